Source: an optimization exercise on an open RTL-to-GDS flow (aim: small area). Production flows keep margins and buffers that such runs may drop. Where RTL was checked, it was by simulation tests only, not by an equivalence proof against the original. Order is by start time. A run may have started before the one above it ended, and the first run may already hold edits. The series may have gaps, and a smaller design here may also do less where the tests do not look. For runs 1 and 3 to 5, only the layout was checked, not whether the RTL still works. Power figures rest on the tool's default switching activity, not on a simulated workload.

===== run.sh =====
#!/bin/bash
# synth_recipe.tcl (not shown) runs the flow's synth.tcl, then flattens the netlist and writes it again
# the make line also repeats each setting of config.mk as NAME=value (left out here)
make -C /OpenROAD-flow-scripts/flow DESIGN_CONFIG=/design/flow/config.mk WORK_HOME=/design/flow/orfs CLKGATE_MAP_FILE= SYNTH_SCRIPT=/design/flow/synth_recipe.tcl finish

===== config.mk =====
export PLATFORM = sky130hd
export DESIGN_NAME = RISCVCPU
export DESIGN_NICKNAME = RISCVCPU
export VERILOG_FILES = /design/flow/design.v
export SDC_FILE = /design/flow/constraint.sdc
export NUM_CORES = 4
export LEC_CHECK = 0
export CAP_MARGIN = 20
export CORE_MARGIN = 2
export CORE_UTILIZATION = 40
export SLEW_MARGIN = 20

===== constraint.sdc =====
create_clock -name core_clock -period 20.0 [get_ports {clock}]
set_input_delay 4.0000 -clock core_clock [delete_from_list [all_inputs] [get_ports {clock}]]
set_output_delay 4.0000 -clock core_clock [all_outputs]
set_load 0.01 [all_outputs]

===== design.v =====
localparam int TAGMSB = 19;
localparam int TAGLSB = 6;
localparam logic [2:0] NO_EXCEPTION= 3'b0;
localparam logic [2:0] INVALID_ADDR = 3'b1;
localparam logic [2:0] UNALIGNED_ACCESS = 3'b10;
localparam logic [2:0] OVERFLOW = 3'b11;
localparam logic [2:0] DIVIDE_BY_ZERO = 3'b100;
localparam logic [31:0] INIT_ADDR = 32'h0000000;
localparam logic [31:0] EXCPT_ADDR = 32'h0002004;
localparam logic [6:0] LW      = 7'b0000011;
localparam logic [6:0] SW      = 7'b0100011;
localparam logic [6:0] LB      = 7'b0000011;
localparam logic [6:0] SB      = 7'b0100011;
localparam logic [6:0] JALR    = 7'b1100111;
localparam logic [6:0] BEQ     = 7'b1100011;
localparam logic [31:0] NOP_INST= 32'h00000013;
localparam logic [6:0] ALUopR  = 7'b0110011;  
localparam logic [6:0] ALUopI  = 7'b0010011;  
localparam logic [6:0] DRAIN_CACHE = 7'b1111111;
localparam logic [2:0] ADD     = 3'b000;
localparam logic [2:0] SUB     = 3'b000;
localparam logic [2:0] MUL     = 3'b000;
localparam logic [6:0] ADDSUB  = 7'b0000000;
localparam logic [6:0] MULOP   = 7'b0000001;
localparam logic [2:0] LW_FUNCT3 = 3'b010;
localparam logic [2:0] SW_FUNCT3 = 3'b010;
localparam logic [2:0] LB_FUNCT3 = 3'b000;
localparam logic [2:0] SB_FUNCT3 = 3'b000;
localparam logic [2:0] LH_FUNCT3 = 3'b100;
localparam logic [2:0] SH_FUNCT3 = 3'b100;
localparam logic [2:0] DIV    = 3'b100;
typedef struct packed {
    logic stall;
    logic takebranch;
    logic dcache_stall;
    logic load_use_stall;
    logic stall_mul;
    logic [2:0] excpt_out;
} control_signals_t;
typedef struct packed {
    logic [31:0] instruction;
    logic [6:0]  opcode;
    logic [4:0]  rs1;
    logic [4:0]  rs2;
} if_id_bus_t;
typedef struct packed {
    logic [31:0] instruction;
    logic [31:0] decodeA;
    logic [31:0] decodeB;
    logic [31:0] branch_offset;
    logic [6:0]  opcode;
    logic [4:0]  rs1;
    logic [4:0]  rs2;
    logic [4:0]  rd;
    logic [2:0]  funct3;
    logic [6:0]  funct7;
    logic [31:0] imm_i;
} id_ex_bus_t;
typedef struct packed {
    logic [31:0] instruction;
    logic [31:0] alu_result;
    logic [31:0] b_val;
    logic [6:0]  opcode;
    logic [4:0]  rd;
    logic [2:0]  funct3;
} ex_mem_bus_t;
typedef struct packed {
    logic [31:0] instruction;
    logic [31:0] wb_value;
    logic [6:0]  opcode;
    logic [4:0]  rd;
} mem_wb_bus_t;
typedef struct packed {
    logic valid;
    logic dirty;
    logic [TAGMSB:TAGLSB] tag;
} cache_tag_type;
typedef struct packed {
    logic [1:0] index;
    logic       we;
} cache_req_type;
typedef logic [127:0] cache_data_type;
typedef struct packed {
    logic [31:0] addr;
    logic [31:0] data;
    logic        rw;
    logic        valid;
} cpu_req_type;
typedef struct packed {
    logic [31:0] data;
    logic        ready;
} cpu_result_type;
typedef struct packed {
    logic [31:0]    addr;
    logic [127:0]   data;
    logic           rw;
    logic           valid;
} mem_req_type;
typedef struct packed {
    cache_data_type data;
    logic           ready;
} mem_data_type;
typedef struct packed {
  logic        valid;
  logic [31:0] addr;
  logic [31:0] data;
  logic [3:0]  wstrb;
} sb_entry_t;
localparam id_ex_bus_t  id_ex_nop  = '0;
localparam ex_mem_bus_t ex_mem_nop = '0;
localparam mem_wb_bus_t mem_wb_nop = '0;
localparam if_id_bus_t  if_id_nop  = '0;
module RISCVCPU(
    input  logic         clock,
    input  logic         reset,
    output logic [31:0]  imem_addr,
    input  logic [127:0] imem_data,
    output logic [9:0]   dmem_index,
    input  logic [127:0] dmem_rdata,
    output logic         dmem_we,
    output logic [127:0] dmem_wdata,
    output logic         wb_en,
    output logic [4:0]   wb_rd,
    output logic [31:0]  wb_data
);
    control_signals_t ctrl_signals;
    if_id_bus_t if_id_bus_in, if_id_bus_out;
    id_ex_bus_t id_ex_bus_in, id_ex_bus_out;
    ex_mem_bus_t ex_mem_bus_in, ex_mem_bus_out;
    mem_wb_bus_t mem_wb_bus_in, mem_wb_bus_out;
    logic bypassAfromMEM, bypassBfromMEM;
    logic bypassAfromALUinWB, bypassBfromALUinWB;
    logic bypassAfromLDinWB, bypassBfromLDinWB;
    logic bypassDecodeAfromWB, bypassDecodeBfromWB;
    logic takebranch;
    logic load_use_stall;
    logic dCacheStall;
    logic iCacheStall;
    logic stall_mul;
    logic [2:0] excpt;
    logic [31:0] regfile_out_rs1, regfile_out_rs2;
    RegFile regfile(
        .clock(clock),
        .reset(reset),
        .mem_wb_bus_in(mem_wb_bus_out),
        .regfile_out_rs1(regfile_out_rs1),
        .regfile_out_rs2(regfile_out_rs2),
        .rs1_idx(id_ex_bus_in.rs1),
        .rs2_idx(id_ex_bus_in.rs2),
        .excpt_in(excpt),
        .excpt_inst_in(ex_mem_bus_out.instruction)
    );
    logic [31:0] JalAddr;
    logic [31:0] if_pc;
    IF if_stage(
        .clock(clock),
        .reset(reset),
        .stall(ctrl_signals.stall),
        .iCacheStall(iCacheStall),
        .takebranch(ctrl_signals.takebranch),
        .branch_offset(id_ex_bus_in.branch_offset),
        .id_ex_bus_in(id_ex_bus_in),
        .JalAddr(JalAddr),
        .excpt_in(excpt),
        .PC(if_pc)
    );
    ID id_stage(
        .clock(clock),
        .reset(reset),
        .if_id_bus_in(if_id_bus_out),
        .mem_wb_bus_in(mem_wb_bus_out),
        .ctrl_signals_in(ctrl_signals),
        .RegsVal1(regfile_out_rs1),
        .RegsVal2(regfile_out_rs2),
        .id_ex_bus_out(id_ex_bus_in)
    );
    EX ex_stage(
        .clock(clock),
        .reset(reset),
        .id_ex_bus_in(id_ex_bus_out),
        .id_ex_bus_in_mul(id_ex_bus_in),
        .ex_mem_bus_out(ex_mem_bus_in),
        .ex_mem_bus_in(ex_mem_bus_out),
        .mem_wb_bus_in(mem_wb_bus_out),
        .bypassAfromMEM(bypassAfromMEM),
        .bypassBfromMEM(bypassBfromMEM),
        .bypassAfromALUinWB(bypassAfromALUinWB),
        .bypassBfromALUinWB(bypassBfromALUinWB),
        .bypassAfromLDinWB(bypassAfromLDinWB),
        .bypassBfromLDinWB(bypassBfromLDinWB),
        .ctrl_signals_in(ctrl_signals),
        .stall_mul(stall_mul)
    );
    MEM mem_stage(
        .clock(clock),
        .reset(reset),
        .ex_mem_bus_in(ex_mem_bus_out),
        .mem_wb_bus_out(mem_wb_bus_in),
        .stall(dCacheStall),
        .excpt_in(excpt),
        .dmem_index(dmem_index),
        .dmem_rdata(dmem_rdata),
        .dmem_we(dmem_we),
        .dmem_wdata(dmem_wdata)
    );
    PipelineRegs pipeline_regs(
        .clock(clock),
        .reset(reset),
        .ctrl_signals(ctrl_signals),
        .if_id_bus_in(if_id_bus_in), .if_id_bus_out(if_id_bus_out),
        .id_ex_bus_in(id_ex_bus_in), .id_ex_bus_out(id_ex_bus_out),
        .ex_mem_bus_in(ex_mem_bus_in), .ex_mem_bus_out(ex_mem_bus_out),
        .mem_wb_bus_in(mem_wb_bus_in), .mem_wb_bus_out(mem_wb_bus_out),
        .excpt_in(excpt)
    );
    ControlUnit control_unit (
        .id_ex_bus_in(id_ex_bus_in),
        .ex_mem_bus_in(ex_mem_bus_in),
        .mem_wb_bus_in(mem_wb_bus_in),
        .takebranch(takebranch),
        .JalAddr(JalAddr)
    );
    HazardUnit hazard_unit(
        .id_ex_bus_in(id_ex_bus_in),
        .ex_mem_bus_in(ex_mem_bus_in),
        .ex_mem_bus_out(ex_mem_bus_out),
        .stall(load_use_stall),
        .excpt_out(excpt)
    );
    BypassUnit bypass_unit(
        .id_ex_bus_in(id_ex_bus_out),
        .ex_mem_bus_in(ex_mem_bus_out),
        .mem_wb_bus_in(mem_wb_bus_out),
        .bypassAfromMEM(bypassAfromMEM),
        .bypassBfromMEM(bypassBfromMEM),
        .bypassAfromALUinWB(bypassAfromALUinWB),
        .bypassBfromALUinWB(bypassBfromALUinWB),
        .bypassAfromLDinWB(bypassAfromLDinWB),
        .bypassBfromLDinWB(bypassBfromLDinWB),
        .bypassDecodeAfromWB(bypassDecodeAfromWB),
        .bypassDecodeBfromWB(bypassDecodeBfromWB)
    );
    logic [31:0] tlb_phys_addr;
    logic        iTLB_stall;
    ITLB i_tlb(
    .clock         (clock),
    .reset         (reset),
    .virt_addr_in  (if_pc), 
    .phys_addr_out (tlb_phys_addr),
    .iTLB_stall    (iTLB_stall)
);
    logic [31:0] iCache_instr;     
    logic [31:0] iCache_memAddr;   
    logic [127:0] iMem_data;        
    ICache i_cache(
    .clock       (clock),
    .reset       (reset),
    .addr_in     (tlb_phys_addr >> 2),
    .data_out    (iCache_instr),
    .iCache_stall(iCacheStall),
    .mem_addr    (iCache_memAddr),
    .mem_dataOut (iMem_data)
);
    assign imem_addr = iCache_memAddr;
    assign iMem_data = imem_data;
    assign if_id_bus_in.opcode = '0;
    assign if_id_bus_in.rs1 = '0;
    assign if_id_bus_in.rs2 = '0;
    assign if_id_bus_in.instruction = iCacheStall ? 32'h00000013 : iCache_instr;
    always_comb begin
        ctrl_signals.takebranch    = takebranch;
        ctrl_signals.dcache_stall  = dCacheStall;
        ctrl_signals.load_use_stall= load_use_stall;
        ctrl_signals.stall_mul     = stall_mul;
        ctrl_signals.excpt_out     = excpt;
        ctrl_signals.stall         = load_use_stall | dCacheStall | stall_mul | iTLB_stall;
    end
    assign wb_en   = (excpt == 3'b000) &&
                     ((mem_wb_bus_out.opcode == LW) || (mem_wb_bus_out.opcode == ALUopR) || (mem_wb_bus_out.opcode == ALUopI)) &&
                     (mem_wb_bus_out.rd != 0);
    assign wb_rd   = mem_wb_bus_out.rd;
    assign wb_data = mem_wb_bus_out.wb_value;
endmodule
module IF(
    input  logic clock,
    input  logic reset,
    input  logic stall,
    input  logic iCacheStall,   
    input  logic takebranch,
    input  logic [31:0] branch_offset,
    input  id_ex_bus_t id_ex_bus_in,
    input  logic [31:0] JalAddr,
    output if_id_bus_t if_id_bus_out,
    input logic [2:0] excpt_in,
    output logic [31:0] PC
);
    always_ff @(posedge clock or posedge reset) begin
        if (reset) begin
            PC <= INIT_ADDR;
        end else if (excpt_in) begin
            PC <= EXCPT_ADDR;
        end  
        else if (takebranch) begin
            if (id_ex_bus_in.opcode == JALR) 
                PC <= JalAddr;
            else
                PC <= (PC - 32'd4) + branch_offset;
        end 
        else if (!stall) begin
            if (iCacheStall)
                PC <= PC;           
            else
                PC <= PC + 32'd4;   
        end
    end
endmodule
module ITLB(
    input  logic         clock,
    input  logic         reset,
    input  logic [31:0]  virt_addr_in,
    output logic [31:0]  phys_addr_out,
    output logic         iTLB_stall
);
    typedef enum logic [1:0] {
        IDLE,
        FAULT
    } state_t;
    state_t curr_state, next_state;
    logic        tlb_valid;
    logic [21:0] tlb_vpn;    
    logic [21:0] tlb_ppn;    
    logic [3:0] fault_counter;
    wire [9:0] page_offset = virt_addr_in[9:0];
    always_ff @(posedge clock or posedge reset) begin
        if (reset) begin
            curr_state     <= FAULT;
            tlb_valid      <= 1'b0;     
            fault_counter  <= 4'd0;
            tlb_vpn        <= 22'd0;
            tlb_ppn        <= 22'd0;
        end
        else begin
            curr_state <= next_state;
            case (curr_state)
                IDLE: begin
                end
                FAULT: begin
                    if (fault_counter < 4'd10) begin
                        fault_counter <= fault_counter + 4'd1;
                    end
                    else begin
                        tlb_valid     <= 1'b1;
                        tlb_vpn       <= virt_addr_in[31:10]; 
                        tlb_ppn       <= virt_addr_in[31:10];  
                        fault_counter <= 4'd0;
                    end
                end
            endcase
        end
    end
    always_comb begin
        next_state   = curr_state;
        iTLB_stall   = 1'b0;   
        case (curr_state)
            IDLE: begin
                if (!tlb_valid || (virt_addr_in[31:10] != tlb_vpn)) begin
                    next_state   = FAULT;
                    iTLB_stall   = 1'b1;
                end
            end
            FAULT: begin
                iTLB_stall = 1'b1;
                if (fault_counter == 4'd10) begin
                    next_state = IDLE;
                end
            end
        endcase
    end
    assign phys_addr_out = (tlb_valid && (virt_addr_in[31:10] == tlb_vpn))
                           ? {tlb_ppn, page_offset} + 4'd0000
                           : 32'hDEAD_BEEF;
endmodule
module ICache(
    input  logic         clock,
    input  logic         reset,
    input  logic [31:0]  addr_in,
    output logic [31:0]  data_out,
    output logic         iCache_stall,
    output logic [31:0]  mem_addr,
    input  logic [127:0] mem_dataOut
);
    typedef enum logic [1:0] {
        RESET_STATE, 
        IDLE,        
        MISS          
    } cache_state_e;
    cache_state_e state, next_state;
    logic [1:0]  index;
    logic [27:0] tag_in; 
    logic [1:0]  offset;
    logic         validMem [3:0];
    logic [27:0]  tagMem   [3:0];
    logic [127:0] dataMem  [3:0];
    logic [2:0] miss_wait_counter;
    assign offset  = addr_in[1:0];    
    assign index   = addr_in[3:2];    
    assign tag_in  = addr_in[31:4];   
    assign mem_addr = addr_in & 32'hFFFFFFFC;
    logic hit;
    assign hit = validMem[index] && (tagMem[index] == tag_in);
    always_comb begin
        unique case (state)
            RESET_STATE:  iCache_stall = 1;       
            IDLE:         iCache_stall = !hit;    
            MISS:         iCache_stall = 1;       
            default:      iCache_stall = 1;
        endcase
    end
    always_comb begin
        next_state = state; 
        case (state)
            RESET_STATE: begin
                next_state = IDLE;
            end
            IDLE: begin
                if (!hit) begin
                    next_state = MISS;
                end
            end
            MISS: begin
                if (miss_wait_counter == 0)
                    next_state = IDLE;
            end
        endcase
    end
    always_ff @(posedge clock or posedge reset) begin
        if (reset) begin
            validMem[0] <= 0;
            validMem[1] <= 0;
            validMem[2] <= 0;
            validMem[3] <= 0;
            tagMem[0] <= '0;
            tagMem[1] <= '0;
            tagMem[2] <= '0;
            tagMem[3] <= '0;
            dataMem[0] <= '0;
            dataMem[1] <= '0;
            dataMem[2] <= '0;
            dataMem[3] <= '0;
            miss_wait_counter <= 0;
            state <= RESET_STATE;
        end
        else begin
            state <= next_state;  
            case (next_state)
                IDLE: begin
                    miss_wait_counter <= 0;
                end
                MISS: begin
                    if (state != MISS) begin
                        miss_wait_counter <= 2;
                    end
                    else if (miss_wait_counter > 0) begin
                        miss_wait_counter <= miss_wait_counter - 1;
                        if (miss_wait_counter == 1) begin
                            dataMem[index]  <= mem_dataOut;
                            tagMem[index]   <= tag_in;
                            validMem[index] <= 1'b1;
                        end
                    end
                end
                default: ;
            endcase
        end
    end
    always_comb begin
        if ((state == IDLE) && hit) begin
            unique case (offset)
                2'd0: data_out = dataMem[index][127 : 96];
                2'd1: data_out = dataMem[index][95  : 64];
                2'd2: data_out = dataMem[index][63  : 32];
                2'd3: data_out = dataMem[index][31  :  0];
            endcase
        end
        else begin
            data_out = 32'h00000000;
        end
    end
endmodule
module ID(
    input  logic clock,
    input  logic reset,
    input  if_id_bus_t if_id_bus_in,
    input  mem_wb_bus_t mem_wb_bus_in,
    input  control_signals_t ctrl_signals_in,
    input logic [31:0] RegsVal1,
    input logic [31:0] RegsVal2,
    output id_ex_bus_t id_ex_bus_out
);
    logic [6:0]  IFIDop;
    logic [4:0]  IFIDrs1, IFIDrs2, IFIDrd;
    logic [2:0]  IFIDfunct3;
    logic [6:0]  IFIDfunct7;
    Decoder dec(
        .instruction(if_id_bus_in.instruction),
        .opcode(IFIDop), .rs1(IFIDrs1), .rs2(IFIDrs2), .rd(IFIDrd),
        .funct3(IFIDfunct3), .funct7(IFIDfunct7)
    );
    logic [31:0] DecodeA, DecodeB;
    always_comb begin
        DecodeA = (mem_wb_bus_in.rd === IFIDrs1 && mem_wb_bus_in.rd !== 0 && ((mem_wb_bus_in.opcode === ALUopR)||(mem_wb_bus_in.opcode===ALUopI)||(mem_wb_bus_in.opcode===LW)))
                  ? mem_wb_bus_in.wb_value : RegsVal1;
        DecodeB = (mem_wb_bus_in.rd === IFIDrs2 && mem_wb_bus_in.rd !== 0 && ((mem_wb_bus_in.opcode === ALUopR)||(mem_wb_bus_in.opcode===ALUopI)||(mem_wb_bus_in.opcode===LW)))
                  ? mem_wb_bus_in.wb_value : RegsVal2;
    end
    logic [31:0] branch_offset;
    assign branch_offset = {{20{if_id_bus_in.instruction[31]}},
                            if_id_bus_in.instruction[31],
                            if_id_bus_in.instruction[7],
                            if_id_bus_in.instruction[30:25],
                            if_id_bus_in.instruction[11:8], 1'b0};
    logic [31:0] imm_i;
    assign imm_i = {{20{if_id_bus_in.instruction[31]}}, if_id_bus_in.instruction[31:20]};
    assign id_ex_bus_out.instruction = if_id_bus_in.instruction;
    assign id_ex_bus_out.decodeA = DecodeA;
    assign id_ex_bus_out.decodeB = DecodeB;
    assign id_ex_bus_out.branch_offset = branch_offset;
    assign id_ex_bus_out.imm_i = imm_i;
    assign id_ex_bus_out.opcode = IFIDop;
    assign id_ex_bus_out.rs1 = IFIDrs1;
    assign id_ex_bus_out.rs2 = IFIDrs2;
    assign id_ex_bus_out.rd  = IFIDrd;
    assign id_ex_bus_out.funct3 = IFIDfunct3;
    assign id_ex_bus_out.funct7 = IFIDfunct7;
endmodule
module Decoder(
    input  logic [31:0] instruction,
    output logic [6:0]  opcode,
    output logic [4:0]  rs1,
    output logic [4:0]  rs2,
    output logic [4:0]  rd,
    output logic [2:0]  funct3,
    output logic [6:0]  funct7
);
    assign opcode = instruction[6:0];
    assign rd     = instruction[11:7];
    assign funct3 = instruction[14:12];
    assign rs1    = instruction[19:15];
    assign rs2    = instruction[24:20];
    assign funct7 = instruction[31:25];
endmodule
module RegFile(
    input logic clock,
    input logic reset,
    input mem_wb_bus_t mem_wb_bus_in,
    output logic [31:0] regfile_out_rs1,
    output logic [31:0] regfile_out_rs2,
    input  logic [4:0] rs1_idx,
    input  logic [4:0] rs2_idx,
    input logic [2:0] excpt_in,
    input [31:0] excpt_inst_in
);
    logic [31:0] Regs[0:31];
    always  @(posedge clock) begin
        if (excpt_in) begin
        end else if (((mem_wb_bus_in.opcode == LW) || (mem_wb_bus_in.opcode == ALUopR) || (mem_wb_bus_in.opcode == ALUopI))
            && (mem_wb_bus_in.rd != 0)) begin
            Regs[mem_wb_bus_in.rd] <= mem_wb_bus_in.wb_value;
        end
        Regs[0] <= 0;
    end
    assign regfile_out_rs1 = Regs[rs1_idx];
    assign regfile_out_rs2 = Regs[rs2_idx];
endmodule
module EX(
    input  logic clock,
    input  logic reset,
    input  id_ex_bus_t id_ex_bus_in,
    input  id_ex_bus_t id_ex_bus_in_mul,
    input  mem_wb_bus_t mem_wb_bus_in,
    output ex_mem_bus_t ex_mem_bus_out,
    input ex_mem_bus_t ex_mem_bus_in,
    input bypassAfromMEM,
    input bypassBfromMEM,
    input bypassAfromALUinWB,
    input bypassBfromALUinWB,
    input bypassAfromLDinWB,
    input bypassBfromLDinWB,
    input control_signals_t ctrl_signals_in,
    output logic stall_mul
    );
    logic [31:0] Ain, Bin;
    logic [31:0] BValue;  
    ALUInputSelect alu_input_select(
        .clock(clock),
        .IDEXop(id_ex_bus_in.opcode),
        .IDEXIR(id_ex_bus_in.instruction),
        .IDEXA(id_ex_bus_in.decodeA),
        .IDEXB(id_ex_bus_in.decodeB),
        .EXMEMALUOut(ex_mem_bus_in.alu_result),
        .MEMWBValue(mem_wb_bus_in.wb_value),
        .bypassAfromMEM(bypassAfromMEM),
        .bypassAfromALUinWB(bypassAfromALUinWB),
        .bypassAfromLDinWB(bypassAfromLDinWB),
        .bypassBfromMEM(bypassBfromMEM),
        .bypassBfromALUinWB(bypassBfromALUinWB),
        .bypassBfromLDinWB(bypassBfromLDinWB),
        .Ain(Ain),
        .Bin(Bin),
        .BypassRs2SW(BValue)
    );
    logic [31:0] EXMEMALUOut;
    logic [31:0] singleCycleALUResult;
    ALU alu(
        .clock(clock),
        .Ain(Ain),
        .Bin(Bin),
        .IDEXop(id_ex_bus_in.opcode),
        .IDEXfunct3(id_ex_bus_in.funct3),
        .IDEXfunct7(id_ex_bus_in.funct7),
        .EXMEMALUOut(singleCycleALUResult)
    );
    logic isMUL;
    logic [2:0] mul_stall_counter;
    logic startMulCycle;
    assign isMUL = (id_ex_bus_in.opcode == ALUopR) &&
                (id_ex_bus_in.funct7 == 7'b0000001) &&
                (id_ex_bus_in.funct3 == 3'b000);
    assign stall_mul = (isMUL && mul_stall_counter == 0) || (mul_stall_counter > 1);
    always_ff @(posedge clock or posedge reset) begin
        if (reset) begin
            mul_stall_counter <= 3'd0;
        end else begin
            if (isMUL && mul_stall_counter == 0) begin
                mul_stall_counter <= 3'd5;
            end else if (mul_stall_counter > 0) begin
                mul_stall_counter <= mul_stall_counter - 1;
            end
        end
    end
    logic [31:0] mul_result;
    logic        mul_valid_out;
    logic        mul_stall_out;
    MUL mul_unit(
        .clock(clock),
        .reset(reset),
        .A_in(Ain),
        .B_in(Bin),
        .valid_in(isMUL),        
        .result_out(mul_result),
        .valid_out(mul_valid_out),
        .stall_out(mul_stall_out)
    );
    always_comb begin
        if (isMUL && mul_valid_out)
            EXMEMALUOut = mul_result;    
        else if (isMUL && stall_mul)
            EXMEMALUOut = 32'd0;         
        else
            EXMEMALUOut = singleCycleALUResult;
    end
    assign ex_mem_bus_out.instruction = id_ex_bus_in.instruction;
    assign ex_mem_bus_out.alu_result = EXMEMALUOut;
    assign ex_mem_bus_out.b_val = (id_ex_bus_in.funct3 == SB_FUNCT3) ? {{24{BValue[7]}},  BValue[7:0]}  :   
                              (id_ex_bus_in.funct3 == SH_FUNCT3) ? {{16{BValue[15]}}, BValue[15:0]} :   
                            BValue;   
    assign ex_mem_bus_out.opcode = id_ex_bus_in.opcode;
    assign ex_mem_bus_out.rd = id_ex_bus_in.rd;
    assign ex_mem_bus_out.funct3 = id_ex_bus_in.funct3;
endmodule
module ALUInputSelect(
    input  logic clock,
    input  logic [6:0] IDEXop,
    input  logic [31:0] IDEXIR,
    input  logic [31:0] IDEXA,
    input  logic [31:0] IDEXB,
    input  logic [31:0] EXMEMALUOut,
    input  logic [31:0] MEMWBValue,
    input  logic bypassAfromMEM,
    input  logic bypassAfromALUinWB,
    input  logic bypassAfromLDinWB,
    input  logic bypassBfromMEM,
    input  logic bypassBfromALUinWB,
    input  logic bypassBfromLDinWB,
    output logic [31:0] Ain,
    output logic [31:0] Bin,
    output logic [31:0] BypassRs2SW  
);
    logic [31:0] BypassB;
    assign Ain = (bypassAfromMEM === 1'b1) ? EXMEMALUOut
             : ((bypassAfromALUinWB === 1'b1) || (bypassAfromLDinWB === 1'b1))
                ? MEMWBValue
                : IDEXA;
    assign BypassB = (bypassBfromMEM === 1'b1) ? EXMEMALUOut :
                     ((bypassBfromALUinWB === 1'b1) || (bypassBfromLDinWB === 1'b1)) ? MEMWBValue
                    : IDEXB;
    assign BypassRs2SW = BypassB;  
    logic [31:0] imm_i;  
    logic [31:0] imm_s;
    assign imm_i = {{20{IDEXIR[31]}}, IDEXIR[31:20]};
    assign imm_s = {{20{IDEXIR[31]}}, IDEXIR[31:25], IDEXIR[11:7]};
    assign Bin =
        (IDEXop == ALUopI || IDEXop == LW) ? imm_i :
        (IDEXop == SW)                    ? imm_s :
                                            BypassB;
endmodule
module ALU(
    input  logic clock,
    input  logic [31:0] Ain,
    input  logic [31:0] Bin,
    input  logic [6:0] IDEXop,
    input  logic [2:0] IDEXfunct3,
    input  logic [6:0] IDEXfunct7,
    output logic [31:0] EXMEMALUOut
);
    always_comb begin
        EXMEMALUOut = 0;
        if (IDEXop == LW || IDEXop == SW || IDEXop == ALUopI) begin
            case (IDEXop)
                LW, SW: EXMEMALUOut = Ain + Bin;
                ALUopI: begin
                    case (IDEXfunct3)
                        3'b000: EXMEMALUOut = Ain + Bin; 
                        3'b010: EXMEMALUOut = ($signed(Ain) < $signed(Bin)) ? 1 : 0;
                        3'b001: EXMEMALUOut = Ain << Bin[4:0];
                        default: EXMEMALUOut = 0;
                    endcase
                end
            endcase
        end else if (IDEXop == ALUopR) begin
            case ({IDEXfunct7, IDEXfunct3})
                {7'b0000000, 3'b000}: EXMEMALUOut = Ain + Bin;
                {7'b0100000, 3'b000}: EXMEMALUOut = Ain - Bin;
                {7'b0000000, 3'b111}: EXMEMALUOut = Ain & Bin;
                {7'b0000000, 3'b110}: EXMEMALUOut = Ain | Bin;
                {7'b0000001, 3'b000}: EXMEMALUOut = Ain * Bin;
                {7'b0000000, 3'b010}: EXMEMALUOut = ($signed(Ain) < $signed(Bin)) ? 1 : 0;
                default: EXMEMALUOut = 0;
            endcase
        end
    end
endmodule
module MUL(
    input  logic         clock,
    input  logic         reset,
    input  logic [31:0]  A_in,
    input  logic [31:0]  B_in,
    input  logic         valid_in,    
    output logic [31:0]  result_out,
    output logic         valid_out,   
    output logic         stall_out    
);
    logic [31:0] stage1_value;
    logic [31:0] stage2_value;
    logic [31:0] stage3_value;
    logic [31:0] stage4_value;
    logic [31:0] stage5_value;
    logic stage1_valid, stage2_valid, stage3_valid, stage4_valid, stage5_valid;
    logic [2:0] mul_stall_counter;
    always_ff @(posedge clock or posedge reset) begin
        if (reset) begin
            mul_stall_counter <= 3'd0;
        end
        else begin
            if (valid_in) begin
                mul_stall_counter <= 3'd4;
            end
            else if (mul_stall_counter > 0) begin
                mul_stall_counter <= mul_stall_counter - 1;
            end
        end
    end
    assign stall_out = (mul_stall_counter > 0);
    always_ff @(posedge clock or posedge reset) begin
        if (reset) begin
            stage1_value <= 32'd0;
            stage1_valid <= 1'b0;
        end
        else begin
            if (valid_in) begin
                stage1_value <= A_in * B_in;   
                stage1_valid <= 1'b1;
            end
            else begin
                stage1_value <= 32'd0;
                stage1_valid <= 1'b0;
            end
        end
    end
    always_ff @(posedge clock or posedge reset) begin
        if (reset) begin
            stage2_value <= 32'd0;
            stage2_valid <= 1'b0;
        end
        else begin
            stage2_value <= stage1_value;
            stage2_valid <= stage1_valid;
        end
    end
    always_ff @(posedge clock or posedge reset) begin
        if (reset) begin
            stage3_value <= 32'd0;
            stage3_valid <= 1'b0;
        end
        else begin
            stage3_value <= stage2_value;
            stage3_valid <= stage2_valid;
        end
    end
    always_ff @(posedge clock or posedge reset) begin
        if (reset) begin
            stage4_value <= 32'd0;
            stage4_valid <= 1'b0;
        end
        else begin
            stage4_value <= stage3_value;
            stage4_valid <= stage3_valid;
        end
    end
    always_ff @(posedge clock or posedge reset) begin
        if (reset) begin
            stage5_value <= 32'd0;
            stage5_valid <= 1'b0;
        end
        else begin
            stage5_value <= stage4_value;
            stage5_valid <= stage4_valid;
        end
    end
    assign result_out = stage5_value;
    assign valid_out  = stage5_valid;
endmodule
module MEM(
    input  logic                 clock,
    input  logic                 reset,
    input ex_mem_bus_t          ex_mem_bus_in,
    output mem_wb_bus_t          mem_wb_bus_out,
    output logic                stall,
    input logic [2:0]               excpt_in,
    output logic [9:0]          dmem_index,
    input  logic [127:0]        dmem_rdata,
    output logic                dmem_we,
    output logic [127:0]        dmem_wdata
);
    localparam ENTRY_COUNT = 4;
    cpu_req_type  cpu_req;
    assign cpu_req.addr  = ex_mem_bus_in.alu_result;   
    assign cpu_req.data  = ex_mem_bus_in.b_val;        
    assign cpu_req.rw    = (ex_mem_bus_in.opcode == SW);  
    assign cpu_req.valid = (
        (ex_mem_bus_in.opcode == LW) ||
        (ex_mem_bus_in.opcode == SW) 
    );
    mem_req_type   mem_req;
    mem_data_type  mem_data;
    logic [3:0] wstrb;
    always_comb begin
        wstrb = 4'b0000;
        if (ex_mem_bus_in.opcode == SW ) begin
            wstrb = 4'b1111;
            if (ex_mem_bus_in.funct3 == SB_FUNCT3) begin
                case (ex_mem_bus_in.alu_result[1:0])
                    2'b00: wstrb = 4'b0001;
                    2'b01: wstrb = 4'b0010;
                    2'b10: wstrb = 4'b0100;
                    2'b11: wstrb = 4'b1000;
                endcase
            end
        end
    end
    logic             sb_enq_valid;
    logic [31:0]      sb_enq_addr, sb_enq_data;
    logic             sb_enq_ready;
    logic             sb_deq_req;
    logic             sb_deq_valid;
    logic [31:0]      sb_deq_addr, sb_deq_data;
    logic             sb_drain_done;  
    logic [31:0] sb_load_data;
    logic        sb_load_hit;
    logic [2:0] sb_count;
    logic force_sb_drain;   
    StoreBuffer #(.ENTRY_COUNT(4)) sb (
        .clock       (clock),
        .reset       (reset),
        .enq_valid   (sb_enq_valid),
        .enq_addr    (sb_enq_addr),
        .enq_data    (sb_enq_data),
        .enq_ready   (sb_enq_ready),
        .enq_wstrb   (wstrb),
        .deq_req     (sb_deq_req),
        .deq_addr    (sb_deq_addr),
        .deq_data    (sb_deq_data),
        .deq_valid   (sb_deq_valid),
        .load_addr   (cpu_req.addr),
        .sb_load_data(sb_load_data),
        .sb_load_hit (sb_load_hit),
        .count_out(sb_count),
        .full       (force_sb_drain),   
        .flush       (1'b0),  
        .excpt_in    (excpt_in)
    );
    cpu_result_type cpu_res;
    dm_cache_fsm cache_controller(
        .clock       (clock),
        .reset       (reset),
        .cpu_req   (cpu_req),
        .cpu_res   (cpu_res),
        .mem_req   (mem_req),
        .mem_data  (mem_data),
        .sb_drain_valid(sb_deq_valid),    
        .sb_drain_addr (sb_deq_addr),
        .sb_drain_data (sb_deq_data),
        .sb_drain_done (sb_drain_done),   
        .force_drain   (force_sb_drain),   
        .excpt_in      (excpt_in)
    );
    DMemory main_memory (
        .clock    (clock),
        .reset    (reset),
        .mem_req  (mem_req),    
        .mem_data (mem_data),    
        .excpt_in (excpt_in),
        .dmem_index (dmem_index),
        .dmem_rdata (dmem_rdata),
        .dmem_we    (dmem_we),
        .dmem_wdata (dmem_wdata)
    );
    assign sb_deq_req = sb_deq_valid && ( ~cpu_req.valid || force_sb_drain );
    logic store_hit_and_done;
    assign store_hit_and_done = (cpu_req.valid && cpu_req.rw && cpu_res.ready);
    assign sb_enq_valid = store_hit_and_done;
    assign sb_enq_addr  = cpu_req.addr;
    assign sb_enq_data  = cpu_req.data;
    logic [31:0] finalValue;
    logic [31:0] rawData;
    always_comb begin
        finalValue = '0;
        rawData = '0;
        unique case (ex_mem_bus_in.opcode)
            ALUopR, ALUopI: begin
            finalValue = ex_mem_bus_in.alu_result;
            end
            LW: begin
            if (sb_load_hit) begin
                rawData = sb_load_data;  
            end else begin
                rawData = cpu_res.data; 
            end
            if (ex_mem_bus_in.funct3 == 3'b000) begin
                unique case (ex_mem_bus_in.alu_result[1:0])
                2'b11: finalValue = {{24{rawData[ 7]}}, rawData[ 7:0]};
                2'b10: finalValue = {{24{rawData[15]}}, rawData[15:8]};
                2'b01: finalValue = {{24{rawData[23]}}, rawData[23:16]};
                2'b00: finalValue = {{24{rawData[31]}}, rawData[31:24]};
                endcase
            end
            else begin
                finalValue = rawData;
            end
            end
            SW: begin
            finalValue = 32'b0;
            end
            default: begin
            finalValue = ex_mem_bus_in.alu_result;
            end
        endcase
    end
    assign mem_wb_bus_out.instruction = ex_mem_bus_in.instruction;
    assign mem_wb_bus_out.opcode      = ex_mem_bus_in.opcode;
    assign mem_wb_bus_out.rd          = ex_mem_bus_in.rd;
    assign mem_wb_bus_out.wb_value    = finalValue;
    assign stall = (
        (~cpu_res.ready && cpu_req.valid)
        || (store_hit_and_done && ~sb_enq_ready)
        || (force_sb_drain)
    );
endmodule
module StoreBuffer #(
  parameter ENTRY_COUNT = 4
)(
  input  logic                clock,
  input  logic                reset,
  input  logic                enq_valid,       
  input  logic [31:0]         enq_addr,
  input  logic [31:0]         enq_data,
  output logic                enq_ready,       
  input  logic [3:0]          enq_wstrb, 
  input  logic                deq_req,         
  output logic [31:0]         deq_addr,
  output logic [31:0]         deq_data,
  output logic                deq_valid,       
  input  logic [31:0]         load_addr,
  output logic [31:0]         sb_load_data,
  output logic                sb_load_hit,
  output logic [$clog2(ENTRY_COUNT+1)-1:0] count_out,
  output logic full,
  input  logic                flush,
  input logic [2:0]              excpt_in
);
  logic        sb_valid [ENTRY_COUNT];
  logic [31:0] sb_addr  [ENTRY_COUNT];
  logic [31:0] sb_data  [ENTRY_COUNT];
  logic [3:0]  sb_wstrb [ENTRY_COUNT];
  int unsigned head, tail;
  logic [$clog2(ENTRY_COUNT+1)-1:0] count; 
  always_ff @(posedge clock or posedge reset) begin
    if (reset) begin
      head  <= '0;
      tail  <= '0;
      count <= '0;
      for (int i=0; i<ENTRY_COUNT; i++) begin
        sb_valid[i] <= 1'b0;
      end
    end else if (excpt_in != 3'b000) begin
      head  <= '0;
      tail  <= '0;
      count <= '0;
      for (int i=0; i<ENTRY_COUNT; i++) begin
        sb_valid[i] <= 1'b0;
      end
    end else begin
      if (flush) begin
        head  <= '0;
        tail  <= '0;
        count <= '0;
        for (int i=0; i<ENTRY_COUNT; i++) begin
          sb_valid[i] <= 1'b0;
        end
      end
      else begin
        if (enq_valid && enq_ready) begin
          sb_valid[tail] <= 1'b1;
          sb_addr[tail]  <= enq_addr;
          sb_data[tail]  <= enq_data;
          sb_wstrb[tail] <= enq_wstrb;
          tail  <= (tail + 1) % ENTRY_COUNT;
          count <= count + 1;
        end
        if (deq_req && deq_valid) begin
          sb_valid[head] <= 1'b0;
          head  <= (head + 1) % ENTRY_COUNT;
          count <= count - 1;
        end
      end
    end
  end
  function logic [31:0] apply_wstrb(
    input logic [31:0] old_data,
    input logic [31:0] new_data,
    input logic [3:0]  wstrb
  );
    logic [31:0] out;
    out = old_data;
    if (wstrb[3]) out[ 7: 0] = new_data[ 7: 0];
    if (wstrb[2]) out[15: 8] = new_data[15: 8];
    if (wstrb[1]) out[23:16] = new_data[23:16];
    if (wstrb[0]) out[31:24] = new_data[31:24];
    apply_wstrb = out;
  endfunction
  assign enq_ready = (count < ENTRY_COUNT);
  assign deq_valid = (count > 0);
  assign deq_addr = sb_addr[head];
  assign deq_data = sb_data[head];
  logic        match_found;
  logic [31:0] match_data;
  logic [31:0] newest_idx;
  logic [31:0] base_data;   
  logic [31:0] merged_data;
  always_comb begin
    match_found = 1'b0;
    base_data   = '0;
    sb_load_hit  = 1'b0;
    sb_load_data = base_data;
    merged_data = base_data;
    for (int i = ENTRY_COUNT-1; i >= 0; i--) begin
      if (sb_valid[i] && (sb_addr[i] == load_addr)) begin
        sb_load_hit  = 1'b1;
        merged_data  = apply_wstrb(merged_data, sb_data[i], sb_wstrb[i]);
      end
    end
    sb_load_data = merged_data;
  end
  assign count_out    = count;
  assign full         = (count == ENTRY_COUNT);
endmodule
module dm_cache_fsm (
  input  bit                     clock,
  input  bit                     reset,
  input  cpu_req_type cpu_req,     
  input  mem_data_type mem_data,   
  output mem_req_type  mem_req,    
  output cpu_result_type cpu_res,   
  input  logic          sb_drain_valid,   
  input  logic [31:0]   sb_drain_addr,
  input  logic [31:0]   sb_drain_data,
  output logic          sb_drain_done,    
  input logic force_drain,
  input logic [2:0] excpt_in
);
  typedef enum {
    idle,
    compare_tag,
    allocate,
    write_back,
    drain_store   
  } cache_state_type;
  cache_state_type rstate, vstate;
  cache_tag_type tag_read;    
  cache_tag_type tag_write;   
  cache_req_type tag_req;     
  cache_data_type data_read;    
  cache_data_type data_write;   
  cache_req_type  data_req;     
  cpu_result_type v_cpu_res;
  mem_req_type v_mem_req;
  assign mem_req = v_mem_req;
  assign cpu_res = v_cpu_res;
  logic        use_cpu_req;    
  logic [31:0] active_addr;
  logic [31:0] active_wdata;   
  logic [31:0] write_back_addr;   
  always_comb begin
    if (cpu_req.valid && !force_drain) begin
      use_cpu_req  = 1'b1;
      active_addr  = cpu_req.addr;
      active_wdata = cpu_req.data;
    end
    else if (sb_drain_valid) begin
      use_cpu_req  = 1'b0;
      active_addr  = sb_drain_addr;
      active_wdata = sb_drain_data;
    end
    else begin
      use_cpu_req  = 1'b0;
      active_addr  = 32'b0;
      active_wdata = 32'b0;
    end
  end
  always_comb begin
    vstate = rstate;
    v_cpu_res = '0;
    tag_write = '0;
    tag_req.we = '0;
    tag_req.index = active_addr[5:4];
    data_req.we = '0;
    data_req.index = active_addr[5:4];
    data_write = data_read;
    case (active_addr[3:2])
      2'b00: data_write[31:0]   = active_wdata;
      2'b01: data_write[63:32]  = active_wdata;
      2'b10: data_write[95:64]  = active_wdata;
      2'b11: data_write[127:96] = active_wdata;
    endcase
    case (cpu_req.addr[3:2])
      2'b00: v_cpu_res.data = data_read[31:0];
      2'b01: v_cpu_res.data = data_read[63:32];
      2'b10: v_cpu_res.data = data_read[95:64];
      2'b11: v_cpu_res.data = data_read[127:96];
    endcase
    v_mem_req.addr  = active_addr;
    v_mem_req.data  = data_read;
    v_mem_req.rw    = '0;
    v_mem_req.valid = '0;
    sb_drain_done = 1'b0;
    if (rstate == write_back) begin
      v_mem_req.addr = write_back_addr;
    end
    else begin
      v_mem_req.addr  = active_addr;
    end
    case (rstate)
      idle: begin
        if (use_cpu_req) begin
          vstate = compare_tag;
        end
        else if (sb_drain_valid) begin
          tag_req.we     = 1'b1;
          tag_write.tag   = sb_drain_addr[TAGMSB:TAGLSB];     
          tag_write.valid = 1'b1;
          tag_write.dirty = 1'b1;
          data_req.we    = 1'b1;
          sb_drain_done = 1'b1;
          vstate = idle;
            vstate = idle;
          end
        else begin
          vstate = idle;
        end
      end
      compare_tag: begin
        if ((cpu_req.addr[TAGMSB:TAGLSB] == tag_read.tag) &&
            (tag_read.valid)) begin
          v_cpu_res.ready = '1;  
          if (cpu_req.rw) begin
            tag_req.we    = '1;
            tag_write.tag   = tag_read.tag;
            tag_write.valid = '1;
            tag_write.dirty = '1;
          end
          vstate = idle;
        end else begin
          tag_req.we       = '1;
          tag_write.valid  = '1;
          tag_write.tag    = cpu_req.addr[TAGMSB:TAGLSB];
          tag_write.dirty  = cpu_req.rw;
          v_mem_req.valid = '1;
          if ((tag_read.valid == 1'b0) || (tag_read.dirty == 1'b0)) begin
            vstate = allocate;
          end else begin
            v_mem_req.rw   = '1;  
            vstate = write_back;
          end
        end
      end
      allocate: begin
        v_mem_req.valid = '1;
        if (mem_data.ready) begin
          vstate = compare_tag;
          data_write = mem_data.data;
          data_req.we = '1;
        end
      end
      write_back: begin
        v_mem_req.rw = '1;  
        v_mem_req.addr = write_back_addr;  
        if (mem_data.ready) begin
          v_mem_req.valid = '1;
          v_mem_req.rw    = '0;  
          vstate          = allocate;
        end
      end
      drain_store: begin
        vstate = idle;
      end
    endcase
  end
  always_ff @(posedge clock) begin
    if (reset | excpt_in  ) begin
      rstate <= idle;
      write_back_addr <= 32'b0;  
    end
    else begin
      rstate <= vstate;
      if ((rstate == compare_tag) && (vstate == write_back)) begin
        write_back_addr <= { tag_read.tag, active_addr[TAGLSB-1:0] };
      end
    end
  end
  dm_cache_tag ctag (
    .clock      (clock),
    .reset      (reset),
    .tag_req  (tag_req),
    .tag_write(tag_write),
    .tag_read (tag_read)
  );
  dm_cache_data cdata (
    .clock        (clock),
    .reset        (reset),
    .data_req   (data_req),
    .data_write (data_write),
    .data_read  (data_read)
  );
endmodule
module dm_cache_data (
  input  bit              clock,
  input  bit              reset,        
  input  cache_req_type   data_req,     
  input  cache_data_type  data_write,   
  output cache_data_type  data_read     
);
  logic [127:0] data_mem [0:3];
  assign data_read = data_mem[data_req.index];
  always_ff @(posedge clock or posedge reset) begin
    if (reset) begin
      for (int i = 0; i < 4; i++) begin
        data_mem[i] <= '0;
      end
    end else if (data_req.we) begin
      data_mem[data_req.index] <= data_write;
    end
  end
endmodule
module dm_cache_tag (
  input  bit                 clock,       
  input  bit                 reset,       
  input  cache_req_type      tag_req,     
  input  cache_tag_type      tag_write,   
  output cache_tag_type      tag_read     
);
  logic [TAGMSB-TAGLSB+2:0] tag_mem [0:3];
  assign tag_read = tag_mem[tag_req.index];
  always_ff @(posedge clock or posedge reset) begin
    if (reset) begin
      for (int i = 0; i < 4; i++) begin
        tag_mem[i] <= '0;
      end
    end else if (tag_req.we) begin
      tag_mem[tag_req.index] <= tag_write;
    end
  end
endmodule
module DMemory(
    input  logic                     clock,
    input  logic                     reset,
    input  mem_req_type   mem_req,
    output mem_data_type  mem_data,
    input  logic [2:0]           excpt_in,
    output logic [9:0]    dmem_index,
    input  logic [127:0]  dmem_rdata,
    output logic          dmem_we,
    output logic [127:0]  dmem_wdata
);
  typedef enum logic [1:0] { M_IDLE, M_WAIT } mstate_t;
  mstate_t rstate, vstate;
  logic [2:0] waitCount;
  assign dmem_index = mem_req.addr[13:4];
  assign dmem_wdata = mem_req.data;
  assign dmem_we    = !excpt_in && rstate == M_WAIT && waitCount == 1 && mem_req.rw == 1'b1;
  always_ff @(posedge clock or posedge reset) begin
    if (reset) begin
      rstate     <= M_IDLE;
      waitCount  <= 0;
    end
    else if (excpt_in) begin
      rstate     <= M_IDLE;
      waitCount  <= 0;
    end
    else begin
      rstate <= vstate;
      if (rstate == M_IDLE && mem_req.valid) begin
        waitCount <= 5;
      end
      else if (rstate == M_WAIT && waitCount != 0) begin
        waitCount <= waitCount - 1;
      end
    end
  end
  always_comb begin
    mem_data.data  = '0;
    mem_data.ready = 1'b0;
    vstate         = rstate;
    case (rstate)
      M_IDLE: begin
        if (mem_req.valid) begin
          vstate = M_WAIT;
        end
      end
      M_WAIT: begin
        if (waitCount == 0) begin
          vstate         = M_IDLE;
          mem_data.ready = 1'b1;
          if (mem_req.rw == 1'b0) begin
            mem_data.data = dmem_rdata;
          end
        end
      end
      default: ;
    endcase
  end
endmodule
module PipelineRegs(
    input logic clock,
    input logic reset,
    input control_signals_t ctrl_signals,
    input if_id_bus_t if_id_bus_in,
    output if_id_bus_t if_id_bus_out,
    input id_ex_bus_t id_ex_bus_in,
    output id_ex_bus_t id_ex_bus_out,
    input ex_mem_bus_t ex_mem_bus_in,
    output ex_mem_bus_t ex_mem_bus_out,
    input mem_wb_bus_t mem_wb_bus_in,
    output mem_wb_bus_t mem_wb_bus_out,
    input logic [2:0] excpt_in
);
    if_id_bus_t if_id_reg;
    id_ex_bus_t id_ex_reg;
    ex_mem_bus_t ex_mem_reg;
    mem_wb_bus_t mem_wb_reg;
    always_ff @(posedge clock or posedge reset) begin
        if (reset) begin
            if_id_reg <= if_id_nop;
            id_ex_reg <= id_ex_nop;
            ex_mem_reg <= ex_mem_nop;
            mem_wb_reg <= mem_wb_nop;
        end
        else if (excpt_in) begin
            if_id_reg <= if_id_nop;
            id_ex_reg <= id_ex_nop;
            ex_mem_reg <= ex_mem_nop;
            mem_wb_reg <= ex_mem_bus_in;
        end else if (ctrl_signals.stall_mul) begin
            mem_wb_reg <= mem_wb_bus_in;
        end else if (ctrl_signals.takebranch && !ctrl_signals.stall) begin
            if_id_reg <= if_id_nop;
            id_ex_reg <= id_ex_bus_in;
            ex_mem_reg <= ex_mem_bus_in;
            mem_wb_reg <= mem_wb_bus_in;
        end else if (ctrl_signals.dcache_stall) begin
            mem_wb_reg <= mem_wb_reg;
        end else if (ctrl_signals.load_use_stall) begin
            id_ex_reg <= id_ex_nop;
            ex_mem_reg <= ex_mem_bus_in;
            mem_wb_reg <= mem_wb_bus_in;
        end else begin
            if_id_reg <= if_id_bus_in;
            id_ex_reg <= id_ex_bus_in;
            ex_mem_reg <= ex_mem_bus_in;
            mem_wb_reg <= mem_wb_bus_in;
        end
    end
    assign if_id_bus_out = if_id_reg;
    assign id_ex_bus_out = id_ex_reg;
    assign ex_mem_bus_out = ex_mem_reg;
    assign mem_wb_bus_out = mem_wb_reg;
endmodule
module ControlUnit(
    input id_ex_bus_t id_ex_bus_in,
    input ex_mem_bus_t ex_mem_bus_in,
    input mem_wb_bus_t mem_wb_bus_in,
    output logic takebranch,
    output logic [31:0] JalAddr
);
    logic bypassAfromMEM, bypassBfromMEM;
    logic bypassAfromALUinWB, bypassBfromALUinWB;
    logic bypassAfromLDinWB, bypassBfromLDinWB;
    logic bypassDecodeAfromWB, bypassDecodeBfromWB;
    BypassUnit bypass_unit(
        .id_ex_bus_in(id_ex_bus_in),
        .ex_mem_bus_in(ex_mem_bus_in),
        .mem_wb_bus_in(mem_wb_bus_in),
        .bypassAfromMEM(bypassAfromMEM),
        .bypassBfromMEM(bypassBfromMEM),
        .bypassAfromALUinWB(bypassAfromALUinWB),
        .bypassBfromALUinWB(bypassBfromALUinWB),
        .bypassAfromLDinWB(bypassAfromLDinWB),
        .bypassBfromLDinWB(bypassBfromLDinWB),
        .bypassDecodeAfromWB(bypassDecodeAfromWB),
        .bypassDecodeBfromWB(bypassDecodeBfromWB)
    );
    logic takebranch_int;
    logic [31:0] A;
    logic [31:0] B;
    assign A = (bypassAfromMEM === 1'b1) ? ex_mem_bus_in.alu_result
             : ((bypassAfromALUinWB === 1'b1) || (bypassAfromLDinWB === 1'b1))
                ? mem_wb_bus_in.wb_value
                : id_ex_bus_in.decodeA;
    assign B = (bypassBfromMEM === 1'b1) ? ex_mem_bus_in.alu_result
             : ((bypassBfromALUinWB === 1'b1) || (bypassBfromLDinWB === 1'b1))
                ? mem_wb_bus_in.wb_value
                : id_ex_bus_in.decodeB;
    assign takebranch_int = ((id_ex_bus_in.opcode == BEQ) && (A == B)) || (id_ex_bus_in.opcode == JALR);
    assign JalAddr = A + id_ex_bus_in.imm_i;
    assign takebranch = takebranch_int;
endmodule
module HazardUnit(
    input  id_ex_bus_t   id_ex_bus_in,
    input  ex_mem_bus_t ex_mem_bus_in,
    input  ex_mem_bus_t ex_mem_bus_out,
    output logic stall,
    output logic [2:0] excpt_out
);
    logic load_use_hazard;
    always_comb begin
        load_use_hazard = (ex_mem_bus_in.opcode == LW) && (
            (((id_ex_bus_in.opcode == LW)) && (id_ex_bus_in.rs1 == ex_mem_bus_in.rd)) ||
            ((id_ex_bus_in.opcode == SW) && ((id_ex_bus_in.rs1 == ex_mem_bus_in.rd) || (id_ex_bus_in.rs2 == ex_mem_bus_in.rd))) ||
            (((id_ex_bus_in.opcode == ALUopR) || (id_ex_bus_in.opcode == ALUopI)) && 
             ((id_ex_bus_in.rs1 == ex_mem_bus_in.rd) || (id_ex_bus_in.rs2 == ex_mem_bus_in.rd))) ||
            ((id_ex_bus_in.opcode == JALR) && (id_ex_bus_in.rs1 == ex_mem_bus_in.rd)) ||
            ((id_ex_bus_in.opcode == BEQ) && ((id_ex_bus_in.rs1 == ex_mem_bus_in.rd)  || (id_ex_bus_in.rs2 == ex_mem_bus_in.rd)))
        );
    end
    always_comb begin
        excpt_out = NO_EXCEPTION;
        if ((ex_mem_bus_out.opcode === LW || ex_mem_bus_out.opcode === SW) && (ex_mem_bus_out.funct3 != SB_FUNCT3 || ex_mem_bus_out.funct3 != LB_FUNCT3)) begin
            if (ex_mem_bus_out.alu_result[1:0] !== 2'b00) begin
                excpt_out = UNALIGNED_ACCESS;
            end
        end else if (id_ex_bus_in.opcode === ALUopR && id_ex_bus_in.funct3 === DIV) begin
            if (id_ex_bus_in.decodeB === 0) begin
                excpt_out = DIVIDE_BY_ZERO;
            end
        end else begin
            excpt_out = NO_EXCEPTION;
        end
    end
    assign stall = load_use_hazard;
endmodule
module BypassUnit(
    input id_ex_bus_t   id_ex_bus_in,
    input ex_mem_bus_t  ex_mem_bus_in,
    input mem_wb_bus_t  mem_wb_bus_in,
    output logic         bypassAfromMEM,
    output logic         bypassBfromMEM,
    output logic         bypassAfromALUinWB,
    output logic         bypassBfromALUinWB,
    output logic         bypassAfromLDinWB,
    output logic         bypassBfromLDinWB,
    output logic         bypassDecodeAfromWB,
    output logic         bypassDecodeBfromWB
);
    assign bypassAfromMEM = (id_ex_bus_in.rs1 == ex_mem_bus_in.rd) && (id_ex_bus_in.rs1 != 0) &&
                            ((ex_mem_bus_in.opcode == ALUopR) || (ex_mem_bus_in.opcode == ALUopI) || (ex_mem_bus_in.opcode == SW));
    assign bypassBfromMEM = (id_ex_bus_in.rs2 == ex_mem_bus_in.rd) && (id_ex_bus_in.rs2 != 0) &&
                            ((ex_mem_bus_in.opcode == ALUopR) || (ex_mem_bus_in.opcode == ALUopI) || (ex_mem_bus_in.opcode == SW));
    assign bypassAfromALUinWB = (id_ex_bus_in.rs1 == mem_wb_bus_in.rd) && (id_ex_bus_in.rs1 != 0) &&
                                ((mem_wb_bus_in.opcode == ALUopR) || (mem_wb_bus_in.opcode == ALUopI) || (mem_wb_bus_in.opcode == SW));
    assign bypassBfromALUinWB = (id_ex_bus_in.rs2 == mem_wb_bus_in.rd) && (id_ex_bus_in.rs2 != 0) &&
                                ((mem_wb_bus_in.opcode == ALUopR) || (mem_wb_bus_in.opcode == ALUopI) || (mem_wb_bus_in.opcode == SW));
    assign bypassAfromLDinWB = (id_ex_bus_in.rs1 == mem_wb_bus_in.rd) && (id_ex_bus_in.rs1 != 0) &&
                               (mem_wb_bus_in.opcode == LW);
    assign bypassBfromLDinWB = (id_ex_bus_in.rs2 == mem_wb_bus_in.rd) && (id_ex_bus_in.rs2 != 0) &&
                               (mem_wb_bus_in.opcode == LW);
endmodule

==> flow_summary_export.csv, run 1 <==
group,metric,value,unit
setup_path,crit_buf_inv,6,
synthesis,synth_top_area_cell,"dfrtp_1",
setup_path,r2r_slack,4.98,ns
sta,fmax,66.6,MHz
pwr,clockPowerShare,23.8,%
pwr,combPwrFrac,44.5,%
pwr,power_frac_seq,31.6,%
setup_path,cp-end-kind,"flop",
synthesis,synthAdderAreaFrac,7.23,%
synthesis,netlist.area_leader.share,24.7,%
floorplan,row_count,240,
synthesis,synth_cells,16100,
clock_tree,cts_max_level,5,
grt,first_global_vias,130000,
cells_and_area,regMostFlops,"regfile.Regs",
clock_tree,clock_latency,1.00,ns
floorplan,boundaryPins,467,
cells_and_area,drive_above_1_share,13.5,%
pwr,power-per-cell-area,135,nW/um2
sta,rsz0062_at_grt,"no",
sta,slew_headroom,11.0,%
run_status,status,"finished clean",
synthesis,muxShareOfSynthArea,13.3,%
setup_path,crit_family,"compound AO/OA/AOI/OAI gates",
synthesis,synth_area_leaders,"dfrtp_1, edfxtp_1, mux4_2",
clock_tree,numCtsBuffers,335,
setup_path,critPathMaxStageDelay,0.84,ns
synthesis,ys_ff_latch,3000,
cells_and_area,design_area,194000,um2
setup_path,cp-startpoint,"pipeline_regs.mem_wb_reg[4]$_DFFE_PP0P_",
sta,maxSlewViolCount,0,
synthesis,synth_edf_count,1264,
cells_and_area,largest_reg_flops,992,
pwr,swShare,42.9,%
synthesis,yosysSeqAreaShare,47.4,%
cells_and_area,fillers,39900,
placed_design,pre_cts_slack,5.59,ns
sta,hold_violations,0,
routing,drt-total-wl,669000,um
routing,route.antenna.remaining_nets,0,
clock_tree,clock_sinks,3000,
clock_tree,post-cts-setup-buffers,0,
sta,max_slew.worst_pin.slew,1.32,ns
floorplan,die-area,434000,um2
synthesis,synthFlopType,"dfrtp_1",
setup_path,critPathKind,"reg2reg",
synthesis,yosys.cell_types.count,123,
clock_tree,clock_path_buffers,4,
pwr,leakage,76.3,nW
grt,grt_max_degree,197,
placed_design,place_inst,21600,
sta,skew,0.0692,ns
sta,timing.final.crit_share,75.1,%
cells_and_area,top_regs,"regfile.Regs x992, i_cache.dataMem x512, mem_stage.cache_controller.cdata.data_mem x512",
grt,grt-ovfl-total,0,
hold_path,holdPathStages,0,
routing,avgRoutedWirePerCell,30.2,um
hold_path,hp-start,"ex_stage.mul_unit.stage3_value[28]$_DFF_PP0_",
grt,track_usage,30.1,%
placed_design,dp_hpwl,457000,um
synthesis,syn_area,171000,um2
pwr,internal-power,14.9,mW
synthesis,postSynthAreaPerCell,10.6,um2
clock_tree,cts-root-buf,"clkbuf_16",
routing,dr.pass1.iters,7,
flow_run,drv_cap,0,
grt,antenna_found_initial,74,
setup_path,cpMaxStageDelayCell,"nor3_2",
clock_tree,hold_buffers,0,
cells_and_area,final_cell_count_no_fill,22200,
clock_tree,path_clk_slew,0.07,ns
synthesis,synth_xor_area_share,2.51,%
floorplan,core_area,427000,um2
synthesis,async_reset_ff_share,56.5,%
routing,dr.first_iter.drc_count,17800,
sta,setup_viol,0,
setup_path,reg2reg_depth,42,
clock_tree,cts_tree,"yes",
synthesis,synth-compound-area-share,13.5,%
sta,worst_slack,4.98,ns
hold_path,hp-class,"reg2reg",
routing,drc,0,
synthesis,yosys_warnings,26,
setup_path,worstPathMaxFanout,33,
floorplan,die_x,659,um
placed_design,placed_cell_area,183000,um2
placed_design,gp_congestion,1.05,
sta,setup_tns,0,ns
cells_and_area,area_delta_synth_final,13.0,%
setup_path,startpoint_type,"flop",
routing,vias,136000,
setup_path,cp.arrival,15.83,ns
synthesis,synth_top_family_by_area,"compound AO/OA/AOI/OAI gates",
setup_path,required,20.81,ns
placed_design,io_buffers,462,
setup_path,worstSetupPathDepth,42,
setup_path,crit-reg2reg-launch,"pipeline_regs.mem_wb_reg[4]$_DFFE_PP0P_",
hold_path,min_to,"ex_stage.mul_unit.stage4_value[28]$_DFF_PP0_",
synthesis,synthSimpleGateAreaFrac,11.6,%
floorplan,initial_core_util,40.1,%
setup_path,cpMostUsedCell,"fa_1",
setup_path,reg2reg_to,"pipeline_regs.if_id_reg[38]$_DFFE_PP0P_",
cells_and_area,num-nets-final,17200,
routing,avgViaCountPerCell,6.14,
clock_tree,cts_resized,0,
sta,layout_min_cycle_time,15.02,ns
grt,grt_pass1_wl,957000,um
pwr,power_switching,11.2,mW
floorplan,die_y,659,um
pwr,peakVddDrop,0.222,mV
worst max path at each step:
| stage | endpoint | slack (ns) |
|---|---|---|
| 2_1_floorplan | mem_stage.cache_controller.rstate[1]$_SDFF_PP0_ | -9.83 |
| 3_3_place_gp | pipeline_regs.if_id_reg[33]$_DFFE_PP0P_ | 5.89 |
| 3_5_place_dp | pipeline_regs.if_id_reg[38]$_DFFE_PP0P_ | 5.59 |
| 4_1_cts | pipeline_regs.if_id_reg[38]$_DFFE_PP0P_ | 5.53 |
| 5_1_grt | pipeline_regs.if_id_reg[38]$_DFFE_PP0P_ | 4.56 |
| 6_report | pipeline_regs.if_id_reg[38]$_DFFE_PP0P_ | 4.98 |
worst register-to-register path: cells and delay by family, from the launching register on:
kind | cells | cell delay, ns
AO/OA/AOI/OAI | 17 | 4.57
buffers and inverters | 6 | 1.01
XOR/XNOR | 3 | 0.86
flip-flops | 1 | 0.70
AND/OR/NAND/NOR | 7 | 3.45
adder cells (fa/ha/maj) | 9 | 4.25
routing by layer:
layer	up-vias	GRT usage, %	share of wire [%]
li1	58200	-	-
met1	68300	40.6	40
met2	7873	44.7	43
met3	1787	7.58	11
met4	80	15.2	6.2
met5	-	0.332	0.11
per-stage QoR:
step | total power [mW] | utilization, % | hold WS, ns
after floorplan | 14.9 | - | 0.331
after global placement | 19.6 | 42.7 | 0.331
after detailed placement | 19.7 | 42.8 | 0.335
after CTS | 25.9 | 45.3 | 0.340
after global routing | 27.2 | 45.4 | 0.351
final | 26.1 | 45.4 | 0.330
power by group through the flow:
| stage | Sequential [mW] | Combinational, mW | Clock, mW |
|---|---|---|---|
| floorplan | 8.32 | 6.62 | 0 |
| global placement | 8.31 | 11.3 | 0 |
| detailed placement | 8.34 | 11.4 | 0 |
| CTS | 8.23 | 11.4 | 6.28 |
| global route | 8.35 | 12.4 | 6.52 |
| finish | 8.24 | 11.6 | 6.21 |
cells by family after synthesis:
kind of cell	Yosys count
AND/OR/NAND/NOR	4636
AO/OA/AOI/OAI	3702
flip-flops	3000
buffers and inverters	1870
multiplexers	1693
adder cells (fa/ha/maj)	743
XOR/XNOR	477
other	1
cell usage after synthesis (85+ instances only):
library cell  instances
a211oi_1            158
a21oi_1             880
a221oi_1            117
a22oi_1             193
a31oi_1              89
and2_1               98
and3_1               85
buf_1               134
buf_2               138
clkbuf_1            800
dfrtp_1            1693
edfxtp_1           1264
fa_1                413
ha_1                329
inv_1               678
mux2_2              608
mux2i_1             684
mux4_2              400
nand2_1            2311
nand3_1             159
nand4_1             115
nor2_1             1325
nor3_1              131
o21ai_0            1276
o221ai_1            100
o22ai_1              87
o31ai_1             124
xnor2_1             292
xor2_1              176
final cells by class:
cell class | instances | area, um2 | share of cell area [%]
Multi-Input combinational cell | 11300 | 83300 | 43.0
Inverter | 700 | 2640 | 1.36
Tap cell | 5687 | 7120 | 3.67
Clock inverter | 125 | 1360 | 0.703
Sequential cell | 3000 | 81200 | 41.9
Timing Repair Buffer | 921 | 8470 | 4.37
Clock buffer | 484 | 9500 | 4.91
Antenna cell | 18 | 45.0 | 0.0233
placed cells by master, fill, tap and decap left out, drive strengths merged, types with 176 or more instances in the layout:
cell type | Yosys | final
buf | 370 | 459
a22oi | 193 | 193
mux2i | 685 | 685
o21ai | 1320 | 1320
xnor2 | 292 | 292
mux2 | 608 | 608
ha | 329 | 329
clkbuf | 800 | 484
nand2 | 2312 | 2312
a21oi | 889 | 889
fa | 413 | 413
inv | 691 | 709
xor2 | 176 | 176
dfrtp | 1693 | 1693
edfxtp | 1264 | 1264
clkdlybuf4s50 | 0 | 462
nor2 | 1327 | 1327
mux4 | 400 | 400
==> inputs of run 2 (changes only) <==
==> design.v (replaced) <==
module RISCVCPU(
    input  logic         clock,
    input  logic         reset,
    output logic [31:0]  imem_addr,
    input  logic [127:0] imem_data,
    output logic [9:0]   dmem_index,
    input  logic [127:0] dmem_rdata,
    output logic         dmem_we,
    output logic [127:0] dmem_wdata,
    output logic         wb_en,
    output logic [4:0]   wb_rd,
    output logic [31:0]  wb_data
);
    logic [31:0] pc;
    logic [3:0]  tcnt;
    logic        tvalid;
    logic [21:0] tvpn;
    logic [2:0]  istate;
    logic [3:0]  ivalid;
    logic [25:0] itag [0:3];
    logic        ifid0;
    logic [31:1] ifid_hi;
    wire  [31:0] ifid = {ifid_hi, ifid0};
    logic [31:7] e_ir;
    logic        eR, eI, eL, eS;
    logic [31:0] e_A, e_B;
    logic [2:0]  mcnt;
    logic [31:0] s1, s2, s3, s4, s5;
    logic        v1, v2, v3, v4, v5;
    logic [31:0] m_alu, m_bval;
    logic [4:0]  m_rd;
    logic        m_byte;
    logic        mRI, mL, mS;
    logic [31:0] w_val;
    logic [4:0]  w_rd;
    logic        w_byp, w_wr;
    logic [31:0] rf [1:31];
    logic [3:0]  sbv;
    logic [13:2] sba [0:3];
    logic [31:0] sbd [0:3];
    logic [3:0]  sbb;
    logic [1:0]  sbh, sbt;
    logic [2:0]  sbc;
    localparam logic [1:0] C_IDLE = 2'd0, C_CMP = 2'd1, C_ALLOC = 2'd2, C_WB = 2'd3;
    logic [1:0]   cstate;
    logic [3:0]   dval, ddirty, dfilled;
    logic [13:6]  dtag [0:3];
    logic [31:0]  dw [0:15];       
    logic [13:6]  wbtag;
    logic [2:0]   mwc;
    wire [6:0] id_op  = ifid[6:0];
    wire [4:0] id_rs1 = ifid[19:15];
    wire [4:0] id_rs2 = ifid[24:20];
    wire       id_v   = id_op[0];
    wire       idR = id_v & ~id_op[6] &  id_op[5] &  id_op[4];
    wire       idI = id_v & ~id_op[6] & ~id_op[5] &  id_op[4];
    wire       idL = id_v & ~id_op[6] & ~id_op[5] & ~id_op[4];
    wire       idS = id_v & ~id_op[6] &  id_op[5] & ~id_op[4];
    wire       idB = id_v &  id_op[6] & ~id_op[2];
    wire       idJ = id_v &  id_op[6] &  id_op[2];
    wire [31:0] rf1 = (id_rs1 == 5'd0) ? 32'd0 : rf[id_rs1];
    wire [31:0] rf2 = (id_rs2 == 5'd0) ? 32'd0 : rf[id_rs2];
    assign wb_en   = w_wr;
    assign wb_rd   = w_rd;
    assign wb_data = w_val;
    wire [31:0] decA = (w_wr && w_rd == id_rs1) ? w_val : rf1;
    wire [31:0] decB = (w_wr && w_rd == id_rs2) ? w_val : rf2;
    wire [4:0] e_rs1 = e_ir[19:15];
    wire [4:0] e_rs2 = e_ir[24:20];
    wire [4:0] e_rd  = e_ir[11:7];
    wire [2:0] e_f3  = e_ir[14:12];
    wire aM = (e_rs1 == m_rd) && (e_rs1 != 5'd0) && (mRI | mS);
    wire bM = (e_rs2 == m_rd) && (e_rs2 != 5'd0) && (mRI | mS);
    wire aW = (e_rs1 == w_rd) && (e_rs1 != 5'd0) && w_byp;
    wire bW = (e_rs2 == w_rd) && (e_rs2 != 5'd0) && w_byp;
    wire [31:0] Ain  = aM ? m_alu : aW ? w_val : e_A;
    wire [31:0] BypB = bM ? m_alu : bW ? w_val : e_B;
    wire [31:0] imm_i = {{20{e_ir[31]}}, e_ir[31:20]};
    wire [31:0] imm_s = {{20{e_ir[31]}}, e_ir[31:25], e_ir[11:7]};
    wire [31:0] Bin  = (eI | eL) ? imm_i : eS ? imm_s : BypB;
    wire isMUL  = eR & e_ir[25];
    wire is_sub = eR & e_ir[30];
    wire is_slt = (eR | eI) & ~e_f3[2] & e_f3[1];
    wire do_sub = is_sub | is_slt;
    wire [31:0] sum = Ain + (do_sub ? ~Bin : Bin) + {31'd0, do_sub};
    wire slt = (Ain[31] ^ Bin[31]) ? Ain[31] : sum[31];
    wire [31:0] sll = Ain << Bin[4:0];
    logic [31:0] alu;
    always_comb begin
        if (isMUL)          alu = v5 ? s5 : 32'd0;
        else if (e_f3[2])   alu = e_f3[0] ? (Ain & Bin) : (Ain | Bin);
        else if (e_f3[0])   alu = sll;
        else if (is_slt)    alu = {31'd0, slt};
        else                alu = sum;
    end
    wire stall_mul = (isMUL && mcnt == 3'd0) || (mcnt > 3'd1);
    wire        cpu_valid = mL | mS;
    wire [13:2] caddr     = m_alu[13:2];
    wire        sb_full   = (sbc == 3'd4);
    wire        sb_any    = (sbc != 3'd0);
    wire        use_cpu   = cpu_valid & ~sb_full;
    wire [13:2] aaddr     = use_cpu ? caddr : sb_any ? sba[sbh] : 12'd0;
    wire [31:0] sb_head_d = sbd[sbh];
    wire [1:0]  aidx      = aaddr[5:4];
    wire [127:0] dline  = {dw[{aidx, 2'd3}], dw[{aidx, 2'd2}], dw[{aidx, 2'd1}], dw[{aidx, 2'd0}]};
    wire [127:0] dread  = dfilled[aidx] ? dline : 128'd0;
    wire         tvld   = dval[aidx];
    wire         tdirty = ddirty[aidx];
    wire [13:6]  ttag   = dtag[aidx];
    wire         thit   = tvld && (ttag == caddr[13:6]);
    wire mem_ready = (mwc == 3'd0);
    wire cmp_miss  = (cstate == C_CMP) && !thit;
    wire cmp_hit   = (cstate == C_CMP) && thit;
    wire need_wb   = tvld & tdirty;
    wire mreq_valid = cmp_miss || (cstate == C_ALLOC) || ((cstate == C_WB) && mem_ready);
    wire mreq_rw    = (cmp_miss && need_wb) || ((cstate == C_WB) && !mem_ready);
    wire drain      = (cstate == C_IDLE) && !use_cpu && sb_any;
    wire alloc_wr   = (cstate == C_ALLOC) && mem_ready;
    assign dmem_index = (cstate == C_WB) ? {wbtag, aidx} : aaddr[13:4];
    assign dmem_we    = (mwc == 3'd1) && mreq_rw;
    assign dmem_wdata = dread;
    wire cpu_ready = cmp_hit;
    wire sb_enq    = mS && cmp_hit;            
    wire sb_deq    = sb_any && (!cpu_valid || sb_full);
    wire dstall    = (!cpu_ready && cpu_valid) || sb_full;
    logic [3:0] sbm;
    always_comb
        for (int i = 0; i < 4; i++) sbm[i] = sbv[i] && (sba[i] == caddr);
    wire sb_hit = |sbm;
    logic [7:0]  fwd_hi;
    logic [23:0] fwd_lo;
    always_comb begin
        fwd_hi = 8'd0;
        fwd_lo = 24'd0;
        for (int i = 3; i >= 0; i--) begin
            if (sbm[i]) fwd_hi = sbd[i][31:24];
            if (sbm[i] && !sbb[i]) fwd_lo = sbd[i][23:0];
        end
    end
    logic [31:0] cword;
    always_comb
        case (caddr[3:2])
            2'd0: cword = dread[31:0];
            2'd1: cword = dread[63:32];
            2'd2: cword = dread[95:64];
            default: cword = dread[127:96];
        endcase
    wire [31:0] raw = sb_hit ? {fwd_hi, fwd_lo} : cword;
    wire [31:0] ldval = m_byte ? {{24{raw[31]}}, raw[31:24]} : raw;
    wire [31:0] mem_out = mL ? ldval : mS ? 32'd0 : m_alu;
    wire cAM = (id_rs1 == e_rd) && (id_rs1 != 5'd0) && (eR | eI | eS);
    wire cBM = (id_rs2 == e_rd) && (id_rs2 != 5'd0) && (eR | eI | eS);
    wire cAW = (id_rs1 == m_rd) && (id_rs1 != 5'd0) && (mRI | mL | mS);
    wire cBW = (id_rs2 == m_rd) && (id_rs2 != 5'd0) && (mRI | mL | mS);
    wire [31:0] cA = cAM ? alu : cAW ? mem_out : decA;
    wire [31:0] cB = cBM ? alu : cBW ? mem_out : decB;
    wire takebranch = (idB && (cA == cB)) || idJ;
    wire lu = eL && ( ((idL | idJ) && (id_rs1 == e_rd)) ||
                      ((idS | idR | idI | idB) && ((id_rs1 == e_rd) || (id_rs2 == e_rd))) );
    wire        tmatch = (pc[31:10] == tvpn);
    wire [31:0] phys   = (tvalid && tmatch) ? pc : 32'hDEAD_BEEF;
    wire        itlb_stall = !((tcnt == 4'd15) && tmatch);
    wire [1:0]  iidx   = phys[5:4];
    wire        ihit   = ivalid[iidx] && (itag[iidx] == phys[31:6]);
    wire        icstall = !((istate == 3'd0) && ihit);
    assign imem_addr = {2'b00, phys[31:4], 2'b00};
    logic [31:0] iword;
    always_comb
        case (phys[3:2])
            2'd0: iword = imem_data[127:96];
            2'd1: iword = imem_data[95:64];
            2'd2: iword = imem_data[63:32];
            default: iword = imem_data[31:0];
        endcase
    wire [31:0] if_instr = icstall ? 32'h00000013 : iword;
    wire stall = lu | dstall | stall_mul | itlb_stall;
    wire [31:0] boff   = {{19{ifid[31]}}, ifid[31], ifid[7], ifid[30:25], ifid[11:8], 1'b0};
    wire [31:0] id_immi = {{20{ifid[31]}}, ifid[31:20]};
    wire [31:0] pc_target = idJ ? (cA + id_immi) : (pc - 32'd4 + boff);
    always_ff @(posedge clock or posedge reset)
        if (reset)                  pc <= 32'd0;
        else if (takebranch)        pc <= pc_target;
        else if (!stall && !icstall) pc <= pc + 32'd4;
    always_ff @(posedge clock or posedge reset)
        if (reset) begin
            tcnt   <= 4'd0;
            tvalid <= 1'b0;
        end else if (tcnt == 4'd15) begin
            if (!tmatch) tcnt <= 4'd0;
        end else if (tcnt == 4'd10) begin
            tcnt   <= 4'd15;
            tvalid <= 1'b1;
        end else
            tcnt <= tcnt + 4'd1;
    always_ff @(posedge clock)
        if (tcnt == 4'd10) tvpn <= pc[31:10];
    always_ff @(posedge clock or posedge reset)
        if (reset) begin
            istate <= 3'd4;
            ivalid <= 4'd0;
        end else begin
            case (istate)
                3'd0:    if (!ihit) istate <= 3'd3;
                3'd4:    istate <= 3'd0;
                default: istate <= istate - 3'd1;
            endcase
            if (istate == 3'd2) ivalid[iidx] <= 1'b1;
        end
    always_ff @(posedge clock)
        if (istate == 3'd2) itag[iidx] <= phys[31:6];
    wire brflush = takebranch && !stall;
    wire en_ifid = !stall_mul && !dstall && !lu;
    wire en_idex = !stall_mul && !dstall;
    wire en_exmem = !stall_mul && !dstall;
    wire en_memwb = stall_mul || !dstall;
    always_ff @(posedge clock or posedge reset)
        if (reset)        ifid0 <= 1'b0;
        else if (en_ifid) ifid0 <= if_instr[0] & !brflush;
    always_ff @(posedge clock)
        if (en_ifid) ifid_hi <= if_instr[31:1];
    always_ff @(posedge clock or posedge reset)
        if (reset) begin
            {eR, eI, eL, eS} <= 4'd0;
        end else if (en_idex) begin
            {eR, eI, eL, eS} <= lu ? 4'd0 : {idR, idI, idL, idS};
        end
    always_ff @(posedge clock)
        if (en_idex) begin
            e_ir <= ifid[31:7];
            e_A  <= decA;
            e_B  <= decB;
        end
    always_ff @(posedge clock or posedge reset)
        if (reset) begin
            mcnt <= 3'd0;
            {v1, v2, v3, v4, v5} <= 5'd0;
        end else begin
            if (isMUL && mcnt == 3'd0) mcnt <= 3'd5;
            else if (mcnt != 3'd0)     mcnt <= mcnt - 3'd1;
            {v1, v2, v3, v4, v5} <= {isMUL, v1, v2, v3, v4};
        end
    always_ff @(posedge clock) begin
        s1 <= Ain * Bin;
        s2 <= s1;
        s3 <= s2;
        s4 <= s3;
        s5 <= s4;
    end
    always_ff @(posedge clock or posedge reset)
        if (reset)         {mRI, mL, mS} <= 3'd0;
        else if (en_exmem) {mRI, mL, mS} <= {eR | eI, eL, eS};
    always_ff @(posedge clock)
        if (en_exmem) begin
            m_alu  <= alu;
            m_bval <= (e_f3 == 3'd0) ? {{24{BypB[7]}}, BypB[7:0]} : BypB;
            m_rd   <= e_rd;
            m_byte <= (e_f3 == 3'd0);
        end
    always_ff @(posedge clock or posedge reset)
        if (reset) begin
            w_byp <= 1'b0;
            w_wr  <= 1'b0;
        end else if (en_memwb) begin
            w_byp <= (mRI | mL | mS) && (m_rd != 5'd0);
            w_wr  <= (mRI | mL) && (m_rd != 5'd0);
        end
    always_ff @(posedge clock)
        if (en_memwb) begin
            w_val <= mem_out;
            w_rd  <= m_rd;
        end
    always_ff @(posedge clock)
        if (w_wr) rf[w_rd] <= w_val;
    always_ff @(posedge clock or posedge reset)
        if (reset) begin
            sbv <= 4'd0;
            sbh <= 2'd0;
            sbt <= 2'd0;
            sbc <= 3'd0;
        end else begin
            if (sb_enq) begin
                sbv[sbt] <= 1'b1;
                sbt <= sbt + 2'd1;
                sbc <= sbc + 3'd1;
            end
            if (sb_deq) begin
                sbv[sbh] <= 1'b0;
                sbh <= sbh + 2'd1;
                sbc <= sbc - 3'd1;
            end
        end
    always_ff @(posedge clock)
        if (sb_enq) begin
            sba[sbt] <= caddr;
            sbd[sbt] <= m_bval;
            sbb[sbt] <= m_byte;
        end
    always_ff @(posedge clock or posedge reset)
        if (reset) begin
            cstate  <= C_IDLE;
            dval    <= 4'd0;
            dfilled <= 4'd0;
        end else begin
            case (cstate)
                C_IDLE:  if (use_cpu) cstate <= C_CMP;
                C_CMP:   if (thit) cstate <= C_IDLE;
                         else cstate <= need_wb ? C_WB : C_ALLOC;
                C_ALLOC: if (mem_ready) cstate <= C_CMP;
                default: if (mem_ready) cstate <= C_ALLOC;
            endcase
            if (drain || cmp_miss) dval[aidx] <= 1'b1;
            if (alloc_wr) dfilled[aidx] <= 1'b1;
        end
    always_ff @(posedge clock) begin
        if (drain || (cmp_hit && mS)) ddirty[aidx] <= 1'b1;
        else if (cmp_miss)            ddirty[aidx] <= mS;
        if (drain)                    dtag[aidx] <= aaddr[13:6];
        else if (cmp_miss)            dtag[aidx] <= caddr[13:6];
        if (cmp_miss && need_wb)      wbtag <= ttag;
    end
    for (genvar li = 0; li < 4; li++) begin : g_line
        for (genvar wj = 0; wj < 4; wj++) begin : g_word
            always_ff @(posedge clock)
                if (aidx == li && (alloc_wr || (drain && aaddr[3:2] == wj)))
                    dw[4*li+wj] <= alloc_wr ? dmem_rdata[32*wj +: 32] : sb_head_d;
        end
    end
    always_ff @(posedge clock or posedge reset)
        if (reset)              mwc <= 3'd7;
        else if (mwc == 3'd7) begin
            if (mreq_valid)     mwc <= 3'd5;
        end else                mwc <= mwc - 3'd1;
endmodule
==> run 2 against run 1 <==
Final cell count is 33% lower. Critical path type unchanged. Non-clock buffer count down 103. Setup slack improved by 2.9 ns. Flip-flop and latch count fell by 666. Utilization grew 0.69 points. Still clean on timing, DRC and antenna. Final area is 23% lower. Highest routed layer unchanged. Via count decreased by 32%. Count of clock-buffer cells in the layout shrank 155.
==> flow_summary_export.csv, run 2 <==
group,metric,value,unit
synthesis,synthTopCellsByCount,"edfxtp_1, nor2_1, nand2_1, inv_1, mux4_2",
cells_and_area,multi_input_area,57200,um2
clock_tree,hold_buffers,0,
grt,grt_pass1_wl,707000,um
routing,vias,93200,
cells_and_area,fillers,28700,
cells_and_area,final_cell_mix,"edfxtp_1, nor2_1, nand2_1, inv_1, mux4_2",
sta,setup_tns,0,ns
placed_design,gp_congestion,1.00,
clock_tree,clock_latency,0.94,ns
setup_path,cp.arrival,12.93,ns
placed_design,dp_hpwl,350000,um
sta,timing.final.crit_share,60.8,%
routing,avgViaCountPerCell,6.24,
routing,drc,0,
routing,avgRoutedWirePerCell,33.8,um
grt,globalRouteMet3Util,6.61,%
synthesis,netlist.area_leader.share,48.1,%
flow_run,drv_cap,0,
synthesis,synth_cells,9971,
setup_path,required,20.77,ns
setup_path,critPathMaxStageDelay,0.79,ns
cells_and_area,area_delta_synth_final,14.8,%
grt,antenna_found_initial,25,
synthesis,async_reset_ff_share,3.64,%
clock_tree,numCtsBuffers,265,
clock_tree,clock_sinks,2334,
grt,busiest_layer,"met2",
synthesis,postSynthAreaPerCell,13.0,um2
grt,first_global_vias,92300,
floorplan,die-area,329000,um2
sta,skew,0.107,ns
clock_tree,cts_max_level,5,
synthesis,synth_top_area_cell,"edfxtp_1",
sta,fmax,82.2,MHz
clock_tree,path_clk_slew,0.06,ns
cells_and_area,largest_reg_flops,992,
grt,grt_max_degree,134,
setup_path,worstPathMaxFanout,47,
routing,dr.pass1.iters,7,
cells_and_area,num-nets-final,11300,
grt,gr-usage-met2,47.0,%
setup_path,cpMaxStageDelayCell,"nor3_1",
sta,layout_min_cycle_time,12.16,ns
grt,grt-ovfl-total,0,
sta,slew_headroom,9.65,%
floorplan,boundaryPins,467,
cells_and_area,top_regs,"rf x992, dw x512, sbd x128",
cells_and_area,layout_commonest_cell,"edfxtp_1",
placed_design,io_buffers,454,
sta,maxSlewViolCount,0,
routing,drt-total-wl,505000,um
synthesis,synth.most_common_cell,"edfxtp_1",
routing,dr.first_iter.drc_count,12300,
synthesis,yosys_warnings,2,
cells_and_area,regMostFlops,"rf",
routing,route.antenna.remaining_nets,0,
floorplan,initial_core_util,40.1,%
grt,grt_util_met1,39.2,%
floorplan,core_area,323000,um2
setup_path,critPathKind,"reg2reg",
synthesis,synth_edf_count,2079,
clock_tree,clock_path_buffers,4,
setup_path,startpoint_type,"flop",
sta,max_slew.worst_pin.slew,1.34,ns
setup_path,cp-end-kind,"flop",
hold_path,hp-class,"reg2reg",
setup_path,cpMostUsedCell,"buf_4",
synthesis,yosys.cell_types.count,122,
run_status,status,"finished clean",
floorplan,die_x,574,um
floorplan,die_y,574,um
synthesis,yosysSeqAreaShare,52.4,%
sta,hold_violations,0,
clock_tree,cts_resized,0,
clock_tree,cts-root-buf,"clkbuf_16",
grt,track_usage,30.0,%
synthesis,ys_ff_latch,2334,
sta,rsz0062_at_grt,"no",
clock_tree,cts_tree,"yes",
floorplan,row_count,209,
synthesis,synthFlopType,"edfxtp_1",
synthesis,synth_area_leaders,"edfxtp_1, mux4_2, fa_1",
synthesis,syn_area,130000,um2
cells_and_area,drive_above_1_share,15.7,%
clock_tree,post-cts-setup-buffers,0,
cells_and_area,regArea,68000,um2
sta,setup_viol,0,
[run 2: cell type report]
cell class,count,share of cell area [%]
Clock buffer,329,4.70
Multi-Input combinational cell,6327,38.4
Sequential cell,2334,45.6
Antenna cell,13,0.0218
Tap cell,4325,3.63
Inverter,644,1.63
Clock inverter,151,1.03
Timing Repair Buffer,818,4.92
[run 2: cells by family after synthesis]
family | after synthesis | synth area share [%]
other | 1 | 0.00289
adders and majority gates | 696 | 9.06
muxes | 914 | 12.9
xor gates and xnor gates | 395 | 2.66
and+or+nand+nor | 2225 | 7.90
buffers and inverters | 1313 | 4.04
AOI/OAI and AO/OA | 2093 | 11.1
DFF | 2334 | 52.4
[run 2: final timing paths]
| kind | depth (start not counted) | start | endpoint | slack, ns |
|---|---|---|---|---|
| min in group asynchronous | 2 | reset | sbv[3]$_DFF_PP0_ | 3.58 |
| worst max-delay path | 39 | sbh[1]$_DFFE_PP0P_ | pc[30]$_DFFE_PP0P_ | 7.84 |
| worst min register to register | 0 | s1[24]$_DFF_P_ | s2[24]$_DFF_P_ | 0.31 |
| worst max register to register | 39 | sbh[1]$_DFFE_PP0P_ | pc[30]$_DFFE_PP0P_ | 7.84 |
| max in group asynchronous | 3 | reset | pc[5]$_DFFE_PP0P_ | 15.11 |
| worst min-delay path | 0 | s1[24]$_DFF_P_ | s2[24]$_DFF_P_ | 0.31 |
[run 2: worst max-delay path: cells and delay by family (launching register included)]
| family | cells | cell delay (ns) |
|---|---|---|
| buffers and inverters | 7 | 2.80 |
| XOR/XNOR | 1 | 0.18 |
| adder cells (fa/ha/maj) | 2 | 0.73 |
| AND/OR/NAND/NOR | 6 | 2.15 |
| AO/OA/AOI/OAI | 20 | 4.37 |
| flip-flops | 1 | 0.34 |
| multiplexers | 3 | 1.27 |
[run 2: per-layer routing]
| metal | share of wire (%) | up-vias |
|---|---|---|
| met5 | 0.018 | - |
| met4 | 6.0 | 16 |
| met3 | 10 | 1115 |
| met2 | 46 | 5524 |
| met1 | 38 | 48000 |
| li1 | - | 38500 |
[run 2: per-stage QoR]
step / hold WS [ns] / setup slack, ns / std cells / util (%) / instance area [um2]
after floorplan: 0.310 / 10.44 / 9974 / - / 130000
after global placement: 0.310 / 8.36 / 14400 / 43.4 / 140000
after detailed placement: 0.312 / 8.31 / 14400 / 43.4 / 140000
after CTS: 0.315 / 8.25 / 14900 / 46.0 / 149000
after global routing: 0.313 / 7.40 / 14900 / 46.0 / 149000
final: 0.306 / 7.84 / 14900 / 46.1 / 149000
Power of run 2 is not shown: default switching activity piles up to over one toggle a cycle in this logic, so the estimate is an artifact.
==> inputs of run 3 (changes only) <==
--- a/design.v
+++ b/design.v
@@ -60,4 +60,11 @@
     wire       idJ = id_v &  id_op[6] &  id_op[2];
-    wire [31:0] rf1 = (id_rs1 == 5'd0) ? 32'd0 : rf[id_rs1];
-    wire [31:0] rf2 = (id_rs2 == 5'd0) ? 32'd0 : rf[id_rs2];
+    logic [31:0] rf1, rf2;
+    always_comb begin
+        rf1 = 32'd0;
+        rf2 = 32'd0;
+        for (int i = 1; i < 32; i++) begin
+            rf1 = rf1 | (rf[i] & {32{id_rs1 == 5'(i)}});
+            rf2 = rf2 | (rf[i] & {32{id_rs2 == 5'(i)}});
+        end
+    end
     assign wb_en   = w_wr;
@@ -96,2 +103,26 @@
     wire stall_mul = (isMUL && mcnt == 3'd0) || (mcnt > 3'd1);
+    logic [31:0] prod;
+    logic [31:0] pprow [0:15];
+    logic [31:0] ppneg;
+    always_comb begin
+        ppneg = 32'd0;
+        for (int j = 0; j < 16; j++) begin
+            logic bh, bm, bl, neg, one, two;
+            logic [32:0] x;
+            logic [31:0] pp;
+            bh = Bin[2*j+1];
+            bm = Bin[2*j];
+            bl = (j == 0) ? 1'b0 : Bin[2*j-1];
+            neg = bh & ~(bm & bl);
+            one = bm ^ bl;
+            two = (bh & ~bm & ~bl) | (~bh & bm & bl);
+            x = {Ain ^ {32{neg}}, neg};
+            for (int k = 0; k < 32; k++) pp[k] = (one & x[k+1]) | (two & x[k]);
+            pprow[j] = pp << (2*j);
+            ppneg[2*j] = neg;
+        end
+        prod = pprow[0] + pprow[1] + pprow[2] + pprow[3] + pprow[4] + pprow[5] + pprow[6] + pprow[7]
+             + pprow[8] + pprow[9] + pprow[10] + pprow[11] + pprow[12] + pprow[13] + pprow[14] + pprow[15]
+             + ppneg;
+    end
     wire        cpu_valid = mL | mS;
@@ -104,4 +135,8 @@
     wire [1:0]  aidx      = aaddr[5:4];
-    wire [127:0] dline  = {dw[{aidx, 2'd3}], dw[{aidx, 2'd2}], dw[{aidx, 2'd1}], dw[{aidx, 2'd0}]};
-    wire [127:0] dread  = dfilled[aidx] ? dline : 128'd0;
+    logic [127:0] dread;
+    always_comb begin
+        dread = 128'd0;
+        for (int l = 0; l < 4; l++)
+            dread = dread | ({dw[4*l+3], dw[4*l+2], dw[4*l+1], dw[4*l]} & {128{aidx == 2'(l) && dfilled[l]}});
+    end
     wire         tvld   = dval[aidx];
@@ -176,9 +211,10 @@
     wire stall = lu | dstall | stall_mul | itlb_stall;
-    wire [31:0] boff   = {{19{ifid[31]}}, ifid[31], ifid[7], ifid[30:25], ifid[11:8], 1'b0};
-    wire [31:0] id_immi = {{20{ifid[31]}}, ifid[31:20]};
-    wire [31:0] pc_target = idJ ? (cA + id_immi) : (pc - 32'd4 + boff);
+    wire [13:0] boff_m4 = {ifid[31], ifid[31], ifid[7], ifid[30:25], ifid[11:8], 1'b0} - 14'd4;
+    wire [31:0] add_a = idJ ? cA : pc;
+    wire [31:0] add_b = idJ ? {{20{ifid[31]}}, ifid[31:20]} :
+                        takebranch ? {{18{boff_m4[13]}}, boff_m4} : 32'd4;
+    wire [31:0] pc_next = add_a + add_b;
     always_ff @(posedge clock or posedge reset)
         if (reset)                  pc <= 32'd0;
-        else if (takebranch)        pc <= pc_target;
-        else if (!stall && !icstall) pc <= pc + 32'd4;
+        else if (takebranch || (!stall && !icstall)) pc <= pc_next;
     always_ff @(posedge clock or posedge reset)
@@ -242,3 +278,3 @@
     always_ff @(posedge clock) begin
-        s1 <= Ain * Bin;
+        s1 <= prod;
         s2 <= s1;
--- a/config.mk
+++ b/config.mk
@@ -9,3 +9,4 @@
 export CORE_MARGIN = 2
-export CORE_UTILIZATION = 40
+export CORE_UTILIZATION = 55
+export CTS_BUF_LIST = sky130_fd_sc_hd__clkbuf_8
 export SLEW_MARGIN = 20
==> run 3 against run 2 <==
Non-clock buffer count fell by 8. Setup slack got worse by 2.4 ns. Maximum frequency fell by 17%. Synthesized area fell by 8.0%. Final area fell by 8.7%. Worst hold slack got worse by 0.060 ns.
==> flow_summary_export.csv, run 3 <==
group,metric,value,unit
run_status,status,"finished clean",
floorplan,boundaryPins,467,
setup_path,cpMaxStageDelayCell,"o21ai_0",
clock_tree,cts_tree,"yes",
routing,dr.pass1.iters,12,
synthesis,async_reset_ff_share,3.70,%
floorplan,core_area,217000,um2
setup_path,required,20.97,ns
routing,drt-total-wl,518000,um
sta,setup_tns,0,ns
setup_path,r2r_slack,5.42,ns
setup_path,critPathMaxStageDelay,0.86,ns
routing,route.antenna.remaining_nets,0,
clock_tree,numCtsBuffers,387,
sta,setup_viol,0,
synthesis,synthFlopType,"edfxtp_1",
floorplan,row_count,171,
clock_tree,clock_path_buffers,4,
clock_tree,hold_buffers,0,
placed_design,io_buffers,454,
placed_design,dp_hpwl,325000,um
synthesis,yosys.cell_types.count,113,
floorplan,die_y,470,um
setup_path,worstPathMaxFanout,55,
routing,avgViaCountPerCell,7.31,
synthesis,synth_area_leaders,"edfxtp_1, a22oi_1, fa_1",
sta,fmax,68.6,MHz
cells_and_area,area_delta_synth_final,13.9,%
setup_path,reg2reg_depth,47,
floorplan,die-area,221000,um2
flow_run,drv_cap,0,
sta,layout_min_cycle_time,14.58,ns
synthesis,postSynthAreaPerCell,12.1,um2
synthesis,syn_area,119000,um2
clock_tree,clock_sinks,2325,
grt,antenna_found_initial,30,
setup_path,startpoint_type,"flop",
cells_and_area,multi_input_area,48800,um2
cells_and_area,top_regs,"rf x992, dw x512, sbd x128",
sta,rsz0062_at_grt,"no",
sta,maxSlewViolCount,0,
setup_path,critPathKind,"reg2reg",
cells_and_area,fillers,17100,
grt,grt_max_degree,90,
grt,track_usage,45.6,%
cells_and_area,layout_commonest_cell,"edfxtp_1",
routing,drc,0,
clock_tree,post-cts-setup-buffers,0,
sta,skew,0.169,ns
cells_and_area,largest_reg_flops,992,
grt,first_global_vias,94100,
routing,vias,99200,
synthesis,synth_top_area_cell,"edfxtp_1",
clock_tree,clock_latency,1.21,ns
setup_path,cp-startpoint,"mS$_DFFE_PP0P_",
cells_and_area,regMostFlops,"rf",
grt,grt-ovfl-total,0,
setup_path,cp-end-kind,"flop",
sta,max_slew.worst_pin.slew,1.37,ns
setup_path,cpMostUsedCell,"a21oi_1",
clock_tree,cts-root-buf,"clkbuf_8",
clock_tree,cts_max_level,5,
sta,timing.final.crit_share,72.9,%
synthesis,synth_edf_count,2079,
cells_and_area,num-nets-final,11100,
clock_tree,cts_resized,0,
routing,avgRoutedWirePerCell,38.2,um
hold_path,hp-class,"reg2reg",
floorplan,die_x,470,um
synthesis,yosysSeqAreaShare,56.8,%
setup_path,reg2reg_to,"pc[31]$_DFFE_PP0P_",
setup_path,cp.arrival,15.55,ns
synthesis,netlist.area_leader.share,52.3,%
synthesis,synth_cells,9884,
synthesis,synthTopCellsByCount,"edfxtp_1, a22oi_1, nand2_1, clkbuf_1, nor2_1",
grt,grt_pass1_wl,714000,um
synthesis,synth.most_common_cell,"edfxtp_1",
floorplan,initial_core_util,55.1,%
cells_and_area,regArea,67800,um2
synthesis,yosys_warnings,3,
cells_and_area,drive_above_1_share,12.4,%
cells_and_area,final_cell_mix,"edfxtp_1, a22oi_1, nand2_1, xnor2_1, clkdlybuf4s50_1",
sta,hold_violations,0,
setup_path,crit-reg2reg-launch,"mS$_DFFE_PP0P_",
clock_tree,path_clk_slew,0.06,ns
routing,dr.first_iter.drc_count,18800,
placed_design,gp_congestion,1.01,
setup_path,setup.worst_path.end,"pc[31]$_DFFE_PP0P_",
synthesis,ys_ff_latch,2325,
sta,slew_headroom,8.03,%
## run 3: changes by cell type after synthesis, moves of 170 or more
| cell | before | now |
|---|---|---|
| nor2_1 | 790 | 476 |
| fa_1 | 412 | 205 |
| mux4_2 | 597 | 71 |
| inv_1 | 630 | 311 |
| a22oi_1 | 145 | 1058 |
| nand3_1 | 159 | 329 |
## run 3: final cells by class
| class | count | area share (%) |
|---|---|---|
| clock inverter | 274 | 1.29 |
| tap | 2854 | 2.63 |
| multi-input combinational | 6546 | 35.9 |
| timing repair buffer | 810 | 5.31 |
| inverter | 328 | 0.915 |
| clock buffer | 405 | 4.10 |
| sequential | 2325 | 49.9 |
| antenna | 21 | 0.0386 |
## run 3: how the worst min path moves through the flow
stage                        start             end  slack (ns)  cells past startpoint
finish              s3[29]$_DFF_P_  s4[29]$_DFF_P_        0.25                      0
floorplan            s1[0]$_DFF_P_   s2[0]$_DFF_P_        0.31                      0
CTS                 s3[29]$_DFF_P_  s4[29]$_DFF_P_        0.26                      0
global placement    s3[10]$_DFF_P_  s4[10]$_DFF_P_        0.31                      0
global route        s3[29]$_DFF_P_  s4[29]$_DFF_P_        0.26                      0
detailed placement  s1[30]$_DFF_P_  s2[30]$_DFF_P_        0.31                      0
## run 3: through the flow
step | cells | utilization (%) | instance area, um2 | setup WS, ns | hold WS [ns]
after detailed placement | 12900 | 59.4 | 129000 | 5.89 | 0.312
after floorplan | 9887 | - | 119000 | 8.92 | 0.310
final | 13600 | 62.8 | 136000 | 5.42 | 0.247
after CTS | 13500 | 62.7 | 136000 | 5.71 | 0.256
after global placement | 12900 | 59.3 | 128000 | 6.03 | 0.309
after global routing | 13500 | 62.8 | 136000 | 4.65 | 0.260
## run 3: routing by layer
layer | global-route usage, % | up-vias | routed length, um | part of all wire (%)
met4 | 28.7 | 30 | 40600 | 7.8
met5 | 0.541 | - | 271 | 0.052
met1 | 59.2 | 48400 | 182000 | 35
met2 | 64.0 | 9287 | 213000 | 41
li1 | - | 39300 | - | -
met3 | 17.7 | 2168 | 81700 | 16
## run 3: logic make-up (layout without fill, tap and decap cells)
group                    count (synthesis)  count (layout)  share of synthesized area (%)
AO/OA/AOI/OAI                         2863            2863                           17.0
XOR/XNOR                               574             574                           4.22
adder cells (fa/ha/maj)                425             425                           5.71
buffers and inverters                 1016            1817                           3.33
flip-flops                            2325            2325                           56.8
multiplexers                           287             287                           3.32
other                                    1              25                        0.00314
AND/OR/NAND/NOR                       2393            2393                           9.65
## run 3: worst max-delay path: cells and delay by family, from the launching register on
| family | cells | cell delay, ns |
|---|---|---|
| muxes | 2 | 0.62 |
| AOI/OAI and AO/OA | 26 | 7.01 |
| xor gates and xnor gates | 2 | 0.43 |
| and+or+nand+nor | 10 | 3.41 |
| DFF | 1 | 0.55 |
| adders and majority gates | 2 | 0.42 |
| buffers and inverters | 5 | 1.84 |
Power of run 3 is left out for the same reason.
==> inputs of run 4 (changes only) <==
--- a/design.v
+++ b/design.v
@@ -27,3 +27,3 @@
     logic [2:0]  mcnt;
-    logic [31:0] s1, s2, s3, s4, s5;
+    logic [31:0] mq0, mqp;
     logic        v1, v2, v3, v4, v5;
@@ -96,3 +96,3 @@
     always_comb begin
-        if (isMUL)          alu = v5 ? s5 : 32'd0;
+        if (isMUL)          alu = (mcnt == 3'd1) ? mq0 : v5 ? mqp : 32'd0;
         else if (e_f3[2])   alu = e_f3[0] ? (Ain & Bin) : (Ain | Bin);
@@ -278,7 +278,4 @@
     always_ff @(posedge clock) begin
-        s1 <= prod;
-        s2 <= s1;
-        s3 <= s2;
-        s4 <= s3;
-        s5 <= s4;
+        if (isMUL && mcnt == 3'd0) mq0 <= prod;
+        if (mcnt == 3'd1)          mqp <= prod;
     end
==> flow/run.sh (new file) <==
#!/bin/bash
# Own layout flow: the standard flow (standard.sh) unchanged, except that
# the port buffers that global placement inserts use the smallest buffer cell.
set -euo pipefail
bash standard.sh "BUFFER_PORTS_ARGS=-buffer_cell sky130_fd_sc_hd__buf_1" finish > standard_flow.log 2>&1
==> standard.sh (new file) <==
#!/bin/bash
# synth_recipe.tcl (not shown) runs the flow's synth.tcl, then flattens the netlist and writes it again
# the make line also repeats each setting of config.mk as NAME=value (left out here)
make -C /OpenROAD-flow-scripts/flow DESIGN_CONFIG=/design/flow/config.mk WORK_HOME=/design/flow/orfs CLKGATE_MAP_FILE= SYNTH_SCRIPT=/design/flow/synth_recipe.tcl "${@:-finish}"
--- a/config.mk
+++ b/config.mk
@@ -9,4 +9,5 @@
 export CORE_MARGIN = 2
-export CORE_UTILIZATION = 55
-export CTS_BUF_LIST = sky130_fd_sc_hd__clkbuf_8
+export CORE_UTILIZATION = 40
+export CTS_CLUSTER_DIAMETER = 100
+export CTS_CLUSTER_SIZE = 22
 export SLEW_MARGIN = 20
removed: run.sh
==> run 4 against run 3 <==
Via count up 1.1%. Synthesized area up 1.1%. Non-clock buffer count up 35. Worst hold slack better by 0.11 ns. Maximum frequency down 0.23%. Setup slack worse by 0.034 ns. Die area up 39%. Critical endpoint is now pc[30]$_DFFE_PP0P_. Routed wire length up 4.3%. Utilization down 19 points. Still clean.
==> flow_summary_export.csv, run 4 <==
group,metric,value,unit
synthesis,async_reset_ff_share,3.86,%
cells_and_area,drive_above_1_share,9.70,%
grt,grt_max_degree,74,
setup_path,critPathKind,"reg2reg",
synthesis,netlist.area_leader.share,53.3,%
placed_design,io_buffers,454,
setup_path,cp.arrival,15.38,ns
synthesis,synth_top_area_cell,"edfxtp_1",
clock_tree,hold_buffers,0,
setup_path,required,20.77,ns
synthesis,synth_area_leaders,"edfxtp_1, a22oi_1, fa_1",
placed_design,gp_congestion,1.03,
sta,slew_headroom,10.6,%
clock_tree,cts_tree,"yes",
floorplan,row_count,201,
routing,vias,100000,
synthesis,synthFlopType,"edfxtp_1",
sta,fmax,68.4,MHz
grt,grt-ovfl-total,0,
cells_and_area,num-nets-final,11100,
sta,layout_min_cycle_time,14.61,ns
routing,drc,0,
setup_path,worstPathMaxFanout,22,
cells_and_area,top_regs,"rf x992, dw x512, sbd x128",
cells_and_area,area_delta_synth_final,9.58,%
sta,rsz0062_at_grt,"no",
floorplan,die-area,306000,um2
floorplan,die_x,553,um
setup_path,cpMaxStageDelayCell,"nor4_1",
placed_design,placed_cell_area,128000,um2
clock_tree,cts_max_level,3,
setup_path,startpoint_type,"flop",
grt,grt_pass1_wl,738000,um
synthesis,ys_ff_latch,2229,
cells_and_area,final_cell_mix,"edfxtp_1, a22oi_1, nand2_1, nand3_1, buf_1",
synthesis,synthTopCellsByCount,"edfxtp_1, a22oi_1, nand2_1, nand3_1, clkbuf_1",
sta,max_slew.worst_pin.slew,1.34,ns
synthesis,syn_area,121000,um2
run_status,status,"finished clean",
synthesis,postSynthAreaPerCell,11.8,um2
grt,first_global_vias,93400,
clock_tree,path_clk_slew,0.09,ns
synthesis,yosysSeqAreaShare,55.1,%
clock_tree,post-cts-setup-buffers,0,
routing,avgViaCountPerCell,6.92,
clock_tree,clock_sinks,2229,
routing,dr.pass1.iters,12,
flow_run,drv_cap,0,
cells_and_area,design_area,132000,um2
cells_and_area,fillers,27600,
grt,track_usage,33.9,%
clock_tree,clock_latency,0.99,ns
cells_and_area,largest_reg_flops,992,
setup_path,cpMostUsedCell,"a21oi_1",
floorplan,boundaryPins,467,
sta,setup_tns,0,ns
floorplan,die_y,553,um
sta,maxSlewViolCount,0,
cells_and_area,regMostFlops,"rf",
setup_path,critPathMaxStageDelay,1.09,ns
sta,skew,0.131,ns
sta,hold_violations,0,
synthesis,synth_edf_count,2143,
synthesis,yosys_warnings,3,
placed_design,dp_hpwl,355000,um
synthesis,yosys.cell_types.count,112,
clock_tree,numCtsBuffers,124,
hold_path,hp-class,"reg2reg",
clock_tree,clock_path_buffers,4,
clock_tree,cts-root-buf,"clkbuf_16",
routing,dr.first_iter.drc_count,20500,
sta,timing.final.crit_share,73.1,%
placed_design,pre_cts_slack,6.35,ns
sta,setup_viol,0,
sta,worst_slack,5.39,ns
routing,route.antenna.remaining_nets,0,
routing,avgRoutedWirePerCell,37.2,um
synthesis,synth_cells,10200,
grt,antenna_found_initial,47,
cells_and_area,layout_commonest_cell,"edfxtp_1",
sta,holdWs,0.356,ns
setup_path,cp-end-kind,"flop",
routing,drt-total-wl,540000,um
synthesis,synth.most_common_cell,"edfxtp_1",
floorplan,initial_core_util,40.2,%
floorplan,core_area,300000,um2
clock_tree,cts_resized,0,
[run 4: through the flow]
stage	instances	util (%)
after global placement	14300	42.8
after CTS	14500	44.0
after floorplan	10200	-
after global routing	14500	44.1
final	14500	44.1
after detailed placement	14300	42.8
[run 4: final cells by class]
cell class	count	area, um2	share of cell area (%)
antenna	15	37.5	0.0284
sequential	2229	66500	50.3
clock buffer	163	3260	2.46
timing repair buffer	845	4700	3.55
tap	3958	4950	3.74
clock inverter	23	334	0.253
multi-input combinational	6907	51100	38.6
inverter	356	1350	1.02
[run 4: critical path, delay by kind of cell, from the launching register on]
kind / cells / cell delay (ns)
and+or+nand+nor: 10 / 3.80
buffers and inverters: 2 / 0.68
xor gates and xnor gates: 3 / 0.55
adders and majority gates: 2 / 0.90
DFF: 1 / 0.83
AOI/OAI and AO/OA: 26 / 6.67
muxes: 2 / 1.00
[run 4: worst paths after layout]
check	start	end	slack, ns	cells after the start
setup reg to reg	w_rd[3]$_DFFE_PP_	pc[30]$_DFFE_PP0P_	5.39	45
min in group asynchronous	reset	v2$_DFF_PP0_	3.18	2
hold reg to reg	v2$_DFF_PP0_	v3$_DFF_PP0_	0.36	0
max in group asynchronous	reset	sbh[1]$_DFFE_PP0P_	15.34	3
setup / recovery	w_rd[3]$_DFFE_PP_	pc[30]$_DFFE_PP0P_	5.39	45
hold / removal	v2$_DFF_PP0_	v3$_DFF_PP0_	0.36	0
[run 4: kinds of logic (layout without fill, tap and decap cells)]
family	Yosys count	count (layout)	synth area share (%)
flops	2229	2229	55.1
other cells	1	19	0.00311
mux	343	343	3.77
simple gates	2875	2875	11.8
buf+inv	1080	1387	3.46
xor+xnor	550	550	4.00
fa+ha+maj	423	423	5.63
compound gates	2712	2712	16.2
[run 4: routing by layer]
layer  track usage [%]  vias to the layer above  part of all wire, %
li1                  -                    39900                    -
met1              45.1                    49400                   37
met2              48.5                     8967                   41
met3              11.4                     1905                   15
met4              18.5                       52                  7.0
met5                 0                        -                0.068
Power of run 4 is left out for the same reason.
==> inputs of run 5 (changes only) <==
--- a/config.mk
+++ b/config.mk
@@ -11,3 +11,3 @@
 export CTS_CLUSTER_DIAMETER = 100
-export CTS_CLUSTER_SIZE = 22
+export CTS_CLUSTER_SIZE = 18
 export SLEW_MARGIN = 20
==> run 5 against run 4 <==
Count of clock-buffer cells in the layout increased by 33. Non-clock buffer count increased by 2. Register-to-register slack improved by 0.03 ns. Flip-flop and latch count unchanged. Synthesized cell count unchanged. Synthesized area unchanged.
==> flow_summary_export.csv, run 5 <==
group,metric,value,unit
grt,grt_max_degree,74,
grt,antenna_found_initial,49,
cells_and_area,area_delta_synth_final,10.1,%
routing,avgRoutedWirePerCell,37.2,um
clock_tree,cts_tree,"yes",
clock_tree,path_clk_slew,0.08,ns
clock_tree,cts_resized,0,
cells_and_area,num-nets-final,11200,
synthesis,postSynthAreaPerCell,11.8,um2
routing,vias,99900,
grt,first_global_vias,93600,
sta,layout_min_cycle_time,14.58,ns
cells_and_area,top_regs,"rf x992, dw x512, sbd x128",
sta,setup_viol,0,
cells_and_area,layout_commonest_cell,"edfxtp_1",
flow_run,drv_cap,0,
placed_design,gp_congestion,1.03,
sta,max_slew.worst_pin.slew,1.34,ns
floorplan,boundaryPins,467,
synthesis,synth_area_leaders,"edfxtp_1, a22oi_1, fa_1",
synthesis,synth.most_common_cell,"edfxtp_1",
floorplan,die_x,553,um
sta,fmax,68.6,MHz
clock_tree,numCtsBuffers,150,
synthesis,synthTopCellsByCount,"edfxtp_1, a22oi_1, nand2_1, nand3_1, clkbuf_1",
synthesis,synth_top_area_cell,"edfxtp_1",
sta,setup_tns,0,ns
routing,route.antenna.remaining_nets,0,
sta,timing.final.crit_share,72.9,%
synthesis,async_reset_ff_share,3.86,%
sta,hold_violations,0,
cells_and_area,design_area,133000,um2
routing,dr.pass1.iters,10,
clock_tree,clock_latency,0.92,ns
placed_design,dp_hpwl,355000,um
cells_and_area,final_cell_mix,"edfxtp_1, a22oi_1, nand2_1, nand3_1, buf_1",
sta,maxSlewViolCount,0,
routing,drc,0,
setup_path,worstPathMaxFanout,22,
setup_path,cp.arrival,15.35,ns
floorplan,die-area,306000,um2
floorplan,die_y,553,um
synthesis,ys_ff_latch,2229,
grt,grt_pass1_wl,740000,um
routing,dr.first_iter.drc_count,20100,
clock_tree,clock_sinks,2229,
clock_tree,clock_path_buffers,4,
setup_path,r2r_slack,5.42,ns
setup_path,critPathKind,"reg2reg",
synthesis,synthFlopType,"edfxtp_1",
sta,holdWs,0.349,ns
setup_path,cpMaxStageDelayCell,"nor4_1",
setup_path,cp-end-kind,"flop",
setup_path,cpMostUsedCell,"a21oi_1",
floorplan,initial_core_util,40.2,%
floorplan,core_area,300000,um2
setup_path,critPathMaxStageDelay,1.08,ns
cells_and_area,largest_reg_flops,992,
synthesis,yosys_warnings,3,
setup_path,startpoint_type,"flop",
cells_and_area,drive_above_1_share,9.93,%
synthesis,syn_area,121000,um2
floorplan,row_count,201,
routing,avgViaCountPerCell,6.88,
synthesis,yosysSeqAreaShare,55.1,%
routing,drt-total-wl,541000,um
sta,slew_headroom,10.6,%
synthesis,netlist.area_leader.share,53.3,%
sta,rsz0062_at_grt,"no",
sta,skew,0.0853,ns
synthesis,synth_edf_count,2143,
synthesis,yosys.cell_types.count,112,
clock_tree,cts-root-buf,"clkbuf_16",
placed_design,io_buffers,454,
clock_tree,post-cts-setup-buffers,0,
placed_design,placed_cell_area,128000,um2
grt,grt-ovfl-total,0,
clock_tree,hold_buffers,0,
clock_tree,cts_max_level,4,
hold_path,hp-class,"reg2reg",
cells_and_area,regMostFlops,"rf",
synthesis,synth_cells,10200,
setup_path,required,20.77,ns
run_status,status,"finished clean",
grt,track_usage,34.0,%
-- run 5: cells by family after synthesis --
family	share of synthesized area [%]
AO/OA/AOI/OAI	16.2
XOR/XNOR	4.00
adder cells (fa/ha/maj)	5.63
buffers and inverters	3.46
flip-flops	55.1
multiplexers	3.77
other	0.00311
AND/OR/NAND/NOR	11.8
-- run 5: stage by stage --
| step | utilization [%] | instances | worst slack (ns) |
|---|---|---|---|
| floorplan | - | 10200 | 8.64 |
| global placement | 42.8 | 14300 | 6.43 |
| detailed placement | 42.8 | 14300 | 6.35 |
| CTS | 44.2 | 14500 | 6.33 |
| global route | 44.3 | 14500 | 5.06 |
| finish | 44.3 | 14500 | 5.42 |
-- run 5: area by class of cell --
type | instances | area [um2]
fill | 27500 | 167000
sequential | 2229 | 66500
multi-input combinational | 6907 | 51100
tap | 3958 | 4950
timing repair buffer | 847 | 4720
clock buffer | 196 | 4020
inverter | 356 | 1350
clock inverter | 20 | 231
antenna | 15 | 37.5
-- run 5: worst paths after layout --
path,start,endpoint,cells past startpoint
max,w_rd[3]$_DFFE_PP_,pc[30]$_DFFE_PP0P_,45
min,v3$_DFF_PP0_,v4$_DFF_PP0_,0
max reg2reg,w_rd[3]$_DFFE_PP_,pc[30]$_DFFE_PP0P_,45
min reg2reg,v3$_DFF_PP0_,v4$_DFF_PP0_,0
max in group asynchronous,reset,sbh[1]$_DFFE_PP0P_,3
min in group asynchronous,reset,v4$_DFF_PP0_,2
-- run 5: per-layer routing --
layer	up-vias	part of all wire [%]	track usage, %
met4	57	7.0	18.8
met5	-	0.083	0.266
met2	8960	41	48.8
met3	1866	15	11.5
li1	40000	-	-
met1	49000	37	44.9
-- run 5: worst max-delay path: cells and delay by family (launching register included) --
kind                       cells  cell delay [ns]
AOI/OAI and AO/OA             26             6.72
xor gates and xnor gates       3             0.54
adders and majority gates      2             0.89
buffers and inverters          2             0.67
DFF                            1             0.82
muxes                          2             1.03
and+or+nand+nor               10             3.71
Power of run 5 is left out for the same reason.
==> inputs of run 6 (changes only) <==
--- a/design.v
+++ b/design.v
@@ -28,2 +28,5 @@
     logic [31:0] mq0, mqp;
+    logic [31:0] macc;           
+    logic [31:0] mw;             
+    logic        mwa, mwb;       
     logic        v1, v2, v3, v4, v5;
@@ -103,4 +106,11 @@
     wire stall_mul = (isMUL && mcnt == 3'd0) || (mcnt > 3'd1);
-    logic [31:0] prod;
-    logic [31:0] pprow [0:15];
+    wire        mfirst = (mcnt == 3'd0) || (mcnt == 3'd3);
+    wire        mhi    = mfirst;
+    wire        mmid   = (mcnt == 3'd5) || (mcnt == 3'd2);
+    wire        mold   = (mcnt == 3'd5) || (mcnt == 3'd4);
+    wire [31:0] mA = (mold && mwa) ? mw : Ain;
+    wire [31:0] mB = (mold && mwb) ? mw : Bin;
+    wire [12:0] mwin = mhi ? {4'd0, mB[31:23]} : mmid ? mB[23:11] : {mB[11:0], 1'b0};
+    logic [31:0] mstep;
+    logic [31:0] pprow [0:5];
     logic [31:0] ppneg;
@@ -108,3 +118,3 @@
         ppneg = 32'd0;
-        for (int j = 0; j < 16; j++) begin
+        for (int j = 0; j < 6; j++) begin
             logic bh, bm, bl, neg, one, two;
@@ -112,5 +122,5 @@
             logic [31:0] pp;
-            bh = Bin[2*j+1];
-            bm = Bin[2*j];
-            bl = (j == 0) ? 1'b0 : Bin[2*j-1];
+            bh = mwin[2*j+2];
+            bm = mwin[2*j+1];
+            bl = mwin[2*j];
             neg = bh & ~(bm & bl);
@@ -118,3 +128,3 @@
             two = (bh & ~bm & ~bl) | (~bh & bm & bl);
-            x = {Ain ^ {32{neg}}, neg};
+            x = {mA ^ {32{neg}}, neg};
             for (int k = 0; k < 32; k++) pp[k] = (one & x[k+1]) | (two & x[k]);
@@ -123,5 +133,4 @@
         end
-        prod = pprow[0] + pprow[1] + pprow[2] + pprow[3] + pprow[4] + pprow[5] + pprow[6] + pprow[7]
-             + pprow[8] + pprow[9] + pprow[10] + pprow[11] + pprow[12] + pprow[13] + pprow[14] + pprow[15]
-             + ppneg;
+        mstep = (mfirst ? 32'd0 : {macc[19:0], 12'd0})
+              + pprow[0] + pprow[1] + pprow[2] + pprow[3] + pprow[4] + pprow[5] + ppneg;
     end
@@ -278,4 +287,10 @@
     always_ff @(posedge clock) begin
-        if (isMUL && mcnt == 3'd0) mq0 <= prod;
-        if (mcnt == 3'd1)          mqp <= prod;
+        macc <= mstep;
+        if (mcnt == 3'd4) mq0 <= mstep;
+        if (mcnt == 3'd1) mqp <= mstep;
+        if (mcnt == 3'd0) begin
+            mw  <= w_val;
+            mwa <= aW && !aM;
+            mwb <= bW && !bM;
+        end
     end
--- a/config.mk
+++ b/config.mk
@@ -11,3 +11,3 @@
 export CTS_CLUSTER_DIAMETER = 100
-export CTS_CLUSTER_SIZE = 18
+export CTS_CLUSTER_SIZE = 22
 export SLEW_MARGIN = 20
==> run 6 against run 5 <==
Synthesized cell count is 6.1% lower. Still clean. Via count is 3.7% lower. Critical path type unchanged. Global-route usage increased by 1.7 points. Die area is 3.4% lower.
==> flow_summary_export.csv, run 6 <==
group,metric,value,unit
synthesis,yosysSeqAreaShare,58.3,%
setup_path,critPathMaxStageDelay,0.98,ns
cells_and_area,largest_reg_flops,992,
floorplan,die_y,544,um
grt,antenna_found_initial,40,
floorplan,die-area,296000,um2
synthesis,async_reset_ff_share,3.77,%
cells_and_area,fillers,26700,
grt,grt_pass1_wl,735000,um
setup_path,worstPathMaxFanout,56,
grt,grt_max_degree,111,
sta,layout_min_cycle_time,15.03,ns
setup_path,reg2reg_to,"pc[31]$_DFFE_PP0P_",
sta,rsz0062_at_grt,"no",
placed_design,gp_congestion,1.01,
sta,setup_viol,0,
clock_tree,clock_latency,0.95,ns
synthesis,syn_area,117000,um2
flow_run,drv_cap,0,
sta,fmax,66.5,MHz
sta,timing.final.crit_share,75.1,%
clock_tree,clock_path_buffers,4,
placed_design,dp_hpwl,355000,um
setup_path,required,20.77,ns
routing,drc,0,
clock_tree,hold_buffers,0,
cells_and_area,layout_commonest_cell,"edfxtp_1",
cells_and_area,area_delta_synth_final,10.2,%
cells_and_area,regMostFlops,"rf",
sta,skew,0.0932,ns
clock_tree,cts_resized,0,
setup_path,reg2reg_depth,45,
routing,route.antenna.remaining_nets,0,
synthesis,postSynthAreaPerCell,12.2,um2
setup_path,r2r_slack,4.97,ns
cells_and_area,top_regs,"rf x992, dw x512, sbd x128",
clock_tree,clock_sinks,2283,
synthesis,synth_edf_count,2177,
sta,max_slew.worst_pin.slew,1.27,ns
setup_path,setup.worst_path.end,"pc[31]$_DFFE_PP0P_",
sta,maxSlewViolCount,0,
sta,slew_headroom,12.7,%
setup_path,cpMaxStageDelayCell,"o31ai_1",
clock_tree,cts_tree,"yes",
routing,vias,96200,
synthesis,ys_ff_latch,2283,
setup_path,critPathKind,"reg2reg",
clock_tree,numCtsBuffers,125,
cells_and_area,regArea,67900,um2
floorplan,core_area,291000,um2
floorplan,row_count,198,
synthesis,synthFlopType,"edfxtp_1",
clock_tree,cts_max_level,3,
clock_tree,cts-root-buf,"clkbuf_16",
routing,dr.first_iter.drc_count,18000,
cells_and_area,multi_input_area,46400,um2
grt,grt-ovfl-total,0,
clock_tree,path_clk_slew,0.09,ns
routing,dr.pass1.iters,13,
floorplan,initial_core_util,40.1,%
run_status,status,"finished clean",
grt,track_usage,35.7,%
routing,avgViaCountPerCell,6.92,
cells_and_area,drive_above_1_share,10.3,%
cells_and_area,num-nets-final,10400,
sta,hold_violations,0,
setup_path,crit-reg2reg-launch,"mS$_DFFE_PP0P_",
synthesis,synthTopCellsByCount,"edfxtp_1, a22oi_1, nand2_1, clkbuf_1, nor2_1",
setup_path,cp-end-kind,"flop",
synthesis,synth.most_common_cell,"edfxtp_1",
floorplan,boundaryPins,467,
synthesis,synth_top_area_cell,"edfxtp_1",
routing,avgRoutedWirePerCell,39.4,um
hold_path,hp-class,"reg2reg",
setup_path,cpMostUsedCell,"buf_4",
floorplan,die_x,544,um
sta,setup_tns,0,ns
synthesis,yosys.cell_types.count,106,
synthesis,netlist.area_leader.share,56.1,%
synthesis,synth_area_leaders,"edfxtp_1, a22oi_1, xnor2_1",
grt,first_global_vias,89600,
synthesis,yosys_warnings,3,
setup_path,cp.arrival,15.80,ns
placed_design,io_buffers,454,
routing,drt-total-wl,547000,um
clock_tree,post-cts-setup-buffers,0,
synthesis,synth_cells,9594,
setup_path,cp-startpoint,"mS$_DFFE_PP0P_",
setup_path,startpoint_type,"flop",
cells_and_area,final_cell_mix,"edfxtp_1, a22oi_1, nand2_1, buf_1, buf_4",
==> run 6: cell types whose count changed after synthesis, sizes merged, moves of 30 or more <==
cell	before	now
nand3	627	386
nand2	706	754
inv	352	234
clkbuf	542	507
a22o	134	203
edfxtp	2143	2177
a221oi	38	72
and3	159	119
nand4	238	186
fa	205	122
a22oi	935	990
and2	94	124
xnor2	439	364
ha	204	138
==> run 6: metal layers <==
layer	share of wire, %	global-route usage (%)	routed length (um)
met1	36	45.6	197000
met2	42	52.9	232000
met3	14	10.7	74900
met4	7.7	22.3	42300
met5	0.059	0.0812	323
==> run 6: kinds of logic (layout without fill, tap and decap cells) <==
group | count (synthesis) | in the layout | share of synthesized area (%)
AOI/OAI and AO/OA | 2778 | 2778 | 17.2
other | 1 | 25 | 0.00322
muxes | 303 | 303 | 3.50
xor gates and xnor gates | 458 | 458 | 3.44
adders and majority gates | 274 | 274 | 3.70
buffers and inverters | 911 | 1287 | 3.06
and+or+nand+nor | 2586 | 2586 | 10.8
DFF | 2283 | 2283 | 58.3
==> run 6: worst max-delay path, delay by kind of cell (launching register included) <==
kind / cells / cell delay, ns
compound gates: 25 / 7.70
xor+xnor: 2 / 0.44
fa+ha+maj: 2 / 0.54
buf+inv: 5 / 1.90
flops: 1 / 0.62
mux: 2 / 0.53
simple gates: 9 / 3.06
==> run 6: final cells by class <==
class,instances,share of cell area [%]
diodes,21,0.0409
inverters,235,0.694
flip-flops and latches,2283,52.9
clock inverters,23,0.219
clock buffers,165,2.58
repair buffers,864,3.74
well taps,3900,3.80
multi-input cells,6403,36.1
==> run 6: worst min-delay path by stage <==
stage	from	to	cells past startpoint
finish	v4$_DFF_PP0_	v5$_DFF_PP0_	0
global route	v4$_DFF_PP0_	v5$_DFF_PP0_	0
CTS	v2$_DFF_PP0_	v3$_DFF_PP0_	0
detailed placement	v2$_DFF_PP0_	v3$_DFF_PP0_	0
global placement	v4$_DFF_PP0_	v5$_DFF_PP0_	0
floorplan	v1$_DFF_PP0_	v2$_DFF_PP0_	0
==> run 6: per-stage QoR <==
step / setup WS, ns / hold slack (ns) / cells / utilization, % / instance area [um2]
after detailed placement: 5.07 / 0.335 / 13700 / 42.9 / 125000
final: 4.97 / 0.355 / 13900 / 44.2 / 129000
after global placement: 4.79 / 0.336 / 13700 / 42.9 / 125000
after floorplan: 8.74 / 0.331 / 9597 / - / 117000
after CTS: 5.03 / 0.355 / 13900 / 44.2 / 128000
after global routing: 4.39 / 0.375 / 13900 / 44.2 / 128000
Power of run 6 is not shown: the default activity estimate is doubtful for this run.
==> inputs of run 7 (changes only) <==
==> run.sh (new file) <==
#!/bin/bash
# synth_recipe.tcl (not shown) runs the flow's synth.tcl, then flattens the netlist and writes it again
# the make line also repeats each setting of config.mk as NAME=value (left out here)
make -C /OpenROAD-flow-scripts/flow DESIGN_CONFIG=/design/flow/config.mk WORK_HOME=/design/flow/orfs CLKGATE_MAP_FILE= SYNTH_SCRIPT=/design/flow/synth_recipe.tcl finish
removed: flow/run.sh
removed: standard.sh
==> run 7 against run 6 <==
Routed wire length is 0.71% lower. Synthesized area stayed put. Critical path depth stayed put. Setup slack better by 0.078 ns. Via count is 0.55% lower. Clock skew is 0.030 ns higher.
==> flow_summary_export.csv, run 7 <==
group,metric,value,unit
routing,avgRoutedWirePerCell,39.1,um
setup_path,cp-end-kind,"flop",
synthesis,netlist.area_leader.share,56.1,%
grt,track_usage,35.6,%
cells_and_area,num-nets-final,10400,
synthesis,synth_top_area_cell,"edfxtp_1",
sta,worst_slack,5.05,ns
flow_run,drv_cap,0,
clock_tree,clock_sinks,2283,
setup_path,cpMaxStageDelayCell,"nor3_1",
floorplan,row_count,198,
clock_tree,clock_latency,0.98,ns
routing,vias,95700,
clock_tree,cts-root-buf,"clkbuf_16",
setup_path,worstPathMaxFanout,29,
synthesis,synthTopCellsByCount,"edfxtp_1, a22oi_1, nand2_1, clkbuf_1, nor2_1",
grt,grt_max_degree,94,
setup_path,startpoint_type,"flop",
synthesis,synth_edf_count,2177,
sta,hold_violations,0,
grt,antenna_found_initial,34,
sta,skew,0.123,ns
routing,dr.pass1.iters,12,
floorplan,die-area,296000,um2
routing,avgViaCountPerCell,6.89,
cells_and_area,drive_above_1_share,10.0,%
cells_and_area,final_cell_mix,"edfxtp_1, a22oi_1, nand2_1, clkdlybuf4s50_1, buf_4",
synthesis,yosysSeqAreaShare,58.3,%
sta,setup_tns,0,ns
setup_path,required,20.79,ns
cells_and_area,regArea,67900,um2
grt,first_global_vias,90100,
sta,rsz0062_at_grt,"no",
cells_and_area,top_regs,"rf x992, dw x512, sbd x128",
setup_path,critPathMaxStageDelay,0.93,ns
synthesis,synth_area_leaders,"edfxtp_1, a22oi_1, xnor2_1",
floorplan,core_area,291000,um2
floorplan,boundaryPins,467,
sta,layout_min_cycle_time,14.95,ns
clock_tree,path_clk_slew,0.10,ns
placed_design,io_buffers,454,
synthesis,synth.most_common_cell,"edfxtp_1",
sta,maxSlewViolCount,0,
routing,dr.first_iter.drc_count,17900,
floorplan,die_x,544,um
synthesis,synthFlopType,"edfxtp_1",
routing,route.antenna.remaining_nets,0,
cells_and_area,layout_commonest_cell,"edfxtp_1",
sta,holdWs,0.356,ns
placed_design,pre_cts_slack,5.68,ns
synthesis,async_reset_ff_share,3.77,%
cells_and_area,multi_input_area,46300,um2
sta,setup_viol,0,
sta,timing.final.crit_share,74.8,%
floorplan,initial_core_util,40.1,%
hold_path,hp-class,"reg2reg",
routing,drc,0,
synthesis,synth_cells,9594,
run_status,status,"finished clean",
grt,grt-ovfl-total,0,
placed_design,gp_congestion,1.03,
clock_tree,cts_tree,"yes",
sta,max_slew.worst_pin.slew,1.30,ns
clock_tree,post-cts-setup-buffers,0,
cells_and_area,area_delta_synth_final,12.5,%
cells_and_area,regMostFlops,"rf",
routing,drt-total-wl,543000,um
synthesis,ys_ff_latch,2283,
sta,fmax,66.9,MHz
clock_tree,hold_buffers,0,
sta,slew_headroom,12.3,%
floorplan,die_y,544,um
cells_and_area,largest_reg_flops,992,
placed_design,dp_hpwl,350000,um
grt,grt_pass1_wl,736000,um
synthesis,syn_area,117000,um2
clock_tree,clock_path_buffers,4,
clock_tree,cts_max_level,3,
synthesis,yosys.cell_types.count,106,
clock_tree,cts_resized,0,
synthesis,yosys_warnings,3,
setup_path,critPathKind,"reg2reg",
clock_tree,numCtsBuffers,125,
synthesis,postSynthAreaPerCell,12.2,um2
cells_and_area,fillers,26100,
setup_path,cp.arrival,15.74,ns
-- run 7: per-layer routing --
metal	routed length (um)	GRT usage [%]	share of wire (%)	vias up
met1	193000	44.3	36	47500
met5	204	0	0.038	-
met3	78900	12.9	15	2033
met2	229000	52.3	42	8076
li1	-	-	-	38000
met4	42500	22.4	7.8	32
-- run 7: layout make-up --
class                   instances  share of cell area (%)
inverters                     235                   0.678
flip-flops and latches       2283                    51.8
repair buffers                855                    5.75
well taps                    3900                    3.72
diodes                         21                  0.0400
clock inverters                19                   0.189
clock buffers                 172                    2.59
multi-input cells            6403                    35.3
-- run 7: through the flow --
step           std cells  util, %  area, um2
6_report           13900     45.2     131000
5_1_grt            13900     45.1     131000
3_5_place_dp       13700     43.9     127000
2_1_floorplan       9597        -     117000
3_3_place_gp       13700     43.8     127000
4_1_cts            13900     45.1     131000
-- run 7: path summary, 6_finish.rpt --
| kind | startpoint | end | slack [ns] | cells past startpoint |
|---|---|---|---|---|
| min reg2reg | v2$_DFF_PP0_ | v3$_DFF_PP0_ | 0.36 | 0 |
| min in group asynchronous | reset | v4$_DFF_PP0_ | 3.60 | 2 |
| max reg2reg | mS$_DFFE_PP0P_ | pc[31]$_DFFE_PP0P_ | 5.05 | 45 |
| max in group asynchronous | reset | sbh[1]$_DFFE_PP0P_ | 15.08 | 3 |
| min | v2$_DFF_PP0_ | v3$_DFF_PP0_ | 0.36 | 0 |
| max | mS$_DFFE_PP0P_ | pc[31]$_DFFE_PP0P_ | 5.05 | 45 |
-- run 7: critical path: cells and delay by family (launching register included) --
kind	cells	cell delay (ns)
AO/OA/AOI/OAI	22	5.94
XOR/XNOR	1	0.20
adder cells (fa/ha/maj)	2	0.69
buffers and inverters	5	1.24
flip-flops	1	0.74
multiplexers	3	1.18
AND/OR/NAND/NOR	12	4.79
-- run 7: cell families after synthesis --
group | synth area share [%]
other | 0.00322
xor gates and xnor gates | 3.44
adders and majority gates | 3.70
muxes | 3.50
AOI/OAI and AO/OA | 17.2
DFF | 58.3
buffers and inverters | 3.06
and+or+nand+nor | 10.8
Power of run 7 is not shown: the default activity estimate is doubtful for this run.
==> inputs of run 8 (changes only) <==
==> flow/run.sh (new file) <==
#!/bin/bash
# Own layout flow: the standard flow (standard.sh) unchanged, except that
# the port buffers that global placement inserts use the smallest buffer cell.
set -euo pipefail
bash standard.sh "BUFFER_PORTS_ARGS=-buffer_cell sky130_fd_sc_hd__buf_1" finish > standard_flow.log 2>&1
==> standard.sh (new file) <==
#!/bin/bash
# synth_recipe.tcl (not shown) runs the flow's synth.tcl, then flattens the netlist and writes it again
# the make line also repeats each setting of config.mk as NAME=value (left out here)
make -C /OpenROAD-flow-scripts/flow DESIGN_CONFIG=/design/flow/config.mk WORK_HOME=/design/flow/orfs CLKGATE_MAP_FILE= SYNTH_SCRIPT=/design/flow/synth_recipe.tcl "${@:-finish}"
--- a/config.mk
+++ b/config.mk
@@ -10,4 +10,5 @@
 export CORE_UTILIZATION = 40
-export CTS_CLUSTER_DIAMETER = 100
-export CTS_CLUSTER_SIZE = 22
+export CTS_CLUSTER_DIAMETER = 90
+export CTS_CLUSTER_SIZE = 24
+export GPL_TIMING_DRIVEN = 0
 export SLEW_MARGIN = 20
removed: run.sh
==> run 8 against run 7 <==
Register-to-register slack worse by 1.9 ns. Flip-flop and latch count did not move. Synthesized area is the same. Non-clock buffer count rose by 508. Synthesized cell count did not move. Critical path type unchanged. Largest cell class unchanged.
==> flow_summary_export.csv, run 8 <==
group,metric,value,unit
placed_design,gp_congestion,1.05,
setup_path,cpMaxStageDelayCell,"a21oi_1",
setup_path,cp-end-kind,"flop",
floorplan,die_x,544,um
routing,avgViaCountPerCell,6.97,
grt,track_usage,40.2,%
sta,maxSlewViolCount,0,
clock_tree,cts_resized,0,
synthesis,synth_area_leaders,"edfxtp_1, a22oi_1, xnor2_1",
sta,timing.final.crit_share,84.5,%
clock_tree,cts_tree,"yes",
synthesis,synthTopCellsByCount,"edfxtp_1, a22oi_1, nand2_1, clkbuf_1, nor2_1",
synthesis,yosysSeqAreaShare,58.3,%
cells_and_area,drive_above_1_share,9.41,%
cells_and_area,top_regs,"rf x992, dw x512, sbd x128",
cells_and_area,regMostFlops,"rf",
cells_and_area,area_delta_synth_final,13.6,%
flow_run,drv_cap,0,
sta,layout_min_cycle_time,16.90,ns
cells_and_area,regArea,67900,um2
setup_path,required,20.74,ns
routing,vias,100000,
routing,route.antenna.remaining_nets,0,
hold_path,hp-class,"reg2reg",
run_status,status,"finished clean",
sta,max_slew.worst_pin.slew,1.39,ns
synthesis,syn_area,117000,um2
synthesis,synth_cells,9594,
synthesis,synth_edf_count,2177,
clock_tree,clock_latency,0.92,ns
clock_tree,post-cts-setup-buffers,0,
routing,avgRoutedWirePerCell,42.5,um
synthesis,synthFlopType,"edfxtp_1",
cells_and_area,layout_commonest_cell,"edfxtp_1",
grt,first_global_vias,94200,
sta,setup_tns,0,ns
synthesis,yosys_warnings,3,
sta,fmax,59.2,MHz
floorplan,initial_core_util,40.1,%
grt,antenna_found_initial,61,
synthesis,synth.most_common_cell,"edfxtp_1",
synthesis,synth_top_area_cell,"edfxtp_1",
floorplan,die_y,544,um
grt,grt-ovfl-total,0,
cells_and_area,multi_input_area,46100,um2
placed_design,io_buffers,454,
clock_tree,cts-root-buf,"clkbuf_16",
clock_tree,path_clk_slew,0.10,ns
synthesis,async_reset_ff_share,3.77,%
setup_path,critPathKind,"reg2reg",
setup_path,startpoint_type,"flop",
grt,grt_pass1_wl,815000,um
routing,dr.first_iter.drc_count,18500,
cells_and_area,fillers,26500,
setup_path,r2r_slack,3.10,ns
synthesis,yosys.cell_types.count,106,
setup_path,cp.arrival,17.64,ns
routing,drt-total-wl,612000,um
routing,drc,0,
cells_and_area,largest_reg_flops,992,
floorplan,core_area,291000,um2
clock_tree,cts_max_level,3,
synthesis,postSynthAreaPerCell,12.2,um2
sta,hold_violations,0,
setup_path,critPathMaxStageDelay,1.08,ns
synthesis,netlist.area_leader.share,56.1,%
floorplan,row_count,198,
clock_tree,hold_buffers,0,
routing,dr.pass1.iters,8,
sta,slew_headroom,7.26,%
sta,setup_viol,0,
sta,skew,0.115,ns
sta,rsz0062_at_grt,"no",
floorplan,die-area,296000,um2
grt,grt_max_degree,103,
clock_tree,clock_sinks,2283,
cells_and_area,num-nets-final,10900,
cells_and_area,final_cell_mix,"edfxtp_1, a22oi_1, nand2_1, buf_1, nor2_1",
synthesis,ys_ff_latch,2283,
cells_and_area,finish.utilization,45.6,%
placed_design,dp_hpwl,457000,um
clock_tree,clock_path_buffers,3,
setup_path,worstPathMaxFanout,10,
clock_tree,numCtsBuffers,119,
floorplan,boundaryPins,467,
run 8: area by class of cell:
cell class | instances | share of cell area (%)
well taps | 3900 | 3.68
diodes | 34 | 0.0642
multi-input cells | 6403 | 34.8
repair buffers | 687 | 4.53
inverters | 235 | 0.675
clock inverters | 42 | 0.514
plain buffers | 676 | 2.13
flip-flops and latches | 2283 | 51.3
clock buffers | 157 | 2.37
run 8: worst max-delay path: cells and delay by family (launching register included):
| family | cells | cell delay, ns |
|---|---|---|
| AOI/OAI and AO/OA | 26 | 8.71 |
| xor gates and xnor gates | 3 | 0.59 |
| adders and majority gates | 2 | 0.58 |
| buffers and inverters | 6 | 2.81 |
| DFF | 1 | 0.39 |
| muxes | 2 | 0.77 |
| and+or+nand+nor | 10 | 2.86 |
run 8: cells by family (layout without fill, tap and decap cells):
| kind of cell | Yosys count | in the layout | share of synthesized area, % |
|---|---|---|---|
| AO/OA/AOI/OAI | 2778 | 2778 | 17.2 |
| AND/OR/NAND/NOR | 2586 | 2586 | 10.8 |
| flip-flops | 2283 | 2283 | 58.3 |
| buffers and inverters | 911 | 1797 | 3.06 |
| XOR/XNOR | 458 | 458 | 3.44 |
| multiplexers | 303 | 303 | 3.50 |
| adder cells (fa/ha/maj) | 274 | 274 | 3.70 |
| other | 1 | 38 | 0.00322 |
run 8: metal layers:
layer | wire length [um] | up-vias | GRT usage, % | part of all wire [%]
met2 | 261000 | 8993 | 60.1 | 43
met1 | 219000 | 50100 | 50.3 | 36
met3 | 85300 | 2208 | 13.8 | 14
met4 | 46500 | 58 | 24.2 | 7.6
met5 | 687 | - | 0.260 | 0.11
li1 | - | 39200 | - | -
run 8: worst paths after layout:
check | cells after the start | end | from
worst max register to register | 49 | pc[31]$_DFFE_PP0P_ | w_rd[0]$_DFFE_PP_
worst max-delay path | 49 | pc[31]$_DFFE_PP0P_ | w_rd[0]$_DFFE_PP_
worst min register to register | 0 | v4$_DFF_PP0_ | v3$_DFF_PP0_
max in group asynchronous | 3 | mwc[1]$_DFFE_PP1P_ | reset
worst min-delay path | 0 | v4$_DFF_PP0_ | v3$_DFF_PP0_
min in group asynchronous | 2 | pc[24]$_DFFE_PP0P_ | reset
run 8: stage by stage:
stage	worst slack, ns	cell area (um2)	hold slack, ns	instances
6_report	3.10	133000	0.354	14400
5_1_grt	2.60	132000	0.369	14400
4_1_cts	3.68	132000	0.359	14400
3_5_place_dp	3.80	128000	0.338	14200
3_3_place_gp	3.56	123000	0.333	14000
2_1_floorplan	8.74	117000	0.331	9597
Power of run 8 is not shown: the default activity estimate is doubtful for this run.
==> inputs of run 9 (changes only) <==
--- a/design.v
+++ b/design.v
@@ -163,3 +163,3 @@
     assign dmem_index = (cstate == C_WB) ? {wbtag, aidx} : aaddr[13:4];
-    assign dmem_we    = (mwc == 3'd1) && mreq_rw;
+    assign dmem_we    = !reset && (mwc == 3'd1) && mreq_rw;
     assign dmem_wdata = dread;
--- a/config.mk
+++ b/config.mk
@@ -10,5 +10,4 @@
 export CORE_UTILIZATION = 40
-export CTS_CLUSTER_DIAMETER = 90
-export CTS_CLUSTER_SIZE = 24
-export GPL_TIMING_DRIVEN = 0
+export CTS_CLUSTER_DIAMETER = 100
+export CTS_CLUSTER_SIZE = 22
 export SLEW_MARGIN = 20
==> run 9 against run 8 <==
Clock skew down 0.0025 ns. Critical path depth fell by 5. Worst hold slack improved by 0.0036 ns. Sequential share of layout area up 1.3 points. Non-clock buffer count fell by 490. Still clean. Critical path type unchanged. Final area is 2.5% lower. Via count fell by 2.9%. Utilization shrank 1.1 points. Setup slack gained 2.8 ns. Routed wire length is 9.4% lower. Count of clock-buffer cells in the layout increased by 27.
==> flow_summary_export.csv, run 9 <==
group,metric,value,unit
run_status,status,"finished clean",
clock_tree,cts_max_level,4,
cells_and_area,drive_above_1_share,10.1,%
setup_path,crit_family,"compound AO/OA/AOI/OAI gates",
setup_path,r2r_slack,5.92,ns
routing,route.antenna.remaining_nets,0,
cells_and_area,top_regs,"rf x992, dw x512, sbd x128",
synthesis,synth.most_common_cell,"edfxtp_1",
sta,layout_min_cycle_time,14.08,ns
synthesis,yosys.cell_types.count,104,
synthesis,synth_edf_count,2177,
sta,slew_headroom,6.68,%
grt,grt-ovfl-total,0,
clock_tree,path_clk_slew,0.09,ns
sta,fmax,71.0,MHz
floorplan,row_count,198,
synthesis,async_reset_ff_share,3.77,%
floorplan,core_area,291000,um2
cells_and_area,layout_commonest_cell,"edfxtp_1",
synthesis,synth_cells,9619,
synthesis,yosys_warnings,3,
clock_tree,clock_path_buffers,4,
sta,setup_tns,0,ns
setup_path,cpMaxStageDelayCell,"a31oi_1",
routing,drt-total-wl,555000,um
cells_and_area,largest_reg_flops,992,
floorplan,die_x,544,um
floorplan,initial_core_util,40.2,%
setup_path,cp-end-kind,"flop",
setup_path,startpoint_type,"flop",
cells_and_area,regMostFlops,"rf",
clock_tree,cts_tree,"yes",
cells_and_area,area_delta_synth_final,10.6,%
cells_and_area,final_cell_mix,"edfxtp_1, a22oi_1, nand2_1, buf_1, nor2_1",
grt,grt_max_degree,96,
cells_and_area,num-nets-final,10500,
setup_path,worstPathMaxFanout,20,
clock_tree,cts-root-buf,"clkbuf_16",
synthesis,syn_area,117000,um2
sta,worst_slack,5.92,ns
clock_tree,numCtsBuffers,137,
routing,dr.pass1.iters,14,
setup_path,crit_buf_inv,2,
synthesis,synthTopCellsByCount,"edfxtp_1, a22oi_1, nand2_1, clkbuf_1, nor2_1",
clock_tree,clock_latency,0.94,ns
clock_tree,post-cts-setup-buffers,0,
routing,avgRoutedWirePerCell,39.7,um
sta,timing.final.crit_share,70.4,%
synthesis,postSynthAreaPerCell,12.1,um2
grt,grt_pass1_wl,744000,um
floorplan,boundaryPins,467,
clock_tree,hold_buffers,0,
setup_path,cpMostUsedCell,"a21oi_1",
routing,avgViaCountPerCell,6.98,
sta,setup_viol,0,
floorplan,die_y,544,um
setup_path,crit-reg2reg-launch,"e_ir[21]$_DFFE_PP_",
sta,hold_violations,0,
setup_path,cp.arrival,14.92,ns
placed_design,io_buffers,454,
setup_path,reg2reg_depth,44,
synthesis,synth_area_leaders,"edfxtp_1, a22oi_1, xnor2_1",
grt,antenna_found_initial,43,
clock_tree,cts_resized,0,
cells_and_area,fillers,26500,
setup_path,cp-startpoint,"e_ir[21]$_DFFE_PP_",
routing,dr.first_iter.drc_count,18700,
routing,drc,0,
cells_and_area,final_cell_count_no_fill,14000,
setup_path,setup.worst_path.end,"pc[31]$_DFFE_PP0P_",
setup_path,required,20.84,ns
hold_path,hp-class,"reg2reg",
placed_design,gp_congestion,1.06,
setup_path,worstSetupPathDepth,44,
synthesis,netlist.area_leader.share,56.0,%
sta,holdWs,0.358,ns
synthesis,synthFlopType,"edfxtp_1",
synthesis,synth_top_area_cell,"edfxtp_1",
floorplan,die-area,296000,um2
placed_design,pre_cts_slack,6.55,ns
setup_path,critPathKind,"reg2reg",
clock_tree,clock_sinks,2283,
flow_run,drv_cap,0,
sta,skew,0.113,ns
sta,maxSlewViolCount,0,
grt,first_global_vias,90800,
placed_design,place_inst,13700,
setup_path,critPathMaxStageDelay,0.90,ns
setup_path,reg2reg_to,"pc[31]$_DFFE_PP0P_",
grt,track_usage,36.1,%
placed_design,dp_hpwl,362000,um
synthesis,ys_ff_latch,2283,
routing,vias,97500,
sta,rsz0062_at_grt,"no",
sta,max_slew.worst_pin.slew,1.39,ns
synthesis,yosysSeqAreaShare,58.2,%
[run 9: cell count changes in the layout (fill, tap and decap cells not counted), sizes merged, moves of 30 or more]
cell and change:
clkbuf -483, a22oi +71, and3 -56, o21ai -42
a31oi +34, a211oi +33, a2111oi -31, and2 +30
[run 9: cell type report]
type / instances / area, um2 / area share, %
Timing Repair Buffer: 873 / 4860 / 3.76
Sequential cell: 2283 / 67900 / 52.6
Antenna cell: 50 / 125 / 0.0969
Inverter: 245 / 927 / 0.718
Clock buffer: 184 / 3750 / 2.91
Tap cell: 3900 / 4880 / 3.78
Multi-Input combinational cell: 6410 / 46300 / 35.8
Clock inverter: 27 / 387 / 0.299
[run 9: metal layers]
metal	up-vias	GRT usage, %	wire length, um
li1	38300	-	-
met1	48000	44.6	193000
met2	8854	52.5	231000
met3	2279	13.3	82500
met4	34	24.7	48000
met5	-	0.211	267
[run 9: through the flow]
| step | util, % | area (um2) |
|---|---|---|
| 6_report | 44.5 | 129000 |
| 5_1_grt | 44.4 | 129000 |
| 4_1_cts | 44.4 | 129000 |
| 3_5_place_dp | 43.0 | 125000 |
| 3_3_place_gp | 43.0 | 125000 |
| 2_1_floorplan | - | 117000 |
[run 9: how the worst min path moves through the flow]
| stage | from | end | slack, ns | cells after the start |
|---|---|---|---|---|
| global placement | v3$_DFF_PP0_ | v4$_DFF_PP0_ | 0.33 | 0 |
| global route | v1$_DFF_PP0_ | v2$_DFF_PP0_ | 0.37 | 0 |
| detailed placement | v3$_DFF_PP0_ | v4$_DFF_PP0_ | 0.34 | 0 |
| finish | v3$_DFF_PP0_ | v4$_DFF_PP0_ | 0.36 | 0 |
| CTS | v3$_DFF_PP0_ | v4$_DFF_PP0_ | 0.36 | 0 |
| floorplan | v1$_DFF_PP0_ | v2$_DFF_PP0_ | 0.33 | 0 |
[run 9: worst reg2reg max path, delay by kind of cell (launching register included)]
family                   cells  cell delay, ns
AO/OA/AOI/OAI               27            8.15
AND/OR/NAND/NOR             11            3.36
buffers and inverters        2            0.58
multiplexers                 1            0.58
adder cells (fa/ha/maj)      2            0.53
flip-flops                   1            0.48
XOR/XNOR                     1            0.27
[run 9: kinds of logic (layout without fill, tap and decap cells)]
kind of cell	count (synthesis)	count (layout)	synth area share, %
compound gates	2819	2819	17.6
simple gates	2562	2562	10.6
flops	2283	2283	58.2
buf+inv	929	1329	3.08
xor+xnor	452	452	3.39
mux	297	297	3.44
fa+ha+maj	276	276	3.71
other cells	1	54	0.00321
Power of run 9 is left out: the tool's default activity adds up to more than one toggle a clock period on the data nets, which glitch-free logic cannot reach.

-- what the ideal ports hide --
The flow's constraints put no driver on any port. The routed layouts listed below were extracted and timed again, unchanged, in two steps. Step 1 (the two cells are an assumption about what drives the block):
set clk [get_ports {clock}]
set_driving_cell -lib_cell sky130_fd_sc_hd__clkbuf_16 $clk
set_driving_cell -lib_cell sky130_fd_sc_hd__buf_2 [delete_from_list [all_inputs] $clk]
Step 2 also shifts input and output timing later by t, the mid clock arrival at the registers, as if the neighbouring blocks saw the same clock. Three values: no drivers, after step 1, after step 2; two values: the first two.
run	shift t [ns]	setup WS [ns]	worst hold slack (ns)	worst data-port slew with drivers (ns)	pins driven straight from the clock port
run 1	1.084	4.979 / 4.979 / 4.979	0.330 / 0.330 / 0.330	0.19	1
run 2	0.995	7.837 / 7.837 / 7.837	0.306 / 0.306 / 0.306	0.11	1
run 3	1.221	5.423 / 5.423 / 5.423	0.247 / 0.247 / 0.247	0.14	1
run 4	1.037	5.389 / 5.389 / 5.389	0.356 / 0.356 / 0.356	0.15	1
run 5	0.990	5.422 / 5.422 / 5.422	0.349 / 0.349 / 0.349	0.15	1
run 6	1.037	4.972 / 4.972 / 4.972	0.355 / 0.355 / 0.355	0.16	1
run 7	1.016	5.050 / 5.050 / 5.050	0.356 / 0.356 / 0.356	0.15	1
run 8	0.979	3.100 / 3.100 / 3.100	0.354 / 0.354 / 0.354	0.19	1
run 9	1.014	5.921 / 5.921 / 5.921	0.358 / 0.358 / 0.358	0.19	1
After both steps every run listed still meets setup and hold.
